Background: an optimization exercise with open tools, aiming at small area and a short achievable clock period. Do not read the settings as production practice.
RTL that was checked went through simulation tests only; none was proved equivalent to the original.
The runs stand in the order in which they began. Some may have run side by side, so a run need not build on the results above it, and the first need not be the original design.
Not every run is shown, and edits may drop behaviour that the tests do not exercise.
Only the layout flow was run in runs 2 to 4, 8 and 20; the RTL was not checked for function there.
No activity file was given, so power comes from the tool's default toggle rates.

===== flow/config.mk =====
export PLATFORM = sky130hd
export DESIGN_NAME = packet_identifier
export DESIGN_NICKNAME = packet_identifier
export VERILOG_FILES = /design/flow/design.v
export SDC_FILE = /design/flow/constraint.sdc
export NUM_CORES = 4
export LEC_CHECK = 0
export CAP_MARGIN = 20
export CELL_PAD_IN_SITES_DETAIL_PLACEMENT = 2
export CELL_PAD_IN_SITES_GLOBAL_PLACEMENT = 2
export CORE_MARGIN = 2
export CORE_UTILIZATION = 25
export PLACE_DENSITY = 0.4
export SLEW_MARGIN = 20

===== flow/constraint.sdc =====
create_clock -name core_clock -period 500.0 [get_ports {clk}]
set_input_delay 100.0000 -clock core_clock [delete_from_list [all_inputs] [get_ports {clk}]]
set_output_delay 100.0000 -clock core_clock [all_outputs]
set_load 0.01 [all_outputs]

===== flow/design.v =====
module packet_identifier #(
    parameter GEN1_PIPEWIDTH = 8 ,	
	parameter GEN2_PIPEWIDTH = 16 ,	
	parameter GEN3_PIPEWIDTH = 32 ,	
	parameter GEN4_PIPEWIDTH = 8 ,	
	parameter GEN5_PIPEWIDTH =8
)(
input [511:0]data_in,
input [63:0]DK,
input valid_pd,
input [2:0]gen,
input linkup,
input clk,
input rst,
input [4:0]numberOfDetectedLanes,
input [127:0]syncHeader,
output [511:0] data_out,
output [63:0]pl_valid,
output [63:0]pl_dlpstart,
output [63:0]pl_dlpend,
output [63:0]pl_tlpstart,
output [63:0]pl_tlpedb,
output [63:0]pl_tlpend,
output w
);
wire hld;
wire sel;
wire [63:0]valid;
wire [511:0]data;
wire [511:0]data_sel1;
wire [511:0]data_sel2;
wire [383:0] bytetype_sel1;
wire [63:0]DK_in;
wire [383:0] bytetype_sel2;
Gen1_2_DataPath gen1_2_db(
    .Data_in(data_in),
    .DK(DK),
    .valid(valid),
    .Data_out(data_sel1),
    .clk(clk),
    .rst(rst),
    .dlpstart   (bytetype_sel1[63:0]    ),
    .dlpend     (bytetype_sel1[127:64]  ),
    .tlpstart   (bytetype_sel1[191:128]  ),
    .tlpedb     (bytetype_sel1[255:192] ),
.tlpend         (bytetype_sel1[319:256]  ),
    .valid_d    (bytetype_sel1[383:320  ])
);
Gen3_DataPath gen3_db(
    .Data_in(data_in),
    .syncHeader(syncHeader),
    .valid(valid),
    .clk(clk),
    .Data_out(data_sel2),
    .dlpstart (bytetype_sel2[63:0]   ),
    .dlpend   (bytetype_sel2[127:64] ),
    .tlpstart (bytetype_sel2[191:128]),
    .tlpedb   (bytetype_sel2[255:192]),
    .tlpend   (bytetype_sel2[319:256]),
    .valid_d  (bytetype_sel2[383:320])  ,
    .rst(rst)
);
Gen_ctrl #(
     .GEN1_PIPEWIDTH(GEN1_PIPEWIDTH),	
	 .GEN2_PIPEWIDTH(GEN2_PIPEWIDTH),	
	 .GEN3_PIPEWIDTH(GEN3_PIPEWIDTH),								
	 .GEN4_PIPEWIDTH(GEN4_PIPEWIDTH),	
	 .GEN5_PIPEWIDTH(GEN5_PIPEWIDTH)
) gen_ctrl(
    .valid_pd(valid_pd),
    .gen(gen),
    .linkup(linkup),
    .numberOfDetectedLanes(numberOfDetectedLanes),
    .sel(sel),
    .valid(valid),
    .w(w)
);
Gen_mux gen_mux(
    .data_in1(data_sel1),
    .data_in2(data_sel2),
    .bytetype1(bytetype_sel1),
    .bytetype2(bytetype_sel2),
    .sel(sel),
    .data_out(data_out),
    .ByteType({pl_valid,pl_tlpend,pl_tlpedb,pl_tlpstart,pl_dlpend,pl_dlpstart})
);
endmodule
module Gen_ctrl
 #( 
    parameter GEN1_PIPEWIDTH = 8 ,	
	parameter GEN2_PIPEWIDTH = 16 ,	
	parameter GEN3_PIPEWIDTH = 32 ,								
	parameter GEN4_PIPEWIDTH = 8 ,	
	parameter GEN5_PIPEWIDTH = 8 
)(
    input valid_pd,
    input [2:0]gen,
    input linkup,
    input [4:0]numberOfDetectedLanes,
    output sel,
    output [63:0]valid,
    output w
);
localparam gen1_sel = 3'd1;
localparam gen2_sel = 3'd2;
localparam gen3_sel = 3'd3;
localparam gen4_sel = 3'd4;
localparam gen5_sel = 3'd5;
localparam N = 64;
reg [63:0]valid_reg;
always @*
begin
    case (gen)
    gen1_sel: 
        case (numberOfDetectedLanes)
            5'b00001: valid_reg = {{(64 - (GEN1_PIPEWIDTH/8)*1){1'b0}},{(GEN1_PIPEWIDTH/8)*1{1'b1}}};
            5'b00010: valid_reg = {{(64 - (GEN1_PIPEWIDTH/8)*2){1'b0}},{(GEN1_PIPEWIDTH/8)*2{1'b1}}};
            5'b00100: valid_reg = {{(64 - (GEN1_PIPEWIDTH/8)*4){1'b0}},{(GEN1_PIPEWIDTH/8)*4{1'b1}}};
            5'b01000: valid_reg = {{(64 - (GEN1_PIPEWIDTH/8)*8){1'b0}},{(GEN1_PIPEWIDTH/8)*8{1'b1}}};
            default: valid_reg = {{(64 - (GEN1_PIPEWIDTH/8)*16){1'b0}},{(GEN1_PIPEWIDTH/8)*16{1'b1}}}; 
        endcase 
    gen2_sel:
        case (numberOfDetectedLanes)
            5'b00001: valid_reg = {{(64 - (GEN2_PIPEWIDTH/8)*1){1'b0}},{(GEN2_PIPEWIDTH/8)*1{1'b1}}};
            5'b00010: valid_reg = {{(64 - (GEN2_PIPEWIDTH/8)*2){1'b0}},{(GEN2_PIPEWIDTH/8)*2{1'b1}}};
            5'b00100: valid_reg = {{(64 - (GEN2_PIPEWIDTH/8)*4){1'b0}},{(GEN2_PIPEWIDTH/8)*4{1'b1}}};
            5'b01000: valid_reg = {{(64 - (GEN2_PIPEWIDTH/8)*8){1'b0}},{(GEN2_PIPEWIDTH/8)*8{1'b1}}};
            default: valid_reg = {{(64 - (GEN2_PIPEWIDTH/8)*16){1'b0}},{(GEN2_PIPEWIDTH/8)*16{1'b1}}}; 
        endcase 
    gen3_sel: 
        case (numberOfDetectedLanes)
            5'b00001: valid_reg = {{(64 - (GEN3_PIPEWIDTH/8)*1){1'b0}},{(GEN3_PIPEWIDTH/8)*1{1'b1}}};
            5'b00010: valid_reg = {{(64 - (GEN3_PIPEWIDTH/8)*2){1'b0}},{(GEN3_PIPEWIDTH/8)*2{1'b1}}};
            5'b00100: valid_reg = {{(64 - (GEN3_PIPEWIDTH/8)*4){1'b0}},{(GEN3_PIPEWIDTH/8)*4{1'b1}}};
            5'b01000: valid_reg = {{(64 - (GEN3_PIPEWIDTH/8)*8){1'b0}},{(GEN3_PIPEWIDTH/8)*8{1'b1}}};
            default: valid_reg = {{(64 - (GEN3_PIPEWIDTH/8)*16){1'b0}},{(GEN3_PIPEWIDTH/8)*16{1'b1}}}; 
        endcase 
    gen4_sel: 
        case (numberOfDetectedLanes)
            5'b00001: valid_reg = {{(64 - (GEN4_PIPEWIDTH/8)*1){1'b0}},{(GEN4_PIPEWIDTH/8)*1{1'b1}}};
            5'b00010: valid_reg = {{(64 - (GEN4_PIPEWIDTH/8)*2){1'b0}},{(GEN4_PIPEWIDTH/8)*2{1'b1}}};
            5'b00100: valid_reg = {{(64 - (GEN4_PIPEWIDTH/8)*4){1'b0}},{(GEN4_PIPEWIDTH/8)*4{1'b1}}};
            5'b01000: valid_reg = {{(64 - (GEN4_PIPEWIDTH/8)*8){1'b0}},{(GEN4_PIPEWIDTH/8)*8{1'b1}}};
            default: valid_reg = {{(64 - (GEN4_PIPEWIDTH/8)*16){1'b0}},{(GEN4_PIPEWIDTH/8)*16{1'b1}}}; 
        endcase 
    gen5_sel: 
        case (numberOfDetectedLanes)
            5'b00001: valid_reg = {{(64 - (GEN5_PIPEWIDTH/8)*1){1'b0}},{(GEN5_PIPEWIDTH/8)*1{1'b1}}};
            5'b00010: valid_reg = {{(64 - (GEN5_PIPEWIDTH/8)*2){1'b0}},{(GEN5_PIPEWIDTH/8)*2{1'b1}}};
            5'b00100: valid_reg = {{(64 - (GEN5_PIPEWIDTH/8)*4){1'b0}},{(GEN5_PIPEWIDTH/8)*4{1'b1}}};
            5'b01000: valid_reg = {{(64 - (GEN5_PIPEWIDTH/8)*8){1'b0}},{(GEN5_PIPEWIDTH/8)*8{1'b1}}};
            default: valid_reg = {{(64 - (GEN5_PIPEWIDTH/8)*16){1'b0}},{(GEN5_PIPEWIDTH/8)*16{1'b1}}}; 
        endcase 
    default:
    valid_reg = 64'b0;
    endcase
end
assign sel =(gen == gen1_sel | gen == gen2_sel)? 1'b0:1'b1;
assign w = valid_pd & linkup;
assign valid = valid_reg;  
endmodule
module Gen1_2_DataPath(
    input [511:0]Data_in,
    input [63:0]DK,
    input [63:0]valid,
    output [511:0]Data_out,
    input clk,
    input rst,
    output [63:0]dlpstart ,
    output [63:0]dlpend   ,
    output [63:0]tlpstart ,
    output [63:0]tlpedb   ,
    output [63:0]tlpend   ,
    output [63:0]valid_d
);
wire [63:0]tlp_or_dllp1;
wire [63:0]tlp_or_dllp2;
localparam N = 64;
wire [1:0]tlp_or_dllp_reg_in;
wire [1:0]tlp_or_dllp_reg_out;
assign Data_out = Data_in;
generate
    genvar i;
    for(i=0;i<64;i = i + 1)
        begin  : generate_checkbytes
          if(i == 0)
          begin
            check_byte CheckByte(
                .data_in(Data_in[8*(i+1)-1:8*i]),
                .tlp_or_dllp_in(tlp_or_dllp_reg_out),
                .valid(valid[i]),
                .DK(DK[i]),
                .byte_type({valid_d[i],tlpstart[i],tlpend[i],dlpend[i],dlpstart[i],tlpedb[i]}),
                .tlp_or_dllp_out({tlp_or_dllp1[0],tlp_or_dllp2[0]})
            );  
          end
          else if (i == N-1) begin
              check_byte CheckByte(
                .data_in(Data_in[8*(i+1)-1:8*i]),
                .tlp_or_dllp_in({tlp_or_dllp1[62],tlp_or_dllp2[62]}),
                .valid(valid[i]),
                .DK(DK[i]),
                .byte_type({valid_d[i],tlpstart[i],tlpend[i],dlpend[i],dlpstart[i],tlpedb[i]}),
                .tlp_or_dllp_out(tlp_or_dllp_reg_in)
            );  
          end
          else 
          begin
             check_byte CheckByte(
                .data_in(Data_in[8*(i+1)-1:8*i]),
                .tlp_or_dllp_in({tlp_or_dllp1[i-1],tlp_or_dllp2[i-1]}),
                .valid(valid[i]),
                .DK(DK[i]),
                .byte_type({valid_d[i],tlpstart[i],tlpend[i],dlpend[i],dlpstart[i],tlpedb[i]}),
                .tlp_or_dllp_out({tlp_or_dllp1[i],tlp_or_dllp2[i]})
            );      
          end  
        end
endgenerate
reg [1:0] data_out_reg;
always @(posedge clk) begin
    if (!rst)
        data_out_reg <= 2'b00;
    else
        data_out_reg <= tlp_or_dllp_reg_in;
end
assign tlp_or_dllp_reg_out = data_out_reg;
endmodule
module Gen3_DataPath(
  input  [511:0]Data_in,
  input  [63:0]valid,
  input  [127:0]syncHeader,
input    clk,
input rst,
  output [511:0]Data_out,
  output [63:0]dlpstart ,
  output [63:0]dlpend   ,
  output [63:0]tlpstart ,
  output [63:0]tlpedb   ,
  output [63:0]tlpend   ,
  output [63:0]valid_d
);
localparam N = 65;
wire [11:0]count_limit[0:64];
wire [11:0]count_byte[0:64]; 
wire [2:0]header_byte[0:64];
assign Data_out = Data_in;
generate
  genvar i;
  for(i=0;i<64;i = i + 1)
      begin  : generate_checkbytes_gen3
        if(i == 0)
        begin
          Gen_3_check_byte CheckByte3(
              .data_in(Data_in[8*(i+1)-1:8*i]),
              .byte_count_in(count_byte[N-1]),
              .byte_header_in(header_byte[N-1]),
              .count_limit_in(count_limit[N-1]),
              .syncHeader(syncHeader[2*(i+1)-1:2*i]),
              .valid(valid[i]),
              .byte_count_out(count_byte[i]),
              .byte_header_out(header_byte[i]),
              .count_limit_out(count_limit[i]),
              .byte_type({valid_d[i],tlpstart[i],tlpend[i],dlpend[i],dlpstart[i],tlpedb[i]}),
              .rst(rst)
          );  
        end
        else if (i == N-2) begin
            Gen_3_check_byte CheckByte3(
              .data_in(Data_in[8*(i+1)-1:8*i]),
              .byte_count_in( count_byte[62]  ),
              .byte_header_in(header_byte[62]),
              .count_limit_in(count_limit[62]),
              .syncHeader    (syncHeader[2*(i+1)-1:2*i]),
              .valid(valid[i]),
              .byte_count_out(count_byte[i]),
              .byte_header_out(header_byte[i]),
              .count_limit_out(count_limit[i]),
              .byte_type({valid_d[i],tlpstart[i],tlpend[i],dlpend[i],dlpstart[i],tlpedb[i]}),
              .rst(rst)  
            );  
        end
        else 
        begin
          Gen_3_check_byte CheckByte3(
            .data_in(Data_in[8*(i+1)-1:8*i]),
            .byte_count_in(count_byte[i-1]),
            .byte_header_in(header_byte[i-1]),
            .count_limit_in(count_limit[i-1]),
            .syncHeader(syncHeader[2*(i+1)-1:2*i]),
            .valid(valid[i]),
            .byte_count_out(count_byte[i]),
            .byte_header_out(header_byte[i]),
            .count_limit_out(count_limit[i]),
            .byte_type({valid_d[i],tlpstart[i],tlpend[i],dlpend[i],dlpstart[i],tlpedb[i]}),
            .rst(rst)  
          );    
        end  
      end
endgenerate
reg [26:0] data_out_reg;
always @(posedge clk) begin
    data_out_reg <= {count_byte[63],header_byte[63],count_limit[63]};
end
assign {count_byte[64],header_byte[64],count_limit[64]} = data_out_reg;
endmodule
module check_byte(
    input   [7:0]data_in,
    input   [1:0]tlp_or_dllp_in, 
    input   valid,
    input   DK,
    output  [5:0]byte_type,
    output  [1:0]tlp_or_dllp_out
);
    localparam STP = 8'b111_11011 ;
    localparam SDP = 8'b010_11100 ;
    localparam END = 8'b111_11101 ;
    localparam EDB = 8'b111_11110 ;
    localparam PAD = 8'b111_10111;
    localparam data       = 6'b100_000;
    localparam  not_valid = 6'b000_000;
    localparam tlpstart   = 6'b010_000;
    localparam tlpend     = 6'b001_000;
    localparam dllpend    = 6'b000_100;
    localparam dllpstart  = 6'b000_010;
    localparam tlpedb     = 6'b000_001;
    localparam tlp = 2'b01;
    localparam dllp = 2'b10;
    localparam not_valid_data = 2'b00 ;
    reg[5:0] type_reg;    
    reg [1:0]tlp_or_dllp_out_reg;
    reg [1:0]tlp_or_dllp_in_reg;
    always @*
    begin
        tlp_or_dllp_out_reg=tlp_or_dllp_in;
        type_reg=not_valid;  
        if(valid)begin
            if(DK)
            begin
              case (data_in)
            SDP:begin
                tlp_or_dllp_out_reg = dllp;
                type_reg = dllpstart;
            end 
            STP:begin
                    tlp_or_dllp_out_reg = tlp;  
                    type_reg = tlpstart;
                end
            END:begin
                if (tlp_or_dllp_in == dllp)
                    begin
                        tlp_or_dllp_out_reg = not_valid_data;
                        type_reg = dllpend;
                    end
                 if (tlp_or_dllp_in == tlp) begin
                    tlp_or_dllp_out_reg = not_valid_data;
                    type_reg = tlpend;     
                 end
                end    
            EDB: begin
                type_reg = tlpedb ;
                tlp_or_dllp_out_reg = not_valid_data;
                end             
            default:type_reg = not_valid; 
              endcase  
            end
            else 
            begin
              if(tlp_or_dllp_in != not_valid_data)begin 
               type_reg=data;
              end 
            end
        end
    end
assign byte_type = type_reg;
assign tlp_or_dllp_out = tlp_or_dllp_out_reg;
endmodule
module Gen_3_check_byte(
    input   [7:0]data_in,
    input   valid,
    input   [11:0]byte_count_in,
    input   [2:0]byte_header_in,
    input   [11:0]count_limit_in,
    input   [1:0]syncHeader,
    input rst,
    output   [5:0]byte_type,
    output   [11:0]byte_count_out,
    output   [2:0]byte_header_out,
    output   [11:0]count_limit_out
);
    localparam STP = 4'b1111 ;
    localparam SDP_byte1 = 8'b1111_0000;
    localparam SDP_byte2 = 8'b0101_0011 ;
    localparam not_header =3'b000;
    localparam sdp1 = 3'b001;
    localparam sdp2 = 3'b010;
    localparam stp1 = 3'b011;
    localparam stp2 = 3'b100;
    localparam stp3 = 3'b101;
    localparam stp4 = 3'b111;
    localparam edb1 = 3'b110;
    localparam data       = 6'b100_000;
    localparam not_valid  = 6'b000_000;
    localparam tlpstart   = 6'b010_000;
    localparam tlpend     = 6'b001_000;
    localparam dllpend    = 6'b000_100;
    localparam dllpstart  = 6'b000_010;
    localparam tlpedb     = 6'b000_001;
reg   [11:0]byte_count_in_reg;
reg   [2:0]byte_header_in_reg;
reg   [11:0]count_limit_in_reg;
reg   [5:0]type_reg;
always @(*) begin
    byte_count_in_reg = byte_count_in;
    byte_header_in_reg = byte_header_in;
    count_limit_in_reg = count_limit_in;
    type_reg = not_valid;
    if(!rst)
    begin
        byte_count_in_reg = 0;
        byte_header_in_reg= 0;
        count_limit_in_reg= 0;    
    end
    else
    begin
        if(valid  & (syncHeader == 2'b10))
        begin
           if(data_in == SDP_byte1 & byte_header_in == 2'b00)
        begin
            byte_header_in_reg = sdp1;
        end
        else if ((data_in == SDP_byte2) & (byte_header_in == sdp1) ) 
        begin
            count_limit_in_reg = 12'd8;
            byte_count_in_reg = 12'd0;
            type_reg = dllpstart;
            byte_header_in_reg = sdp2;
        end
        if(data_in[3:0] == STP  & byte_header_in == 2'b00)
            begin
                byte_header_in_reg = stp1;
                count_limit_in_reg[3:0] = data_in[7:4];
            end
            else if (byte_header_in == stp1) 
            begin
                byte_header_in_reg = stp2;
                count_limit_in_reg[11:4] = data_in;
            end
            else if (byte_header_in == stp2) 
            begin
                byte_header_in_reg = stp3;
                count_limit_in_reg = count_limit_in_reg << 2;
            end
            else if (byte_header_in == stp3) 
            begin
                byte_count_in_reg = 12'd0;
                type_reg = tlpstart;
                byte_header_in_reg = stp4;
            end
         if((byte_count_in < count_limit_in) && (byte_header_in == stp4))
        begin
            byte_count_in_reg = byte_count_in_reg + 1;
            type_reg = data;
        end
        else if((byte_count_in ==count_limit_in) & (byte_header_in == stp4))
        begin
            count_limit_in_reg = 0;
            byte_count_in_reg = 0;
            byte_header_in_reg = 0;
            if(data_in ==8'b1100_0000)
                type_reg = tlpedb;
            else   
                type_reg = tlpend;
        end 
        if((byte_count_in < count_limit_in) && (byte_header_in == sdp2))
        begin
            byte_count_in_reg = byte_count_in_reg + 1;
            type_reg = data;
        end
        else if((byte_count_in == 8) & (byte_header_in == sdp2))
        begin
            count_limit_in_reg = 0;
            byte_count_in_reg = 0;
            byte_header_in_reg = 0;
            type_reg = dllpend;
        end  
        end
    end
end
assign byte_count_out = byte_count_in_reg;
assign byte_header_out = byte_header_in_reg;
assign count_limit_out = count_limit_in_reg;
assign byte_type = type_reg;
endmodule
module Gen_mux(
    input [511:0]data_in1,
    input [511:0]data_in2,
    input [383:0]bytetype1,
    input [383:0]bytetype2,
    input sel,
    output [511:0]data_out,
    output [383:0] ByteType
);
   assign data_out = sel? data_in2:data_in1;
   assign ByteType = sel? bytetype2:bytetype1;
endmodule

===== flow/run.sh =====
#!/bin/bash
# synth_recipe.tcl (not shown) runs the flow's synth.tcl, then flattens the netlist and writes it again
# the make line also repeats each setting of config.mk as NAME=value (left out here)
make -C /OpenROAD-flow-scripts/flow DESIGN_CONFIG=/design/flow/config.mk WORK_HOME=/design/flow/orfs CLKGATE_MAP_FILE= SYNTH_SCRIPT=/design/flow/synth_recipe.tcl finish

==> impl_metrics.json, run 1 <==
{
  "setup.reg_to_reg.worst_slack_ns": 219.13,
  "pwr.group.combinational_mw": 0.202,
  "hold_path_end": "gen1_2_db.data_out_reg[0]$_SDFF_PN0_",
  "power.combinational.fraction_pct": 97.2,
  "placedInstanceArea_sq_um": 206300,
  "syn2layout_area_growth_pct": 9.045,
  "worstPathArrival_ns": 378.37,
  "cts_buffers": 5,
  "cts_hold_buf": 0,
  "tritoncts_sinks": 29,
  "via_per_inst": 6.186,
  "die_w_um": 874.9,
  "post-route-period-util_pct": 95.67,
  "cap_violations": 0,
  "power_switching_share_pct": 66.99,
  "setup.worst_path.end": "pl_tlpend[63]",
  "first_pass_iters": 6,
  "synth.yosys.warnings": 5,
  "ant_nets": 0,
  "timing.rr.end": "gen3_db.data_out_reg[26]$_SDFF_PN0_",
  "maximum_number_of_pins_on_one_net_before_global_route_repair": 61,
  "worst_slew_pin_slew_ns": 1.348,
  "floorplan.die.height_um": 874.9,
  "gp_congestion": 0.9207,
  "crit_start": "data_in[4]",
  "largest_register_ff_count": 27,
  "clk_pin_slew_ns": 0.05,
  "drt_drc_violations_left": 0,
  "max_slew_headroom_pct": 10.11,
  "setup_ws_ns": 21.63,
  "drive_gt1_share_pct": 19.88,
  "yosys-top-cells-count": "2782 x sky130_fd_sc_hd__nand2_1, 2470 x sky130_fd_sc_hd__nor2_1, 1591 x sky130_fd_sc_hd__a21oi_1, 1557 x sky130_fd_sc_hd__o21ai_0, 967 x sky130_fd_sc_hd__nand3_1",
  "dpl.cell_count": 37080,
  "critical_setup_path_class": "input pin to output pin",
  "outcome": "no timing/DRC/antenna violations",
  "htree_levels": 2,
  "reg2reg_depth": 1078,
  "syn_area_per_cell_sq_um": 7.132,
  "finalHoldViolations": 0,
  "dp_worst_setup_slack_ns": 20.04,
  "clock-root-buffer": "sky130_fd_sc_hd__clkbuf_16",
  "intPower_mw": 0.06872,
  "synth_top_area_cell": "sky130_fd_sc_hd__ha_1",
  "synth_fp_nets": 28200,
  "die_area_sq_um": 765400,
  "vias_in_the_first_global_route": 236400,
  "holdCritStartpoint": "gen1_2_db.data_out_reg[1]$_SDFF_PN0_",
  "wire_per_inst_um": 34.04,
  "max_stage_delay_ns": 0.78,
  "worstPathBufferInverterCount": 43,
  "grt_pass1_wl_mm": 1801,
  "number_of_input_and_output_port_buffers_inserted": 1612,
  "clk_latency_ns": 0.28,
  "synth_seq_area_share_pct": 0.3062,
  "synth-edff-count": 0,
  "clockNetworkPower_mw": 0.00289,
  "initial_antenna_violation_count": 96,
  "synth_largest_type_area_fraction_pct": 5.913,
  "post_synth_main_area_contributors": "sky130_fd_sc_hd__ha_1 5.9%, sky130_fd_sc_hd__nand2_1 5.5%, sky130_fd_sc_hd__nor2_1 4.9%, sky130_fd_sc_hd__a21oi_1 4.2%, sky130_fd_sc_hd__o21ai_0 4.1%",
  "io_pins": 1613,
  "ffs_w_async_s_r_synth_pct": 0,
  "rows": 319,
  "synth_area_sq_um": 189600,
  "drv_slew": 0,
  "worst_r2r_startpoint": "gen3_db.data_out_reg[22]$_SDFF_PN0_",
  "post_synth_inst_count": 26580,
  "crit_fanout": 19,
  "post_layout_nonfiller_instances": 37140,
  "core_area_sq_um": 755200,
  "synth_seq_cells": 29,
  "power_sequential_mw": 0.00304,
  "groute.usage.overall_pct": 31.16,
  "critPathMostFrequentCell": "sky130_fd_sc_hd__a21oi_1",
  "critPathCaptureType": "output pin",
  "hold_depth": 26,
  "switching_power_summed_over_all_nets_mw": 0.1396,
  "setup_violations": 0,
  "netlist-cell-type-count": 258,
  "via_total_after_detailed_routing": 229800,
  "crit_family": "compound AO/OA/AOI/OAI gates",
  "cts_tree": "yes",
  "synth_flop_cell": "sky130_fd_sc_hd__dfxtp_1",
  "drt_iter0_drc": 15780,
  "final_design_area_no_fill_sq_um": 206700,
  "peakVddDrop_mv": 0.001115,
  "final_net_count": 28590,
  "start_kind": "input pin",
  "timing.final.crit_period_ns": 478.37,
  "clock.fmax_ghz": 0.002090,
  "data_required_critical_path_ns": 400.00,
  "hpwl_dp_mm": 1053,
  "initial_core_utilization_pct": 25.11,
  "critical-path-slowest-cell": "sky130_fd_sc_hd__or4_2",
  "cts_max_path_buffers": 2,
  "globalRoute.totalOverflow": 0,
  "wl_mm": 1264,
  "worst-path-stages": 834,
  "pwr-share-clk_pct": 1.4,
  "skew_ns": 0.006338,
  "power_per_cell_area_nw_per_um2": 1.008,
  "leakage_power_summed_over_all_cells_nw": 71.21,
  "min_path_type": "register to register",
  "dominant_power_group": "combinational cells",
  "most_frequent_cell_after_synthesis": "sky130_fd_sc_hd__nand2_1",
  "sequentialPowerShare_pct": 1.5
}
layer usage:
metal	up-vias	global-route usage [%]	wire length [um]
li1	103900	-	-
met1	119600	41.35	572700
met2	5102	52.89	592800
met3	1082	1.865	40930
met4	20	11.86	57940
met5	-	0	126
through the flow:
| step | util, % | hold slack (ns) | total power [mW] | TNS, ns |
|---|---|---|---|---|
| after global routing | 27.37 | 6.798 | 0.2230 | -0.1578 |
| after CTS | 27.33 | 6.732 | 0.2068 | 0 |
| final | 27.38 | 6.793 | 0.2084 | 0 |
| after global placement | 27.31 | 6.688 | 0.2009 | 0 |
| after floorplan | - | 3.218 | 0.1269 | 0 |
| after detailed placement | 27.32 | 6.707 | 0.2030 | 0 |
placed cells by master, fill, tap and decap left out, types with 142 or more instances in the layout:
master | netlist | routed
sky130_fd_sc_hd__buf_4 | 586 | 764
sky130_fd_sc_hd__clkdlybuf4s50_1 | 0 | 1611
sky130_fd_sc_hd__o22ai_1 | 310 | 309
sky130_fd_sc_hd__and2_1 | 154 | 154
sky130_fd_sc_hd__inv_1 | 761 | 760
sky130_fd_sc_hd__a211oi_1 | 272 | 268
sky130_fd_sc_hd__xor2_1 | 166 | 166
sky130_fd_sc_hd__nand2_1 | 2782 | 2778
sky130_fd_sc_hd__xnor2_1 | 192 | 192
sky130_fd_sc_hd__a21o_1 | 306 | 306
sky130_fd_sc_hd__or4_1 | 152 | 152
sky130_fd_sc_hd__mux2i_1 | 356 | 355
sky130_fd_sc_hd__a21oi_2 | 177 | 182
sky130_fd_sc_hd__and3_2 | 175 | 175
sky130_fd_sc_hd__nand3_1 | 967 | 966
sky130_fd_sc_hd__nand2b_1 | 260 | 260
sky130_fd_sc_hd__o2111ai_1 | 161 | 161
sky130_fd_sc_hd__nor2_1 | 2470 | 2460
sky130_fd_sc_hd__a21oi_1 | 1591 | 1583
sky130_fd_sc_hd__and3_1 | 163 | 163
sky130_fd_sc_hd__and2_2 | 217 | 217
sky130_fd_sc_hd__or3_1 | 182 | 181
sky130_fd_sc_hd__nor3_1 | 890 | 878
sky130_fd_sc_hd__nor4_1 | 465 | 444
sky130_fd_sc_hd__ha_1 | 896 | 896
sky130_fd_sc_hd__o31ai_1 | 226 | 222
sky130_fd_sc_hd__o211ai_1 | 335 | 335
sky130_fd_sc_hd__nand4_1 | 718 | 718
sky130_fd_sc_hd__o21ai_1 | 274 | 288
sky130_fd_sc_hd__o21ai_0 | 1557 | 1541
sky130_fd_sc_hd__or2_2 | 142 | 142
sky130_fd_sc_hd__a22oi_1 | 202 | 202
sky130_fd_sc_hd__o21ai_2 | 158 | 159
sky130_fd_sc_hd__a31oi_1 | 351 | 346
sky130_fd_sc_hd__nor2b_1 | 189 | 189
sky130_fd_sc_hd__o21a_1 | 196 | 196
area by class of cell:
cell class	count	area (sq um)
antenna	47	117.6
clock buffer	5	125.1
clock inverter	3	17.52
fill	89620	548400
inverter	938	4023
multi-input combinational	23630	167300
sequential	29	580.6
tap	10110	12650
timing repair buffer	2381	21960
kinds of logic (layout without fill, tap and decap cells):
logic type      Yosys count  after routing  share of synthesized area, %
other cells               0             47                             0
simple gates          12260          12260                         37.01
flops                    29             29                        0.3062
fa+ha+maj               896            896                         5.913
xor+xnor                374            374                         1.791
compound gates         9514           9514                         39.52
buf+inv                2927           3327                         11.96
mux                     588            588                         3.502
repair_timing:
item                       CTS  global route
gates resized for setup      0            24
setup buffers                0             3
setup endpoints to repair    0            11
==> inputs of run 2 (changes only) <==
==> flow/design.v (replaced) <==
module packet_identifier #(
    parameter GEN1_PIPEWIDTH = 8,
    parameter GEN2_PIPEWIDTH = 16,
    parameter GEN3_PIPEWIDTH = 32,
    parameter GEN4_PIPEWIDTH = 8,
    parameter GEN5_PIPEWIDTH = 8
)(
    input  [511:0] data_in,
    input  [63:0]  DK,
    input          valid_pd,
    input  [2:0]   gen,
    input          linkup,
    input          clk,
    input          rst,
    input  [4:0]   numberOfDetectedLanes,
    input  [127:0] syncHeader,
    output [511:0] data_out,
    output [63:0]  pl_valid,
    output [63:0]  pl_dlpstart,
    output [63:0]  pl_dlpend,
    output [63:0]  pl_tlpstart,
    output [63:0]  pl_tlpedb,
    output [63:0]  pl_tlpend,
    output         w
);
assign data_out = data_in;
assign w = valid_pd & linkup;
wire m12 = (gen == 3'd1) | (gen == 3'd2);
reg [2:0] lb;    
reg       bnz;   
reg [2:0] ln;    
always @* begin
    bnz = 1'b1;
    case (gen)
        3'd1: lb = 3'd0;
        3'd2: lb = 3'd1;
        3'd3: lb = 3'd2;
        3'd4: lb = 3'd0;
        3'd5: lb = 3'd0;
        default: begin lb = 3'd0; bnz = 1'b0; end
    endcase
    case (numberOfDetectedLanes)
        5'b00001: ln = 3'd0;
        5'b00010: ln = 3'd1;
        5'b00100: ln = 3'd2;
        5'b01000: ln = 3'd3;
        default:  ln = 3'd4;
    endcase
end
wire [2:0] lv = lb + ln;   
wire [6:0] vseg;
assign vseg[0] = bnz;
assign vseg[1] = bnz & (lv >= 3'd1);
assign vseg[2] = bnz & (lv >= 3'd2);
assign vseg[3] = bnz & (lv >= 3'd3);
assign vseg[4] = bnz & (lv >= 3'd4);
assign vseg[5] = bnz & (lv >= 3'd5);
assign vseg[6] = bnz & (lv >= 3'd6);
reg       pt_q, pd_q, s1_q, hd_q;
reg [6:0] c_q;
reg [5:0] hx_q;
reg        pt, pd, s1, hd;
reg [6:0]  c;
reg [63:0] b1ev;
reg [63:0] o_tlpstart, o_dlpstart, o_tlpend, o_tlpedb, o_dlpend, o_valid;
reg [7:0]  d;
reg        q, p, k, dt;
reg        hiF, isFB, isFD, isFE, is5C, isF0, is53, isxF, isC0;
reg        idle, kFB, k5C, kFD, kFE, stp, sdp1, sdp2, b1, tst, dec, fin;
reg [7:0]  bor;
reg [6:0]  cd;
reg [2:0]  seg;
integer i, b;
always @* begin
    pt = pt_q;
    pd = pd_q;
    s1 = s1_q;
    hd = hd_q;
    c  = c_q;
    for (i = 0; i < 64; i = i + 1) begin
        seg = (i == 0) ? 3'd0 : (i < 2) ? 3'd1 : (i < 4) ? 3'd2 : (i < 8) ? 3'd3 :
              (i < 16) ? 3'd4 : (i < 32) ? 3'd5 : 3'd6;
        d  = data_in[8*i +: 8];
        q  = vseg[seg] & m12;
        p  = vseg[seg] & ~m12 & syncHeader[2*i+1] & ~syncHeader[2*i];
        k  = q & DK[i];
        dt = q & ~DK[i];
        hiF  = &d[7:4];
        isFB = hiF & (d[3:0] == 4'hB);
        isFD = hiF & (d[3:0] == 4'hD);
        isFE = hiF & (d[3:0] == 4'hE);
        isF0 = hiF & (d[3:0] == 4'h0);
        is5C = (d == 8'h5C);
        is53 = (d == 8'h53);
        isxF = &d[3:0];
        isC0 = (d == 8'hC0);
        idle = ~(pt | pd | s1 | hd);
        kFB = k & isFB;
        k5C = k & is5C;
        kFD = k & isFD;
        kFE = k & isFE;
        stp  = p & idle & isxF;
        sdp1 = p & idle & isF0;
        sdp2 = p & s1 & is53;
        b1   = p & hd & c[1] & c[0];
        tst  = p & hd & ~c[1] & c[0];
        dec  = p & (hd | pt | pd);
        bor[0] = dec;
        for (b = 0; b < 7; b = b + 1)
            bor[b+1] = bor[b] & ~c[b];
        fin = bor[7];
        o_tlpstart[i] = kFB | tst;
        o_dlpstart[i] = k5C | sdp2;
        o_tlpend[i]   = (kFD & pt) | (fin & pt & ~isC0);
        o_tlpedb[i]   = kFE | (fin & pt & isC0);
        o_dlpend[i]   = (kFD & pd) | (fin & pd);
        o_valid[i]    = (dt & (pt | pd)) | (dec & ~hd & ~fin);
        b1ev[i] = b1;
        cd = c ^ bor[6:0];
        c[0] = cd[0] & ~sdp2;
        c[1] = cd[1] & ~sdp2;
        c[2] = cd[2] & ~(stp & ~d[4]) & ~sdp2;
        c[3] = cd[3] & ~(stp & ~d[5]);
        c[4] = cd[4] & ~(stp & ~d[6]) & ~sdp2;
        c[5] = cd[5] & ~(stp & ~d[7]) & ~sdp2;
        c[6] = cd[6] & ~(b1 & ~(|d[5:0])) & ~sdp2;
        pt = kFB | (pt & ~(k5C | kFD | kFE) & ~fin) | tst;
        pd = k5C | (pd & ~(kFB | kFD | kFE) & ~fin) | sdp2;
        s1 = sdp1 | (s1 & ~sdp2);
        hd = stp | (hd & ~tst);
    end
end
assign pl_tlpstart = o_tlpstart;
assign pl_dlpstart = o_dlpstart;
assign pl_tlpend   = o_tlpend;
assign pl_tlpedb   = o_tlpedb;
assign pl_dlpend   = o_dlpend;
assign pl_valid    = o_valid;
reg [5:0] hsel;
reg       later;
integer kk;
always @* begin
    hsel = 6'd0;
    later = 1'b0;
    for (kk = 63; kk >= 0; kk = kk - 1) begin
        hsel = hsel | ({6{b1ev[kk] & ~later}} & data_in[8*kk +: 6]);
        later = later | b1ev[kk];
    end
end
wire anyb1 = later;
wire [5:0] hx_pre = anyb1 ? ((hsel == 6'd0) ? 6'd0 : hsel - 6'd1) : hx_q;
wire       norm = pt & ~c[6] & (hx_pre != 6'd0);
always @(posedge clk) begin
    if (!rst) begin
        pt_q <= 1'b0;
        pd_q <= 1'b0;
        s1_q <= 1'b0;
        hd_q <= 1'b0;
        c_q  <= 7'h7F;
        hx_q <= 6'd0;
    end else begin
        pt_q <= pt;
        pd_q <= pd;
        s1_q <= s1;
        hd_q <= hd;
        c_q  <= {c[6] | norm, c[5:0]};
        hx_q <= norm ? hx_pre - 6'd1 : hx_pre;
    end
end
endmodule
==> run 2 against run 1 <==
Synthesized cell count fell by 75%. Area after synthesis decreased by 77%. The run now fails in 3_2_place_iop.
==> impl_metrics.json, run 2 <==
{
  "failed_stage": "3_2_place_iop",
  "synth_area_sq_um": 43840,
  "floorplan.die.height_um": 422.7,
  "synth_top_area_cell": "sky130_fd_sc_hd__ha_1",
  "rows": 153,
  "synth-edff-count": 0,
  "die_w_um": 422.7,
  "synth_flop_cell": "sky130_fd_sc_hd__dfxtp_1",
  "post_synth_main_area_contributors": "sky130_fd_sc_hd__ha_1 13%, sky130_fd_sc_hd__buf_4 9.3%, sky130_fd_sc_hd__nor2_1 7.3%, sky130_fd_sc_hd__nand2_1 5.8%, sky130_fd_sc_hd__o21ai_0 4.4%",
  "error_line": "[ERROR PPL-0024] Number of IO pins (1613) exceeds maximum number of available positions (1530). Increase the die perimeter from 1690.98um to 2193.68um.",
  "netlist-cell-type-count": 154,
  "most_frequent_cell_after_synthesis": "sky130_fd_sc_hd__nor2_1",
  "yosys-top-cells-count": "850 x sky130_fd_sc_hd__nor2_1, 679 x sky130_fd_sc_hd__nand2_1, 542 x sky130_fd_sc_hd__buf_4, 452 x sky130_fd_sc_hd__ha_1, 387 x sky130_fd_sc_hd__o21ai_0",
  "outcome": "aborted with a tool error",
  "synth_largest_type_area_fraction_pct": 12.90,
  "synth_fp_nets": 7931,
  "initial_core_utilization_pct": 25.19,
  "ffs_w_async_s_r_synth_pct": 0,
  "syn_area_per_cell_sq_um": 6.483,
  "synth_seq_area_share_pct": 0.7763,
  "synth.yosys.warnings": 1,
  "synth_seq_cells": 17,
  "post_synth_inst_count": 6762
}
==> run 2: cell types whose count changed after synthesis, moves of 444 or more <==
cell,before,now
sky130_fd_sc_hd__nor3_1,890,306
sky130_fd_sc_hd__ha_1,896,452
sky130_fd_sc_hd__nor2_1,2470,850
sky130_fd_sc_hd__nand2_1,2782,679
sky130_fd_sc_hd__nand4_1,718,194
sky130_fd_sc_hd__a21oi_1,1591,342
sky130_fd_sc_hd__clkbuf_8,455,1
sky130_fd_sc_hd__inv_1,761,226
sky130_fd_sc_hd__nand3_1,967,266
sky130_fd_sc_hd__o21ai_0,1557,387
==> run 2: cells by family after synthesis <==
kind of cell	share of synthesized area, %
and+or+nand+nor	42.54
AOI/OAI and AO/OA	28.31
buffers and inverters	12.84
adders and majority gates	12.95
xor gates and xnor gates	1.558
muxes	1.028
DFF	0.7764
==> inputs of run 3 (changes only) <==
--- a/flow/config.mk
+++ b/flow/config.mk
@@ -6,9 +6,10 @@
 export NUM_CORES = 4
 export LEC_CHECK = 0
+export ABC_AREA = 1
 export CAP_MARGIN = 20
 export CELL_PAD_IN_SITES_DETAIL_PLACEMENT = 2
 export CELL_PAD_IN_SITES_GLOBAL_PLACEMENT = 2
-export CORE_MARGIN = 2
-export CORE_UTILIZATION = 25
+export CORE_AREA = 4 4 1046 156
+export DIE_AREA = 0 0 1050 160
 export PLACE_DENSITY = 0.4
 export SLEW_MARGIN = 20
==> run 3 against run 2 <==
Now clean on timing, DRC and antenna. Area after synthesis fell by 3.3%. Synthesized cell count rose by 11%.
==> impl_metrics.json, run 3 <==
{
  "max_slew_headroom_pct": 29.07,
  "intPower_mw": 0.04784,
  "htree_levels": 1,
  "synth_top_family_by_area": "simple AND/OR/NAND/NOR gates",
  "post_synth_fa_ha_maj_area_fraction_pct": 13.39,
  "layout.cells.most_common": "sky130_fd_sc_hd__clkdlybuf4s50_1",
  "drive_gt1_share_pct": 8.415,
  "synth-edff-count": 0,
  "crit_family": "adder cells",
  "post_synth_main_area_contributors": "sky130_fd_sc_hd__ha_1 13%, sky130_fd_sc_hd__inv_1 12%, sky130_fd_sc_hd__nand2_1 12%, sky130_fd_sc_hd__nor2_1 9.3%, sky130_fd_sc_hd__buf_4 9.1%",
  "ffs_w_async_s_r_synth_pct": 0,
  "critical_setup_path_class": "input pin to output pin",
  "initial_core_utilization_pct": 27.21,
  "dominant_power_group": "combinational cells",
  "power_sequential_mw": 0.00187,
  "outcome": "no timing/DRC/antenna violations",
  "synth_fp_nets": 8703,
  "via_per_inst": 5.074,
  "groute.usage.overall_pct": 28.02,
  "setup.reg_to_reg.worst_slack_ns": 351.19,
  "worst_r2r_startpoint": "pt_q$_SDFF_PN0_",
  "synth_xor_area_share_pct": 0.04132,
  "hpwl_dp_mm": 224.2,
  "synth_top_area_cell": "sky130_fd_sc_hd__ha_1",
  "crit_start": "gen[1]",
  "reg2reg_depth": 1039,
  "dpl.cell_count": 10770,
  "post-route-period-util_pct": 68.56,
  "post-cts-setup-buffers": 0,
  "most_frequent_cell_after_synthesis": "sky130_fd_sc_hd__inv_1",
  "clk_pin_slew_ns": 0.06,
  "clk_latency_ns": 0.25,
  "critPathCaptureType": "output pin",
  "globalRoute.totalOverflow": 0,
  "hold_depth": 4,
  "maximum_number_of_pins_on_one_net_before_global_route_repair": 31,
  "grt_pass1_wl_mm": 370.1,
  "most-common-layout-cells": "1612 x sky130_fd_sc_hd__clkdlybuf4s50_1, 1378 x sky130_fd_sc_hd__inv_1, 1306 x sky130_fd_sc_hd__nand2_1, 1049 x sky130_fd_sc_hd__nor2_1, 459 x sky130_fd_sc_hd__nand3_1",
  "die_area_sq_um": 168000,
  "final_net_count": 9809,
  "post_layout_nonfiller_instances": 10780,
  "detailroute.wirelength.met2_mm": 112.1,
  "die_w_mm": 1.050,
  "vias_in_the_first_global_route": 57030,
  "hold_path_end": "hx_q[0]$_SDFF_PN0_",
  "synth_largest_type_area_fraction_pct": 13.34,
  "wl_mm": 249.9,
  "setup.worst_path.end": "pl_dlpend[63]",
  "tritoncts_sinks": 17,
  "clockNetworkPower_mw": 0.00169,
  "clock.fmax_ghz": 0.002917,
  "synth_flop_cell": "sky130_fd_sc_hd__dfxtp_1",
  "cts_tree": "yes",
  "cts_hold_buf": 0,
  "drt_drc_violations_left": 0,
  "critical-path-slowest-cell": "sky130_fd_sc_hd__clkdlybuf4s50_1",
  "timing.rr.end": "hx_q[1]$_SDFF_PN0_",
  "finalHoldViolations": 0,
  "synth_area_sq_um": 42390,
  "worst_slew_pin_slew_ns": 1.056,
  "data_required_critical_path_ns": 400.00,
  "sequentialPowerShare_pct": 1.3,
  "first_pass_iters": 5,
  "cts_max_path_buffers": 2,
  "synth.yosys.warnings": 1,
  "start_kind": "input pin",
  "totalNegativeSetupSlack_ns": 0,
  "seq_cell_area_sq_um": 340.3,
  "clock-root-buffer": "sky130_fd_sc_hd__clkbuf_16",
  "rsz0062_at_grt": "false",
  "core_area_sq_um": 155800,
  "syn2layout_area_growth_pct": 35.64,
  "pwr.group.combinational_mw": 0.136,
  "routed_wire_length_on_met3_mm": 11.03,
  "gp_congestion": 0.9460,
  "holdCritStartpoint": "hx_q[0]$_SDFF_PN0_",
  "post_synth_inst_count": 7534,
  "filler_cell_count": 19550,
  "power.combinational.fraction_pct": 97.4,
  "cts-resized-gates": 0,
  "worstPathBufferInverterCount": 84,
  "synth_seq_area_share_pct": 0.8028,
  "peakVddDrop_mv": 0.002552,
  "rows": 55,
  "worst-path-stages": 881,
  "via_total_after_detailed_routing": 54710,
  "cap_violations": 0,
  "drt-met1-wl_mm": 124.3,
  "syn_area_per_cell_sq_um": 5.627,
  "setup_violations": 0,
  "power_per_cell_area_nw_per_um2": 2.423,
  "min_path_type": "register to register",
  "initial_antenna_violation_count": 9,
  "critPathMostFrequentCell": "sky130_fd_sc_hd__ha_1",
  "largest_register_ff_count": 7,
  "drt_iter0_drc": 3504,
  "ant_nets": 0,
  "synth_compound_gate_area_share_pct": 10.24,
  "skew_ns": 0.002868,
  "cts_buffers": 3,
  "wire_per_inst_um": 23.18,
  "floorplan.die.height_um": 160,
  "total_power_mw": 0.1393,
  "switching_power_summed_over_all_nets_mw": 0.09145,
  "post_synth_and_or_nand_nor_area_fraction_pct": 53.62,
  "timing.final.crit_period_ns": 342.82,
  "io_pins": 1613,
  "leakage_power_summed_over_all_cells_nw": 28.04,
  "number_of_input_and_output_port_buffers_inserted": 1612,
  "synth_seq_cells": 17,
  "pwr-share-clk_pct": 1.2,
  "worstPathArrival_ns": 242.82,
  "drv_slew": 0,
  "crit_fanout": 5,
  "multi_input_comb_area_sq_um": 32800,
  "max_stage_delay_ns": 0.56,
  "power_switching_share_pct": 65.64,
  "synth_mux_area_share_pct": 0,
  "netlist-cell-type-count": 68,
  "yosys-top-cells-count": "1379 x sky130_fd_sc_hd__inv_1, 1306 x sky130_fd_sc_hd__nand2_1, 1051 x sky130_fd_sc_hd__nor2_1, 513 x sky130_fd_sc_hd__buf_4, 459 x sky130_fd_sc_hd__nand3_1",
  "max_used_layer": "met5"
}
-- run 3: metal layers --
metal | track usage, % | vias to the layer above
met4 | 2.827 | 2
met1 | 40.79 | 27060
met2 | 46.03 | 1042
li1 | - | 26490
met5 | 0 | -
met3 | 2.903 | 116
-- run 3: logic make-up (layout without fill, tap and decap cells) --
group	Yosys count	in the layout
AOI/OAI and AO/OA	752	752
xor gates and xnor gates	2	2
adders and majority gates	453	453
buffers and inverters	1941	3046
DFF	17	17
other	0	6
and+or+nand+nor	4369	4369
-- run 3: final cells by class --
cell class                 instances  area share [%]
sequential                        17          0.5919
multi-input combinational       5576           57.04
clock buffer                       3          0.1306
inverter                        1411           9.237
clock inverter                     1         0.01306
antenna                            6         0.02611
timing repair buffer            1631           28.31
tap                             2137           4.650
-- run 3: per-stage QoR --
stage	hold WS, ns	util [%]	setup WS, ns	area [sq um]
2_1_floorplan	0.5582	-	181.59	42390
3_3_place_gp	0.5907	36.84	165.46	57390
3_5_place_dp	0.6049	36.84	158.26	57400
4_1_cts	0.6170	36.89	158.19	57480
5_1_grt	0.6582	36.91	145.18	57500
6_report	0.6059	36.91	157.18	57500
==> inputs of run 4 (changes only) <==
==> flow/flow/run.sh (new file) <==
#!/bin/bash
# Own layout flow: the standard flow (standard.sh) with
#  - the standard flow's synthesis script, but an area-oriented ABC mapping script (flow/area.abc),
#    no full-adder extraction and no buffers on pass-through wires;
#  - sky130_fd_sc_hd__buf_1 as the buffer on every input and output port.
# Each tool's output goes to the ORFS logs under orfs/logs; make's output to flow_make.log.
set -euo pipefail
W=$(pwd)
# the ORFS synthesis script, with the ABC arguments re-pointed at our script
sed -e 's|^source \$::env(SCRIPTS_DIR)/synth_preamble.tcl$|&\nset abc_args [list -script '"$W"'/flow/area.abc {*}$lib_args {*}$lib_dont_use_args]|' \
    "$FLOW_HOME/scripts/synth.tcl" > "$W/synth_own_orfs.tcl"
grep -q "flow/area.abc" "$W/synth_own_orfs.tcl"
# The standard flow's synthesis wrapper, sourcing the patched script
sed -e "s|source \$::env(SCRIPTS_DIR)/synth.tcl|source $W/synth_own_orfs.tcl|" \
    "$W/synth_recipe.tcl" > "$W/synth_own.tcl"
grep -q "synth_own_orfs.tcl" "$W/synth_own.tcl"
bash "$W/standard.sh" \
    SYNTH_SCRIPT="$W/synth_own.tcl" \
    SYNTH_INSBUF=0 \
    ADDER_MAP_FILE= \
    "BUFFER_PORTS_ARGS=-buffer_cell sky130_fd_sc_hd__buf_1" \
    finish > "$W/flow_make.log" 2>&1
test -s "$W/out/final.def"
==> flow/flow/area.abc (new file) <==
strash
&get -n
&st
&syn2
&dch -f
&nf -R 1000
&put
==> flow/standard.sh (new file) <==
#!/bin/bash
# synth_recipe.tcl (not shown) runs the flow's synth.tcl, then flattens the netlist and writes it again
# the make line also repeats each setting of config.mk as NAME=value (left out here)
make -C /OpenROAD-flow-scripts/flow DESIGN_CONFIG=/design/flow/config.mk WORK_HOME=/design/flow/orfs CLKGATE_MAP_FILE= SYNTH_SCRIPT=/design/flow/synth_recipe.tcl "${@:-finish}"
removed: flow/run.sh
==> run 4 against run 3 <==
Sequential share of layout area increased by 0.35 points. Utilization decreased by 14 points. Clock-buffer cell count unchanged. Routed wire length increased by 9.3%. Area after synthesis decreased by 38%. Fmax increased by 4.8%. First-iteration DRC count increased by 38%.
==> impl_metrics.json, run 4 <==
{
  "outcome": "no timing/DRC/antenna violations",
  "syn2layout_area_growth_pct": 36.22,
  "power.combinational.fraction_pct": 97.3,
  "clock.fmax_ghz": 0.003056,
  "yosys-top-cells-count": "964 x sky130_fd_sc_hd__nor2_1, 612 x sky130_fd_sc_hd__nand2_1, 423 x sky130_fd_sc_hd__nor3_1, 256 x sky130_fd_sc_hd__nand3_1, 212 x sky130_fd_sc_hd__o21ai_0",
  "drt_iter0_drc": 4844,
  "crit_fanout": 8,
  "synth-edff-count": 0,
  "worst_slew_pin_slew_ns": 1.384,
  "core_area_sq_um": 155800,
  "netlist-cell-type-count": 63,
  "synth_seq_cells": 17,
  "setup_violations": 0,
  "critPathCaptureType": "output pin",
  "final_net_count": 7166,
  "via_per_inst": 5.390,
  "floorplan.die.height_um": 160,
  "ffs_w_async_s_r_synth_pct": 0,
  "synth_seq_area_share_pct": 1.285,
  "totalNegativeSetupSlack_ns": 0,
  "crit_family": "simple AND/OR/NAND/NOR gates",
  "peakVddDrop_mv": 0.002357,
  "cts-resized-gates": 0,
  "wl_mm": 273.1,
  "synth_area_sq_um": 26490,
  "intPower_mw": 0.04418,
  "critical_setup_path_class": "input pin to output pin",
  "rsz0062_at_grt": "false",
  "crit_start": "gen[0]",
  "clk_pin_slew_ns": 0.06,
  "drt_drc_violations_left": 0,
  "io_pins": 1613,
  "hpwl_dp_mm": 247.2,
  "post-route-period-util_pct": 65.45,
  "tritoncts_sinks": 17,
  "timing.final.crit_period_ns": 327.25,
  "gp_congestion": 0.9662,
  "critical-path-slowest-cell": "sky130_fd_sc_hd__a21oi_1",
  "initial_core_utilization_pct": 17.00,
  "synth_largest_type_area_fraction_pct": 13.66,
  "leakage_power_summed_over_all_cells_nw": 11.05,
  "holdCritStartpoint": "hx_q[1]$_SDFF_PN0_",
  "power_sequential_mw": 0.00223,
  "pwr-share-clk_pct": 1.2,
  "synth.yosys.warnings": 1,
  "setup.reg_to_reg.worst_slack_ns": 366.06,
  "cap_violations": 0,
  "reg2reg_depth": 556,
  "most-common-layout-cells": "1580 x sky130_fd_sc_hd__buf_1, 960 x sky130_fd_sc_hd__nor2_1, 611 x sky130_fd_sc_hd__nand2_1, 422 x sky130_fd_sc_hd__nor3_1, 256 x sky130_fd_sc_hd__nand3_1",
  "synth_flop_cell": "sky130_fd_sc_hd__dfxtp_1",
  "power_per_cell_area_nw_per_um2": 4.112,
  "timing.hold.ws_ns": 0.6441,
  "cts_tree": "yes",
  "die_w_mm": 1.050,
  "drive_gt1_share_pct": 1.938,
  "wire_per_inst_um": 31.77,
  "power_switching_share_pct": 70.21,
  "globalRoute.totalOverflow": 0,
  "setup.worst_path.end": "pl_tlpend[63]",
  "rows": 55,
  "post_synth_inst_count": 4761,
  "skew_ns": 0.003852,
  "cts_buffers": 3,
  "ant_nets": 0,
  "worstPathBufferInverterCount": 17,
  "via_total_after_detailed_routing": 46330,
  "first_pass_iters": 6,
  "syn_area_per_cell_sq_um": 5.564,
  "initial_antenna_violation_count": 36,
  "hold_depth": 3,
  "start_kind": "input pin",
  "drv_slew": 0,
  "clockNetworkPower_mw": 0.00180,
  "worstPathArrival_ns": 227.25,
  "dominant_power_group": "combinational cells",
  "largest_register_ff_count": 7,
  "most_frequent_cell_after_synthesis": "sky130_fd_sc_hd__nor2_1",
  "max_stage_delay_ns": 0.84,
  "layout.cells.most_common": "sky130_fd_sc_hd__buf_1",
  "timing.rr.end": "hx_q[4]$_SDFF_PN0_",
  "max_slew_headroom_pct": 7.737,
  "worst_r2r_startpoint": "hd_q$_SDFF_PN0_",
  "pwr.group.combinational_mw": 0.144,
  "hold_path_end": "hx_q[1]$_SDFF_PN0_",
  "vias_in_the_first_global_route": 45030,
  "sequentialPowerShare_pct": 1.5,
  "clk_latency_ns": 0.26,
  "clock-root-buffer": "sky130_fd_sc_hd__clkbuf_16",
  "groute.usage.overall_pct": 30.50,
  "synth_top_area_cell": "sky130_fd_sc_hd__nor2_1",
  "synth_fp_nets": 5477,
  "data_required_critical_path_ns": 400.00,
  "cts_hold_buf": 0,
  "cts_max_path_buffers": 2,
  "htree_levels": 1,
  "finalHoldViolations": 0,
  "maximum_number_of_pins_on_one_net_before_global_route_repair": 29,
  "die_area_sq_um": 168000,
  "worst-path-stages": 548,
  "grt_pass1_wl_mm": 371.4,
  "critPathMostFrequentCell": "sky130_fd_sc_hd__nand2_1",
  "min_path_type": "register to register",
  "number_of_input_and_output_port_buffers_inserted": 1580,
  "filler_cell_count": 19960,
  "switching_power_summed_over_all_nets_mw": 0.1042,
  "post-cts-setup-buffers": 0,
  "post_synth_main_area_contributors": "sky130_fd_sc_hd__nor2_1 14%, sky130_fd_sc_hd__nand2_1 8.7%, sky130_fd_sc_hd__nor3_1 8.0%, sky130_fd_sc_hd__xnor2_1 5.5%, sky130_fd_sc_hd__nand3_1 4.8%"
}
run 4: cell count changes in the layout (fill, tap and decap cells not counted), moves of 167 or more:
cell	change
sky130_fd_sc_hd__nand2_2	-194
sky130_fd_sc_hd__buf_1	+1580
sky130_fd_sc_hd__nand3_1	-203
sky130_fd_sc_hd__clkdlybuf4s50_1	-1612
sky130_fd_sc_hd__inv_1	-1378
sky130_fd_sc_hd__xnor2_1	+167
sky130_fd_sc_hd__ha_1	-452
sky130_fd_sc_hd__nand2_1	-695
run 4: power by group through the flow:
stage | combinational [mW] | clock, mW | sequential [mW]
2_1_floorplan | 0.0822 | 0 | 0.00205
3_3_place_gp | 0.137 | 0 | 0.00222
run 4: area by class of cell:
cell class / count / area [sq um] / area share, %
diodes: 9 / 22.52 / 0.06241
clock buffers: 3 / 75.07 / 0.2080
clock inverters: 1 / 7.507 / 0.02080
inverters: 147 / 551.8 / 1.529
multi-input cells: 4597 / 25700 / 71.23
flip-flops and latches: 17 / 340.3 / 0.9431
well taps: 2137 / 2674 / 7.410
repair buffers: 1684 / 6711 / 18.60
run 4: cells by family after synthesis:
family | after synthesis | share of synthesized area (%)
buffers and inverters | 147 | 2.083
XOR/XNOR | 293 | 9.688
AO/OA/AOI/OAI | 946 | 24.20
multiplexers | 1 | 0.03779
flip-flops | 17 | 1.285
AND/OR/NAND/NOR | 3357 | 62.70
run 4: how the worst max path moves through the flow:
stage              start            end  slack, ns
global placement  gen[0]  pl_tlpedb[63]     177.90
floorplan         gen[0]  pl_tlpend[63]     208.13
run 4: through the flow:
| step | setup WS, ns | total power, mW | utilization [%] | std cells | area (sq um) |
|---|---|---|---|---|---|
| after detailed placement | 175.94 | 0.1409 | 23.06 | 8579 | 35930 |
| after global placement | 177.90 | 0.1394 | 23.06 | 8579 | 35930 |
| after global routing | 160.48 | 0.1587 | 23.15 | 8588 | 36070 |
| final | 172.75 | 0.1484 | 23.16 | 8595 | 36080 |
| after CTS | 175.14 | 0.1436 | 23.12 | 8583 | 36020 |
| after floorplan | 208.13 | 0.08425 | - | 4761 | 26490 |
run 4: routing by layer:
layer | track usage, % | up-vias | share of wire [%]
met5 | 0 | - | 0.010
met4 | 1.025 | 6 | 0.31
met3 | 7.440 | 43 | 9.2
met2 | 40.39 | 1363 | 37
met1 | 49.94 | 23870 | 53
li1 | - | 21040 | -
==> inputs of run 5 (changes only) <==
--- a/flow/design.v
+++ b/flow/design.v
@@ -57,8 +57,8 @@
 assign vseg[5] = bnz & (lv >= 3'd5);
 assign vseg[6] = bnz & (lv >= 3'd6);
-reg       pt_q, pd_q, s1_q, hd_q;
+reg       act_q, ty_q, hd_q, s1_q;
 reg [6:0] c_q;
 reg [5:0] hx_q;
-reg        pt, pd, s1, hd;
+reg        act, ty, hd, s1, e0, e1;
 reg [6:0]  c;
 reg [63:0] b1ev;
@@ -67,15 +67,17 @@
 reg        q, p, k, dt;
 reg        hiF, isFB, isFD, isFE, is5C, isF0, is53, isxF, isC0;
-reg        idle, kFB, k5C, kFD, kFE, stp, sdp1, sdp2, b1, tst, dec, fin;
-reg [7:0]  bor;
+reg        kFB, k5C, kFD, kFE, stp, sdp1, sdp2, b1, tst, dec, fin, c2, zs;
+reg [6:0]  bor;
 reg [6:0]  cd;
 reg [2:0]  seg;
 integer i, b;
 always @* begin
-    pt = pt_q;
-    pd = pd_q;
-    s1 = s1_q;
-    hd = hd_q;
-    c  = c_q;
+    act = act_q;
+    ty  = ty_q;
+    hd  = hd_q;
+    s1  = s1_q;
+    c   = c_q;
+    e0  = (c_q == 7'd0);
+    e1  = (c_q == 7'd1);
     for (i = 0; i < 64; i = i + 1) begin
         seg = (i == 0) ? 3'd0 : (i < 2) ? 3'd1 : (i < 4) ? 3'd2 : (i < 8) ? 3'd3 :
@@ -95,27 +97,29 @@
         isxF = &d[3:0];
         isC0 = (d == 8'hC0);
-        idle = ~(pt | pd | s1 | hd);
         kFB = k & isFB;
         k5C = k & is5C;
         kFD = k & isFD;
         kFE = k & isFE;
-        stp  = p & idle & isxF;
-        sdp1 = p & idle & isF0;
+        stp  = p & ~act & ~s1 & isxF;
+        sdp1 = p & ~act & ~s1 & isF0;
         sdp2 = p & s1 & is53;
-        b1   = p & hd & c[1] & c[0];
-        tst  = p & hd & ~c[1] & c[0];
-        dec  = p & (hd | pt | pd);
-        bor[0] = dec;
-        for (b = 0; b < 7; b = b + 1)
-            bor[b+1] = bor[b] & ~c[b];
-        fin = bor[7];
+        dec  = p & act;
+        fin  = dec & e0;
+        b1   = dec & hd & c[1] & c[0];
+        tst  = dec & hd & ~c[1] & c[0];
+        c2   = (c == 7'd2);
         o_tlpstart[i] = kFB | tst;
         o_dlpstart[i] = k5C | sdp2;
-        o_tlpend[i]   = (kFD & pt) | (fin & pt & ~isC0);
-        o_tlpedb[i]   = kFE | (fin & pt & isC0);
-        o_dlpend[i]   = (kFD & pd) | (fin & pd);
-        o_valid[i]    = (dt & (pt | pd)) | (dec & ~hd & ~fin);
+        o_tlpend[i]   = (kFD & act & ty) | (fin & ty & ~isC0);
+        o_tlpedb[i]   = kFE | (fin & ty & isC0);
+        o_dlpend[i]   = (kFD & act & ~ty) | (fin & ~ty);
+        o_valid[i]    = (dt & act) | (dec & ~hd & ~fin);
         b1ev[i] = b1;
-        cd = c ^ bor[6:0];
+        zs = 1'b1;
+        for (b = 0; b < 7; b = b + 1) begin
+            bor[b] = dec & zs;
+            zs = zs & ~c[b];
+        end
+        cd = c ^ bor;
         c[0] = cd[0] & ~sdp2;
         c[1] = cd[1] & ~sdp2;
@@ -125,8 +129,10 @@
         c[5] = cd[5] & ~(stp & ~d[7]) & ~sdp2;
         c[6] = cd[6] & ~(b1 & ~(|d[5:0])) & ~sdp2;
-        pt = kFB | (pt & ~(k5C | kFD | kFE) & ~fin) | tst;
-        pd = k5C | (pd & ~(kFB | kFD | kFE) & ~fin) | sdp2;
-        s1 = sdp1 | (s1 & ~sdp2);
-        hd = stp | (hd & ~tst);
+        e0  = dec ? e1 : e0;
+        e1  = dec ? c2 : e1;
+        act = kFB | k5C | stp | sdp2 | (act & ~fin & ~kFD & ~kFE);
+        ty  = kFB | stp | (ty & ~k5C & ~sdp2);
+        hd  = stp | (hd & ~tst);
+        s1  = sdp1 | (s1 & ~sdp2);
     end
 end
@@ -150,20 +156,20 @@
 wire anyb1 = later;
 wire [5:0] hx_pre = anyb1 ? ((hsel == 6'd0) ? 6'd0 : hsel - 6'd1) : hx_q;
-wire       norm = pt & ~c[6] & (hx_pre != 6'd0);
+wire       norm = act & ~hd & ty & ~c[6] & (hx_pre != 6'd0);
 always @(posedge clk) begin
     if (!rst) begin
-        pt_q <= 1'b0;
-        pd_q <= 1'b0;
-        s1_q <= 1'b0;
-        hd_q <= 1'b0;
-        c_q  <= 7'h7F;
-        hx_q <= 6'd0;
+        act_q <= 1'b0;
+        ty_q  <= 1'b0;
+        hd_q  <= 1'b0;
+        s1_q  <= 1'b0;
+        c_q   <= 7'h7F;
+        hx_q  <= 6'd0;
     end else begin
-        pt_q <= pt;
-        pd_q <= pd;
-        s1_q <= s1;
-        hd_q <= hd;
-        c_q  <= {c[6] | norm, c[5:0]};
-        hx_q <= norm ? hx_pre - 6'd1 : hx_pre;
+        act_q <= act;
+        ty_q  <= ty;
+        hd_q  <= hd;
+        s1_q  <= s1;
+        c_q   <= {c[6] | norm, c[5:0]};
+        hx_q  <= norm ? hx_pre - 6'd1 : hx_pre;
     end
 end
--- a/flow/flow/run.sh
+++ b/flow/flow/run.sh
@@ -18,4 +18,5 @@
     SYNTH_SCRIPT="$W/synth_own.tcl" \
     SYNTH_INSBUF=0 \
+    SETUP_SLACK_MARGIN=250 \
     ADDER_MAP_FILE= \
     "BUFFER_PORTS_ARGS=-buffer_cell sky130_fd_sc_hd__buf_1" \
==> run 5 against run 4 <==
Utilization increased by 5.1 points. Register-to-register slack improved by 78 ns. Die area unchanged. Power decreased by 48%. Fmax increased by 32%. Clock power decreased by 7%. Routed wire length increased by 12%. First-iteration DRC count increased by 6.0%.
==> impl_metrics.json, run 5 <==
{
  "outcome": "no timing/DRC/antenna violations",
  "via_per_inst": 5.635,
  "synth_flop_cell": "sky130_fd_sc_hd__dfxtp_1",
  "netlist-cell-type-count": 69,
  "synth_largest_type_area_fraction_pct": 12.74,
  "syn2layout_area_growth_pct": 51.93,
  "largest_register_ff_count": 7,
  "crit_fanout": 9,
  "rows": 55,
  "dp_worst_setup_slack_ns": 230.99,
  "cts_max_path_buffers": 2,
  "setup.reg_to_reg.worst_slack_ns": 443.94,
  "wire_per_inst_um": 32.92,
  "number_of_input_and_output_port_buffers_inserted": 1580,
  "max_used_layer": "met5",
  "drt-met1-wl_mm": 160.0,
  "drv_slew": 0,
  "cts_tree": "yes",
  "most-common-layout-cells": "1573 x sky130_fd_sc_hd__buf_1, 902 x sky130_fd_sc_hd__nor2_1, 719 x sky130_fd_sc_hd__nand2_1, 369 x sky130_fd_sc_hd__buf_4, 355 x sky130_fd_sc_hd__nor3_1",
  "multi_input_comb_area_sq_um": 31360,
  "cts_buffers": 3,
  "power_switching_share_pct": 67.81,
  "crit_start": "gen[0]",
  "clk_latency_ns": 0.26,
  "synth_top_family_by_area": "simple AND/OR/NAND/NOR gates",
  "synth_seq_area_share_pct": 1.176,
  "ant_nets": 0,
  "seq_cell_area_sq_um": 340.3,
  "timing.final.crit_period_ns": 248.21,
  "drt_drc_violations_left": 0,
  "clock-root-buffer": "sky130_fd_sc_hd__clkbuf_16",
  "first_pass_iters": 6,
  "drive_gt1_share_pct": 13.65,
  "floorplan.die.height_um": 160,
  "most_frequent_cell_after_synthesis": "sky130_fd_sc_hd__nor2_1",
  "power_per_cell_area_nw_per_um2": 1.756,
  "post_synth_inst_count": 5192,
  "critPathCaptureType": "output pin",
  "synth.yosys.warnings": 1,
  "die_w_mm": 1.050,
  "critical_setup_path_class": "input pin to output pin",
  "skew_ns": 0.004548,
  "sequentialPowerShare_pct": 2.4,
  "peakVddDrop_mv": 0.0009515,
  "initial_antenna_violation_count": 28,
  "post_synth_fa_ha_maj_area_fraction_pct": 0,
  "synth_seq_cells": 17,
  "rsz0062_at_grt": "false",
  "min_path_type": "register to register",
  "clock.fmax_ghz": 0.004029,
  "wl_mm": 306.2,
  "synth_compound_gate_area_share_pct": 26.46,
  "worstPathArrival_ns": 148.21,
  "worst_slew_pin_slew_ns": 1.376,
  "totalNegativeSetupSlack_ns": 0,
  "max_stage_delay_ns": 0.58,
  "start_kind": "input pin",
  "die_area_sq_um": 168000,
  "final_net_count": 7873,
  "hpwl_dp_mm": 268.8,
  "critical-path-slowest-cell": "sky130_fd_sc_hd__or4_4",
  "synth_area_sq_um": 28940,
  "post_synth_main_area_contributors": "sky130_fd_sc_hd__nor2_1 13%, sky130_fd_sc_hd__nand2_1 9.8%, sky130_fd_sc_hd__nor3_1 7.6%, sky130_fd_sc_hd__o21ai_0 5.2%, sky130_fd_sc_hd__xnor2_1 5.2%",
  "filler_cell_count": 19750,
  "yosys-top-cells-count": "982 x sky130_fd_sc_hd__nor2_1, 759 x sky130_fd_sc_hd__nand2_1, 442 x sky130_fd_sc_hd__nor3_1, 302 x sky130_fd_sc_hd__o21ai_0, 283 x sky130_fd_sc_hd__nand3_1",
  "ffs_w_async_s_r_synth_pct": 0,
  "clk_pin_slew_ns": 0.05,
  "maximum_number_of_pins_on_one_net_before_global_route_repair": 31,
  "syn_area_per_cell_sq_um": 5.574,
  "tritoncts_sinks": 17,
  "gp_congestion": 1.038,
  "routed_wire_length_on_met3_mm": 31.48,
  "synth_top_area_cell": "sky130_fd_sc_hd__nor2_1",
  "synth_mux_area_share_pct": 1.297,
  "worst_r2r_startpoint": "c_q[4]$_SDFF_PN1_",
  "globalRoute.totalOverflow": 0,
  "pwr-share-clk_pct": 2.2,
  "intPower_mw": 0.02484,
  "groute.usage.overall_pct": 33.88,
  "setup_ws_ns": 251.79,
  "post_synth_and_or_nand_nor_area_fraction_pct": 60.63,
  "data_required_critical_path_ns": 400.00,
  "core_area_sq_um": 155800,
  "power.combinational.fraction_pct": 95.4,
  "setup_violations": 0,
  "grt_pass1_wl_mm": 414.6,
  "synth_xor_area_share_pct": 8.292,
  "initial_core_utilization_pct": 18.58,
  "cap_violations": 0,
  "vias_in_the_first_global_route": 50610,
  "cts_hold_buf": 0,
  "synth_fp_nets": 5908,
  "detailroute.wirelength.met2_mm": 112.9,
  "via_total_after_detailed_routing": 52420,
  "drt_iter0_drc": 5135,
  "htree_levels": 1,
  "critPathMostFrequentCell": "sky130_fd_sc_hd__buf_4",
  "layout.cells.most_common": "sky130_fd_sc_hd__buf_1",
  "max_slew_headroom_pct": 8.266,
  "leakage_power_summed_over_all_cells_nw": 13.80,
  "holdCritStartpoint": "hx_q[5]$_SDFF_PN0_",
  "io_pins": 1613,
  "finalHoldViolations": 0,
  "switching_power_summed_over_all_nets_mw": 0.05236,
  "synth-edff-count": 0,
  "post-route-period-util_pct": 49.64
}
run 5: critical path, delay by kind of cell:
family | cells | cell delay [ns]
simple gates | 160 | 33.75
compound gates | 41 | 8.78
buf+inv | 25 | 4.12
xor+xnor | 5 | 0.87
mux | 2 | 0.40
run 5: cell families after synthesis:
family,after synthesis
flip-flops,17
buffers and inverters,165
AND/OR/NAND/NOR,3569
AO/OA/AOI/OAI,1130
XOR/XNOR,274
multiplexers,37
run 5: power groups by stage:
stage                     sequential, mW  clock, mW  combinational (mW)
after floorplan                  0.00174          0              0.0333
after global placement           0.00186          0              0.0612
after detailed placement         0.00185          0              0.0622
after CTS                        0.00185    0.00170              0.0670
after global routing             0.00190    0.00177              0.0783
final                            0.00187    0.00168              0.0737
run 5: area by class of cell:
class | instances | area share [%]
sequential | 17 | 0.7740
tap | 2137 | 6.081
multi-input combinational | 5011 | 71.31
inverter | 165 | 1.440
clock buffer | 4 | 0.1793
antenna | 9 | 0.05122
timing repair buffer | 1959 | 20.16
run 5: timing repair:
action / 4_1_cts / 5_1_grt
endpoints found under the setup margin: 116 / 37
cloned: 1 / 0
resized for setup: 440 / 367
pin swaps: 61 / 95
buffers inserted: 89 / 119
run 5: metal layers:
layer | GRT usage [%] | up-vias
met2 | 43.95 | 1696
met4 | 1.588 | 18
met1 | 54.47 | 27220
li1 | - | 23370
met5 | 0 | -
met3 | 10.83 | 111
run 5: path summary, 6_finish.rpt:
path | to | cells after the start
min | hx_q[5]$_SDFF_PN0_ | 2
min reg2reg | hx_q[5]$_SDFF_PN0_ | 2
max | pl_tlpstart[63] | 233
max reg2reg | hx_q[5]$_SDFF_PN0_ | 251
run 5: per-stage QoR:
step / power (mW) / cells / instance area [sq um] / util, % / hold slack [ns]
after floorplan: 0.03502 / 5192 / 28950 / - / 0.5149
after global placement: 0.06309 / 9075 / 39010 / 25.04 / 0.5560
after detailed placement: 0.06406 / 9076 / 39020 / 25.04 / 0.5761
after CTS: 0.07059 / 9170 / 41490 / 26.63 / 0.5855
after global routing: 0.08201 / 9294 / 43950 / 28.21 / 0.6470
final: 0.07721 / 9302 / 43970 / 28.22 / 0.5931
==> inputs of run 6 (changes only) <==
--- a/flow/flow/run.sh
+++ b/flow/flow/run.sh
@@ -18,5 +18,4 @@
     SYNTH_SCRIPT="$W/synth_own.tcl" \
     SYNTH_INSBUF=0 \
-    SETUP_SLACK_MARGIN=250 \
     ADDER_MAP_FILE= \
     "BUFFER_PORTS_ARGS=-buffer_cell sky130_fd_sc_hd__buf_1" \
==> run 6 against run 5 <==
Still clean. First-iteration DRC count up 7.5%. Cell count decreased by 2.3%. Critical path depth is 12 lower. Sequential share of layout area is 0.095 points higher. Worst setup slack lost 23 ns. Via count down 2.6%. Worst hold slack improved by 0.0067 ns. Largest power group unchanged.
==> impl_metrics.json, run 6 <==
{
  "initial_antenna_violation_count": 40,
  "groute.usage.overall_pct": 33.58,
  "syn2layout_area_growth_pct": 35.38,
  "reg2reg_depth": 241,
  "cts_max_path_buffers": 2,
  "htree_levels": 1,
  "wl_mm": 300.6,
  "crit_fanout": 13,
  "max_stage_delay_ns": 0.88,
  "post-cts-setup-buffers": 0,
  "yosys-top-cells-count": "982 x sky130_fd_sc_hd__nor2_1, 759 x sky130_fd_sc_hd__nand2_1, 442 x sky130_fd_sc_hd__nor3_1, 302 x sky130_fd_sc_hd__o21ai_0, 283 x sky130_fd_sc_hd__nand3_1",
  "post_synth_main_area_contributors": "sky130_fd_sc_hd__nor2_1 13%, sky130_fd_sc_hd__nand2_1 9.8%, sky130_fd_sc_hd__nor3_1 7.6%, sky130_fd_sc_hd__o21ai_0 5.2%, sky130_fd_sc_hd__xnor2_1 5.2%",
  "ant_nets": 0,
  "drv_slew": 0,
  "cts-resized-gates": 0,
  "grt_pass1_wl_mm": 408.7,
  "sequentialPowerShare_pct": 2.7,
  "synth_mux_area_share_pct": 1.297,
  "worstPathArrival_ns": 171.30,
  "synth_area_sq_um": 28940,
  "power.combinational.fraction_pct": 94.8,
  "max_slew_headroom_pct": 9.853,
  "clk_latency_ns": 0.25,
  "ffs_w_async_s_r_synth_pct": 0,
  "min_path_type": "register to register",
  "clk_pin_slew_ns": 0.06,
  "die_area_sq_um": 168000,
  "drive_gt1_share_pct": 3.096,
  "totalNegativeSetupSlack_ns": 0,
  "cts_buffers": 3,
  "cts_tree": "yes",
  "post_synth_fa_ha_maj_area_fraction_pct": 0,
  "placedInstanceArea_sq_um": 39020,
  "intPower_mw": 0.01980,
  "wire_per_inst_um": 33.09,
  "peakVddDrop_mv": 0.0009890,
  "worst_slew_pin_slew_ns": 1.348,
  "synth_top_area_cell": "sky130_fd_sc_hd__nor2_1",
  "start_kind": "input pin",
  "synth.yosys.warnings": 1,
  "largest_register_ff_count": 7,
  "synth_flop_cell": "sky130_fd_sc_hd__dfxtp_1",
  "synth_largest_type_area_fraction_pct": 12.74,
  "drt_iter0_drc": 5518,
  "power_per_cell_area_nw_per_um2": 1.725,
  "hold_depth": 2,
  "switching_power_summed_over_all_nets_mw": 0.04778,
  "cap_violations": 0,
  "synth_xor_area_share_pct": 8.292,
  "netlist-cell-type-count": 69,
  "setup_violations": 0,
  "synth_compound_gate_area_share_pct": 26.46,
  "via_total_after_detailed_routing": 51060,
  "critPathMostFrequentCell": "sky130_fd_sc_hd__nor3_1",
  "leakage_power_summed_over_all_cells_nw": 11.74,
  "rsz0062_at_grt": "false",
  "synth-edff-count": 0,
  "pwr-share-clk_pct": 2.5,
  "critical-path-slowest-cell": "sky130_fd_sc_hd__a21oi_1",
  "synth_fp_nets": 5908,
  "post_synth_and_or_nand_nor_area_fraction_pct": 60.63,
  "final_net_count": 7661,
  "initial_core_utilization_pct": 18.58,
  "cts_hold_buf": 0,
  "syn_area_per_cell_sq_um": 5.574,
  "most-common-layout-cells": "1580 x sky130_fd_sc_hd__buf_1, 979 x sky130_fd_sc_hd__nor2_1, 759 x sky130_fd_sc_hd__nand2_1, 429 x sky130_fd_sc_hd__nor3_1, 301 x sky130_fd_sc_hd__o21ai_0",
  "data_required_critical_path_ns": 400.00,
  "finalHoldViolations": 0,
  "synth_top_family_by_area": "simple AND/OR/NAND/NOR gates",
  "floorplan.die.height_um": 160,
  "total_power_mw": 0.06759,
  "gp_congestion": 1.019,
  "most_frequent_cell_after_synthesis": "sky130_fd_sc_hd__nor2_1",
  "power_switching_share_pct": 70.69,
  "post-route-period-util_pct": 54.26,
  "layout.cells.most_common": "sky130_fd_sc_hd__buf_1",
  "post_synth_inst_count": 5192,
  "synth_seq_cells": 17,
  "clock.fmax_ghz": 0.003686,
  "io_pins": 1613,
  "number_of_input_and_output_port_buffers_inserted": 1580,
  "hpwl_dp_mm": 269.1,
  "final_design_area_no_fill_sq_um": 39180,
  "die_w_mm": 1.050,
  "skew_ns": 0.003316,
  "filler_cell_count": 20120,
  "clock-root-buffer": "sky130_fd_sc_hd__clkbuf_16",
  "via_per_inst": 5.620,
  "critical_setup_path_class": "input pin to output pin",
  "first_pass_iters": 6,
  "timing.final.crit_period_ns": 271.30,
  "timing.hold.ws_ns": 0.5998,
  "synth_seq_area_share_pct": 1.176,
  "critPathCaptureType": "output pin",
  "drt_drc_violations_left": 0,
  "core_area_sq_um": 155800,
  "vias_in_the_first_global_route": 49640,
  "rows": 55,
  "outcome": "no timing/DRC/antenna violations",
  "tritoncts_sinks": 17,
  "maximum_number_of_pins_on_one_net_before_global_route_repair": 34,
  "globalRoute.totalOverflow": 0
}
-- run 6: power by group through the flow --
stage | clock network (mW) | registers [mW] | logic (mW)
final | 0.00169 | 0.00184 | 0.0641
after CTS | 0.00172 | 0.00183 | 0.0620
after floorplan | 0 | 0.00174 | 0.0333
after global routing | 0.00177 | 0.00187 | 0.0689
after global placement | 0 | 0.00185 | 0.0608
after detailed placement | 0 | 0.00185 | 0.0617
-- run 6: metrics by stage --
stage / worst slack [ns] / util (%) / instances
2_1_floorplan: 249.70 / - / 5192
3_3_place_gp: 231.77 / 25.04 / 9073
3_5_place_dp: 231.10 / 25.05 / 9074
4_1_cts: 230.87 / 25.10 / 9078
5_1_grt: 223.07 / 25.14 / 9081
6_report: 228.70 / 25.15 / 9085
-- run 6: cells by family after synthesis --
logic type | count (synthesis)
muxes | 37
xor gates and xnor gates | 274
AOI/OAI and AO/OA | 1130
buffers and inverters | 165
and+or+nand+nor | 3569
DFF | 17
-- run 6: path summary, 6_finish.rpt --
check	startpoint	endpoint	slack (ns)
worst max-delay path	gen[1]	pl_valid[63]	228.70
worst min-delay path	hx_q[5]$_SDFF_PN0_	hx_q[5]$_SDFF_PN0_	0.60
worst max register to register	s1_q$_SDFF_PN0_	hx_q[4]$_SDFF_PN0_	422.38
worst min register to register	hx_q[5]$_SDFF_PN0_	hx_q[5]$_SDFF_PN0_	0.60
-- run 6: layer usage --
metal / GRT usage [%] / vias to the layer above / part of all wire, %
met5: 0 / - / 0.029
met1: 54.08 / 26380 / 53
li1: - / 22920 / -
met3: 11.40 / 88 / 10
met4: 1.701 / 12 / 0.52
met2: 42.85 / 1657 / 36
-- run 6: cell type report --
class	instances	area, sq um	share of cell area (%)
diodes	4	10.01	0.02555
clock buffers	4	78.83	0.2012
inverters	165	619.3	1.581
multi-input cells	5010	28250	72.10
flip-flops and latches	17	340.3	0.8686
well taps	2137	2674	6.824
repair buffers	1748	7209	18.40
-- run 6: critical path: cells and delay by family --
kind / cells / cell delay [ns]
AOI/OAI and AO/OA: 39 / 14.54
xor gates and xnor gates: 3 / 0.47
buffers and inverters: 16 / 3.06
muxes: 1 / 0.47
and+or+nand+nor: 162 / 52.54
==> inputs of run 7 (changes only) <==
--- a/flow/flow/run.sh
+++ b/flow/flow/run.sh
@@ -18,4 +18,5 @@
     SYNTH_SCRIPT="$W/synth_own.tcl" \
     SYNTH_INSBUF=0 \
+    SETUP_SLACK_MARGIN=238 \
     ADDER_MAP_FILE= \
     "BUFFER_PORTS_ARGS=-buffer_cell sky130_fd_sc_hd__buf_1" \
==> run 7 against run 6 <==
Still clean on timing, DRC and antenna. Critical path type unchanged. Global-route usage grew 0.062 points. Cell area grew 2.2%. Power grew 2.6%. Highest routed layer unchanged.
==> impl_metrics.json, run 7 <==
{
  "cts_tree": "yes",
  "globalRoute.totalOverflow": 0,
  "die_w_mm": 1.050,
  "synth_mux_area_share_pct": 1.297,
  "synth_compound_gate_area_share_pct": 26.46,
  "number_of_input_and_output_port_buffers_inserted": 1580,
  "cts_hold_buf": 0,
  "synth_xor_area_share_pct": 8.292,
  "holdCritStartpoint": "hx_q[5]$_SDFF_PN0_",
  "crit_family": "simple AND/OR/NAND/NOR gates",
  "drive_gt1_share_pct": 5.174,
  "worstPathArrival_ns": 158.10,
  "clock-root-buffer": "sky130_fd_sc_hd__clkbuf_16",
  "final_design_area_no_fill_sq_um": 40030,
  "io_pins": 1613,
  "tritoncts_sinks": 17,
  "min_path_type": "register to register",
  "most-common-layout-cells": "1580 x sky130_fd_sc_hd__buf_1, 959 x sky130_fd_sc_hd__nor2_1, 757 x sky130_fd_sc_hd__nand2_1, 410 x sky130_fd_sc_hd__nor3_1, 289 x sky130_fd_sc_hd__o21ai_0",
  "drv_slew": 0,
  "post-route-period-util_pct": 51.62,
  "hpwl_dp_mm": 269.1,
  "synth_seq_area_share_pct": 1.176,
  "post_synth_main_area_contributors": "sky130_fd_sc_hd__nor2_1 13%, sky130_fd_sc_hd__nand2_1 9.8%, sky130_fd_sc_hd__nor3_1 7.6%, sky130_fd_sc_hd__o21ai_0 5.2%, sky130_fd_sc_hd__xnor2_1 5.2%",
  "yosys-top-cells-count": "982 x sky130_fd_sc_hd__nor2_1, 759 x sky130_fd_sc_hd__nand2_1, 442 x sky130_fd_sc_hd__nor3_1, 302 x sky130_fd_sc_hd__o21ai_0, 283 x sky130_fd_sc_hd__nand3_1",
  "post_synth_and_or_nand_nor_area_fraction_pct": 60.63,
  "rsz0062_at_grt": "false",
  "first_pass_iters": 5,
  "drt_drc_violations_left": 0,
  "synth_largest_type_area_fraction_pct": 12.74,
  "synth_fp_nets": 5908,
  "htree_levels": 1,
  "syn_area_per_cell_sq_um": 5.574,
  "cap_violations": 0,
  "vias_in_the_first_global_route": 49810,
  "synth_top_area_cell": "sky130_fd_sc_hd__nor2_1",
  "synth_seq_cells": 17,
  "synth_flop_cell": "sky130_fd_sc_hd__dfxtp_1",
  "wire_per_inst_um": 33.09,
  "critPathMostFrequentCell": "sky130_fd_sc_hd__nand2_1",
  "post_synth_fa_ha_maj_area_fraction_pct": 0,
  "most_frequent_cell_after_synthesis": "sky130_fd_sc_hd__nor2_1",
  "critical-path-slowest-cell": "sky130_fd_sc_hd__or4_4",
  "drt_iter0_drc": 5504,
  "leakage_power_summed_over_all_cells_nw": 12.07,
  "die_area_sq_um": 168000,
  "skew_ns": 0.002177,
  "crit_start": "gen[1]",
  "floorplan.die.height_um": 160,
  "wl_mm": 301.7,
  "post_synth_inst_count": 5192,
  "synth.yosys.warnings": 1,
  "outcome": "no timing/DRC/antenna violations",
  "max_stage_delay_ns": 0.68,
  "start_kind": "input pin",
  "placedInstanceArea_sq_um": 39020,
  "rows": 55,
  "initial_antenna_violation_count": 43,
  "worst_slew_pin_slew_ns": 1.287,
  "netlist-cell-type-count": 69,
  "critPathCaptureType": "output pin",
  "peakVddDrop_mv": 0.001004,
  "dpl.cell_count": 9074,
  "via_per_inst": 5.611,
  "initial_core_utilization_pct": 18.58,
  "crit_fanout": 13,
  "clk_latency_ns": 0.25,
  "via_total_after_detailed_routing": 51170,
  "worst_r2r_startpoint": "s1_q$_SDFF_PN0_",
  "grt_pass1_wl_mm": 409.5,
  "clock.fmax_ghz": 0.003875,
  "clk_pin_slew_ns": 0.06,
  "synth-edff-count": 0,
  "maximum_number_of_pins_on_one_net_before_global_route_repair": 34,
  "layout.cells.most_common": "sky130_fd_sc_hd__buf_1",
  "totalNegativeSetupSlack_ns": 0,
  "syn2layout_area_growth_pct": 38.32,
  "filler_cell_count": 20090,
  "groute.usage.overall_pct": 33.65,
  "cts_max_path_buffers": 2,
  "power_per_cell_area_nw_per_um2": 1.732,
  "cts_buffers": 3,
  "timing.final.crit_period_ns": 258.10,
  "synth_area_sq_um": 28940,
  "data_required_critical_path_ns": 400.00,
  "post_layout_nonfiller_instances": 9120,
  "setup_violations": 0,
  "worstPathBufferInverterCount": 26,
  "core_area_sq_um": 155800,
  "max_slew_headroom_pct": 14.20,
  "final_net_count": 7694,
  "largest_register_ff_count": 7,
  "total_power_mw": 0.06935,
  "gp_congestion": 1.019,
  "ffs_w_async_s_r_synth_pct": 0,
  "timing.hold.ws_ns": 0.6020,
  "critical_setup_path_class": "input pin to output pin",
  "synth_top_family_by_area": "simple AND/OR/NAND/NOR gates",
  "ant_nets": 0,
  "setup.reg_to_reg.worst_slack_ns": 434.64,
  "finalHoldViolations": 0
}
## run 7: cell count changes in the layout (fill, tap and decap cells not counted), sizes merged
cell	previous run	this run
buf	1747	1779
diode	4	6
clkbuf	5	6
## run 7: layer usage
metal,GRT usage [%],share of wire [%]
met1,53.98,53
met2,42.95,36
met3,11.63,11
met4,1.872,0.58
met5,0,0.029
## run 7: worst paths after layout
check / endpoint / depth (start not counted)
worst min register to register: hx_q[5]$_SDFF_PN0_ / 2
worst max-delay path: pl_dlpstart[63] / 232
worst min-delay path: hx_q[5]$_SDFF_PN0_ / 2
worst max register to register: hx_q[4]$_SDFF_PN0_ / 252
## run 7: final cells by class
type	count	area [sq um]	area share [%]
Antenna cell	6	15.01	0.03751
Clock buffer	4	78.83	0.1969
Inverter	165	619.3	1.547
Multi-Input combinational cell	5010	28850	72.06
Sequential cell	17	340.3	0.8502
Tap cell	2137	2674	6.679
Timing Repair Buffer	1781	7457	18.63
## run 7: power by group
part / switching (mW) / leakage (nW) / internal (mW)
Sequential: 0.000278 / 0.139 / 0.00156
Clock: 0.000604 / 0.0382 / 0.00109
Combinational: 0.0477 / 11.9 / 0.0181
Total: 0.0486 / 12.1 / 0.0207
## run 7: through the flow
step	setup WS, ns	util, %
after floorplan	249.70	-
final	241.90	25.69
after global placement	231.77	25.04
after global routing	237.91	25.68
after detailed placement	231.10	25.05
after CTS	238.05	25.26
## run 7: logic make-up (layout without fill, tap and decap cells)
| group | Yosys count | after routing |
|---|---|---|
| AOI/OAI and AO/OA | 1130 | 1130 |
| xor gates and xnor gates | 274 | 274 |
| and+or+nand+nor | 3569 | 3569 |
| muxes | 37 | 37 |
| buffers and inverters | 165 | 1950 |
| DFF | 17 | 17 |
| other | 0 | 6 |
## run 7: worst reg2reg max path: cells and delay by family, from the launching register on
family,cells,cell delay [ns]
XOR/XNOR,2,0.30
AO/OA/AOI/OAI,42,11.60
multiplexers,4,1.39
AND/OR/NAND/NOR,178,45.94
buffers and inverters,26,5.69
flip-flops,1,0.38
## run 7: timing repair
item,in CTS,in global routing
endpoints found under the setup margin,42,43
gates resized for setup,53,112
setup buffers,7,25
pin swaps,3,15
==> inputs of run 8 (changes only) <==
==> flow/design.v (replaced) <==
module packet_identifier #(
    parameter GEN1_PIPEWIDTH = 8,
    parameter GEN2_PIPEWIDTH = 16,
    parameter GEN3_PIPEWIDTH = 32,
    parameter GEN4_PIPEWIDTH = 8,
    parameter GEN5_PIPEWIDTH = 8
)(
    input  [511:0] data_in,
    input  [63:0]  DK,
    input          valid_pd,
    input  [2:0]   gen,
    input          linkup,
    input          clk,
    input          rst,
    input  [4:0]   numberOfDetectedLanes,
    input  [127:0] syncHeader,
    output [511:0] data_out,
    output [63:0]  pl_valid,
    output [63:0]  pl_dlpstart,
    output [63:0]  pl_dlpend,
    output [63:0]  pl_tlpstart,
    output [63:0]  pl_tlpedb,
    output [63:0]  pl_tlpend,
    output         w
);
assign data_out = data_in;
assign w = valid_pd & linkup;
wire m12 = (gen == 3'd1) | (gen == 3'd2);
reg [2:0] lb;    
reg       bnz;   
reg [2:0] ln;    
always @* begin
    bnz = 1'b1;
    case (gen)
        3'd1: lb = 3'd0;
        3'd2: lb = 3'd1;
        3'd3: lb = 3'd2;
        3'd4: lb = 3'd0;
        3'd5: lb = 3'd0;
        default: begin lb = 3'd0; bnz = 1'b0; end
    endcase
    case (numberOfDetectedLanes)
        5'b00001: ln = 3'd0;
        5'b00010: ln = 3'd1;
        5'b00100: ln = 3'd2;
        5'b01000: ln = 3'd3;
        default:  ln = 3'd4;
    endcase
end
wire [2:0] lv = lb + ln;   
wire [6:0] vseg;
assign vseg[0] = bnz;
assign vseg[1] = bnz & (lv >= 3'd1);
assign vseg[2] = bnz & (lv >= 3'd2);
assign vseg[3] = bnz & (lv >= 3'd3);
assign vseg[4] = bnz & (lv >= 3'd4);
assign vseg[5] = bnz & (lv >= 3'd5);
assign vseg[6] = bnz & (lv >= 3'd6);
reg       act_q, ty_q, hd_q, s1_q;
reg [1:0] lo_q;
reg [4:0] h_q;
reg [5:0] hx_q;
wire [64:0] act, ty, hd, s1, pend, z, o;        
wire [1:0]  lo [0:64];
wire [4:0]  h  [0:64];
wire [63:0] act_n, ty_n, hd_n, s1_n, pend_n, z_n, o_n;   
wire [1:0]  lo_n [0:63];
wire [4:0]  h_n  [0:63];
wire [63:0] b1ev;
assign act[0]  = act_q;
assign ty[0]   = ty_q;
assign hd[0]   = hd_q;
assign s1[0]   = s1_q;
assign lo[0]   = lo_q;
assign h[0]    = h_q;
assign pend[0] = 1'b0;
assign z[0]    = (h_q == 5'd0);
assign o[0]    = (h_q == 5'd1);
genvar i;
generate
    for (i = 0; i < 64; i = i + 1) begin : g_byte
        localparam integer SEG = (i == 0) ? 0 : (i < 2) ? 1 : (i < 4) ? 2 : (i < 8) ? 3 :
                                 (i < 16) ? 4 : (i < 32) ? 5 : 6;
        check_byte cb (
            .d(data_in[8*i +: 8]),
            .q(vseg[SEG] & m12),
            .p(vseg[SEG] & ~m12 & syncHeader[2*i+1] & ~syncHeader[2*i]),
            .dk(DK[i]),
            .act(act[i]), .ty(ty[i]), .hd(hd[i]), .s1(s1[i]),
            .lo(lo[i]), .h(h[i]), .pend(pend[i]), .z(z[i]), .o(o[i]),
            .act_o(act_n[i]), .ty_o(ty_n[i]), .hd_o(hd_n[i]), .s1_o(s1_n[i]),
            .lo_o(lo_n[i]), .h_o(h_n[i]), .pend_o(pend_n[i]), .z_o(z_n[i]), .o_o(o_n[i]),
            .tlpstart(pl_tlpstart[i]), .dlpstart(pl_dlpstart[i]), .tlpend(pl_tlpend[i]),
            .tlpedb(pl_tlpedb[i]), .dlpend(pl_dlpend[i]), .valid(pl_valid[i]),
            .b1(b1ev[i])
        );
        assign act[i+1] = act_n[i];
        assign ty[i+1]  = ty_n[i];
        assign hd[i+1]  = hd_n[i];
        assign s1[i+1]  = s1_n[i];
        assign lo[i+1]  = lo_n[i];
        if (i % 4 == 3) begin : g_sync
            wire [4:0] hm = h_n[i] - 5'd1;
            assign h[i+1]    = pend_n[i] ? hm : h_n[i];
            assign pend[i+1] = 1'b0;
            assign z[i+1]    = pend_n[i] ? (h_n[i] == 5'd1) : (h_n[i] == 5'd0);
            assign o[i+1]    = pend_n[i] ? (h_n[i] == 5'd2) : (h_n[i] == 5'd1);
        end else begin : g_pass
            assign h[i+1]    = h_n[i];
            assign pend[i+1] = pend_n[i];
            assign z[i+1]    = z_n[i];
            assign o[i+1]    = o_n[i];
        end
    end
endgenerate
reg [5:0] hsel;
integer kk;
always @* begin
    hsel = 6'd0;
    for (kk = 0; kk < 64; kk = kk + 1)
        hsel = hsel | ({6{b1ev[kk]}} & data_in[8*kk +: 6]);
end
wire anyb1 = |b1ev;
wire [5:0] hx_pre = anyb1 ? ((hsel == 6'd0) ? 6'd0 : hsel - 6'd1) : hx_q;
wire       norm = act[64] & ~hd[64] & ty[64] & ~h[64][4] & (hx_pre != 6'd0);
always @(posedge clk) begin
    if (!rst) begin
        act_q <= 1'b0;
        ty_q  <= 1'b0;
        hd_q  <= 1'b0;
        s1_q  <= 1'b0;
        lo_q  <= 2'd0;
        h_q   <= 5'd0;
        hx_q  <= 6'd0;
    end else begin
        act_q <= act[64];
        ty_q  <= ty[64];
        hd_q  <= hd[64];
        s1_q  <= s1[64];
        lo_q  <= lo[64];
        h_q   <= {h[64][4] | norm, h[64][3:0]};
        hx_q  <= norm ? hx_pre - 6'd1 : hx_pre;
    end
end
endmodule
module check_byte(
    input  [7:0] d,
    input        q,         
    input        p,         
    input        dk,        
    input        act, ty, hd, s1,
    input  [1:0] lo,
    input  [4:0] h,
    input        pend, z, o,
    output       act_o, ty_o, hd_o, s1_o,
    output [1:0] lo_o,
    output [4:0] h_o,
    output       pend_o, z_o, o_o,
    output       tlpstart, dlpstart, tlpend, tlpedb, dlpend, valid,
    output       b1
);
    wire k  = q & dk;
    wire dt = q & ~dk;
    wire hiF  = &d[7:4];
    wire isFB = hiF & (d[3:0] == 4'hB);
    wire isFD = hiF & (d[3:0] == 4'hD);
    wire isFE = hiF & (d[3:0] == 4'hE);
    wire isF0 = hiF & (d[3:0] == 4'h0);
    wire is5C = (d == 8'h5C);
    wire is53 = (d == 8'h53);
    wire isxF = &d[3:0];
    wire isC0 = (d == 8'hC0);
    wire kFB = k & isFB;
    wire k5C = k & is5C;
    wire kFD = k & isFD;
    wire kFE = k & isFE;
    wire stp  = p & ~act & ~s1 & isxF;    
    wire sdp1 = p & ~act & ~s1 & isF0;    
    wire sdp2 = p & s1 & is53;            
    wire ld   = stp | sdp2;
    wire dec  = p & act;                  
    wire l0   = (lo == 2'd0);
    wire fin  = dec & l0 & z;             
    wire bor  = dec & l0 & ~z;            
    assign b1 = p & hd & (lo == 2'd3);    
    wire tst  = p & hd & (lo == 2'd1);    
    wire hlz  = ~(|d[5:0]);               
    assign lo_o   = stp ? 2'd3 : sdp2 ? 2'd0 : lo - {1'b0, dec};
    assign h_o    = stp ? {1'b1, d[7:4]} : sdp2 ? 5'd2 : b1 ? {~hlz, h[3:0]} : h;
    assign pend_o = ~ld & (pend | bor);
    assign z_o    = ~ld & (b1 ? (hlz & (h[3:0] == 4'd0)) : bor ? o : z);
    assign o_o    = ~ld & (b1 ? (hlz & (h[3:0] == 4'd1)) : ~bor & o);
    assign act_o = kFB | k5C | stp | sdp2 | (act & ~fin & ~kFD & ~kFE);
    assign ty_o  = kFB | stp | (ty & ~k5C & ~sdp2);
    assign hd_o  = stp | (hd & ~tst);
    assign s1_o  = sdp1 | (s1 & ~sdp2);
    assign tlpstart = kFB | tst;
    assign dlpstart = k5C | sdp2;
    assign tlpend   = (kFD & act & ty) | (fin & ty & ~isC0);
    assign tlpedb   = kFE | (fin & ty & isC0);
    assign dlpend   = (kFD & act & ~ty) | (fin & ~ty);
    assign valid    = (dt & act) | (dec & ~hd & ~fin);
endmodule
==> run 8 against run 7 <==
Clock skew increased by 0.0064 ns. Sequential power is 16% higher. Clock-buffer cell count down 1. Critical path depth is 72 higher. Die area unchanged. Non-clock buffer count up 32. Cell count is 1.3% lower. Largest cell class unchanged.
==> impl_metrics.json, run 8 <==
{
  "outcome": "no timing/DRC/antenna violations",
  "skew_ns": 0.008605,
  "netlist-cell-type-count": 66,
  "initial_antenna_violation_count": 9,
  "layout.cells.most_common": "sky130_fd_sc_hd__buf_1",
  "most-common-layout-cells": "1580 x sky130_fd_sc_hd__buf_1, 875 x sky130_fd_sc_hd__nor2_1, 794 x sky130_fd_sc_hd__nand2_1, 339 x sky130_fd_sc_hd__nor3_1, 308 x sky130_fd_sc_hd__a21oi_1",
  "drive_gt1_share_pct": 9.402,
  "wl_mm": 238.0,
  "syn_area_per_cell_sq_um": 5.463,
  "tritoncts_sinks": 17,
  "setup.reg_to_reg.worst_slack_ns": 438.75,
  "synth-edff-count": 0,
  "critPathCaptureType": "output pin",
  "core_area_sq_um": 155800,
  "data_required_critical_path_ns": 400.00,
  "gp_congestion": 0.8902,
  "vias_in_the_first_global_route": 48750,
  "rsz0062_at_grt": "false",
  "synth_area_sq_um": 27550,
  "via_per_inst": 5.361,
  "worstPathBufferInverterCount": 27,
  "hpwl_dp_mm": 207.9,
  "hold_depth": 2,
  "synth_mux_area_share_pct": 0.3861,
  "synth_flop_cell": "sky130_fd_sc_hd__dfxtp_1",
  "crit_fanout": 12,
  "post_synth_main_area_contributors": "sky130_fd_sc_hd__nor2_1 13%, sky130_fd_sc_hd__nand2_1 11%, sky130_fd_sc_hd__nor3_1 6.8%, sky130_fd_sc_hd__a21oi_1 6.4%, sky130_fd_sc_hd__nand3_1 5.1%",
  "rows": 55,
  "drt_iter0_drc": 3520,
  "totalNegativeSetupSlack_ns": 0,
  "most_frequent_cell_after_synthesis": "sky130_fd_sc_hd__nor2_1",
  "via_total_after_detailed_routing": 48240,
  "grt_pass1_wl_mm": 346.1,
  "yosys-top-cells-count": "944 x sky130_fd_sc_hd__nor2_1, 826 x sky130_fd_sc_hd__nand2_1, 373 x sky130_fd_sc_hd__nor3_1, 351 x sky130_fd_sc_hd__a21oi_1, 278 x sky130_fd_sc_hd__nand3_1",
  "finalHoldViolations": 0,
  "floorplan.die.height_um": 160,
  "die_area_sq_um": 168000,
  "timing.final.crit_period_ns": 258.34,
  "reg2reg_depth": 312,
  "clock.fmax_ghz": 0.003871,
  "critical_setup_path_class": "input pin to output pin",
  "ffs_w_async_s_r_synth_pct": 0,
  "synth.yosys.warnings": 1,
  "cts_tree": "yes",
  "post_synth_inst_count": 5043,
  "initial_core_utilization_pct": 17.68,
  "worstPathArrival_ns": 158.34,
  "synth_seq_cells": 17,
  "first_pass_iters": 6,
  "cts_max_path_buffers": 2,
  "synth_top_area_cell": "sky130_fd_sc_hd__nor2_1",
  "globalRoute.totalOverflow": 0,
  "groute.usage.overall_pct": 26.38,
  "critical-path-slowest-cell": "sky130_fd_sc_hd__or4b_4",
  "max_slew_headroom_pct": 31.23,
  "drv_slew": 0,
  "synth_fp_nets": 5759,
  "post_synth_fa_ha_maj_area_fraction_pct": 0,
  "drt_drc_violations_left": 0,
  "critPathMostFrequentCell": "sky130_fd_sc_hd__nand2_1",
  "syn2layout_area_growth_pct": 45.62,
  "filler_cell_count": 19940,
  "start_kind": "input pin",
  "post-route-period-util_pct": 51.67,
  "largest_register_ff_count": 6,
  "timing.rr.end": "hx_q[4]$_SDFF_PN0_",
  "ant_nets": 0,
  "synth_xor_area_share_pct": 4.197,
  "power_per_cell_area_nw_per_um2": 3.806,
  "cts_hold_buf": 0,
  "synth_top_family_by_area": "simple AND/OR/NAND/NOR gates",
  "synth_largest_type_area_fraction_pct": 12.86,
  "peakVddDrop_mv": 0.001265,
  "clk_latency_ns": 0.28,
  "cts_buffers": 3,
  "number_of_input_and_output_port_buffers_inserted": 1580,
  "synth_seq_area_share_pct": 1.235,
  "synth_compound_gate_area_share_pct": 29.64,
  "htree_levels": 1,
  "hold_path_end": "hx_q[5]$_SDFF_PN0_",
  "final_net_count": 7577,
  "maximum_number_of_pins_on_one_net_before_global_route_repair": 31,
  "wire_per_inst_um": 26.44,
  "clock-root-buffer": "sky130_fd_sc_hd__clkbuf_16",
  "cap_violations": 0,
  "fin_util_pct": 25.75,
  "die_w_mm": 1.050,
  "worst_slew_pin_slew_ns": 1.022,
  "crit_family": "simple AND/OR/NAND/NOR gates",
  "min_path_type": "register to register",
  "holdCritStartpoint": "hx_q[5]$_SDFF_PN0_",
  "worst_r2r_startpoint": "s1_q$_SDFF_PN0_",
  "setup_violations": 0,
  "post_synth_and_or_nand_nor_area_fraction_pct": 62.34,
  "clk_pin_slew_ns": 0.05,
  "max_stage_delay_ns": 0.61,
  "io_pins": 1613,
  "leakage_power_summed_over_all_cells_nw": 13.00
}
-- run 8: kinds of logic (layout without fill, tap and decap cells) --
family                    after synthesis  after routing
and+or+nand+nor                      3501           3501
xor gates and xnor gates              132            132
AOI/OAI and AO/OA                    1221           1221
buffers and inverters                 162           1979
DFF                                    17             17
muxes                                  10             10
other                                   0              2
-- run 8: what timing repair did --
action,in CTS,in global routing
cloned,0,1
setup endpoints to repair,88,44
pin swaps,30,47
setup buffers,44,79
resized for setup,286,246
-- run 8: where the power goes --
part | switching (mW) | internal, mW | leakage, nW
registers | 0.000389 | 0.00174 | 0.139
logic | 0.0993 | 0.0494 | 12.8
clock network | 0.000718 | 0.00109 | 0.0371
total | 0.100 | 0.0522 | 13.0
-- run 8: worst register-to-register path, delay by kind of cell (launching register included) --
kind	cells	cell delay (ns)
DFF	1	0.50
and+or+nand+nor	230	44.14
buffers and inverters	27	4.57
muxes	1	0.37
AOI/OAI and AO/OA	51	11.02
xor gates and xnor gates	3	0.58
-- run 8: cell type report --
type	count	area (sq um)	share of cell area, %
clock buffers	3	75.07	0.1871
flip-flops and latches	17	340.3	0.8484
inverters	162	609.3	1.519
repair buffers	1813	7687	19.16
well taps	2137	2674	6.665
clock inverters	1	7.507	0.01871
multi-input cells	4864	28720	71.59
diodes	2	5.005	0.01248
-- run 8: per-layer routing --
layer | wire [um] | vias up | global-route usage [%] | part of all wire [%]
met2 | 102900 | 802 | 40.70 | 43
met5 | 0 | - | 0 | 0
li1 | - | 22740 | - | -
met4 | 852 | 0 | 1.025 | 0.36
met1 | 126900 | 24660 | 41.98 | 53
met3 | 7315 | 35 | 1.093 | 3.1
-- run 8: per-stage QoR --
stage	setup WS (ns)	total power [mW]	std cells	hold WS (ns)	cell area [sq um]
6_report	241.66	0.1527	8999	0.5877	40110
5_1_grt	237.63	0.1670	8998	0.6231	40110
4_1_cts	238.00	0.1421	8917	0.5969	38590
3_5_place_dp	223.47	0.1324	8869	0.5896	37100
3_3_place_gp	224.61	0.1305	8869	0.5645	37090
2_1_floorplan	238.27	0.08469	5043	0.5192	27560
-- run 8: worst max-delay path by stage --
| stage | endpoint | cells after the start | from | slack (ns) |
|---|---|---|---|---|
| final | pl_tlpend[63] | 304 | gen[2] | 241.66 |
| after floorplan | pl_tlpend[63] | 258 | gen[1] | 238.27 |
| after global routing | pl_tlpedb[63] | 317 | gen[1] | 237.63 |
| after CTS | pl_tlpedb[63] | 319 | gen[2] | 238.00 |
| after global placement | pl_tlpedb[63] | 299 | gen[1] | 224.61 |
| after detailed placement | pl_tlpedb[63] | 297 | gen[1] | 223.47 |
==> inputs of run 9 (changes only) <==
--- a/flow/design.v
+++ b/flow/design.v
@@ -175,29 +175,26 @@
     wire kFD = k & isFD;
     wire kFE = k & isFE;
-    wire stp  = p & ~act & ~s1 & isxF;    
-    wire sdp1 = p & ~act & ~s1 & isF0;    
-    wire sdp2 = p & s1 & is53;            
-    wire ld   = stp | sdp2;
-    wire dec  = p & act;                  
     wire l0   = (lo == 2'd0);
-    wire fin  = dec & l0 & z;             
-    wire bor  = dec & l0 & ~z;            
-    assign b1 = p & hd & (lo == 2'd3);    
-    wire tst  = p & hd & (lo == 2'd1);    
-    wire hlz  = ~(|d[5:0]);               
-    assign lo_o   = stp ? 2'd3 : sdp2 ? 2'd0 : lo - {1'b0, dec};
-    assign h_o    = stp ? {1'b1, d[7:4]} : sdp2 ? 5'd2 : b1 ? {~hlz, h[3:0]} : h;
-    assign pend_o = ~ld & (pend | bor);
-    assign z_o    = ~ld & (b1 ? (hlz & (h[3:0] == 4'd0)) : bor ? o : z);
-    assign o_o    = ~ld & (b1 ? (hlz & (h[3:0] == 4'd1)) : ~bor & o);
-    assign act_o = kFB | k5C | stp | sdp2 | (act & ~fin & ~kFD & ~kFE);
-    assign ty_o  = kFB | stp | (ty & ~k5C & ~sdp2);
-    assign hd_o  = stp | (hd & ~tst);
-    assign s1_o  = sdp1 | (s1 & ~sdp2);
+    wire zb   = p & l0 & z;                
+    wire bor  = p & l0 & ~z;               
+    assign b1 = p & hd & (lo == 2'd3);     
+    wire tst  = p & hd & (lo == 2'd1);     
+    wire hlz  = ~(|d[5:0]);                
+    wire sdp2 = p & s1 & is53;             
+    wire fin  = act & zb;
+    assign act_o  = act ? ~(kFD | kFE | zb) : (kFB | k5C | (p & (s1 ? is53 : isxF)));
+    assign lo_o   = act ? lo - {1'b0, p} : {~s1, ~s1};
+    assign h_o    = act ? (b1 ? {~hlz, h[3:0]} : h) : (s1 ? 5'd2 : {1'b1, d[7:4]});
+    assign pend_o = act & (pend | bor);
+    assign z_o    = act & (b1 ? (hlz & (h[3:0] == 4'd0)) : bor ? o : z);
+    assign o_o    = act & (b1 ? (hlz & (h[3:0] == 4'd1)) : ~bor & o);
+    assign hd_o   = act ? (hd & ~tst) : (p & ~s1 & isxF);
+    assign ty_o   = act ? (kFB | (ty & ~k5C)) : (kFB | (p & ~s1));
+    assign s1_o   = ~act & (s1 ? ~(p & is53) : (p & isF0));
     assign tlpstart = kFB | tst;
     assign dlpstart = k5C | sdp2;
-    assign tlpend   = (kFD & act & ty) | (fin & ty & ~isC0);
+    assign tlpend   = act & ((kFD & ty) | (zb & ty & ~isC0));
     assign tlpedb   = kFE | (fin & ty & isC0);
-    assign dlpend   = (kFD & act & ~ty) | (fin & ~ty);
-    assign valid    = (dt & act) | (dec & ~hd & ~fin);
+    assign dlpend   = act & ((kFD & ~ty) | (zb & ~ty));
+    assign valid    = act & (dt | (p & ~hd & ~zb));
 endmodule
==> run 9 against run 8 <==
Non-clock buffer count shrank 121. Fmax is 0.46% higher. Area after synthesis grew 1.4%. Utilization shrank 1.2 points. Register-to-register slack better by 1.7 ns. Die area stayed put. Highest routed layer unchanged. Via count up 1.0%. Worst hold slack got worse by 0.0073 ns. Critical path type unchanged. Still clean.
==> impl_metrics.json, run 9 <==
{
  "die_w_mm": 1.050,
  "maximum_number_of_pins_on_one_net_before_global_route_repair": 28,
  "post_synth_main_area_contributors": "sky130_fd_sc_hd__nand2_1 11%, sky130_fd_sc_hd__nor2_1 11%, sky130_fd_sc_hd__nor3_1 6.9%, sky130_fd_sc_hd__o21ai_0 5.8%, sky130_fd_sc_hd__nand3_1 5.4%",
  "totalNegativeSetupSlack_ns": 0,
  "final_net_count": 7456,
  "crit_fanout": 27,
  "timing.final.crit_period_ns": 257.17,
  "synth.yosys.warnings": 1,
  "cts_buffers": 3,
  "number_of_input_and_output_port_buffers_inserted": 1580,
  "worst_slew_pin_slew_ns": 1.001,
  "wl_mm": 242.4,
  "leakage_power_summed_over_all_cells_nw": 11.01,
  "synth_top_area_cell": "sky130_fd_sc_hd__nand2_1",
  "drive_gt1_share_pct": 4.096,
  "critical_setup_path_class": "input pin to output pin",
  "synth_flop_cell": "sky130_fd_sc_hd__dfxtp_1",
  "grt_pass1_wl_mm": 350.6,
  "most-common-layout-cells": "1580 x sky130_fd_sc_hd__buf_1, 840 x sky130_fd_sc_hd__nand2_1, 775 x sky130_fd_sc_hd__nor2_1, 371 x sky130_fd_sc_hd__nor3_1, 305 x sky130_fd_sc_hd__o21ai_0",
  "initial_core_utilization_pct": 17.94,
  "gp_congestion": 0.9021,
  "start_kind": "input pin",
  "drv_slew": 0,
  "synth_largest_type_area_fraction_pct": 11.34,
  "most_frequent_cell_after_synthesis": "sky130_fd_sc_hd__nand2_1",
  "largest_register_ff_count": 6,
  "clock-root-buffer": "sky130_fd_sc_hd__clkbuf_16",
  "seq_cell_area_sq_um": 340.3,
  "fin_util_pct": 24.60,
  "drt_drc_violations_left": 0,
  "rsz0062_at_grt": "false",
  "min_path_type": "register to register",
  "skew_ns": 0.003005,
  "ffs_w_async_s_r_synth_pct": 0,
  "wire_per_inst_um": 27.29,
  "synth_seq_cells": 17,
  "cts_max_path_buffers": 2,
  "globalRoute.totalOverflow": 0,
  "outcome": "no timing/DRC/antenna violations",
  "worstPathArrival_ns": 157.17,
  "first_pass_iters": 5,
  "power_per_cell_area_nw_per_um2": 1.523,
  "post-route-period-util_pct": 51.43,
  "syn2layout_area_growth_pct": 37.13,
  "peakVddDrop_mv": 0.001108,
  "syn_area_per_cell_sq_um": 5.542,
  "critPathMostFrequentCell": "sky130_fd_sc_hd__nand2_1",
  "critical-path-slowest-cell": "sky130_fd_sc_hd__a211oi_1",
  "post_synth_inst_count": 5042,
  "cts_tree": "yes",
  "synth_fp_nets": 5758,
  "setup_violations": 0,
  "cap_violations": 0,
  "core_area_sq_um": 155800,
  "hpwl_dp_mm": 212.3,
  "critPathCaptureType": "output pin",
  "synth_area_sq_um": 27940,
  "layout.cells.most_common": "sky130_fd_sc_hd__buf_1",
  "vias_in_the_first_global_route": 48650,
  "max_slew_headroom_pct": 32.23,
  "synth_seq_area_share_pct": 1.218,
  "finalHoldViolations": 0,
  "initial_antenna_violation_count": 9,
  "synth-edff-count": 0,
  "rows": 55,
  "clk_pin_slew_ns": 0.07,
  "clock.fmax_ghz": 0.003888,
  "clk_latency_ns": 0.28,
  "via_per_inst": 5.485,
  "max_stage_delay_ns": 0.76,
  "drt_iter0_drc": 3879,
  "htree_levels": 1,
  "multi_input_comb_area_sq_um": 27820,
  "filler_cell_count": 19890,
  "netlist-cell-type-count": 69,
  "yosys-top-cells-count": "844 x sky130_fd_sc_hd__nand2_1, 806 x sky130_fd_sc_hd__nor2_1, 386 x sky130_fd_sc_hd__nor3_1, 322 x sky130_fd_sc_hd__o21ai_0, 301 x sky130_fd_sc_hd__nand3_1",
  "via_total_after_detailed_routing": 48730,
  "data_required_critical_path_ns": 400.00,
  "tritoncts_sinks": 17,
  "total_power_mw": 0.05836,
  "groute.usage.overall_pct": 26.89,
  "die_area_sq_um": 168000,
  "floorplan.die.height_um": 160,
  "io_pins": 1613,
  "ant_nets": 0
}
==> run 9: changes by cell type after synthesis, sizes merged, moves of 35 or more <==
cell / previous run / this run
nor2: 944 / 806
and3: 96 / 56
o21ai: 218 / 322
a31oi: 52 / 91
a21oi: 351 / 294
nor2b: 79 / 44
nor4: 127 / 68
==> run 9: path summary, 6_finish.rpt <==
kind	cells past startpoint	slack, ns	end	start
worst min-delay path	2	0.58	hx_q[5]$_SDFF_PN0_	hx_q[5]$_SDFF_PN0_
worst min register to register	2	0.58	hx_q[5]$_SDFF_PN0_	hx_q[5]$_SDFF_PN0_
worst max register to register	237	440.42	h_q[4]$_SDFF_PN0_	h_q[2]$_SDFF_PN0_
worst max-delay path	233	242.83	pl_valid[63]	gen[1]
==> run 9: final cells by class <==
class	instances	area share, %
multi-input cells	4865	72.60
repair buffers	1692	17.66
well taps	2137	6.977
inverters	161	1.606
flip-flops and latches	17	0.8881
clock buffers	3	0.1959
diodes	8	0.05224
clock inverters	1	0.01306
==> run 9: cells by family after synthesis <==
kind of cell	synth area share, %
compound gates	33.21
xor+xnor	3.980
buf+inv	2.163
flops	1.218
mux	1.446
simple gates	57.99
==> run 9: what timing repair did <==
action | CTS | global route
setup buffers | 0 | 0
setup endpoints to repair | 35 | 46
gates resized for setup | 51 | 156
pin swaps | 0 | 1
gates cloned | 0 | 1
hold buffers | 0 | 0
==> run 9: per-stage QoR <==
stage               instance area (sq um)  hold WS, ns  std cells  worst slack [ns]
finish                              38320       0.5804       8884            242.83
CTS                                 37720       0.5895       8874            238.08
floorplan                           27940       0.5343       5042            241.29
detailed placement                  37470       0.5717       8870            232.85
global route                        38310       0.6260       8881            237.98
global placement                    37460       0.5553       8869            233.47
==> run 9: where the power goes <==
| part | internal, mW | switching (mW) |
|---|---|---|
| logic | 0.0153 | 0.0391 |
| registers | 0.00165 | 0.000393 |
| clock network | 0.00108 | 0.000818 |
==> run 9: layer usage <==
metal / part of all wire (%) / GRT usage [%] / vias up
met1: 53 / 42.39 / 24900
met3: 4.2 / 2.397 / 57
met2: 42 / 40.74 / 999
met4: 0.56 / 1.556 / 0
met5: 0 / 0 / -
li1: - / - / 22780
==> run 9: worst max-delay path: cells and delay by family <==
family	cells	cell delay [ns]
compound gates	86	22.19
xor+xnor	2	0.46
buf+inv	25	5.50
mux	4	1.71
simple gates	116	27.05
==> inputs of run 10 (changes only) <==
--- a/flow/flow/run.sh
+++ b/flow/flow/run.sh
@@ -18,5 +18,5 @@
     SYNTH_SCRIPT="$W/synth_own.tcl" \
     SYNTH_INSBUF=0 \
-    SETUP_SLACK_MARGIN=238 \
+    SETUP_SLACK_MARGIN=245 \
     ADDER_MAP_FILE= \
     "BUFFER_PORTS_ARGS=-buffer_cell sky130_fd_sc_hd__buf_1" \
==> run 10 against run 9 <==
Cell count up 0.88%. Worst hold slack worse by 0.0080 ns. Sequential cell count unchanged. Routed wire length up 1.2%. Cell area up 4.5%. Still clean. Via count up 1.1%. Clock-buffer cell count up 1. Clock skew down 0.0012 ns. Area after synthesis unchanged. Sequential share of layout area about the same. Worst setup slack better by 5.7 ns. Critical path type unchanged.
==> impl_metrics.json, run 10 <==
{
  "drt_iter0_drc": 3924,
  "rows": 55,
  "ant_nets": 0,
  "first_pass_iters": 6,
  "cap_violations": 0,
  "hold_depth": 2,
  "start_kind": "input pin",
  "hold_path_end": "hx_q[5]$_SDFF_PN0_",
  "io_pins": 1613,
  "critPathMostFrequentCell": "sky130_fd_sc_hd__nand2_1",
  "synth_area_sq_um": 27940,
  "post_synth_inst_count": 5042,
  "crit_fanout": 27,
  "data_required_critical_path_ns": 400.00,
  "max_stage_delay_ns": 0.65,
  "die_w_mm": 1.050,
  "timing.rr.end": "h_q[4]$_SDFF_PN0_",
  "most-common-layout-cells": "1576 x sky130_fd_sc_hd__buf_1, 836 x sky130_fd_sc_hd__nand2_1, 743 x sky130_fd_sc_hd__nor2_1, 359 x sky130_fd_sc_hd__nor3_1, 290 x sky130_fd_sc_hd__nand3_1",
  "core_area_sq_um": 155800,
  "drive_gt1_share_pct": 7.682,
  "peakVddDrop_mv": 0.0009869,
  "cts_buffers": 3,
  "initial_core_utilization_pct": 17.94,
  "reg2reg_depth": 248,
  "via_per_inst": 5.497,
  "grt_pass1_wl_mm": 353.3,
  "placedInstanceArea_sq_um": 37500,
  "ffs_w_async_s_r_synth_pct": 0,
  "intPower_mw": 0.01987,
  "synth_seq_cells": 17,
  "clock.fmax_ghz": 0.003976,
  "drt_drc_violations_left": 0,
  "cts_max_path_buffers": 2,
  "most_frequent_cell_after_synthesis": "sky130_fd_sc_hd__nand2_1",
  "groute.usage.overall_pct": 27.14,
  "cts_tree": "yes",
  "final_design_area_no_fill_sq_um": 40060,
  "outcome": "no timing/DRC/antenna violations",
  "crit_start": "gen[2]",
  "sequentialPowerShare_pct": 3.3,
  "filler_cell_count": 19860,
  "netlist-cell-type-count": 69,
  "globalRoute.totalOverflow": 0,
  "setup.reg_to_reg.worst_slack_ns": 445.53,
  "via_total_after_detailed_routing": 49260,
  "synth-edff-count": 0,
  "final_net_count": 7538,
  "tritoncts_sinks": 17,
  "initial_antenna_violation_count": 8,
  "critPathCaptureType": "output pin",
  "wire_per_inst_um": 27.39,
  "power.combinational.fraction_pct": 93.7,
  "vias_in_the_first_global_route": 48960,
  "critical_setup_path_class": "input pin to output pin",
  "power_switching_share_pct": 67.82,
  "worstPathArrival_ns": 151.50,
  "worst_slew_pin_slew_ns": 0.9760,
  "switching_power_summed_over_all_nets_mw": 0.04189,
  "post_synth_main_area_contributors": "sky130_fd_sc_hd__nand2_1 11%, sky130_fd_sc_hd__nor2_1 11%, sky130_fd_sc_hd__nor3_1 6.9%, sky130_fd_sc_hd__o21ai_0 5.8%, sky130_fd_sc_hd__nand3_1 5.4%",
  "floorplan.die.height_um": 160,
  "power_per_cell_area_nw_per_um2": 1.542,
  "synth.yosys.warnings": 1,
  "gp_congestion": 0.9140,
  "clk_pin_slew_ns": 0.06,
  "syn_area_per_cell_sq_um": 5.542,
  "skew_ns": 0.001776,
  "syn2layout_area_growth_pct": 43.35,
  "synth_fp_nets": 5758,
  "holdCritStartpoint": "hx_q[5]$_SDFF_PN0_",
  "drv_slew": 0,
  "min_path_type": "register to register",
  "synth_top_area_cell": "sky130_fd_sc_hd__nand2_1",
  "hpwl_dp_mm": 213.1,
  "totalNegativeSetupSlack_ns": 0,
  "wl_mm": 245.4,
  "timing.final.crit_period_ns": 251.50,
  "post-route-period-util_pct": 50.30,
  "pwr-share-clk_pct": 3.0,
  "synth_seq_area_share_pct": 1.218,
  "leakage_power_summed_over_all_cells_nw": 11.59,
  "synth_flop_cell": "sky130_fd_sc_hd__dfxtp_1",
  "synth_largest_type_area_fraction_pct": 11.34,
  "clk_latency_ns": 0.27,
  "die_area_sq_um": 168000,
  "clock-root-buffer": "sky130_fd_sc_hd__clkbuf_16",
  "yosys-top-cells-count": "844 x sky130_fd_sc_hd__nand2_1, 806 x sky130_fd_sc_hd__nor2_1, 386 x sky130_fd_sc_hd__nor3_1, 322 x sky130_fd_sc_hd__o21ai_0, 301 x sky130_fd_sc_hd__nand3_1",
  "max_slew_headroom_pct": 34.69,
  "worst_r2r_startpoint": "act_q$_SDFF_PN0_",
  "finalHoldViolations": 0,
  "number_of_input_and_output_port_buffers_inserted": 1580,
  "setup_violations": 0,
  "critical-path-slowest-cell": "sky130_fd_sc_hd__o41ai_2",
  "largest_register_ff_count": 6,
  "htree_levels": 1,
  "maximum_number_of_pins_on_one_net_before_global_route_repair": 28,
  "layout.cells.most_common": "sky130_fd_sc_hd__buf_1",
  "rsz0062_at_grt": "false"
}
-- run 10: cell counts after synthesis --
No cell type changed its count.
-- run 10: final cells by class --
type / instances / area [sq um] / area share, %
Sequential cell: 17 / 340.3 / 0.8496
Inverter: 161 / 621.8 / 1.552
Timing Repair Buffer: 1772 / 7441 / 18.58
Tap cell: 2137 / 2674 / 6.675
Multi-Input combinational cell: 4867 / 28890 / 72.13
Clock buffer: 4 / 78.83 / 0.1968
Antenna cell: 4 / 10.01 / 0.02499
-- run 10: cells by family (layout without fill, tap and decap cells) --
family / count (synthesis) / in the layout / synth area share, %
AOI/OAI and AO/OA: 1384 / 1387 / 33.21
xor gates and xnor gates: 127 / 127 / 3.980
buffers and inverters: 161 / 1937 / 2.163
DFF: 17 / 17 / 1.218
muxes: 39 / 39 / 1.446
other: 0 / 4 / 0
and+or+nand+nor: 3314 / 3314 / 57.99
-- run 10: critical path: cells and delay by family --
| family | cells | cell delay [ns] |
|---|---|---|
| AND/OR/NAND/NOR | 116 | 26.38 |
| AO/OA/AOI/OAI | 84 | 16.46 |
| XOR/XNOR | 3 | 0.64 |
| buffers and inverters | 39 | 7.39 |
| multiplexers | 1 | 0.39 |
-- run 10: worst max path at each step --
stage | slack, ns | to | depth (start not counted)
final | 248.50 | pl_tlpend[63] | 243
after global routing | 244.71 | pl_tlpend[63] | 248
after CTS | 245.03 | pl_tlpend[63] | 263
after detailed placement | 232.40 | pl_valid[63] | 226
after global placement | 233.20 | pl_valid[63] | 239
after floorplan | 245.26 | pl_valid[63] | 221
-- run 10: per-stage QoR --
step                      worst slack (ns)  power [mW]  util (%)  cells  hold WS [ns]
after global placement              233.20     0.05339     24.07   8872        0.5570
after floorplan                     245.26     0.02902         -   5042        0.5343
after detailed placement            232.40     0.05402     24.07   8872        0.5694
final                               248.50     0.06177     25.71   8962        0.5724
after CTS                           245.03     0.05782     24.73   8891        0.5854
after global routing                244.71     0.06666     25.71   8959        0.6135
-- run 10: metal layers --
layer / part of all wire [%] / wire, um / GRT usage (%) / vias to the layer above
met2: 42 / 103600 / 40.98 / 1113
met3: 4.5 / 11140 / 2.389 / 71
met1: 53 / 129200 / 42.89 / 25140
met4: 0.63 / 1536 / 1.581 / 0
li1: - / - / - / 22940
met5: 0 / 0 / 0 / -
-- run 10: power groups by stage --
stage	sequential, mW	combinational [mW]	clock [mW]
after CTS	0.00201	0.0539	0.00191
final	0.00205	0.0579	0.00185
after detailed placement	0.00202	0.0520	0
after global routing	0.00209	0.0626	0.00199
after global placement	0.00203	0.0514	0
after floorplan	0.00183	0.0272	0
-- run 10: what timing repair did --
item                       in CTS  in global routing
gates cloned                    3                  0
hold buffers                    0                  0
pin swaps                      10                 31
gates resized for setup       231                278
setup endpoints to repair      82                 46
buffers inserted               12                 67
==> inputs of run 11 (changes only) <==
--- a/flow/flow/run.sh
+++ b/flow/flow/run.sh
@@ -18,5 +18,5 @@
     SYNTH_SCRIPT="$W/synth_own.tcl" \
     SYNTH_INSBUF=0 \
-    SETUP_SLACK_MARGIN=245 \
+    SETUP_SLACK_MARGIN=252 \
     ADDER_MAP_FILE= \
     "BUFFER_PORTS_ARGS=-buffer_cell sky130_fd_sc_hd__buf_1" \
==> run 11 against run 10 <==
Cell count is 2.5% higher. Via count increased by 3.1%. Sequential share of layout area shrank 0.083 points. Combinational power up 17%. Fmax grew 2.2%. First-iteration DRC count is 5.6% lower. Critical path type unchanged. Die area unchanged. Critical endpoint is now pl_valid[63]. Cell area increased by 11%. Area after synthesis unchanged. Still clean on timing, DRC and antenna.
==> impl_metrics.json, run 11 <==
{
  "outcome": "no timing/DRC/antenna violations",
  "max_stage_delay_ns": 0.59,
  "final_design_area_no_fill_sq_um": 44370,
  "clk_pin_slew_ns": 0.06,
  "total_power_mw": 0.07176,
  "most_frequent_cell_after_synthesis": "sky130_fd_sc_hd__nand2_1",
  "ffs_w_async_s_r_synth_pct": 0,
  "syn_area_per_cell_sq_um": 5.542,
  "die_area_sq_um": 168000,
  "setup_violations": 0,
  "clk_latency_ns": 0.26,
  "cts_hold_buf": 0,
  "vias_in_the_first_global_route": 50910,
  "totalNegativeSetupSlack_ns": 0,
  "maximum_number_of_pins_on_one_net_before_global_route_repair": 24,
  "post_synth_main_area_contributors": "sky130_fd_sc_hd__nand2_1 11%, sky130_fd_sc_hd__nor2_1 11%, sky130_fd_sc_hd__nor3_1 6.9%, sky130_fd_sc_hd__o21ai_0 5.8%, sky130_fd_sc_hd__nand3_1 5.4%",
  "clock.fmax_ghz": 0.004062,
  "clock-root-buffer": "sky130_fd_sc_hd__clkbuf_16",
  "wl_mm": 254.1,
  "synth_top_area_cell": "sky130_fd_sc_hd__nand2_1",
  "critPathMostFrequentCell": "sky130_fd_sc_hd__buf_4",
  "initial_antenna_violation_count": 4,
  "synth_flop_cell": "sky130_fd_sc_hd__dfxtp_1",
  "synth_seq_area_share_pct": 1.218,
  "critical_setup_path_class": "input pin to output pin",
  "grt_pass1_wl_mm": 363.0,
  "critical-path-slowest-cell": "sky130_fd_sc_hd__or4_1",
  "synth-edff-count": 0,
  "dp_worst_setup_slack_ns": 230.33,
  "core_area_sq_um": 155800,
  "gp_congestion": 0.9173,
  "ant_nets": 0,
  "cap_violations": 0,
  "critPathCaptureType": "output pin",
  "timing.final.crit_period_ns": 246.20,
  "power_per_cell_area_nw_per_um2": 1.617,
  "skew_ns": 0.002141,
  "dpl.cell_count": 8828,
  "most-common-layout-cells": "1572 x sky130_fd_sc_hd__buf_1, 797 x sky130_fd_sc_hd__nand2_1, 685 x sky130_fd_sc_hd__nor2_1, 388 x sky130_fd_sc_hd__buf_4, 322 x sky130_fd_sc_hd__nor3_1",
  "via_per_inst": 5.526,
  "number_of_input_and_output_port_buffers_inserted": 1580,
  "leakage_power_summed_over_all_cells_nw": 13.54,
  "synth_largest_type_area_fraction_pct": 11.34,
  "tritoncts_sinks": 17,
  "post_synth_inst_count": 5042,
  "drt_iter0_drc": 3703,
  "synth_area_sq_um": 27940,
  "io_pins": 1613,
  "htree_levels": 1,
  "globalRoute.totalOverflow": 0,
  "cts_tree": "yes",
  "placedInstanceArea_sq_um": 37510,
  "synth.yosys.warnings": 1,
  "setup_ws_ns": 253.80,
  "worst_slew_pin_slew_ns": 1.163,
  "drt_drc_violations_left": 0,
  "start_kind": "input pin",
  "groute.usage.overall_pct": 27.87,
  "worstPathArrival_ns": 146.20,
  "first_pass_iters": 8,
  "drv_slew": 0,
  "worstPathBufferInverterCount": 38,
  "rsz0062_at_grt": "false",
  "data_required_critical_path_ns": 400.00,
  "die_w_mm": 1.050,
  "wire_per_inst_um": 27.65,
  "floorplan.die.height_um": 160,
  "max_slew_headroom_pct": 22.38,
  "via_total_after_detailed_routing": 50780,
  "timing.hold.ws_ns": 0.5878,
  "min_path_type": "register to register",
  "post_layout_nonfiller_instances": 9189,
  "final_net_count": 7767,
  "netlist-cell-type-count": 69,
  "largest_register_ff_count": 6,
  "finalHoldViolations": 0,
  "drive_gt1_share_pct": 16.21,
  "crit_family": "simple AND/OR/NAND/NOR gates",
  "rows": 55,
  "initial_core_utilization_pct": 17.94,
  "hpwl_dp_mm": 212.3,
  "crit_fanout": 23,
  "post-route-period-util_pct": 49.24,
  "peakVddDrop_mv": 0.001139,
  "syn2layout_area_growth_pct": 58.79,
  "synth_fp_nets": 5758,
  "cts_max_path_buffers": 2,
  "layout.cells.most_common": "sky130_fd_sc_hd__buf_1",
  "yosys-top-cells-count": "844 x sky130_fd_sc_hd__nand2_1, 806 x sky130_fd_sc_hd__nor2_1, 386 x sky130_fd_sc_hd__nor3_1, 322 x sky130_fd_sc_hd__o21ai_0, 301 x sky130_fd_sc_hd__nand3_1",
  "fin_util_pct": 28.48,
  "synth_seq_cells": 17,
  "cts_buffers": 3
}
[run 11: cell counts after synthesis]
Identical to the previous run, type by type.
[run 11: power by group]
part	switching, mW	internal, mW	total, mW
sequential	0.000381	0.00165	0.00203
clock	0.000679	0.00108	0.00176
combinational	0.0456	0.0224	0.0680
[run 11: final timing paths]
path / from / to / slack [ns] / cells past startpoint
setup / recovery: gen[1] / pl_valid[63] / 253.80 / 237
hold / removal: hx_q[5]$_SDFF_PN0_ / hx_q[5]$_SDFF_PN0_ / 0.59 / 2
setup reg to reg: act_q$_SDFF_PN0_ / hx_q[3]$_SDFF_PN0_ / 451.01 / 243
hold reg to reg: hx_q[5]$_SDFF_PN0_ / hx_q[5]$_SDFF_PN0_ / 0.59 / 2
[run 11: layout make-up]
cell class                 count  area, sq um
timing repair buffer        1990         9148
clock buffer                   3        75.07
inverter                     161        635.6
tap                         2137         2674
clock inverter                 1        5.005
multi-input combinational   4878        31490
fill                       19640       111400
antenna                        2        5.005
sequential                    17        340.3
[run 11: cell families after synthesis]
logic type             Yosys count  synth area share, %
AND/OR/NAND/NOR               3314                57.99
flip-flops                      17                1.218
AO/OA/AOI/OAI                 1384                33.21
buffers and inverters          161                2.163
XOR/XNOR                       127                3.980
multiplexers                    39                1.446
[run 11: metal layers]
| layer | track usage [%] | share of wire (%) |
|---|---|---|
| met4 | 1.379 | 0.52 |
| met3 | 1.712 | 4.1 |
| met5 | 0 | 0 |
| met2 | 42.75 | 43 |
| met1 | 44.10 | 52 |
[run 11: worst reg2reg max path, delay by kind of cell (launching register included)]
| kind | cells | cell delay [ns] |
|---|---|---|
| compound gates | 75 | 14.91 |
| xor+xnor | 2 | 0.37 |
| buf+inv | 35 | 5.73 |
| flops | 1 | 0.89 |
| mux | 4 | 1.14 |
| simple gates | 127 | 25.86 |
[run 11: what timing repair did]
action	CTS	global route
cloned	14	2
pin swaps	95	118
endpoints found under the setup margin	135	44
gates resized for setup	614	450
setup buffers	190	149
==> inputs of run 12 (changes only) <==
--- a/flow/design.v
+++ b/flow/design.v
@@ -61,8 +61,8 @@
 reg [4:0] h_q;
 reg [5:0] hx_q;
-wire [64:0] act, ty, hd, s1, pend, z, o;        
+wire [64:0] act, ty, hd, s1, pend, z;           
 wire [1:0]  lo [0:64];
 wire [4:0]  h  [0:64];
-wire [63:0] act_n, ty_n, hd_n, s1_n, pend_n, z_n, o_n;   
+wire [63:0] act_n, ty_n, hd_n, s1_n, pend_n, z_n;   
 wire [1:0]  lo_n [0:63];
 wire [4:0]  h_n  [0:63];
@@ -76,5 +76,4 @@
 assign pend[0] = 1'b0;
 assign z[0]    = (h_q == 5'd0);
-assign o[0]    = (h_q == 5'd1);
 genvar i;
 generate
@@ -88,7 +87,7 @@
             .dk(DK[i]),
             .act(act[i]), .ty(ty[i]), .hd(hd[i]), .s1(s1[i]),
-            .lo(lo[i]), .h(h[i]), .pend(pend[i]), .z(z[i]), .o(o[i]),
+            .lo(lo[i]), .h(h[i]), .pend(pend[i]), .z(z[i]),
             .act_o(act_n[i]), .ty_o(ty_n[i]), .hd_o(hd_n[i]), .s1_o(s1_n[i]),
-            .lo_o(lo_n[i]), .h_o(h_n[i]), .pend_o(pend_n[i]), .z_o(z_n[i]), .o_o(o_n[i]),
+            .lo_o(lo_n[i]), .h_o(h_n[i]), .pend_o(pend_n[i]), .z_o(z_n[i]),
             .tlpstart(pl_tlpstart[i]), .dlpstart(pl_dlpstart[i]), .tlpend(pl_tlpend[i]),
             .tlpedb(pl_tlpedb[i]), .dlpend(pl_dlpend[i]), .valid(pl_valid[i]),
@@ -105,10 +104,8 @@
             assign pend[i+1] = 1'b0;
             assign z[i+1]    = pend_n[i] ? (h_n[i] == 5'd1) : (h_n[i] == 5'd0);
-            assign o[i+1]    = pend_n[i] ? (h_n[i] == 5'd2) : (h_n[i] == 5'd1);
         end else begin : g_pass
             assign h[i+1]    = h_n[i];
             assign pend[i+1] = pend_n[i];
             assign z[i+1]    = z_n[i];
-            assign o[i+1]    = o_n[i];
         end
     end
@@ -152,9 +149,9 @@
     input  [1:0] lo,
     input  [4:0] h,
-    input        pend, z, o,
+    input        pend, z,
     output       act_o, ty_o, hd_o, s1_o,
     output [1:0] lo_o,
     output [4:0] h_o,
-    output       pend_o, z_o, o_o,
+    output       pend_o, z_o,
     output       tlpstart, dlpstart, tlpend, tlpedb, dlpend, valid,
     output       b1
@@ -187,6 +184,5 @@
     assign h_o    = act ? (b1 ? {~hlz, h[3:0]} : h) : (s1 ? 5'd2 : {1'b1, d[7:4]});
     assign pend_o = act & (pend | bor);
-    assign z_o    = act & (b1 ? (hlz & (h[3:0] == 4'd0)) : bor ? o : z);
-    assign o_o    = act & (b1 ? (hlz & (h[3:0] == 4'd1)) : ~bor & o);
+    assign z_o    = act & (b1 ? (hlz & (h[3:0] == 4'd0)) : z);
     assign hd_o   = act ? (hd & ~tst) : (p & ~s1 & isxF);
     assign ty_o   = act ? (kFB | (ty & ~k5C)) : (kFB | (p & ~s1));
--- a/flow/flow/run.sh
+++ b/flow/flow/run.sh
@@ -18,5 +18,5 @@
     SYNTH_SCRIPT="$W/synth_own.tcl" \
     SYNTH_INSBUF=0 \
-    SETUP_SLACK_MARGIN=252 \
+    SETUP_SLACK_MARGIN=238 \
     ADDER_MAP_FILE= \
     "BUFFER_PORTS_ARGS=-buffer_cell sky130_fd_sc_hd__buf_1" \
==> run 12 against run 11 <==
Still clean. Sequential share of layout area is 0.15 points higher. Non-clock buffer count is 302 lower. Routed wire length fell by 3.8%.
==> impl_metrics.json, run 12 <==
{
  "leakage_power_summed_over_all_cells_nw": 10.91,
  "totalNegativeSetupSlack_ns": 0,
  "crit_family": "simple AND/OR/NAND/NOR gates",
  "synth-edff-count": 0,
  "tritoncts_sinks": 17,
  "maximum_number_of_pins_on_one_net_before_global_route_repair": 31,
  "worstPathBufferInverterCount": 40,
  "pwr-share-clk_pct": 2.8,
  "dp_worst_setup_slack_ns": 233.53,
  "vias_in_the_first_global_route": 47570,
  "synth_largest_type_area_fraction_pct": 11.56,
  "sequentialPowerShare_pct": 3.2,
  "grt_pass1_wl_mm": 350.3,
  "initial_core_utilization_pct": 17.20,
  "reg2reg_depth": 258,
  "htree_levels": 1,
  "post_synth_main_area_contributors": "sky130_fd_sc_hd__nand2_1 12%, sky130_fd_sc_hd__nor2_1 11%, sky130_fd_sc_hd__nor3_1 7.0%, sky130_fd_sc_hd__a21oi_1 5.5%, sky130_fd_sc_hd__nand3_1 5.1%",
  "timing.rr.end": "hx_q[2]$_SDFF_PN0_",
  "critical_setup_path_class": "input pin to output pin",
  "die_w_mm": 1.050,
  "critical-path-slowest-cell": "sky130_fd_sc_hd__a2111oi_1",
  "layout.cells.most_common": "sky130_fd_sc_hd__buf_1",
  "intPower_mw": 0.01839,
  "netlist-cell-type-count": 71,
  "io_pins": 1613,
  "cap_violations": 0,
  "rsz0062_at_grt": "false",
  "power_per_cell_area_nw_per_um2": 1.598,
  "clock.fmax_ghz": 0.003887,
  "drive_gt1_share_pct": 4.103,
  "cts_hold_buf": 0,
  "rows": 55,
  "via_total_after_detailed_routing": 47460,
  "worst-path-stages": 252,
  "most_frequent_cell_after_synthesis": "sky130_fd_sc_hd__nand2_1",
  "setup.worst_path.end": "pl_tlpend[63]",
  "globalRoute.totalOverflow": 0,
  "number_of_input_and_output_port_buffers_inserted": 1580,
  "crit_fanout": 19,
  "cts_tree": "yes",
  "most-common-layout-cells": "1578 x sky130_fd_sc_hd__buf_1, 822 x sky130_fd_sc_hd__nand2_1, 736 x sky130_fd_sc_hd__nor2_1, 354 x sky130_fd_sc_hd__nor3_1, 278 x sky130_fd_sc_hd__a21oi_1",
  "syn2layout_area_growth_pct": 38.48,
  "initial_antenna_violation_count": 11,
  "power.combinational.fraction_pct": 94.0,
  "synth_flop_cell": "sky130_fd_sc_hd__dfxtp_1",
  "cts_buffers": 3,
  "post_synth_inst_count": 4815,
  "syn_area_per_cell_sq_um": 5.566,
  "fin_util_pct": 23.82,
  "synth_top_area_cell": "sky130_fd_sc_hd__nand2_1",
  "die_area_sq_um": 168000,
  "skew_ns": 0.004329,
  "core_area_sq_um": 155800,
  "wire_per_inst_um": 28.27,
  "synth_area_sq_um": 26800,
  "power_switching_share_pct": 68.98,
  "drt_iter0_drc": 4026,
  "drt_drc_violations_left": 0,
  "switching_power_summed_over_all_nets_mw": 0.04090,
  "final_net_count": 7224,
  "max_stage_delay_ns": 0.63,
  "floorplan.die.height_um": 160,
  "first_pass_iters": 5,
  "data_required_critical_path_ns": 400.00,
  "setup_violations": 0,
  "drv_slew": 0,
  "clk_pin_slew_ns": 0.05,
  "min_path_type": "register to register",
  "setup.reg_to_reg.worst_slack_ns": 440.31,
  "critPathCaptureType": "output pin",
  "cts_max_path_buffers": 2,
  "yosys-top-cells-count": "825 x sky130_fd_sc_hd__nand2_1, 771 x sky130_fd_sc_hd__nor2_1, 375 x sky130_fd_sc_hd__nor3_1, 296 x sky130_fd_sc_hd__a21oi_1, 275 x sky130_fd_sc_hd__nand3_1",
  "setup_ws_ns": 242.70,
  "gp_congestion": 0.8927,
  "worstPathArrival_ns": 157.30,
  "worst_r2r_startpoint": "h_q[0]$_SDFF_PN0_",
  "clk_latency_ns": 0.25,
  "ant_nets": 0,
  "max_slew_headroom_pct": 26.82,
  "crit_start": "gen[0]",
  "timing.final.crit_period_ns": 257.30,
  "peakVddDrop_mv": 0.0008504,
  "wl_mm": 244.5,
  "synth_seq_cells": 17,
  "ffs_w_async_s_r_synth_pct": 0,
  "worst_slew_pin_slew_ns": 1.098,
  "synth_seq_area_share_pct": 1.270,
  "groute.usage.overall_pct": 27.13,
  "hpwl_dp_mm": 215.6,
  "finalHoldViolations": 0,
  "via_per_inst": 5.488,
  "synth.yosys.warnings": 1,
  "outcome": "no timing/DRC/antenna violations",
  "clock-root-buffer": "sky130_fd_sc_hd__clkbuf_16",
  "largest_register_ff_count": 6,
  "start_kind": "input pin",
  "synth_fp_nets": 5531,
  "post-route-period-util_pct": 51.46
}
-- run 12: cell count changes after synthesis, sizes merged, moves of 16 or more --
cell and delta:
o21ai -52, nor2 -35, xnor2 +29, a22o +19, and3 +16, nor3b -29, a31oi -27, nand2 -19
nand3 -26, a211oi -18, nand4 -21
-- run 12: worst reg2reg max path, delay by kind of cell, from the launching register on --
kind                      cells  cell delay (ns)
and+or+nand+nor             137            31.07
AOI/OAI and AO/OA            77            18.78
buffers and inverters        40             8.70
xor gates and xnor gates      4             0.68
DFF                           1             0.33
-- run 12: per-layer routing --
metal	routed length, um	GRT usage, %	up-vias
met2	103300	40.96	1158
met4	1343	1.562	4
met1	129300	43.40	24380
met5	23	0	-
met3	10540	1.557	70
li1	-	-	21850
-- run 12: area by class of cell --
class / count / area (sq um)
inverters: 147 / 563.0
multi-input cells: 4651 / 26700
repair buffers: 1688 / 6744
clock inverters: 1 / 5.005
diodes: 4 / 10.01
clock buffers: 3 / 75.07
flip-flops and latches: 17 / 340.3
well taps: 2137 / 2674
fillers: 19940 / 118700
-- run 12: cell families after synthesis --
logic type | share of synthesized area, %
simple gates | 57.11
xor+xnor | 5.392
mux | 0.7983
flops | 1.270
compound gates | 33.30
buf+inv | 2.059
fa+ha+maj | 0.07470
-- run 12: power by group through the flow --
stage,logic [mW],registers [mW],clock network (mW)
6_report,0.0557,0.00191,0.00165
4_1_cts,0.0532,0.00190,0.00167
3_3_place_gp,0.0522,0.00194,0
5_1_grt,0.0604,0.00196,0.00173
3_5_place_dp,0.0528,0.00192,0
2_1_floorplan,0.0277,0.00183,0
-- run 12: how the worst min path moves through the flow --
stage | slack (ns) | startpoint | cells past startpoint | end
finish | 0.60 | hx_q[5]$_SDFF_PN0_ | 2 | hx_q[5]$_SDFF_PN0_
floorplan | 0.53 | hx_q[5]$_SDFF_PN0_ | 2 | hx_q[5]$_SDFF_PN0_
detailed placement | 0.58 | hx_q[5]$_SDFF_PN0_ | 2 | hx_q[5]$_SDFF_PN0_
global placement | 0.57 | hx_q[5]$_SDFF_PN0_ | 2 | hx_q[5]$_SDFF_PN0_
global route | 0.64 | hx_q[5]$_SDFF_PN0_ | 2 | hx_q[5]$_SDFF_PN0_
CTS | 0.59 | hx_q[5]$_SDFF_PN0_ | 2 | hx_q[5]$_SDFF_PN0_
-- run 12: stage by stage --
step                      total power, mW  area, sq um  instances  hold slack (ns)
after global routing              0.06407        37110       8647           0.6399
final                             0.05930        37110       8648           0.5952
after global placement            0.05413        36230       8633           0.5710
after CTS                         0.05681        36430       8637           0.5901
after floorplan                   0.02952        26800       4815           0.5303
after detailed placement          0.05467        36240       8633           0.5770
-- run 12: timing repair --
action | 4_1_cts | 5_1_grt
pin swaps | 0 | 1
resized for setup | 40 | 168
setup buffers | 0 | 7
hold endpoints to repair | 0 | 0
endpoints found under the setup margin | 30 | 45
==> inputs of run 13 (changes only) <==
--- a/flow/config.mk
+++ b/flow/config.mk
@@ -10,6 +10,6 @@
 export CELL_PAD_IN_SITES_DETAIL_PLACEMENT = 2
 export CELL_PAD_IN_SITES_GLOBAL_PLACEMENT = 2
-export CORE_AREA = 4 4 1046 156
-export DIE_AREA = 0 0 1050 160
+export CORE_AREA = 4 4 1116 116
+export DIE_AREA = 0 0 1120 120
 export PLACE_DENSITY = 0.4
 export SLEW_MARGIN = 20
==> run 13 against run 12 <==
Still clean. Power fell by 6.5%. Worst hold slack got worse by 0.0080 ns. Clock skew fell by 0.0018 ns. Cell count fell by 5.7%. Global-route usage fell by 0.97 points. Combinational power fell by 7.0%. Critical endpoint unchanged.
==> impl_metrics.json, run 13 <==
{
  "outcome": "no timing/DRC/antenna violations",
  "cap_violations": 0,
  "synth_area_sq_um": 26800,
  "layout.cells.most_common": "sky130_fd_sc_hd__buf_1",
  "final_net_count": 7191,
  "drv_slew": 0,
  "dpl.cell_count": 8149,
  "yosys-top-cells-count": "825 x sky130_fd_sc_hd__nand2_1, 771 x sky130_fd_sc_hd__nor2_1, 375 x sky130_fd_sc_hd__nor3_1, 296 x sky130_fd_sc_hd__a21oi_1, 275 x sky130_fd_sc_hd__nand3_1",
  "rsz0062_at_grt": "false",
  "first_pass_iters": 5,
  "ant_nets": 0,
  "number_of_input_and_output_port_buffers_inserted": 1580,
  "floorplan.die.height_um": 120,
  "timing.final.crit_period_ns": 257.11,
  "holdCritStartpoint": "hx_q[5]$_SDFF_PN0_",
  "die_w_mm": 1.120,
  "io_pins": 1613,
  "post_synth_inst_count": 4815,
  "post_layout_nonfiller_instances": 8155,
  "hold_path_end": "hx_q[5]$_SDFF_PN0_",
  "tritoncts_sinks": 17,
  "syn2layout_area_growth_pct": 34.53,
  "rows": 40,
  "maximum_number_of_pins_on_one_net_before_global_route_repair": 31,
  "reg2reg_depth": 245,
  "gp_congestion": 0.9085,
  "groute.usage.overall_pct": 26.17,
  "synth-edff-count": 0,
  "worst_r2r_startpoint": "act_q$_SDFF_PN0_",
  "die_area_sq_um": 134400,
  "globalRoute.totalOverflow": 0,
  "grt_pass1_wl_mm": 286.8,
  "most-common-layout-cells": "1579 x sky130_fd_sc_hd__buf_1, 823 x sky130_fd_sc_hd__nand2_1, 739 x sky130_fd_sc_hd__nor2_1, 362 x sky130_fd_sc_hd__nor3_1, 286 x sky130_fd_sc_hd__a21oi_1",
  "max_slew_headroom_pct": 30.00,
  "via_total_after_detailed_routing": 45830,
  "cts_buffers": 3,
  "worst_slew_pin_slew_ns": 1.039,
  "power_per_cell_area_nw_per_um2": 1.538,
  "initial_core_utilization_pct": 22.15,
  "syn_area_per_cell_sq_um": 5.566,
  "synth_seq_area_share_pct": 1.270,
  "netlist-cell-type-count": 71,
  "synth_seq_cells": 17,
  "cts_max_path_buffers": 2,
  "cts_tree": "yes",
  "synth_fp_nets": 5531,
  "htree_levels": 1,
  "synth_flop_cell": "sky130_fd_sc_hd__dfxtp_1",
  "cts_hold_buf": 0,
  "largest_register_ff_count": 6,
  "clk_pin_slew_ns": 0.05,
  "setup_violations": 0,
  "finalHoldViolations": 0,
  "drt_drc_violations_left": 0,
  "clock-root-buffer": "sky130_fd_sc_hd__clkbuf_16",
  "totalNegativeSetupSlack_ns": 0,
  "initial_antenna_violation_count": 1,
  "via_per_inst": 5.619,
  "peakVddDrop_mv": 0.001374,
  "vias_in_the_first_global_route": 46720,
  "critPathCaptureType": "output pin",
  "critPathMostFrequentCell": "sky130_fd_sc_hd__nand2_1",
  "wire_per_inst_um": 23.44,
  "min_path_type": "register to register",
  "crit_fanout": 23,
  "leakage_power_summed_over_all_cells_nw": 10.71,
  "critical-path-slowest-cell": "sky130_fd_sc_hd__or4b_1",
  "ffs_w_async_s_r_synth_pct": 0,
  "timing.rr.end": "hx_q[2]$_SDFF_PN0_",
  "max_stage_delay_ns": 0.65,
  "clk_latency_ns": 0.25,
  "skew_ns": 0.002541,
  "synth.yosys.warnings": 1,
  "clock.fmax_ghz": 0.003889,
  "core_area_sq_um": 121000,
  "setup.reg_to_reg.worst_slack_ns": 440.74,
  "post_synth_main_area_contributors": "sky130_fd_sc_hd__nand2_1 12%, sky130_fd_sc_hd__nor2_1 11%, sky130_fd_sc_hd__nor3_1 7.0%, sky130_fd_sc_hd__a21oi_1 5.5%, sky130_fd_sc_hd__nand3_1 5.1%",
  "hold_depth": 2,
  "most_frequent_cell_after_synthesis": "sky130_fd_sc_hd__nand2_1",
  "hpwl_dp_mm": 164.2,
  "data_required_critical_path_ns": 400.00,
  "start_kind": "input pin",
  "drive_gt1_share_pct": 2.950,
  "worstPathArrival_ns": 157.11,
  "wl_mm": 191.2,
  "synth_top_area_cell": "sky130_fd_sc_hd__nand2_1",
  "critical_setup_path_class": "input pin to output pin",
  "post-route-period-util_pct": 51.42,
  "synth_largest_type_area_fraction_pct": 11.56,
  "drt_iter0_drc": 3253
}
[run 13: cell types whose count changed in the layout (fill, tap and decap cells not counted), sizes merged]
cell,previous run,this run
clkbuf,5,4
buf,1686,1654
inv,0,1
clkinv,145,147
diode,4,1
clkinvlp,3,0
[run 13: where the power goes]
group	internal (mW)	leakage [nW]	total [mW]	switching [mW]
sequential	0.00165	0.140	0.00194	0.000292
clock	0.00107	0.0409	0.00167	0.000597
combinational	0.0150	10.5	0.0518	0.0368
[run 13: what timing repair did]
item | CTS | global route
endpoints found under the setup margin | 28 | 45
gates resized for setup | 28 | 121
pin swaps | 0 | 1
buffers inserted | 0 | 1
[run 13: how the worst max path moves through the flow]
stage                     slack, ns  depth (start not counted)       endpoint                startpoint
after floorplan              242.37                        209  pl_tlpend[63]                    gen[0]
after global routing         237.77                        246  pl_tlpend[63]  numberOfDetectedLanes[3]
final                        242.89                        250  pl_tlpend[63]                    gen[0]
after CTS                    238.01                        239   pl_valid[63]                    gen[1]
after detailed placement     234.44                        219  pl_tlpend[63]                    gen[1]
after global placement       236.62                        217  pl_tlpend[63]                    gen[1]
[run 13: metal layers]
layer  global-route usage (%)  wire length [um]
met1                    38.90             96460
met2                    43.75             87320
met3                   0.9244              6685
met4                    1.376               710
met5                        0                 0
[run 13: layout make-up]
cell class                      count  area, sq um
Fill cell                       15840        84910
Multi-Input combinational cell   4651        26480
Timing Repair Buffer             1655         6495
Tap cell                         1680         2102
Inverter                          147        551.8
Sequential cell                    17        340.3
Clock buffer                        3        75.07
Clock inverter                      1        5.005
Antenna cell                        1        2.502
[run 13: through the flow]
| stage | cell area [sq um] | utilization (%) | worst slack, ns | total power, mW | hold slack (ns) |
|---|---|---|---|---|---|
| floorplan | 26800 | - | 242.37 | 0.02952 | 0.5303 |
| global placement | 35430 | 29.29 | 236.62 | 0.05000 | 0.5654 |
| detailed placement | 35430 | 29.29 | 234.44 | 0.05148 | 0.5889 |
| CTS | 35610 | 29.44 | 238.01 | 0.05366 | 0.5977 |
| global route | 36050 | 29.80 | 237.77 | 0.06034 | 0.6528 |
| finish | 36050 | 29.80 | 242.89 | 0.05545 | 0.5872 |
[run 13: logic make-up (layout without fill, tap and decap cells)]
logic type	count (synthesis)	count (layout)	share of synthesized area (%)
XOR/XNOR	165	165	5.392
buffers and inverters	147	1806	2.059
adder cells (fa/ha/maj)	2	2	0.07470
other	0	1	0
AO/OA/AOI/OAI	1311	1311	33.30
multiplexers	21	21	0.7983
flip-flops	17	17	1.270
AND/OR/NAND/NOR	3152	3152	57.11
[run 13: worst max-delay path, delay by kind of cell]
kind | cells | cell delay [ns]
and+or+nand+nor | 137 | 31.21
AOI/OAI and AO/OA | 74 | 17.02
buffers and inverters | 34 | 7.52
muxes | 2 | 0.57
xor gates and xnor gates | 3 | 0.56
==> inputs of run 14 (changes only) <==
==> flow/config.mk (replaced) <==
export PLATFORM = sky130hd
export DESIGN_NAME = packet_identifier
export DESIGN_NICKNAME = packet_identifier
export VERILOG_FILES = /design/flow/design.v
export SDC_FILE = /design/flow/constraint.sdc
export NUM_CORES = 4
export LEC_CHECK = 0
export ABC_AREA = 1
export CAP_MARGIN = 20
export CELL_PAD_IN_SITES_DETAIL_PLACEMENT = 1
export CELL_PAD_IN_SITES_GLOBAL_PLACEMENT = 1
export CORE_AREA = 4 4 1046 156
export DIE_AREA = 0 0 1050 160
export PLACE_DENSITY = 0.5
export SLEW_MARGIN = 20
==> run 14 against run 13 <==
Still clean. Routed wire length up 43%. Cell area up 2.8%. Sequential share of layout area about the same. Non-clock buffer count up 18. Area after synthesis unchanged. Clock power up 3%. Via count up 10%. Critical path type unchanged. Largest power group unchanged.
==> impl_metrics.json, run 14 <==
{
  "syn2layout_area_growth_pct": 38.25,
  "netlist-cell-type-count": 71,
  "synth.yosys.warnings": 1,
  "rows": 55,
  "floorplan.die.height_um": 160,
  "die_area_sq_um": 168000,
  "initial_core_utilization_pct": 17.20,
  "tritoncts_sinks": 17,
  "critical_setup_path_class": "input pin to output pin",
  "drt_drc_violations_left": 0,
  "cap_violations": 0,
  "critPathCaptureType": "output pin",
  "totalNegativeSetupSlack_ns": 0,
  "power.combinational.fraction_pct": 93.8,
  "clk_pin_slew_ns": 0.06,
  "crit_fanout": 18,
  "critical-path-slowest-cell": "sky130_fd_sc_hd__or4b_1",
  "via_total_after_detailed_routing": 50400,
  "synth_largest_type_area_fraction_pct": 11.56,
  "synth-edff-count": 0,
  "cts_tree": "yes",
  "skew_ns": 0.002352,
  "timing.final.crit_period_ns": 258.45,
  "post-route-period-util_pct": 51.69,
  "drt_iter0_drc": 6738,
  "power_per_cell_area_nw_per_um2": 1.588,
  "layout.cells.most_common": "sky130_fd_sc_hd__buf_1",
  "synth_top_area_cell": "sky130_fd_sc_hd__nand2_1",
  "max_stage_delay_ns": 0.64,
  "vias_in_the_first_global_route": 45820,
  "intPower_mw": 0.01788,
  "most-common-layout-cells": "1579 x sky130_fd_sc_hd__buf_1, 822 x sky130_fd_sc_hd__nand2_1, 736 x sky130_fd_sc_hd__nor2_1, 351 x sky130_fd_sc_hd__nor3_1, 284 x sky130_fd_sc_hd__a21oi_1",
  "htree_levels": 1,
  "worst_slew_pin_slew_ns": 1.342,
  "placedInstanceArea_sq_um": 36220,
  "groute.usage.overall_pct": 30.11,
  "initial_antenna_violation_count": 39,
  "switching_power_summed_over_all_nets_mw": 0.04096,
  "largest_register_ff_count": 6,
  "wl_mm": 273.5,
  "die_w_mm": 1.050,
  "most_frequent_cell_after_synthesis": "sky130_fd_sc_hd__nand2_1",
  "cts_max_path_buffers": 2,
  "synth_seq_area_share_pct": 1.270,
  "grt_pass1_wl_mm": 372.0,
  "io_pins": 1613,
  "outcome": "no timing/DRC/antenna violations",
  "synth_area_sq_um": 26800,
  "synth_flop_cell": "sky130_fd_sc_hd__dfxtp_1",
  "maximum_number_of_pins_on_one_net_before_global_route_repair": 31,
  "clock.fmax_ghz": 0.003869,
  "core_area_sq_um": 155800,
  "ant_nets": 0,
  "worstPathArrival_ns": 158.45,
  "cts_hold_buf": 0,
  "syn_area_per_cell_sq_um": 5.566,
  "max_slew_headroom_pct": 9.858,
  "synth_seq_cells": 17,
  "clk_latency_ns": 0.26,
  "finalHoldViolations": 0,
  "hpwl_dp_mm": 242.2,
  "first_pass_iters": 6,
  "post_synth_inst_count": 4815,
  "peakVddDrop_mv": 0.001145,
  "yosys-top-cells-count": "825 x sky130_fd_sc_hd__nand2_1, 771 x sky130_fd_sc_hd__nor2_1, 375 x sky130_fd_sc_hd__nor3_1, 296 x sky130_fd_sc_hd__a21oi_1, 275 x sky130_fd_sc_hd__nand3_1",
  "pwr-share-clk_pct": 2.9,
  "clock-root-buffer": "sky130_fd_sc_hd__clkbuf_16",
  "critPathMostFrequentCell": "sky130_fd_sc_hd__nand2_1",
  "number_of_input_and_output_port_buffers_inserted": 1580,
  "cts_buffers": 3,
  "gp_congestion": 1.129,
  "data_required_critical_path_ns": 400.00,
  "via_per_inst": 5.831,
  "start_kind": "input pin",
  "synth_fp_nets": 5531,
  "globalRoute.totalOverflow": 0,
  "drive_gt1_share_pct": 3.882,
  "final_design_area_no_fill_sq_um": 37050,
  "setup_violations": 0,
  "rsz0062_at_grt": "false",
  "sequentialPowerShare_pct": 3.3,
  "drv_slew": 0,
  "wire_per_inst_um": 31.64,
  "ffs_w_async_s_r_synth_pct": 0,
  "post_synth_main_area_contributors": "sky130_fd_sc_hd__nand2_1 12%, sky130_fd_sc_hd__nor2_1 11%, sky130_fd_sc_hd__nor3_1 7.0%, sky130_fd_sc_hd__a21oi_1 5.5%, sky130_fd_sc_hd__nand3_1 5.1%",
  "final_net_count": 7209,
  "min_path_type": "register to register",
  "leakage_power_summed_over_all_cells_nw": 10.87,
  "power_switching_share_pct": 69.60,
  "fin_util_pct": 23.78,
  "timing.hold.ws_ns": 0.5917,
  "setup.reg_to_reg.worst_slack_ns": 439.17
}
-- run 14: power groups by stage --
| stage | Clock (mW) | Sequential, mW | Combinational, mW |
|---|---|---|---|
| 2_1_floorplan | 0 | 0.00183 | 0.0277 |
| 3_3_place_gp | 0 | 0.00192 | 0.0506 |
| 3_5_place_dp | 0 | 0.00193 | 0.0511 |
| 4_1_cts | 0.00173 | 0.00191 | 0.0517 |
| 5_1_grt | 0.00183 | 0.00198 | 0.0584 |
| 6_report | 0.00172 | 0.00195 | 0.0552 |
-- run 14: timing repair --
item,CTS,global route
endpoints found under the setup margin,35,46
pin swaps,0,1
resized for setup,45,142
setup buffers,0,1
-- run 14: final cells by class --
type                    count  area, sq um
fillers                 20890       118800
inverters                 147        559.3
clock inverters             1        7.507
diodes                     15        37.54
flip-flops and latches     17        340.3
multi-input cells        4651        26730
well taps                2137         2674
repair buffers           1673         6630
clock buffers               3        75.07
-- run 14: cell families (layout without fill, tap and decap cells) --
logic type               count (synthesis)  in the layout  synth area share (%)
flip-flops                              17             17                 1.270
AO/OA/AOI/OAI                         1311           1311                 33.30
other                                    0             15                     0
XOR/XNOR                               165            165                 5.392
multiplexers                            21             21                0.7983
adder cells (fa/ha/maj)                  2              2               0.07470
AND/OR/NAND/NOR                       3152           3152                 57.11
buffers and inverters                  147           1824                 2.059
-- run 14: worst max-delay path: cells and delay by family --
| kind | cells | cell delay, ns |
|---|---|---|
| xor+xnor | 3 | 0.54 |
| mux | 2 | 0.58 |
| compound gates | 74 | 17.60 |
| simple gates | 126 | 31.74 |
| buf+inv | 35 | 7.77 |
-- run 14: stage by stage --
stage | power, mW | instances | setup slack, ns
after CTS | 0.05533 | 8628 | 238.10
after detailed placement | 0.05307 | 8624 | 233.11
after floorplan | 0.02952 | 4815 | 242.37
final | 0.05885 | 8644 | 241.55
after global routing | 0.06216 | 8640 | 237.90
after global placement | 0.05255 | 8624 | 233.88
-- run 14: worst paths after layout --
kind | to | cells past startpoint | startpoint
setup / recovery | pl_tlpstart[63] | 240 | numberOfDetectedLanes[2]
setup reg to reg | hx_q[2]$_SDFF_PN0_ | 252 | h_q[0]$_SDFF_PN0_
hold reg to reg | hx_q[5]$_SDFF_PN0_ | 2 | hx_q[5]$_SDFF_PN0_
hold / removal | hx_q[5]$_SDFF_PN0_ | 2 | hx_q[5]$_SDFF_PN0_
-- run 14: metal layers --
layer  vias to the layer above  wire, um  share of wire (%)  track usage (%)
met5                         -       225              0.082                0
met2                      2786     98450                 36            37.61
li1                      21860         -                  -                -
met4                        24      4978                1.8            4.642
met1                     25440    132500                 48            46.94
met3                       289     37320                 14            11.96
==> inputs of run 15 (changes only) <==
--- a/flow/design.v
+++ b/flow/design.v
@@ -67,4 +67,5 @@
 wire [1:0]  lo_n [0:63];
 wire [4:0]  h_n  [0:63];
+wire [4:0]  h_a  [0:63];
 wire [63:0] b1ev;
 assign act[0]  = act_q;
@@ -89,5 +90,5 @@
             .lo(lo[i]), .h(h[i]), .pend(pend[i]), .z(z[i]),
             .act_o(act_n[i]), .ty_o(ty_n[i]), .hd_o(hd_n[i]), .s1_o(s1_n[i]),
-            .lo_o(lo_n[i]), .h_o(h_n[i]), .pend_o(pend_n[i]), .z_o(z_n[i]),
+            .lo_o(lo_n[i]), .h_o(h_n[i]), .h_a(h_a[i]), .pend_o(pend_n[i]), .z_o(z_n[i]),
             .tlpstart(pl_tlpstart[i]), .dlpstart(pl_dlpstart[i]), .tlpend(pl_tlpend[i]),
             .tlpedb(pl_tlpedb[i]), .dlpend(pl_dlpend[i]), .valid(pl_valid[i]),
@@ -103,5 +104,5 @@
             assign h[i+1]    = pend_n[i] ? hm : h_n[i];
             assign pend[i+1] = 1'b0;
-            assign z[i+1]    = pend_n[i] ? (h_n[i] == 5'd1) : (h_n[i] == 5'd0);
+            assign z[i+1]    = act[i] & (pend_n[i] ? (h_a[i] == 5'd1) : (h_a[i] == 5'd0));
         end else begin : g_pass
             assign h[i+1]    = h_n[i];
@@ -153,4 +154,5 @@
     output [1:0] lo_o,
     output [4:0] h_o,
+    output [4:0] h_a,       
     output       pend_o, z_o,
     output       tlpstart, dlpstart, tlpend, tlpedb, dlpend, valid,
@@ -182,5 +184,6 @@
     assign act_o  = act ? ~(kFD | kFE | zb) : (kFB | k5C | (p & (s1 ? is53 : isxF)));
     assign lo_o   = act ? lo - {1'b0, p} : {~s1, ~s1};
-    assign h_o    = act ? (b1 ? {~hlz, h[3:0]} : h) : (s1 ? 5'd2 : {1'b1, d[7:4]});
+    assign h_a    = b1 ? {~hlz, h[3:0]} : h;
+    assign h_o    = act ? h_a : (s1 ? 5'd2 : {1'b1, d[7:4]});
     assign pend_o = act & (pend | bor);
     assign z_o    = act & (b1 ? (hlz & (h[3:0] == 4'd0)) : z);
==> flow/config.mk (replaced) <==
export PLATFORM = sky130hd
export DESIGN_NAME = packet_identifier
export DESIGN_NICKNAME = packet_identifier
export VERILOG_FILES = /design/flow/design.v
export SDC_FILE = /design/flow/constraint.sdc
export NUM_CORES = 4
export LEC_CHECK = 0
export ABC_AREA = 1
export CAP_MARGIN = 20
export CELL_PAD_IN_SITES_DETAIL_PLACEMENT = 2
export CELL_PAD_IN_SITES_GLOBAL_PLACEMENT = 2
export CORE_AREA = 4 4 1116 116
export DIE_AREA = 0 0 1120 120
export PLACE_DENSITY = 0.4
export SLEW_MARGIN = 20
export TNS_END_PERCENT = 0
==> run 15 against run 14 <==
Critical path depth is 14 lower. Power is 9.4% lower. Non-clock buffer count is 4 lower. Sequential cell count stayed put. Synthesized cell count is 0.71% higher. Clock skew hardly changed. Critical path type unchanged. Critical endpoint is now pl_tlpend[63].
==> impl_metrics.json, run 15 <==
{
  "maximum_number_of_pins_on_one_net_before_global_route_repair": 33,
  "reg2reg_depth": 237,
  "timing.final.crit_period_ns": 256.55,
  "finalHoldViolations": 0,
  "via_per_inst": 5.606,
  "min_path_type": "register to register",
  "synth_mux_area_share_pct": 1.228,
  "post_synth_inst_count": 4849,
  "cts_max_path_buffers": 2,
  "leakage_power_summed_over_all_cells_nw": 10.55,
  "filler_cell_count": 15900,
  "synth_seq_cells": 17,
  "groute.usage.overall_pct": 26.15,
  "ant_nets": 0,
  "final_net_count": 7239,
  "most-common-layout-cells": "1580 x sky130_fd_sc_hd__buf_1, 871 x sky130_fd_sc_hd__nand2_1, 745 x sky130_fd_sc_hd__nor2_1, 372 x sky130_fd_sc_hd__nor3_1, 283 x sky130_fd_sc_hd__o21ai_0",
  "crit_fanout": 24,
  "syn_area_per_cell_sq_um": 5.524,
  "via_total_after_detailed_routing": 45990,
  "synth-edff-count": 0,
  "io_pins": 1613,
  "globalRoute.totalOverflow": 0,
  "clk_latency_ns": 0.25,
  "worstPathArrival_ns": 156.55,
  "wl_mm": 190.0,
  "number_of_input_and_output_port_buffers_inserted": 1580,
  "total_power_mw": 0.05334,
  "drv_slew": 0,
  "synth_flop_cell": "sky130_fd_sc_hd__dfxtp_1",
  "syn2layout_area_growth_pct": 33.84,
  "cts_buffers": 3,
  "drt_drc_violations_left": 0,
  "initial_core_utilization_pct": 22.15,
  "clock-root-buffer": "sky130_fd_sc_hd__clkbuf_16",
  "data_required_critical_path_ns": 400.00,
  "netlist-cell-type-count": 65,
  "synth_xor_area_share_pct": 4.839,
  "hpwl_dp_mm": 163.7,
  "synth_fp_nets": 5565,
  "initial_antenna_violation_count": 3,
  "skew_ns": 0.002648,
  "max_slew_headroom_pct": 33.52,
  "dp_worst_setup_slack_ns": 237.99,
  "layout.cells.most_common": "sky130_fd_sc_hd__buf_1",
  "synth_largest_type_area_fraction_pct": 12.22,
  "vias_in_the_first_global_route": 47200,
  "core_area_sq_um": 121000,
  "totalNegativeSetupSlack_ns": 0,
  "most_frequent_cell_after_synthesis": "sky130_fd_sc_hd__nand2_1",
  "grt_pass1_wl_mm": 287.2,
  "synth_top_area_cell": "sky130_fd_sc_hd__nand2_1",
  "synth_top_family_by_area": "simple AND/OR/NAND/NOR gates",
  "setup_violations": 0,
  "largest_register_ff_count": 6,
  "hold_depth": 2,
  "critPathCaptureType": "output pin",
  "synth_seq_area_share_pct": 1.270,
  "setup_ws_ns": 243.45,
  "post_synth_and_or_nand_nor_area_fraction_pct": 57.38,
  "drive_gt1_share_pct": 2.392,
  "max_stage_delay_ns": 0.68,
  "ffs_w_async_s_r_synth_pct": 0,
  "rsz0062_at_grt": "false",
  "cap_violations": 0,
  "drt_iter0_drc": 2881,
  "rows": 40,
  "post_synth_fa_ha_maj_area_fraction_pct": 0.07473,
  "peakVddDrop_mv": 0.001024,
  "clk_pin_slew_ns": 0.05,
  "synth_area_sq_um": 26790,
  "die_area_sq_um": 134400,
  "htree_levels": 1,
  "first_pass_iters": 7,
  "post_synth_main_area_contributors": "sky130_fd_sc_hd__nand2_1 12%, sky130_fd_sc_hd__nor2_1 11%, sky130_fd_sc_hd__nor3_1 7.0%, sky130_fd_sc_hd__o21ai_0 5.5%, sky130_fd_sc_hd__a21oi_1 5.3%",
  "worst_slew_pin_slew_ns": 0.9972,
  "critical_setup_path_class": "input pin to output pin",
  "outcome": "no timing/DRC/antenna violations",
  "synth.yosys.warnings": 1,
  "cts_tree": "yes",
  "synth_compound_gate_area_share_pct": 32.89,
  "start_kind": "input pin",
  "clock.fmax_ghz": 0.003898,
  "floorplan.die.height_um": 120,
  "cts_hold_buf": 0,
  "yosys-top-cells-count": "872 x sky130_fd_sc_hd__nand2_1, 764 x sky130_fd_sc_hd__nor2_1, 377 x sky130_fd_sc_hd__nor3_1, 295 x sky130_fd_sc_hd__o21ai_0, 284 x sky130_fd_sc_hd__a21oi_1",
  "gp_congestion": 0.9158,
  "wire_per_inst_um": 23.15,
  "power_per_cell_area_nw_per_um2": 1.488,
  "tritoncts_sinks": 17,
  "post-route-period-util_pct": 51.31,
  "critical-path-slowest-cell": "sky130_fd_sc_hd__a21boi_0",
  "die_w_mm": 1.120
}
[run 15: cell types whose count changed after synthesis, moves of 20 or more]
cell,before,now
sky130_fd_sc_hd__xor2_1,51,31
sky130_fd_sc_hd__o21ai_0,270,295
sky130_fd_sc_hd__nand2_1,825,872
sky130_fd_sc_hd__or3_1,94,68
sky130_fd_sc_hd__nor3b_1,59,88
[run 15: power breakdown]
part           internal [mW]  switching [mW]  total (mW)
sequential           0.00162        0.000265     0.00188
clock                0.00107        0.000580     0.00165
combinational         0.0144          0.0354      0.0498
total                 0.0171          0.0363      0.0533
[run 15: logic make-up (layout without fill, tap and decap cells)]
kind of cell	count (synthesis)	after routing
AOI/OAI and AO/OA	1301	1301
xor gates and xnor gates	148	148
adders and majority gates	2	2
buffers and inverters	166	1839
DFF	17	17
muxes	32	32
other	0	2
and+or+nand+nor	3183	3183
[run 15: path summary, 6_finish.rpt]
kind / slack (ns) / startpoint / endpoint
worst max-delay path: 243.45 / gen[1] / pl_tlpend[63]
worst min-delay path: 0.59 / hx_q[1]$_SDFF_PN0_ / hx_q[1]$_SDFF_PN0_
worst max register to register: 441.06 / h_q[0]$_SDFF_PN0_ / hx_q[3]$_SDFF_PN0_
worst min register to register: 0.59 / hx_q[1]$_SDFF_PN0_ / hx_q[1]$_SDFF_PN0_
[run 15: cell type report]
| cell class | count | area, sq um | area share, % |
|---|---|---|---|
| antenna | 2 | 5.005 | 0.01396 |
| clock inverter | 1 | 5.005 | 0.01396 |
| tap | 1680 | 2102 | 5.863 |
| multi-input combinational | 4666 | 26100 | 72.80 |
| sequential | 17 | 340.3 | 0.9492 |
| inverter | 166 | 626.9 | 1.748 |
| clock buffer | 3 | 75.07 | 0.2094 |
| timing repair buffer | 1669 | 6599 | 18.41 |
[run 15: worst max-delay path, delay by kind of cell]
family                 cells  cell delay, ns
buffers and inverters     22            4.32
AND/OR/NAND/NOR          126           30.51
XOR/XNOR                   3            0.68
AO/OA/AOI/OAI             75           20.87
[run 15: repair_timing]
item / in CTS / in global routing
pin swaps: 0 / 2
setup endpoints to repair: 4 / 41
setup buffers: 0 / 3
gates resized for setup: 3 / 69
[run 15: layer usage]
layer	track usage, %	vias to the layer above	part of all wire (%)
met4	1.917	2	0.62
li1	-	21850	-
met3	1.754	74	4.3
met5	0	-	0.0053
met2	43.69	955	46
met1	38.23	23110	50
[run 15: per-stage QoR]
stage | hold WS (ns) | cell area [sq um] | util (%) | std cells
after global routing | 0.6431 | 35850 | 29.63 | 8202
after floorplan | 0.5334 | 26790 | - | 4849
final | 0.5877 | 35850 | 29.64 | 8204
after CTS | 0.5972 | 35600 | 29.43 | 8199
after global placement | 0.5697 | 35520 | 29.36 | 8195
after detailed placement | 0.5849 | 35520 | 29.36 | 8195
==> inputs of run 16 (changes only) <==
--- a/flow/config.mk
+++ b/flow/config.mk
@@ -10,6 +10,6 @@
 export CELL_PAD_IN_SITES_DETAIL_PLACEMENT = 2
 export CELL_PAD_IN_SITES_GLOBAL_PLACEMENT = 2
-export CORE_AREA = 4 4 1116 116
-export DIE_AREA = 0 0 1120 120
+export CORE_AREA = 4 4 1196 96
+export DIE_AREA = 0 0 1200 100
 export PLACE_DENSITY = 0.4
 export SLEW_MARGIN = 20
==> run 16 against run 15 <==
Clock-buffer cell count rose by 1. Area after synthesis did not move. Critical path depth rose by 7. Worst hold slack improved by 0.045 ns. Routed wire length rose by 7.4%. Cell area fell by 0.63%. Critical endpoint is now pl_dlpend[63]. Largest cell class unchanged.
==> impl_metrics.json, run 16 <==
{
  "drive_gt1_share_pct": 2.472,
  "cts_hold_buf": 0,
  "globalRoute.totalOverflow": 0,
  "finalHoldViolations": 0,
  "timing.final.crit_period_ns": 257.85,
  "clk_latency_ns": 0.25,
  "most_frequent_cell_after_synthesis": "sky130_fd_sc_hd__nand2_1",
  "synth_fp_nets": 5565,
  "final_net_count": 7229,
  "synth_top_area_cell": "sky130_fd_sc_hd__nand2_1",
  "dp_worst_setup_slack_ns": 235.76,
  "gr-usage-met3_pct": 2.665,
  "totalNegativeSetupSlack_ns": 0,
  "drv_slew": 0,
  "data_required_critical_path_ns": 400.00,
  "worstPathArrival_ns": 157.85,
  "start_kind": "input pin",
  "rows": 33,
  "worst_slew_pin_slew_ns": 1.097,
  "rsz0062_at_grt": "false",
  "via_per_inst": 5.971,
  "die_w_mm": 1.200,
  "synth_flop_cell": "sky130_fd_sc_hd__dfxtp_1",
  "drt_iter0_drc": 4462,
  "skew_ns": 0.002000,
  "io_pins": 1613,
  "critical-path-slowest-cell": "sky130_fd_sc_hd__or4_1",
  "syn_area_per_cell_sq_um": 5.524,
  "floorplan.die.height_um": 100,
  "crit_start": "gen[1]",
  "hpwl_dp_mm": 175.7,
  "min_path_type": "register to register",
  "peakVddDrop_mv": 0.0007311,
  "cts_tree": "yes",
  "post-route-period-util_pct": 51.57,
  "drt_drc_violations_left": 0,
  "gp_congestion": 0.9780,
  "leakage_power_summed_over_all_cells_nw": 10.52,
  "synth-edff-count": 0,
  "setup_ws_ns": 242.15,
  "synth.yosys.warnings": 1,
  "crit_family": "simple AND/OR/NAND/NOR gates",
  "die_area_sq_um": 120000,
  "critPathMostFrequentCell": "sky130_fd_sc_hd__nand2_1",
  "grt_use_met2_pct": 49.87,
  "worstPathBufferInverterCount": 26,
  "post_synth_main_area_contributors": "sky130_fd_sc_hd__nand2_1 12%, sky130_fd_sc_hd__nor2_1 11%, sky130_fd_sc_hd__nor3_1 7.0%, sky130_fd_sc_hd__o21ai_0 5.5%, sky130_fd_sc_hd__a21oi_1 5.3%",
  "grt_pass1_wl_mm": 300.5,
  "global_route.usage.met1_pct": 47.99,
  "initial_core_utilization_pct": 25.04,
  "vias_in_the_first_global_route": 47390,
  "crit_fanout": 24,
  "htree_levels": 1,
  "via_total_after_detailed_routing": 47870,
  "syn2layout_area_growth_pct": 32.99,
  "cts_max_path_buffers": 2,
  "layout.cells.most_common": "sky130_fd_sc_hd__buf_1",
  "top_usage_layer": "met2",
  "synth_seq_cells": 17,
  "largest_register_ff_count": 6,
  "reg2reg_depth": 240,
  "worst-path-stages": 233,
  "max_slew_headroom_pct": 26.07,
  "synth_area_sq_um": 26790,
  "cap_violations": 0,
  "setup_violations": 0,
  "clock-root-buffer": "sky130_fd_sc_hd__clkbuf_16",
  "hold_depth": 2,
  "core_area_sq_um": 107000,
  "yosys-top-cells-count": "872 x sky130_fd_sc_hd__nand2_1, 764 x sky130_fd_sc_hd__nor2_1, 377 x sky130_fd_sc_hd__nor3_1, 295 x sky130_fd_sc_hd__o21ai_0, 284 x sky130_fd_sc_hd__a21oi_1",
  "outcome": "no timing/DRC/antenna violations",
  "netlist-cell-type-count": 65,
  "maximum_number_of_pins_on_one_net_before_global_route_repair": 26,
  "worst_r2r_startpoint": "h_q[0]$_SDFF_PN0_",
  "seq_cell_area_sq_um": 340.3,
  "post_synth_inst_count": 4849,
  "number_of_input_and_output_port_buffers_inserted": 1580,
  "clk_pin_slew_ns": 0.05,
  "wl_mm": 204.1,
  "ant_nets": 0,
  "num_antenna_cells": 0,
  "tritoncts_sinks": 17,
  "synth_largest_type_area_fraction_pct": 12.22,
  "cts_buffers": 3,
  "ffs_w_async_s_r_synth_pct": 0,
  "first_pass_iters": 5,
  "holdCritStartpoint": "hx_q[1]$_SDFF_PN0_",
  "fin_util_pct": 33.30,
  "synth_seq_area_share_pct": 1.270,
  "power_per_cell_area_nw_per_um2": 1.556,
  "critPathCaptureType": "output pin",
  "multi_input_comb_area_sq_um": 26160,
  "filler_cell_count": 14250,
  "critical_setup_path_class": "input pin to output pin",
  "most-common-layout-cells": "1580 x sky130_fd_sc_hd__buf_1, 871 x sky130_fd_sc_hd__nand2_1, 742 x sky130_fd_sc_hd__nor2_1, 366 x sky130_fd_sc_hd__nor3_1, 282 x sky130_fd_sc_hd__o21ai_0",
  "max_stage_delay_ns": 0.58,
  "initial_antenna_violation_count": 3,
  "groute.usage.overall_pct": 31.48,
  "clock.fmax_ghz": 0.003878,
  "wire_per_inst_um": 25.45
}
## run 16: what timing repair did
item | in CTS | in global routing
pin swaps | 0 | 1
gates resized for setup | 13 | 86
setup buffers | 0 | 1
gates cloned | 0 | 0
endpoints found under the setup margin | 15 | 41
## run 16: power by group
part | leakage (nW) | internal (mW) | total [mW] | switching [mW]
clock network | 0.0382 | 0.00108 | 0.00159 | 0.000506
logic | 10.3 | 0.0144 | 0.0518 | 0.0374
registers | 0.140 | 0.00162 | 0.00204 | 0.000426
total | 10.5 | 0.0171 | 0.0554 | 0.0383
## run 16: cells by family after synthesis
group                      synth area share (%)
muxes                                     1.228
xor gates and xnor gates                  4.839
AOI/OAI and AO/OA                         32.89
and+or+nand+nor                           57.38
buffers and inverters                     2.326
adders and majority gates               0.07473
DFF                                       1.270
## run 16: worst paths after layout
kind / endpoint / slack (ns)
worst max-delay path: pl_dlpend[63] / 242.15
worst min-delay path: hx_q[1]$_SDFF_PN0_ / 0.63
worst min register to register: hx_q[1]$_SDFF_PN0_ / 0.63
worst max register to register: hx_q[3]$_SDFF_PN0_ / 439.19
## run 16: per-layer routing
metal | routed length, um | vias up
li1 | - | 21860
met1 | 100400 | 24300
met2 | 88470 | 1604
met3 | 13720 | 104
met4 | 1468 | 2
met5 | 12 | -
## run 16: layout make-up
type                       count  share of cell area (%)
tap                         1505                   5.286
multi-input combinational   4666                   73.43
timing repair buffer        1659                   18.35
clock buffer                   4                  0.2213
sequential                    17                  0.9553
inverter                     166                   1.759
## run 16: metrics by stage
stage | cell area (sq um) | hold WS [ns] | std cells | power [mW]
finish | 35630 | 0.6326 | 8017 | 0.05545
global route | 35630 | 0.6379 | 8017 | 0.05943
CTS | 35330 | 0.6266 | 8016 | 0.05322
detailed placement | 35210 | 0.5949 | 8012 | 0.05126
global placement | 35210 | 0.5754 | 8012 | 0.04952
floorplan | 26790 | 0.5334 | 4849 | 0.02850
## run 16: tightest hold or removal path, cell delays in order, from the launching register on
cell,delay (ns)
sky130_fd_sc_hd__dfxtp_1,0.32
sky130_fd_sc_hd__a22o_1,0.19
sky130_fd_sc_hd__a21oi_1,0.07
==> inputs of run 17 (changes only) <==
--- a/flow/flow/run.sh
+++ b/flow/flow/run.sh
@@ -18,5 +18,5 @@
     SYNTH_SCRIPT="$W/synth_own.tcl" \
     SYNTH_INSBUF=0 \
-    SETUP_SLACK_MARGIN=238 \
+    SETUP_SLACK_MARGIN=246 \
     ADDER_MAP_FILE= \
     "BUFFER_PORTS_ARGS=-buffer_cell sky130_fd_sc_hd__buf_1" \
--- a/flow/config.mk
+++ b/flow/config.mk
@@ -10,6 +10,6 @@
 export CELL_PAD_IN_SITES_DETAIL_PLACEMENT = 2
 export CELL_PAD_IN_SITES_GLOBAL_PLACEMENT = 2
-export CORE_AREA = 4 4 1196 96
-export DIE_AREA = 0 0 1200 100
+export CORE_AREA = 4 4 1116 116
+export DIE_AREA = 0 0 1120 120
 export PLACE_DENSITY = 0.4
 export SLEW_MARGIN = 20
==> run 17 against run 16 <==
Non-clock buffer count increased by 29. Sequential share of layout area about the same. Still clean on timing, DRC and antenna. Die area increased by 12%. Critical path depth decreased by 4. Power increased by 0.27%. Synthesized cell count unchanged. Utilization decreased by 2.8 points. Fmax increased by 3.2%. Highest routed layer unchanged. Clock-buffer cell count decreased by 1.
==> impl_metrics.json, run 17 <==
{
  "outcome": "no timing/DRC/antenna violations",
  "cts_max_path_buffers": 2,
  "crit_fanout": 24,
  "rsz0062_at_grt": "false",
  "setup.worst_path.end": "pl_valid[63]",
  "timing.rr.end": "hx_q[3]$_SDFF_PN0_",
  "synth_fp_nets": 5565,
  "netlist-cell-type-count": 65,
  "htree_levels": 1,
  "grt_pass1_wl_mm": 288.1,
  "cts_buffers": 3,
  "ant_nets": 0,
  "min_path_type": "register to register",
  "groute.usage.overall_pct": 26.23,
  "data_required_critical_path_ns": 400.00,
  "wire_per_inst_um": 23.22,
  "rows": 40,
  "initial_core_utilization_pct": 22.15,
  "die_area_sq_um": 134400,
  "maximum_number_of_pins_on_one_net_before_global_route_repair": 33,
  "timing.hold.ws_ns": 0.5877,
  "final_net_count": 7259,
  "die_w_mm": 1.120,
  "skew_ns": 0.001172,
  "hpwl_dp_mm": 163.7,
  "start_kind": "input pin",
  "initial_antenna_violation_count": 3,
  "synth_area_sq_um": 26790,
  "post-route-period-util_pct": 49.95,
  "vias_in_the_first_global_route": 47300,
  "cap_violations": 0,
  "clock.fmax_ghz": 0.004004,
  "max_slew_headroom_pct": 32.78,
  "synth_top_area_cell": "sky130_fd_sc_hd__nand2_1",
  "layout.cells.most_common": "sky130_fd_sc_hd__buf_1",
  "syn_area_per_cell_sq_um": 5.524,
  "floorplan.die.height_um": 120,
  "synth_largest_type_area_fraction_pct": 12.22,
  "first_pass_iters": 6,
  "drv_slew": 0,
  "globalRoute.totalOverflow": 0,
  "drive_gt1_share_pct": 5.182,
  "leakage_power_summed_over_all_cells_nw": 10.84,
  "peakVddDrop_mv": 0.001021,
  "critPathMostFrequentCell": "sky130_fd_sc_hd__nand2_1",
  "drt_iter0_drc": 3041,
  "post_synth_inst_count": 4849,
  "reg2reg_depth": 240,
  "ffs_w_async_s_r_synth_pct": 0,
  "cts_tree": "yes",
  "gp_congestion": 0.9158,
  "critical-path-slowest-cell": "sky130_fd_sc_hd__a31oi_1",
  "crit_start": "gen[2]",
  "synth_flop_cell": "sky130_fd_sc_hd__dfxtp_1",
  "syn2layout_area_growth_pct": 37.66,
  "finalHoldViolations": 0,
  "most_frequent_cell_after_synthesis": "sky130_fd_sc_hd__nand2_1",
  "setup_violations": 0,
  "core_area_sq_um": 121000,
  "yosys-top-cells-count": "872 x sky130_fd_sc_hd__nand2_1, 764 x sky130_fd_sc_hd__nor2_1, 377 x sky130_fd_sc_hd__nor3_1, 295 x sky130_fd_sc_hd__o21ai_0, 284 x sky130_fd_sc_hd__a21oi_1",
  "power_switching_share_pct": 67.34,
  "post_synth_main_area_contributors": "sky130_fd_sc_hd__nand2_1 12%, sky130_fd_sc_hd__nor2_1 11%, sky130_fd_sc_hd__nor3_1 7.0%, sky130_fd_sc_hd__o21ai_0 5.5%, sky130_fd_sc_hd__a21oi_1 5.3%",
  "clock-root-buffer": "sky130_fd_sc_hd__clkbuf_16",
  "wl_mm": 190.9,
  "timing.final.crit_period_ns": 249.74,
  "switching_power_summed_over_all_nets_mw": 0.03744,
  "worst_slew_pin_slew_ns": 0.9978,
  "via_per_inst": 5.610,
  "totalNegativeSetupSlack_ns": 0,
  "largest_register_ff_count": 6,
  "worst_r2r_startpoint": "h_q[0]$_SDFF_PN0_",
  "critPathCaptureType": "output pin",
  "synth_seq_cells": 17,
  "setup.reg_to_reg.worst_slack_ns": 447.71,
  "synth-edff-count": 0,
  "intPower_mw": 0.01815,
  "worstPathArrival_ns": 149.74,
  "tritoncts_sinks": 17,
  "via_total_after_detailed_routing": 46140,
  "sequentialPowerShare_pct": 3.4,
  "placedInstanceArea_sq_um": 35520,
  "drt_drc_violations_left": 0,
  "final_design_area_no_fill_sq_um": 36880,
  "io_pins": 1613,
  "pwr-share-clk_pct": 2.9,
  "clk_pin_slew_ns": 0.05,
  "clk_latency_ns": 0.25,
  "max_stage_delay_ns": 0.68,
  "power.combinational.fraction_pct": 93.7,
  "critical_setup_path_class": "input pin to output pin",
  "number_of_input_and_output_port_buffers_inserted": 1580,
  "synth_seq_area_share_pct": 1.270,
  "synth.yosys.warnings": 1,
  "power_per_cell_area_nw_per_um2": 1.508,
  "most-common-layout-cells": "1579 x sky130_fd_sc_hd__buf_1, 864 x sky130_fd_sc_hd__nand2_1, 722 x sky130_fd_sc_hd__nor2_1, 362 x sky130_fd_sc_hd__nor3_1, 276 x sky130_fd_sc_hd__nand3_1"
}
[run 17: cell counts after synthesis]
Identical to the previous run, type by type.
[run 17: power groups by stage]
| stage | registers (mW) | clock network, mW | logic [mW] |
|---|---|---|---|
| after floorplan | 0.00178 | 0 | 0.0267 |
| after global placement | 0.00189 | 0 | 0.0469 |
| after detailed placement | 0.00190 | 0 | 0.0483 |
| after CTS | 0.00188 | 0.00166 | 0.0495 |
| after global routing | 0.00193 | 0.00172 | 0.0567 |
| final | 0.00190 | 0.00163 | 0.0521 |
[run 17: critical path, delay by kind of cell]
kind            cells  cell delay [ns]
simple gates      120            24.71
compound gates     82            19.68
buf+inv            24             4.58
xor+xnor            3             0.53
[run 17: kinds of logic (layout without fill, tap and decap cells)]
group,after synthesis,after routing,share of synthesized area [%]
AND/OR/NAND/NOR,3183,3183,57.38
AO/OA/AOI/OAI,1301,1302,32.89
buffers and inverters,166,1858,2.326
XOR/XNOR,148,148,4.839
multiplexers,32,32,1.228
flip-flops,17,17,1.270
adder cells (fa/ha/maj),2,2,0.07473
other,0,2,0
[run 17: how the worst min path moves through the flow]
| stage | start | end | slack, ns | depth (start not counted) |
|---|---|---|---|---|
| final | hx_q[1]$_SDFF_PN0_ | hx_q[1]$_SDFF_PN0_ | 0.59 | 2 |
| after global routing | hx_q[1]$_SDFF_PN0_ | hx_q[1]$_SDFF_PN0_ | 0.64 | 2 |
| after CTS | hx_q[1]$_SDFF_PN0_ | hx_q[1]$_SDFF_PN0_ | 0.60 | 2 |
| after detailed placement | hx_q[1]$_SDFF_PN0_ | hx_q[1]$_SDFF_PN0_ | 0.58 | 2 |
| after global placement | hx_q[1]$_SDFF_PN0_ | hx_q[1]$_SDFF_PN0_ | 0.57 | 2 |
| after floorplan | hx_q[1]$_SDFF_PN0_ | hx_q[1]$_SDFF_PN0_ | 0.53 | 2 |
[run 17: cell type report]
type | instances | area, sq um
diodes | 2 | 5.005
clock buffers | 3 | 75.07
clock inverters | 1 | 5.005
fillers | 15810 | 84090
inverters | 166 | 630.6
multi-input cells | 4667 | 26960
flip-flops and latches | 17 | 340.3
well taps | 1680 | 2102
repair buffers | 1688 | 6759
[run 17: metrics by stage]
step / total power, mW / std cells / setup slack, ns / util [%]
2_1_floorplan: 0.02850 / 4849 / 246.39 / -
3_3_place_gp: 0.04881 / 8195 / 240.34 / 29.36
3_5_place_dp: 0.05020 / 8195 / 237.99 / 29.36
4_1_cts: 0.05304 / 8207 / 246.18 / 29.76
5_1_grt: 0.06038 / 8222 / 245.90 / 30.48
6_report: 0.05560 / 8224 / 250.26 / 30.48
[run 17: routing by layer]
metal / vias up / wire, um / track usage (%)
li1: 21930 / - / -
met1: 23190 / 94300 / 38.33
met2: 940 / 87260 / 43.96
met3: 85 / 8054 / 1.651
met4: 2 / 1301 / 1.876
met5: - / 10 / 0
[run 17: timing repair]
item	in CTS	in global routing
gates resized for setup	112	218
gates cloned	0	1
endpoints found under the hold margin	0	0
pin swaps	6	7
setup buffers	8	14
setup endpoints to repair	52	42
hold buffers	0	0
==> inputs of run 18 (changes only) <==
--- a/flow/flow/run.sh
+++ b/flow/flow/run.sh
@@ -3,5 +3,7 @@
 #  - the standard flow's synthesis script, but an area-oriented ABC mapping script (flow/area.abc),
 #    no full-adder extraction and no buffers on pass-through wires;
-#  - sky130_fd_sc_hd__buf_1 as the buffer on every input and output port.
+#  - sky130_fd_sc_hd__buf_1 as the buffer on every input and output port;
+#  - timing repair aiming at 238 ns of setup slack (SETUP_SLACK_MARGIN), which
+#    shortens the input-to-output paths through the byte chain.
 # Each tool's output goes to the ORFS logs under orfs/logs; make's output to flow_make.log.
 set -euo pipefail
@@ -18,5 +20,5 @@
     SYNTH_SCRIPT="$W/synth_own.tcl" \
     SYNTH_INSBUF=0 \
-    SETUP_SLACK_MARGIN=246 \
+    SETUP_SLACK_MARGIN=238 \
     ADDER_MAP_FILE= \
     "BUFFER_PORTS_ARGS=-buffer_cell sky130_fd_sc_hd__buf_1" \
==> flow/flow/area.abc (replaced) <==
strash
&get -n
&st
&dch -f
&nf -R 1000 -a
&put
&get -n
&st
&dch -f
&nf -R 1000 -a
&put
==> run 18 against run 17 <==
Largest cell class unchanged. Critical endpoint is now pl_tlpend[63]. Cell count fell by 2.9%. Combinational power rose by 17%. Global-route usage fell by 0.63 points.
==> impl_metrics.json, run 18 <==
{
  "io_pins": 1613,
  "synth_top_area_cell": "sky130_fd_sc_hd__nand2_1",
  "drive_gt1_share_pct": 2.872,
  "hpwl_dp_mm": 160.8,
  "netlist-cell-type-count": 63,
  "clock.fmax_ghz": 0.003898,
  "max_stage_delay_ns": 0.61,
  "rsz0062_at_grt": "false",
  "synth-edff-count": 0,
  "post_layout_nonfiller_instances": 7982,
  "post_synth_main_area_contributors": "sky130_fd_sc_hd__nand2_1 11%, sky130_fd_sc_hd__nor2_1 11%, sky130_fd_sc_hd__nor3_1 6.3%, sky130_fd_sc_hd__a21oi_1 5.3%, sky130_fd_sc_hd__o21ai_0 4.9%",
  "syn_area_per_cell_sq_um": 5.603,
  "initial_core_utilization_pct": 21.48,
  "leakage_power_summed_over_all_cells_nw": 10.58,
  "initial_antenna_violation_count": 6,
  "peakVddDrop_mv": 0.001342,
  "critical_setup_path_class": "input pin to output pin",
  "worst_slew_pin_slew_ns": 1.080,
  "tritoncts_sinks": 17,
  "syn2layout_area_growth_pct": 35.39,
  "post_synth_inst_count": 4638,
  "core_area_sq_um": 121000,
  "critical-path-slowest-cell": "sky130_fd_sc_hd__nor2_1",
  "synth.yosys.warnings": 1,
  "ffs_w_async_s_r_synth_pct": 0,
  "worst_r2r_startpoint": "lo_q[0]$_SDFF_PN0_",
  "maximum_number_of_pins_on_one_net_before_global_route_repair": 26,
  "outcome": "no timing/DRC/antenna violations",
  "dpl.cell_count": 7974,
  "timing.hold.ws_ns": 0.5916,
  "grt_pass1_wl_mm": 280.6,
  "most-common-layout-cells": "1580 x sky130_fd_sc_hd__buf_1, 758 x sky130_fd_sc_hd__nand2_1, 700 x sky130_fd_sc_hd__nor2_1, 305 x sky130_fd_sc_hd__nor3_1, 260 x sky130_fd_sc_hd__a21oi_1",
  "synth_fp_nets": 5354,
  "vias_in_the_first_global_route": 45490,
  "final_net_count": 7019,
  "drt_drc_violations_left": 0,
  "critPathCaptureType": "output pin",
  "floorplan.die.height_um": 120,
  "yosys-top-cells-count": "758 x sky130_fd_sc_hd__nand2_1, 732 x sky130_fd_sc_hd__nor2_1, 328 x sky130_fd_sc_hd__nor3_1, 273 x sky130_fd_sc_hd__a21oi_1, 255 x sky130_fd_sc_hd__o21ai_0",
  "drt-met1-wl_mm": 92.05,
  "fin_util_pct": 29.09,
  "synth_area_sq_um": 25990,
  "die_area_sq_um": 134400,
  "clk_latency_ns": 0.25,
  "setup.reg_to_reg.worst_slack_ns": 441.24,
  "synth_largest_type_area_fraction_pct": 10.95,
  "routed_wire_length_on_met3_mm": 7.145,
  "setup_violations": 0,
  "worstPathArrival_ns": 156.57,
  "first_pass_iters": 8,
  "totalNegativeSetupSlack_ns": 0,
  "hold_depth": 3,
  "cts_buffers": 3,
  "num_antenna_cells": 0,
  "synth_seq_area_share_pct": 1.310,
  "wire_per_inst_um": 23.32,
  "holdCritStartpoint": "hx_q[4]$_SDFF_PN0_",
  "groute.usage.overall_pct": 25.60,
  "die_w_mm": 1.120,
  "timing.final.crit_period_ns": 256.57,
  "skew_ns": 0.005367,
  "min_path_type": "register to register",
  "power_per_cell_area_nw_per_um2": 1.854,
  "drt_iter0_drc": 3078,
  "start_kind": "input pin",
  "cap_violations": 0,
  "most_frequent_cell_after_synthesis": "sky130_fd_sc_hd__nand2_1",
  "data_required_critical_path_ns": 400.00,
  "critPathMostFrequentCell": "sky130_fd_sc_hd__nand2_1",
  "detailroute.wirelength.met2_mm": 85.90,
  "number_of_input_and_output_port_buffers_inserted": 1580,
  "via_total_after_detailed_routing": 44570,
  "rows": 40,
  "ant_nets": 0,
  "via_per_inst": 5.584,
  "cts_max_path_buffers": 2,
  "globalRoute.totalOverflow": 0,
  "gp_congestion": 0.9071,
  "htree_levels": 1,
  "cts_tree": "yes",
  "layout.cells.most_common": "sky130_fd_sc_hd__buf_1",
  "max_used_layer": "met4",
  "clock-root-buffer": "sky130_fd_sc_hd__clkbuf_16",
  "synth_seq_cells": 17,
  "cts_hold_buf": 0,
  "crit_fanout": 20,
  "max_slew_headroom_pct": 27.10,
  "synth_flop_cell": "sky130_fd_sc_hd__dfxtp_1",
  "hold_path_end": "hx_q[4]$_SDFF_PN0_",
  "finalHoldViolations": 0,
  "drv_slew": 0,
  "wl_mm": 186.2,
  "reg2reg_depth": 253,
  "post-route-period-util_pct": 51.31,
  "timing.rr.end": "hx_q[1]$_SDFF_PN0_",
  "clk_pin_slew_ns": 0.05,
  "largest_register_ff_count": 6
}
==> run 18: cell types whose count changed after synthesis, moves of 20 or more <==
cell                      previous run  this run
sky130_fd_sc_hd__nor2_1            764       732
sky130_fd_sc_hd__a22o_1             26        51
sky130_fd_sc_hd__a221o_1           136       108
sky130_fd_sc_hd__nor3b_1            88        45
sky130_fd_sc_hd__or4_1              89       109
sky130_fd_sc_hd__and3_1             61        95
sky130_fd_sc_hd__nor3_1            377       328
sky130_fd_sc_hd__nand2_1           872       758
sky130_fd_sc_hd__nand3_1           280       254
sky130_fd_sc_hd__nor2b_1            27        62
sky130_fd_sc_hd__nand4_1           153       176
sky130_fd_sc_hd__o21ai_0           295       255
==> run 18: worst max-delay path by stage <==
stage                     to  cells past startpoint  slack [ns]                      from
2_1_floorplan  pl_tlpend[63]                    190      246.04                    gen[2]
3_3_place_gp    pl_valid[63]                    221      238.16  numberOfDetectedLanes[0]
3_5_place_dp    pl_valid[63]                    219      236.34  numberOfDetectedLanes[0]
4_1_cts         pl_valid[63]                    227      238.12  numberOfDetectedLanes[0]
5_1_grt        pl_tlpend[63]                    252      237.99  numberOfDetectedLanes[0]
6_report       pl_tlpend[63]                    242      243.43  numberOfDetectedLanes[0]
==> run 18: where the power goes <==
part / internal, mW / switching (mW)
Sequential: 0.00170 / 0.000745
Clock: 0.00108 / 0.000589
Combinational: 0.0183 / 0.0428
Total: 0.0211 / 0.0441
==> run 18: layout make-up <==
cell class	count	area, sq um
Clock buffer	3	75.07
Clock inverter	1	7.507
Fill cell	15860	85780
Inverter	149	559.3
Multi-Input combinational cell	4472	25570
Sequential cell	17	340.3
Tap cell	1680	2102
Timing Repair Buffer	1660	6529
==> run 18: cell families (layout without fill, tap and decap cells) <==
group                  Yosys count  count (layout)  synth area share, %
AO/OA/AOI/OAI                 1231            1231                32.36
XOR/XNOR                       150             150                5.055
buffers and inverters          149            1813                2.152
flip-flops                      17              17                1.310
multiplexers                    17              17               0.6596
AND/OR/NAND/NOR               3074            3074                58.46
==> run 18: timing repair <==
item	CTS	global route
setup buffers	0	3
pin swaps	0	3
resized for setup	13	108
setup endpoints to repair	16	47
==> run 18: stage by stage <==
step | instance area [sq um] | setup WS [ns] | power, mW
6_report | 35180 | 243.43 | 0.06522
5_1_grt | 35180 | 237.99 | 0.07113
4_1_cts | 34780 | 238.12 | 0.06346
3_5_place_dp | 34640 | 236.34 | 0.06124
3_3_place_gp | 34640 | 238.16 | 0.05975
2_1_floorplan | 25990 | 246.04 | 0.03532
==> run 18: critical path: cells and delay by family <==
kind,cells,cell delay [ns]
simple gates,141,33.99
compound gates,66,15.78
buf+inv,29,5.42
xor+xnor,4,0.66
mux,2,0.52
==> run 18: per-layer routing <==
metal,vias up,global-route usage [%]
met1,22500,37.15
met3,67,1.476
met2,848,43.49
met5,-,0
li1,21160,-
met4,0,1.606
==> inputs of run 19 (changes only) <==
--- a/flow/flow/run.sh
+++ b/flow/flow/run.sh
@@ -4,5 +4,5 @@
 #    no full-adder extraction and no buffers on pass-through wires;
 #  - sky130_fd_sc_hd__buf_1 as the buffer on every input and output port;
-#  - timing repair aiming at 238 ns of setup slack (SETUP_SLACK_MARGIN), which
+#  - timing repair aiming at 250 ns of setup slack (SETUP_SLACK_MARGIN), which
 #    shortens the input-to-output paths through the byte chain.
 # Each tool's output goes to the ORFS logs under orfs/logs; make's output to flow_make.log.
@@ -20,5 +20,5 @@
     SYNTH_SCRIPT="$W/synth_own.tcl" \
     SYNTH_INSBUF=0 \
-    SETUP_SLACK_MARGIN=238 \
+    SETUP_SLACK_MARGIN=250 \
     ADDER_MAP_FILE= \
     "BUFFER_PORTS_ARGS=-buffer_cell sky130_fd_sc_hd__buf_1" \
==> run 19 against run 18 <==
Combinational power increased by 15%. Clock-buffer cell count stayed put. Fmax increased by 3.9%. Critical path depth rose by 1. Sequential cell count did not move. Worst setup slack better by 9.5 ns. Cell count is 2.1% higher. First-iteration DRC count is 8.8% higher. Largest cell class unchanged. Highest routed layer is now met5.
==> impl_metrics.json, run 19 <==
{
  "outcome": "no timing/DRC/antenna violations",
  "vias_in_the_first_global_route": 46660,
  "drv_slew": 0,
  "netlist-cell-type-count": 63,
  "synth_seq_area_share_pct": 1.310,
  "io_pins": 1613,
  "setup_violations": 0,
  "cts_tree": "yes",
  "critical-path-slowest-cell": "sky130_fd_sc_hd__nor4_2",
  "clock.fmax_ghz": 0.004048,
  "via_per_inst": 5.605,
  "crit_fanout": 22,
  "wire_per_inst_um": 23.66,
  "synth_area_sq_um": 25990,
  "crit_family": "simple AND/OR/NAND/NOR gates",
  "max_stage_delay_ns": 0.56,
  "most-common-layout-cells": "1580 x sky130_fd_sc_hd__buf_1, 753 x sky130_fd_sc_hd__nand2_1, 631 x sky130_fd_sc_hd__nor2_1, 261 x sky130_fd_sc_hd__nor3_1, 248 x sky130_fd_sc_hd__nand3_1",
  "data_required_critical_path_ns": 400.00,
  "drive_gt1_share_pct": 10.87,
  "largest_register_ff_count": 6,
  "synth_flop_cell": "sky130_fd_sc_hd__dfxtp_1",
  "number_of_input_and_output_port_buffers_inserted": 1580,
  "layout.cells.most_common": "sky130_fd_sc_hd__buf_1",
  "rows": 40,
  "tritoncts_sinks": 17,
  "initial_antenna_violation_count": 6,
  "worst_slew_pin_slew_ns": 1.003,
  "peakVddDrop_mv": 0.001466,
  "groute.usage.overall_pct": 26.09,
  "timing.final.crit_period_ns": 247.04,
  "totalNegativeSetupSlack_ns": 0,
  "final_net_count": 7182,
  "timing.hold.ws_ns": 0.6197,
  "cap_violations": 0,
  "start_kind": "input pin",
  "dp_worst_setup_slack_ns": 234.56,
  "die_w_mm": 1.120,
  "power_per_cell_area_nw_per_um2": 1.921,
  "rsz0062_at_grt": "false",
  "maximum_number_of_pins_on_one_net_before_global_route_repair": 28,
  "via_total_after_detailed_routing": 45660,
  "synth_seq_cells": 17,
  "globalRoute.totalOverflow": 0,
  "wl_mm": 192.8,
  "critical_setup_path_class": "input pin to output pin",
  "critPathMostFrequentCell": "sky130_fd_sc_hd__nand2_1",
  "switching_power_summed_over_all_nets_mw": 0.04863,
  "power.combinational.fraction_pct": 94.6,
  "power_switching_share_pct": 65.28,
  "first_pass_iters": 6,
  "synth_fp_nets": 5354,
  "drt_drc_violations_left": 0,
  "drt_iter0_drc": 3348,
  "cts_buffers": 3,
  "sequentialPowerShare_pct": 3.1,
  "die_area_sq_um": 134400,
  "worstPathArrival_ns": 147.04,
  "core_area_sq_um": 121000,
  "hpwl_dp_mm": 161.3,
  "skew_ns": 0.004230,
  "yosys-top-cells-count": "758 x sky130_fd_sc_hd__nand2_1, 732 x sky130_fd_sc_hd__nor2_1, 328 x sky130_fd_sc_hd__nor3_1, 273 x sky130_fd_sc_hd__a21oi_1, 255 x sky130_fd_sc_hd__o21ai_0",
  "most_frequent_cell_after_synthesis": "sky130_fd_sc_hd__nand2_1",
  "pwr-share-clk_pct": 2.3,
  "worstPathBufferInverterCount": 33,
  "intPower_mw": 0.02586,
  "floorplan.die.height_um": 120,
  "min_path_type": "register to register",
  "cts_max_path_buffers": 2,
  "initial_core_utilization_pct": 21.48,
  "post-route-period-util_pct": 49.41,
  "critPathCaptureType": "output pin",
  "cts_hold_buf": 0,
  "post_synth_inst_count": 4638,
  "ant_nets": 0,
  "synth.yosys.warnings": 1,
  "gp_congestion": 0.9050,
  "leakage_power_summed_over_all_cells_nw": 12.00,
  "synth_largest_type_area_fraction_pct": 10.95,
  "synth-edff-count": 0,
  "clk_pin_slew_ns": 0.05,
  "finalHoldViolations": 0,
  "syn_area_per_cell_sq_um": 5.603,
  "max_slew_headroom_pct": 33.11,
  "clk_latency_ns": 0.25,
  "syn2layout_area_growth_pct": 49.21,
  "htree_levels": 1,
  "setup_ws_ns": 252.97,
  "grt_pass1_wl_mm": 285.9,
  "ffs_w_async_s_r_synth_pct": 0,
  "post_synth_main_area_contributors": "sky130_fd_sc_hd__nand2_1 11%, sky130_fd_sc_hd__nor2_1 11%, sky130_fd_sc_hd__nor3_1 6.3%, sky130_fd_sc_hd__a21oi_1 5.3%, sky130_fd_sc_hd__o21ai_0 4.9%",
  "synth_top_area_cell": "sky130_fd_sc_hd__nand2_1",
  "clock-root-buffer": "sky130_fd_sc_hd__clkbuf_16"
}
[run 19: cell counts after synthesis]
Identical to the previous run, type by type.
[run 19: stage by stage]
| step | power [mW] | area (sq um) | util [%] | std cells |
|---|---|---|---|---|
| 2_1_floorplan | 0.03551 | 26100 | - | 4638 |
| 3_3_place_gp | 0.05981 | 34600 | 28.60 | 7956 |
| 3_5_place_dp | 0.06124 | 34600 | 28.60 | 7956 |
| 4_1_cts | 0.06781 | 36630 | 30.28 | 8020 |
| 5_1_grt | 0.07999 | 38770 | 32.05 | 8146 |
| 6_report | 0.07450 | 38780 | 32.06 | 8147 |
[run 19: routing by layer]
| layer | vias up | GRT usage (%) | part of all wire, % |
|---|---|---|---|
| met5 | - | 0 | 0.0067 |
| met4 | 2 | 1.311 | 0.43 |
| met3 | 75 | 0.7829 | 3.7 |
| met2 | 891 | 45.07 | 47 |
| met1 | 23190 | 37.85 | 49 |
| li1 | 21510 | - | - |
[run 19: power by group through the flow]
stage | clock [mW] | sequential (mW) | combinational, mW
floorplan | 0 | 0.00187 | 0.0336
global placement | 0 | 0.00228 | 0.0575
detailed placement | 0 | 0.00228 | 0.0590
CTS | 0.00173 | 0.00227 | 0.0638
global route | 0.00179 | 0.00231 | 0.0759
finish | 0.00169 | 0.00233 | 0.0705
[run 19: worst reg2reg max path: cells and delay by family (launching register included)]
| family | cells | cell delay (ns) |
|---|---|---|
| compound gates | 72 | 13.04 |
| xor+xnor | 2 | 0.32 |
| simple gates | 143 | 30.08 |
| flops | 1 | 0.49 |
| buf+inv | 32 | 5.17 |
| mux | 2 | 0.40 |
[run 19: cell type report]
| class | instances | area (sq um) |
|---|---|---|
| fillers | 15600 | 82190 |
| multi-input cells | 4478 | 27890 |
| repair buffers | 1817 | 7774 |
| well taps | 1680 | 2102 |
| inverters | 149 | 578.1 |
| flip-flops and latches | 17 | 340.3 |
| clock buffers | 3 | 75.07 |
| clock inverters | 1 | 7.507 |
| diodes | 2 | 5.005 |
[run 19: final timing paths]
| path | from | endpoint | slack (ns) | depth (start not counted) |
|---|---|---|---|---|
| setup reg to reg | h_q[0]$_SDFF_PN0_ | hx_q[1]$_SDFF_PN0_ | 450.31 | 251 |
| hold / removal | hx_q[2]$_SDFF_PN0_ | hx_q[2]$_SDFF_PN0_ | 0.62 | 4 |
| setup / recovery | gen[2] | pl_tlpend[63] | 252.97 | 243 |
| hold reg to reg | hx_q[2]$_SDFF_PN0_ | hx_q[2]$_SDFF_PN0_ | 0.62 | 4 |
[run 19: what timing repair did]
item                                   4_1_cts  5_1_grt
pin swaps                                   38       75
setup endpoints to repair                  102       46
endpoints found under the hold margin        0        0
buffers inserted                            58      121
resized for setup                          400      307
gates cloned                                 2        4
[run 19: cell families (layout without fill, tap and decap cells)]
logic type,count (synthesis),after routing,share of synthesized area (%)
simple gates,3074,3079,58.46
compound gates,1231,1232,32.36
other cells,0,2,0
mux,17,17,0.6596
flops,17,17,1.310
xor+xnor,150,150,5.055
buf+inv,149,1970,2.152
==> inputs of run 20 (changes only) <==
--- a/flow/design.v
+++ b/flow/design.v
@@ -161,13 +161,14 @@
     wire k  = q & dk;
     wire dt = q & ~dk;
-    wire hiF  = &d[7:4];
-    wire isFB = hiF & (d[3:0] == 4'hB);
-    wire isFD = hiF & (d[3:0] == 4'hD);
-    wire isFE = hiF & (d[3:0] == 4'hE);
-    wire isF0 = hiF & (d[3:0] == 4'h0);
-    wire is5C = (d == 8'h5C);
-    wire is53 = (d == 8'h53);
-    wire isxF = &d[3:0];
-    wire isC0 = (d == 8'hC0);
+    wire [3:0] hn = d[7:4], ln = d[3:0];
+    wire hiF = (hn == 4'hF), hi5 = (hn == 4'h5), hiC = (hn == 4'hC);
+    wire isFB = hiF & (ln == 4'hB);
+    wire isFD = hiF & (ln == 4'hD);
+    wire isFE = hiF & (ln == 4'hE);
+    wire isF0 = hiF & (ln == 4'h0);
+    wire is5C = hi5 & (ln == 4'hC);
+    wire is53 = hi5 & (ln == 4'h3);
+    wire isxF = (ln == 4'hF);
+    wire isC0 = hiC & (ln == 4'h0);
     wire kFB = k & isFB;
     wire k5C = k & is5C;
@@ -193,7 +194,8 @@
     assign tlpstart = kFB | tst;
     assign dlpstart = k5C | sdp2;
-    assign tlpend   = act & ((kFD & ty) | (zb & ty & ~isC0));
+    wire endb = act & (kFD | zb);
+    assign tlpend   = endb & ty & ~(zb & isC0);
     assign tlpedb   = kFE | (fin & ty & isC0);
-    assign dlpend   = act & ((kFD & ~ty) | (zb & ~ty));
-    assign valid    = act & (dt | (p & ~hd & ~zb));
+    assign dlpend   = endb & ~ty;
+    assign valid    = act & ~endb & (dt | (p & ~hd));
 endmodule
--- a/flow/flow/run.sh
+++ b/flow/flow/run.sh
@@ -4,5 +4,5 @@
 #    no full-adder extraction and no buffers on pass-through wires;
 #  - sky130_fd_sc_hd__buf_1 as the buffer on every input and output port;
-#  - timing repair aiming at 250 ns of setup slack (SETUP_SLACK_MARGIN), which
+#  - timing repair aiming at 238 ns of setup slack (SETUP_SLACK_MARGIN), which
 #    shortens the input-to-output paths through the byte chain.
 # Each tool's output goes to the ORFS logs under orfs/logs; make's output to flow_make.log.
@@ -20,5 +20,5 @@
     SYNTH_SCRIPT="$W/synth_own.tcl" \
     SYNTH_INSBUF=0 \
-    SETUP_SLACK_MARGIN=250 \
+    SETUP_SLACK_MARGIN=238 \
     ADDER_MAP_FILE= \
     "BUFFER_PORTS_ARGS=-buffer_cell sky130_fd_sc_hd__buf_1" \
==> run 20 against run 19 <==
Clock power about the same. Cell area fell by 9.3%. Via count is 3.4% lower. Critical path depth fell by 11. Area after synthesis down 0.15%. Power decreased by 19%. Sequential share of layout area rose by 0.090 points. Non-clock buffer count decreased by 163. Highest routed layer unchanged.
==> impl_metrics.json, run 20 <==
{
  "outcome": "no timing/DRC/antenna violations",
  "timing.hold.ws_ns": 0.5487,
  "multi_input_comb_area_sq_um": 25560,
  "largest_register_ff_count": 6,
  "cap_violations": 0,
  "most_frequent_cell_after_synthesis": "sky130_fd_sc_hd__nand2_1",
  "syn2layout_area_growth_pct": 35.53,
  "drt_drc_violations_left": 0,
  "hpwl_dp_mm": 161.0,
  "synth_top_area_cell": "sky130_fd_sc_hd__nand2_1",
  "post-route-period-util_pct": 51.36,
  "filler_cell_count": 15830,
  "critical-path-slowest-cell": "sky130_fd_sc_hd__a21boi_0",
  "die_area_sq_um": 134400,
  "vias_in_the_first_global_route": 44610,
  "cts_buffers": 3,
  "cts_tree": "yes",
  "rows": 40,
  "clk_pin_slew_ns": 0.06,
  "setup.reg_to_reg.worst_slack_ns": 441.40,
  "clock-root-buffer": "sky130_fd_sc_hd__clkbuf_16",
  "min_path_type": "register to register",
  "ffs_w_async_s_r_synth_pct": 0,
  "clk_latency_ns": 0.25,
  "timing.final.crit_period_ns": 256.80,
  "max_slew_headroom_pct": 7.958,
  "leakage_power_summed_over_all_cells_nw": 10.51,
  "timing.rr.end": "hx_q[2]$_SDFF_PN0_",
  "number_of_input_and_output_port_buffers_inserted": 1580,
  "wire_per_inst_um": 23.44,
  "critical_setup_path_class": "input pin to output pin",
  "finalHoldViolations": 0,
  "setup_violations": 0,
  "synth-edff-count": 0,
  "synth_fp_nets": 5302,
  "critPathMostFrequentCell": "sky130_fd_sc_hd__nor2_1",
  "synth_seq_area_share_pct": 1.312,
  "rsz0062_at_grt": "false",
  "data_required_critical_path_ns": 400.00,
  "initial_antenna_violation_count": 7,
  "final_net_count": 6961,
  "via_total_after_detailed_routing": 44090,
  "layout.cells.most_common": "sky130_fd_sc_hd__buf_1",
  "tritoncts_sinks": 17,
  "dpl.cell_count": 7918,
  "setup.worst_path.end": "pl_valid[63]",
  "grt_pass1_wl_mm": 278.5,
  "syn_area_per_cell_sq_um": 5.658,
  "post_synth_main_area_contributors": "sky130_fd_sc_hd__nand2_1 10%, sky130_fd_sc_hd__nor2_1 9.7%, sky130_fd_sc_hd__nor3_1 6.7%, sky130_fd_sc_hd__a21oi_1 5.6%, sky130_fd_sc_hd__o21ai_0 5.2%",
  "io_pins": 1613,
  "post_synth_inst_count": 4586,
  "synth_largest_type_area_fraction_pct": 10.01,
  "total_power_mw": 0.06040,
  "initial_core_utilization_pct": 21.45,
  "globalRoute.totalOverflow": 0,
  "critPathCaptureType": "output pin",
  "crit_start": "numberOfDetectedLanes[2]",
  "worst_slew_pin_slew_ns": 1.368,
  "start_kind": "input pin",
  "max_stage_delay_ns": 0.68,
  "num_antenna_cells": 0,
  "worstPathArrival_ns": 156.80,
  "seq_cell_area_sq_um": 340.3,
  "netlist-cell-type-count": 70,
  "ant_nets": 0,
  "power_per_cell_area_nw_per_um2": 1.717,
  "skew_ns": 0.002451,
  "wl_mm": 185.8,
  "peakVddDrop_mv": 0.001090,
  "crit_fanout": 21,
  "synth_seq_cells": 17,
  "cts_max_path_buffers": 2,
  "first_pass_iters": 8,
  "synth_flop_cell": "sky130_fd_sc_hd__dfxtp_1",
  "synth.yosys.warnings": 1,
  "die_w_mm": 1.120,
  "drv_slew": 0,
  "worst_r2r_startpoint": "act_q$_SDFF_PN0_",
  "synth_area_sq_um": 25950,
  "drive_gt1_share_pct": 2.947,
  "post_layout_nonfiller_instances": 7924,
  "gp_congestion": 0.8995,
  "reg2reg_depth": 232,
  "htree_levels": 1,
  "groute.usage.overall_pct": 25.53,
  "core_area_sq_um": 121000,
  "yosys-top-cells-count": "692 x sky130_fd_sc_hd__nand2_1, 674 x sky130_fd_sc_hd__nor2_1, 349 x sky130_fd_sc_hd__nor3_1, 290 x sky130_fd_sc_hd__a21oi_1, 271 x sky130_fd_sc_hd__o21ai_0",
  "maximum_number_of_pins_on_one_net_before_global_route_repair": 23,
  "drt_iter0_drc": 3005,
  "most-common-layout-cells": "1580 x sky130_fd_sc_hd__buf_1, 691 x sky130_fd_sc_hd__nand2_1, 650 x sky130_fd_sc_hd__nor2_1, 322 x sky130_fd_sc_hd__nor3_1, 280 x sky130_fd_sc_hd__a21oi_1",
  "floorplan.die.height_um": 120,
  "via_per_inst": 5.564,
  "clock.fmax_ghz": 0.003894,
  "cts_hold_buf": 0,
  "totalNegativeSetupSlack_ns": 0
}
run 20: critical path: cells and delay by family:
kind / cells / cell delay [ns]
AOI/OAI and AO/OA: 77 / 18.75
xor gates and xnor gates: 3 / 0.82
buffers and inverters: 27 / 5.02
and+or+nand+nor: 125 / 32.06
run 20: power by group:
group | internal [mW] | total [mW] | leakage (nW) | switching, mW
combinational | 0.0169 | 0.0568 | 10.3 | 0.0399
clock | 0.00108 | 0.00168 | 0.0371 | 0.000602
sequential | 0.00167 | 0.00190 | 0.141 | 0.000221
run 20: worst min path at each step:
| stage | cells after the start | slack, ns | end | start |
|---|---|---|---|---|
| 2_1_floorplan | 2 | 0.51 | hx_q[3]$_SDFF_PN0_ | hx_q[3]$_SDFF_PN0_ |
| 3_3_place_gp | 2 | 0.52 | hx_q[3]$_SDFF_PN0_ | hx_q[3]$_SDFF_PN0_ |
| 3_5_place_dp | 2 | 0.54 | hx_q[3]$_SDFF_PN0_ | hx_q[3]$_SDFF_PN0_ |
| 4_1_cts | 2 | 0.56 | hx_q[3]$_SDFF_PN0_ | hx_q[3]$_SDFF_PN0_ |
| 5_1_grt | 2 | 0.60 | hx_q[3]$_SDFF_PN0_ | hx_q[3]$_SDFF_PN0_ |
| 6_report | 2 | 0.55 | hx_q[3]$_SDFF_PN0_ | hx_q[3]$_SDFF_PN0_ |
run 20: per-layer routing:
| layer | global-route usage [%] | wire length (um) | up-vias |
|---|---|---|---|
| li1 | - | - | 21030 |
| met1 | 37.82 | 93340 | 22170 |
| met2 | 41.62 | 83400 | 796 |
| met3 | 2.094 | 7808 | 84 |
| met4 | 1.933 | 1202 | 6 |
| met5 | 0 | 31 | - |
run 20: cell families (layout without fill, tap and decap cells):
logic type / Yosys count / count (layout) / share of synthesized area (%)
AO/OA/AOI/OAI: 1275 / 1275 / 33.26
AND/OR/NAND/NOR: 2960 / 2960 / 57.12
buffers and inverters: 160 / 1818 / 2.314
multiplexers: 25 / 25 / 0.9644
XOR/XNOR: 149 / 149 / 5.029
flip-flops: 17 / 17 / 1.312
run 20: final cells by class:
| cell class | instances | area share, % |
|---|---|---|
| multi-input combinational | 4409 | 72.67 |
| sequential | 17 | 0.9677 |
| tap | 1680 | 5.977 |
| clock inverter | 1 | 0.02135 |
| clock buffer | 3 | 0.2135 |
| inverter | 160 | 1.708 |
| timing repair buffer | 1654 | 18.44 |
run 20: stage by stage:
stage          area, sq um  setup WS, ns  utilization [%]
2_1_floorplan        25950        245.94                -
3_3_place_gp         34590        236.74            28.60
3_5_place_dp         34600        234.71            28.60
4_1_cts              34770        238.02            28.74
5_1_grt              35170        237.95            29.07
6_report             35170        243.20            29.07
run 20: what timing repair did:
action / in CTS / in global routing
setup buffers: 0 / 2
setup endpoints to repair: 24 / 46
resized for setup: 22 / 102
pin swaps: 0 / 1
endpoints found under the hold margin: 0 / 0
==> inputs of run 21 (changes only) <==
--- a/flow/design.v
+++ b/flow/design.v
@@ -161,14 +161,13 @@
     wire k  = q & dk;
     wire dt = q & ~dk;
-    wire [3:0] hn = d[7:4], ln = d[3:0];
-    wire hiF = (hn == 4'hF), hi5 = (hn == 4'h5), hiC = (hn == 4'hC);
-    wire isFB = hiF & (ln == 4'hB);
-    wire isFD = hiF & (ln == 4'hD);
-    wire isFE = hiF & (ln == 4'hE);
-    wire isF0 = hiF & (ln == 4'h0);
-    wire is5C = hi5 & (ln == 4'hC);
-    wire is53 = hi5 & (ln == 4'h3);
-    wire isxF = (ln == 4'hF);
-    wire isC0 = hiC & (ln == 4'h0);
+    wire hiF  = &d[7:4];
+    wire isFB = hiF & (d[3:0] == 4'hB);
+    wire isFD = hiF & (d[3:0] == 4'hD);
+    wire isFE = hiF & (d[3:0] == 4'hE);
+    wire isF0 = hiF & (d[3:0] == 4'h0);
+    wire is5C = (d == 8'h5C);
+    wire is53 = (d == 8'h53);
+    wire isxF = &d[3:0];
+    wire isC0 = (d == 8'hC0);
     wire kFB = k & isFB;
     wire k5C = k & is5C;
@@ -194,8 +193,7 @@
     assign tlpstart = kFB | tst;
     assign dlpstart = k5C | sdp2;
-    wire endb = act & (kFD | zb);
-    assign tlpend   = endb & ty & ~(zb & isC0);
+    assign tlpend   = act & ((kFD & ty) | (zb & ty & ~isC0));
     assign tlpedb   = kFE | (fin & ty & isC0);
-    assign dlpend   = endb & ~ty;
-    assign valid    = act & ~endb & (dt | (p & ~hd));
+    assign dlpend   = act & ((kFD & ~ty) | (zb & ~ty));
+    assign valid    = act & (dt | (p & ~hd & ~zb));
 endmodule
--- a/flow/config.mk
+++ b/flow/config.mk
@@ -8,6 +8,6 @@
 export ABC_AREA = 1
 export CAP_MARGIN = 20
-export CELL_PAD_IN_SITES_DETAIL_PLACEMENT = 2
-export CELL_PAD_IN_SITES_GLOBAL_PLACEMENT = 2
+export CELL_PAD_IN_SITES_DETAIL_PLACEMENT = 0
+export CELL_PAD_IN_SITES_GLOBAL_PLACEMENT = 0
 export CORE_AREA = 4 4 1116 116
 export DIE_AREA = 0 0 1120 120
==> run 21 against run 20 <==
Fmax fell by 0.15%. Critical path depth is 8 higher. Sequential power grew 3%. Largest power group unchanged. Critical endpoint is now pl_tlpend[63]. Routed wire length is 9.3% higher. Non-clock buffer count is 6 higher. Register-to-register slack got worse by 0.11 ns. Largest cell class unchanged. Worst setup slack worse by 0.39 ns. Highest routed layer unchanged. First-iteration DRC count up 120%. Sequential share of layout area is essentially flat.
==> impl_metrics.json, run 21 <==
{
  "netlist-cell-type-count": 63,
  "start_kind": "input pin",
  "post-route-period-util_pct": 51.44,
  "hpwl_dp_mm": 176.2,
  "outcome": "no timing/DRC/antenna violations",
  "synth-edff-count": 0,
  "synth_largest_type_area_fraction_pct": 10.95,
  "min_path_type": "register to register",
  "fin_util_pct": 28.91,
  "wire_per_inst_um": 25.43,
  "ffs_w_async_s_r_synth_pct": 0,
  "initial_core_utilization_pct": 21.48,
  "floorplan.die.height_um": 120,
  "synth_seq_cells": 17,
  "critical-path-slowest-cell": "sky130_fd_sc_hd__nor4_1",
  "io_pins": 1613,
  "initial_antenna_violation_count": 26,
  "largest_register_ff_count": 6,
  "crit_fanout": 22,
  "clk_latency_ns": 0.26,
  "via_per_inst": 5.826,
  "worst_r2r_startpoint": "act_q$_SDFF_PN0_",
  "maximum_number_of_pins_on_one_net_before_global_route_repair": 25,
  "cts_hold_buf": 0,
  "hold_depth": 3,
  "clk_pin_slew_ns": 0.05,
  "total_power_mw": 0.06283,
  "via_total_after_detailed_routing": 46530,
  "globalRoute.totalOverflow": 0,
  "layout.cells.most_common": "sky130_fd_sc_hd__buf_1",
  "final_net_count": 7019,
  "groute.usage.overall_pct": 27.68,
  "die_w_mm": 1.120,
  "syn_area_per_cell_sq_um": 5.603,
  "worstPathBufferInverterCount": 28,
  "clock-root-buffer": "sky130_fd_sc_hd__clkbuf_16",
  "finalHoldViolations": 0,
  "synth_area_sq_um": 25990,
  "post_synth_main_area_contributors": "sky130_fd_sc_hd__nand2_1 11%, sky130_fd_sc_hd__nor2_1 11%, sky130_fd_sc_hd__nor3_1 6.3%, sky130_fd_sc_hd__a21oi_1 5.3%, sky130_fd_sc_hd__o21ai_0 4.9%",
  "cts_max_path_buffers": 2,
  "timing.final.crit_period_ns": 257.19,
  "rsz0062_at_grt": "false",
  "intPower_mw": 0.02090,
  "switching_power_summed_over_all_nets_mw": 0.04192,
  "drt_drc_violations_left": 0,
  "clock.fmax_ghz": 0.003888,
  "grt_pass1_wl_mm": 285.5,
  "ant_nets": 0,
  "synth.yosys.warnings": 1,
  "max_stage_delay_ns": 0.77,
  "drt_iter0_drc": 6462,
  "critical_setup_path_class": "input pin to output pin",
  "synth_flop_cell": "sky130_fd_sc_hd__dfxtp_1",
  "cts_buffers": 3,
  "pwr-share-clk_pct": 2.7,
  "worstPathArrival_ns": 157.19,
  "leakage_power_summed_over_all_cells_nw": 10.53,
  "post-cts-setup-buffers": 0,
  "holdCritStartpoint": "hx_q[0]$_SDFF_PN0_",
  "core_area_sq_um": 121000,
  "power_switching_share_pct": 66.72,
  "totalNegativeSetupSlack_ns": 0,
  "synth_seq_area_share_pct": 1.310,
  "critPathMostFrequentCell": "sky130_fd_sc_hd__nor2_1",
  "wl_mm": 203.1,
  "dp_worst_setup_slack_ns": 239.15,
  "vias_in_the_first_global_route": 39730,
  "skew_ns": 0.003337,
  "setup_ws_ns": 242.81,
  "reg2reg_depth": 250,
  "crit_family": "simple AND/OR/NAND/NOR gates",
  "max_slew_headroom_pct": 32.36,
  "gp_congestion": 1.004,
  "rows": 40,
  "synth_top_area_cell": "sky130_fd_sc_hd__nand2_1",
  "number_of_input_and_output_port_buffers_inserted": 1580,
  "worst_slew_pin_slew_ns": 1.004,
  "cts_tree": "yes",
  "power.combinational.fraction_pct": 94.2,
  "timing.rr.end": "hx_q[1]$_SDFF_PN0_",
  "power_per_cell_area_nw_per_um2": 1.797,
  "cap_violations": 0,
  "first_pass_iters": 8,
  "sequentialPowerShare_pct": 3.1,
  "setup.reg_to_reg.worst_slack_ns": 441.29,
  "yosys-top-cells-count": "758 x sky130_fd_sc_hd__nand2_1, 732 x sky130_fd_sc_hd__nor2_1, 328 x sky130_fd_sc_hd__nor3_1, 273 x sky130_fd_sc_hd__a21oi_1, 255 x sky130_fd_sc_hd__o21ai_0",
  "tritoncts_sinks": 17,
  "data_required_critical_path_ns": 400.00,
  "cts-resized-gates": 0,
  "timing.hold.ws_ns": 0.6060,
  "synth_fp_nets": 5354,
  "post_synth_inst_count": 4638,
  "syn2layout_area_growth_pct": 34.56,
  "htree_levels": 1,
  "peakVddDrop_mv": 0.001304,
  "most-common-layout-cells": "1580 x sky130_fd_sc_hd__buf_1, 758 x sky130_fd_sc_hd__nand2_1, 709 x sky130_fd_sc_hd__nor2_1, 314 x sky130_fd_sc_hd__nor3_1, 267 x sky130_fd_sc_hd__a21oi_1",
  "critPathCaptureType": "output pin",
  "most_frequent_cell_after_synthesis": "sky130_fd_sc_hd__nand2_1",
  "setup_violations": 0,
  "drv_slew": 0,
  "hold_path_end": "hx_q[0]$_SDFF_PN0_",
  "drive_gt1_share_pct": 2.301,
  "die_area_sq_um": 134400
}
## run 21: per-stage QoR
stage	area, sq um	std cells
floorplan	25990	4638
global placement	34650	7977
detailed placement	34650	7977
CTS	34730	7981
global route	34960	7982
finish	34970	7987
## run 21: logic make-up after synthesis
family	share of synthesized area [%]
xor+xnor	5.055
buf+inv	2.152
flops	1.310
compound gates	32.36
simple gates	58.46
mux	0.6596
## run 21: layout make-up
class                           count  area, sq um
Fill cell                       14320        86000
Multi-Input combinational cell   4472        25340
Timing Repair Buffer             1660         6529
Tap cell                         1680         2102
Inverter                          149        559.3
Sequential cell                    17        340.3
Clock buffer                        3        75.07
Antenna cell                        5        12.51
Clock inverter                      1        7.507
## run 21: per-layer routing
metal / wire (um) / vias up / part of all wire, % / GRT usage [%]
li1: - / 21180 / - / -
met1: 101200 / 22550 / 50 / 44.89
met2: 76300 / 2599 / 38 / 36.14
met3: 23770 / 177 / 12 / 6.885
met4: 1703 / 26 / 0.84 / 1.851
met5: 165 / - / 0.081 / 0
## run 21: worst max-delay path by stage
stage | from | cells after the start | endpoint | slack [ns]
finish | numberOfDetectedLanes[0] | 240 | pl_tlpend[63] | 242.81
global route | numberOfDetectedLanes[0] | 253 | pl_valid[63] | 238.03
CTS | numberOfDetectedLanes[0] | 230 | pl_valid[63] | 238.92
detailed placement | numberOfDetectedLanes[0] | 230 | pl_valid[63] | 239.15
global placement | numberOfDetectedLanes[0] | 231 | pl_valid[63] | 238.69
floorplan | gen[2] | 190 | pl_tlpend[63] | 246.04
## run 21: worst reg2reg max path: cells and delay by family, from the launching register on
family	cells	cell delay, ns
compound gates	66	15.16
xor+xnor	2	0.26
buf+inv	29	4.96
flops	1	0.66
mux	2	0.43
simple gates	151	37.08
## run 21: power by group through the flow
stage | clock (mW) | combinational (mW) | sequential, mW
2_1_floorplan | 0 | 0.0335 | 0.00187
3_3_place_gp | 0 | 0.0567 | 0.00197
3_5_place_dp | 0 | 0.0562 | 0.00196
4_1_cts | 0.00174 | 0.0565 | 0.00195
5_1_grt | 0.00179 | 0.0637 | 0.00198
6_report | 0.00171 | 0.0592 | 0.00196

afterwards: timing with drivers on the ports:
How much do the figures lean on ideal ports? The routed layouts below were timed once more, with nothing changed but the port constraints. Step 1 (the two cells are an assumption about what drives the block):
set clk [get_ports {clk}]
set_driving_cell -lib_cell sky130_fd_sc_hd__clkbuf_16 $clk
set_driving_cell -lib_cell sky130_fd_sc_hd__buf_2 [delete_from_list [all_inputs] $clk]
Step 2 moves the port delays by t, midway between the first and last clock arrival at a register: inputs arrive t later, outputs are due t later. That takes back most of the time a late clock gives input paths. a / b / c = no drivers / after step 1 / after step 2; a / b = the first two.
run	t, ns	setup slack, ns	worst setup path at the end	worst data-port slew with drivers (ns)
run 1	0.347	21.629 / 21.606 / 21.606	input to output	0.40
run 3	0.289	157.184 / 157.133 / 157.133	input to output	0.09
run 4	0.297	172.747 / 172.699 / 172.699	input to output	0.15
run 5	0.293	251.794 / 251.682 / 251.682	input to output	0.12
run 6	0.295	228.704 / 228.635 / 228.635	input to output	0.16
run 7	0.294	241.904 / 241.833 / 241.833	input to output	0.15
run 8	0.327	241.659 / 241.599 / 241.599	input to output	0.13
run 9	0.321	242.831 / 242.750 / 242.750	input to output	0.12
run 10	0.319	248.497 / 248.425 / 248.425	input to output	0.11
run 11	0.307	253.803 / 253.738 / 253.738	input to output	0.11
run 12	0.286	242.700 / 242.628 / 242.628	input to output	0.11
run 13	0.280	242.890 / 242.843 / 242.843	input to output	0.07
run 14	0.305	241.554 / 241.495 / 241.495	input to output	0.49
run 15	0.285	243.454 / 243.430 / 243.430	input to output	0.07
run 16	0.274	242.150 / 242.095 / 242.095	input to output	0.07
run 17	0.284	250.257 / 250.221 / 250.221	input to output	0.07
run 18	0.279	243.431 / 243.403 / 243.403	input to output	0.06
run 19	0.280	252.965 / 252.938 / 252.938	input to output	0.07
run 20	0.283	243.198 / 243.148 / 243.148	input to output	0.08
run 21	0.297	242.810 / 242.781 / 242.781	input to output	0.26
After both steps every run listed still meets setup and hold. For run 5, which loses most, drivers alone change the setup slack by -0.112 ns; drivers and shift together by -0.112 ns.
